This is an optimization exercise on Yosys and OpenROAD, whose aim is small area, not a production implementation.
RTL that was checked went through simulation tests only; none was proved equivalent to the original.
Order is by start time. A run may have started before the one above it ended, and the first run may already hold edits.
The series may have gaps, and a smaller design here may also do less where the tests do not look.
Only the layout flow was run in runs 5 to 7; the RTL was not checked for function there.
Power figures rest on the tool's default switching activity, not on a simulated workload.

==> flow/design.v <==
module Proj4WhackAMole(
    input  MAX10_CLK1_50,
    input  rst,              
    input  [9:0] SW,
    input  [3:0] BTN_N,      
    output [7:0] MATRIX_ROW_N,  
    output [7:0] MATRIX_COL,    
    output [7:0] HEX0,
    output [7:0] HEX1,
    output [7:0] HEX2,
    output [7:0] HEX3,
    output [7:0] HEX4,
    output [7:0] HEX5,
    output [9:0] LEDR
);
wire clk = MAX10_CLK1_50;
wire tick100k;    
ClockDivider100k div1(
    .clk_in(clk),
    .rst(rst),
    .tick(tick100k)
);
reg [2:0] row_sel;
always @(posedge clk)
    if (rst)
        row_sel <= 0;
    else if (tick100k)
        row_sel <= row_sel + 1;
wire tick_game;
SlowGameClock game_div(
    .clk_in(clk),
    .rst(rst),
    .en(tick100k),       
    .tick(tick_game)     
);
wire smash_TL = ~BTN_N[0];
wire smash_TR = ~BTN_N[1];
wire smash_BL = ~BTN_N[2];
wire smash_BR = ~BTN_N[3];
wire smash_any = smash_TL | smash_TR | smash_BL | smash_BR;
wire [1:0] smash_zone =
    smash_TL ? 2'b00 :
    smash_TR ? 2'b01 :
    smash_BL ? 2'b10 :
    smash_BR ? 2'b11 :
    2'b11;    
wire start      = SW[0];    
wire reset      = SW[1];    
wire stats      = SW[2];    
wire difficulty = SW[3];    
wire [1:0] mole_row_group;
wire [1:0] mole_col_group;
wire [7:0] score;
wire [7:0] timer_val;    
wire [7:0] high_score;
wire [2:0] lives;        
wire       show_mole;
WhackFSM_QSMASH fsm(
    .clk(clk),
    .rst(rst),
    .en(tick_game),           
    .start(start),
    .reset(reset),
    .smash_zone(smash_zone),
    .smash_any(smash_any),
    .stats(stats),
    .difficulty(difficulty),
    .mole_row_group(mole_row_group),
    .mole_col_group(mole_col_group),
    .score(score),
    .timer_out(timer_val),
    .high_score(high_score),
    .lives(lives),
    .show_mole(show_mole)
);
wire [7:0] row_drive;
wire [7:0] col_drive;
MatrixDriver2x2 matrix(
    .row_sel(row_sel),
    .mole_row_group(mole_row_group),
    .mole_col_group(mole_col_group),
    .show(show_mole),
    .row_out(row_drive),
    .col_out(col_drive)
);
assign MATRIX_ROW_N[0] = ~row_drive[0];
assign MATRIX_ROW_N[1] = ~row_drive[1];
assign MATRIX_ROW_N[2] = ~row_drive[2];
assign MATRIX_ROW_N[3] = ~row_drive[3];
assign MATRIX_ROW_N[4] = ~row_drive[4];
assign MATRIX_ROW_N[5] = ~row_drive[5];
assign MATRIX_ROW_N[6] = ~row_drive[6];
assign MATRIX_ROW_N[7] = ~row_drive[7];
assign MATRIX_COL[0] = col_drive[0];
assign MATRIX_COL[1] = col_drive[1];
assign MATRIX_COL[2] = col_drive[2];
assign MATRIX_COL[3] = col_drive[3];
assign MATRIX_COL[4] = col_drive[4];
assign MATRIX_COL[5] = col_drive[5];
assign MATRIX_COL[6] = col_drive[6];
assign MATRIX_COL[7] = col_drive[7];
assign LEDR[0] = (lives >= 1);
assign LEDR[1] = (lives >= 2);
assign LEDR[2] = (lives >= 3);
assign LEDR[9:3] = 7'b0000000;
reg [3:0] d0, d1, d2, d3, d4, d5;
reg [7:0] sec;
reg [7:0] hund;
wire in_idle  = (lives == 3 && score == 0 && show_mole == 0);
wire game_over = (lives == 0);
wire show_dp = !(game_over && stats);
always @(*) begin
    d5 = score / 10;
    d4 = score % 10;
    sec  = timer_val / 8'd100;    
    hund = timer_val % 8'd100;    
    d3 = sec / 10;           
    d2 = sec % 10;           
    d1 = hund / 10;          
    d0 = hund % 10;          
    if (in_idle) begin
        d5 = 4'hF;    
        d4 = 4'd5;    
        d3 = 4'hC;    
        d2 = 4'hA;    
        d1 = 4'hD;    
        d0 = 4'hC;    
    end
    else if (game_over && !stats) begin
        d5 = 4'hF;
        d4 = 4'hB;    
        d3 = 4'd0;    
        d2 = 4'd5;    
        d1 = 4'hE;    
        d0 = 4'hF;
    end
    else if (game_over && stats) begin
        d5 = 4'hF;               
        d4 = 4'hF;               
        d3 = 4'hF;               
        d2 = 4'hF;               
        d1 = high_score / 10;    
        d0 = high_score % 10;    
    end
end
wire [7:0] h0, h1, h2, h3, h4, h5;
SevenSeg s0(d0, h0);
SevenSeg s1(d1, h1);
SevenSeg s2(d2, h2);
SevenSeg s3(d3, h3);
SevenSeg s4(d4, h4);
SevenSeg s5(d5, h5);
assign HEX0 = h0;
assign HEX1 = h1;
assign HEX2 = show_dp ? (h2 & 8'b01111111) : h2;  
assign HEX3 = h3;
assign HEX4 = h4;
assign HEX5 = h5;
endmodule
module WhackFSM_QSMASH(
    input clk,
    input rst,
    input en,
    input start,
    input reset,
    input [1:0] smash_zone,
    input smash_any,
    input stats,
    input difficulty,
    output reg [1:0] mole_row_group,
    output reg [1:0] mole_col_group,
    output reg [7:0] score,
    output reg [7:0] timer_out,       
    output reg [7:0] high_score,
    output reg [2:0] lives,           
    output reg show_mole
);
reg [2:0] state;
localparam IDLE         = 3'd0;
localparam LIGHT_MOLE   = 3'd1;
localparam WAIT_INPUT   = 3'd2;
localparam CHECK        = 3'd3;
localparam SCORE_UPDATE = 3'd4;
localparam NEXT_ROUND   = 3'd5;
localparam GAME_OVER    = 3'd6;
reg [15:0] timer;
reg [15:0] allowed_time;    
reg [7:0] lfsr;
wire [1:0] mole_zone =
    (mole_row_group < 2 && mole_col_group < 2) ? 2'b00 :
    (mole_row_group < 2 && mole_col_group > 1) ? 2'b01 :
    (mole_row_group > 1 && mole_col_group < 2) ? 2'b10 :
                                                 2'b11;
reg prev_smash_any;
wire smash_edge = smash_any & ~prev_smash_any;
reg prev_start;
wire start_edge = start & ~prev_start;
reg [7:0] new_score;
always @(posedge clk) begin
  if (rst) begin
    state          <= IDLE;
    score          <= 0;
    lives          <= 3;
    show_mole      <= 0;
    timer_out      <= 0;
    allowed_time   <= 16'd200;
    lfsr           <= 8'hA3;
    high_score     <= 0;
    prev_smash_any <= 0;
    prev_start     <= 0;
    timer          <= 0;
    mole_row_group <= 0;
    mole_col_group <= 0;
  end else if (en) begin
    prev_smash_any <= smash_any;
    prev_start     <= start;
    if (reset) begin
        state        <= IDLE;
        score        <= 0;
        lives        <= 3;          
        show_mole    <= 0;
        timer_out    <= 0;
        allowed_time <= difficulty ? 16'd120 : 16'd200;
        lfsr         <= 8'hA3;
        high_score   <= 0;
    end else begin
        case(state)
            IDLE: begin
                show_mole    <= 0;
                timer_out    <= 0;
                allowed_time <= difficulty ? 16'd120 : 16'd200;
                score        <= 0;
                lives        <= 3;    
                if (start)
                    state <= LIGHT_MOLE;
            end
            LIGHT_MOLE: begin
                lfsr <= {lfsr[6:0], lfsr[7] ^ lfsr[5]};
                mole_row_group <= lfsr[1:0];
                mole_col_group <= lfsr[3:2];
                show_mole      <= 1;
                timer          <= allowed_time;
                timer_out      <= 0;
                state          <= WAIT_INPUT;
            end
            WAIT_INPUT: begin
                if (timer != 0)
                    timer <= timer - 1;
                timer_out <= timer_out + 1;
                if (smash_edge) begin
                    if (smash_zone == mole_zone)
                        state <= SCORE_UPDATE;
                    else
                        state <= CHECK;   
                end else if (timer == 0) begin
                    state <= CHECK;       
                end
            end
            CHECK: begin
                if (lives <= 1) begin
                    lives     <= 0;
                    show_mole <= 0;
                    state     <= GAME_OVER;
                end else begin
                    lives <= lives - 1;
                    state <= NEXT_ROUND;
                end
            end
            SCORE_UPDATE: begin
                new_score = score + 1;
                score     <= new_score;
                if (new_score > high_score)
                    high_score <= new_score;
                if (allowed_time > 16'd60)
                    allowed_time <= allowed_time - 16'd10;
                state <= NEXT_ROUND;
            end
            NEXT_ROUND: begin
                show_mole <= 0;
                state     <= LIGHT_MOLE;
            end
            GAME_OVER: begin
                show_mole <= 0;
                if (start_edge) begin
                    state <= IDLE;
                end
            end
            default: begin
                state <= IDLE;
            end
        endcase
    end
  end
end
endmodule
module MatrixDriver2x2(
    input  [2:0] row_sel,
    input  [1:0] mole_row_group,
    input  [1:0] mole_col_group,
    input        show,
    output reg [7:0] row_out,
    output reg [7:0] col_out
);
    parameter FLIP_ROW = 0;
    parameter FLIP_COL = 0;
    wire [2:0] mole_row_raw = {mole_row_group, 1'b0};
    wire [2:0] mole_col_raw = {mole_col_group, 1'b0};
    wire [2:0] mole_row = FLIP_ROW ? (3'd7 - mole_row_raw) : mole_row_raw;
    wire [2:0] mole_col = FLIP_COL ? (3'd7 - mole_col_raw) : mole_col_raw;
    wire [2:0] real_row_sel = FLIP_ROW ? (3'd7 - row_sel) : row_sel;
    always @(*) begin
        row_out = 8'b11111111;
        col_out = 8'b11111111;
        row_out[real_row_sel] = 1'b0;
        if (show && (real_row_sel == mole_row)) begin
            col_out[mole_col] = 1'b0;
        end
    end
endmodule
module SevenSeg(
    input [3:0] val,
    output reg [7:0] seg
);
always @(*) begin
    case(val)
        4'd0: seg = 8'b11000000;  
        4'd1: seg = 8'b11111001;  
        4'd2: seg = 8'b10100100;  
        4'd3: seg = 8'b10110000;  
        4'd4: seg = 8'b10011001;  
        4'd5: seg = 8'b10010010;  
        4'd6: seg = 8'b10000010;  
        4'd7: seg = 8'b11111000;  
        4'd8: seg = 8'b10000000;  
        4'd9: seg = 8'b10010000;  
        4'hA: seg = 8'b10001000;  
        4'hB: seg = 8'b11000111;  
        4'hC: seg = 8'b10000111;  
        4'hD: seg = 8'b10101111;  
        4'hE: seg = 8'b10000110;  
        4'hF: seg = 8'b11111111;  
        default: seg = 8'b11111111;
    endcase
end
endmodule
module ClockDivider100k(
    input  clk_in,
    input  rst,
    output tick
);
parameter HALF = 9'd3;    
reg [8:0] count;
reg clk_out;
assign tick = (count == HALF - 9'd1) && !clk_out;
always @(posedge clk_in) begin
    if (rst) begin
        count   <= 0;
        clk_out <= 0;
    end else if (count == HALF - 9'd1) begin
        count   <= 0;
        clk_out <= ~clk_out;
    end else begin
        count <= count + 1;
    end
end
endmodule
module SlowGameClock(
    input  clk_in,
    input  rst,
    input  en,
    output tick
);
    parameter HALF = 10'd5;    
    reg [9:0] count;
    reg clk_out;
    assign tick = en && (count == HALF - 10'd1) && !clk_out;
    always @(posedge clk_in) begin
        if (rst) begin
            count   <= 0;
            clk_out <= 0;
        end else if (en) begin
            if (count == HALF - 10'd1) begin
                count   <= 0;
                clk_out <= ~clk_out;
            end else begin
                count <= count + 1;
            end
        end
    end
endmodule
==> flow/run.sh <==
#!/bin/bash
# synth_recipe.tcl (not shown) runs the flow's synth.tcl, then flattens the netlist and writes it again
# the make line also repeats each setting of config.mk as NAME=value (left out here)
make -C /OpenROAD-flow-scripts/flow DESIGN_CONFIG=/design/flow/config.mk WORK_HOME=/design/flow/orfs CLKGATE_MAP_FILE= SYNTH_SCRIPT=/design/flow/synth_recipe.tcl finish
==> flow/config.mk <==
export PLATFORM = sky130hd
export DESIGN_NAME = Proj4WhackAMole
export DESIGN_NICKNAME = Proj4WhackAMole
export VERILOG_FILES = /design/flow/design.v
export SDC_FILE = /design/flow/constraint.sdc
export NUM_CORES = 4
export LEC_CHECK = 0
export ABC_AREA = 1
export CAP_MARGIN = 20
export CORE_MARGIN = 2
export CORE_UTILIZATION = 40
export SLEW_MARGIN = 20
==> flow/constraint.sdc <==
create_clock -name core_clock -period 20.0 [get_ports {MAX10_CLK1_50}]
set_input_delay 4.0000 -clock core_clock [delete_from_list [all_inputs] [get_ports {MAX10_CLK1_50}]]
set_output_delay 4.0000 -clock core_clock [all_outputs]
set_load 0.01 [all_outputs]
==> run notes, run 1 <==
ANT nets after route 0; Post-CTS Setup Inserts 0; CP peak stage delay 0.55 ns; Req. time, crit path 16.00 ns; post-synthesis cell type with the largest combined area dfxtp_1; Leak 0.00427 uW; post-synth top area share 24.2%; routability cong. 0.816; FF-to-FF path depth 27; DRT Pass-1 Iters 6; Power Density 43.8 nW/um^2; critical path type in2out; Max Buffers Root-to-Sink 2; CP Capture Type primary output; hold buffer count at cts 0; Reg clk slew, reported paths 0.08 ns; Worst IR Drop VDD 0.0000444 V; Critical Path Start Type input pin; Synth area leaders dfxtp_1 24%, nand2_1 11%, ha_1 9.2%, inv_1 8.1%, nor2_1 6.4%; Num CTS Buffers 9; number of I/O pins 90; Critical Path Source SW[2]; first-pass GRT wire length 33.0 mm; most instantiated cells after synthesis 237 x nand2_1, 179 x inv_1, 141 x nor2_1; most common cell in the synthesized netlist nand2_1; Design Area, Final 9420 um^2; final worst path period share 65.8%; Final Skew 0.0109 ns; reg2reg start div1.count[0]; sequential element share of the synthesized area 24.2%; Final Power 413 uW; via count 7969; Synth Flop Type dfxtp_1; layout cells sized above 1 8.04%; DIE AREA 21900 um^2; Syn-to-layout area delta 13.9%; row count 52; PostCTS Resize Cnt 0; hold path depth 1; Cell Area, Synth 8270 um^2; Top cell by count, worst path nand2_1; Core Region 20300 um^2; #FFs+latches synth 100; WHS 0.463 ns; Syn Inst Count 1282; antenna cell count 0; Critical Path AT 9.16 ns; DR WL/cell 11.9 um; TritonCTS clock tree yes; vias in the first global route 7298; max-cap violations 0; R2R Setup Slk 16.23 ns; post-synth cell types 52; Crit-path slowest cell nor2_1; largest net degree at the start of global routing 42; placed cell area 9140 um^2; EDFF count, synth 0; Hold Fails Final Rpt 0; Fmax achieved 76.0 MHz; Fill cells 2174; setup_tns 0 ns; total gr overflow 0; die height 148 um; port bufs 67; Worst-Margin Slew 0.741 ns; Tmin final 13.16 ns; Ys Warns 6; Syn Area/Cell 6.45 um^2; Slew Viols, Final 0; post-DP HPWL 14.9 mm; antenna violations before repair 0; Starting Density 40.8%; Die X 148 um; Residual DRC 0; Iter 0 DRT Violations 344; outcome finished clean; worst hold path class reg2reg; CP max FO 12; CTS Root Cell clkbuf_16; clock sinks 100; Hold Path Origin game_div.count[9]; vias per std cell 4.94; Buf/Inv on CP 8; GRT Util Overall 17.8%; Hold Crit Endpoint game_div.count[9]; Crit path max-delay family simple AND/OR/NAND/NOR gates; worst relative slew slack 50.1%; Worst-Skew Late Latency 0.36 ns; Routed WL 19.2 mm; Post-synth ARST share 0%; unrepaired setup endpoints after global routing false; final setup vio count 0; RR Endpoint fsm.allowed_time[14]; H-tree Lvls 3; Final #Nets 1416
[cells by family after synthesis]
| kind of cell | count (synthesis) | share of synthesized area, % |
|---|---|---|
| AND/OR/NAND/NOR | 597 | 33.8 |
| adder cells (fa/ha/maj) | 61 | 9.22 |
| flip-flops | 100 | 24.2 |
| other | 2 | 0.0908 |
| multiplexers | 1 | 0.121 |
| XOR/XNOR | 31 | 3.55 |
| AO/OA/AOI/OAI | 247 | 17.0 |
| buffers and inverters | 243 | 12.0 |
[power breakdown]
group | leakage [uW] | internal [uW] | switching, uW
registers | 0.000806 | 202 | 3.27
clock network | 0.000131 | 86.4 | 84.6
logic | 0.00333 | 14.0 | 22.8
[per-layer routing]
metal	wire length [um]	vias up	part of all wire, %	GRT usage [%]
met5	0	-	0	0
met4	185	0	0.96	4.57
met3	744	14	3.9	2.10
met2	8840	153	46	30.4
met1	9470	3521	49	23.8
li1	-	4281	-	-
[metrics by stage]
step                util (%)  std cells  setup slack (ns)
global placement        45.0       1598              6.88
CTS                     46.4       1614              6.79
detailed placement      45.0       1598              6.80
global route            46.4       1614              6.14
finish                  46.4       1614              6.84
floorplan                  -       1296              8.90
[cell usage in the layout (no fill, tap or decap), types with 3 or more instances in the layout]
cell and n:
xor2_2 3, o21ai_2 4, nand3_1 84, xnor2_1 7, a31oi_1 9, xor2_1 21
o211ai_1 13, nand2_4 8, o21ai_0 77, buf_4 3, inv_2 19, nor4_1 11
a211oi_1 13, o21ai_1 15, clkinv_1 6, clkbuf_16 9, inv_1 179, nand4_1 19
nand3_4 4, nand3b_1 6, nand2_2 29, clkinvlp_4 3, nand2_1 237, ha_1 61
nor2_1 141, dfxtp_1 100, a21oi_1 99, conb_1 16, nand3_2 8, or2_2 4
nor3_1 39, clkdlybuf4s50_1 67
[flip-flops by register name, indices dropped and copies added, names as in the netlist]
signal,cells
div1.count,9
fsm.high_score,8
div1.clk_out,1
fsm.score,8
fsm.state,3
fsm.prev_smash_any,1
fsm.mole_col_group,2
fsm.show_mole,1
game_div.clk_out,1
game_div.count,10
fsm.prev_start,1
fsm.timer,16
fsm.mole_row_group,2
fsm.lfsr,8
fsm.timer_out,8
row_sel,3
fsm.allowed_time,15
fsm.lives,3
[layout make-up]
cell class                      instances  area, um^2  area share, %
Tap cell                              270         338           3.59
Clock buffer                            9         225           2.39
Timing Repair Buffer                   70         693           7.36
Multi-Input combinational cell        953        5330           56.6
Sequential cell                       100        2000           21.3
Clock inverter                          7        60.1          0.638
Inverter                              205         772           8.19
[worst max path at each step]
stage,to,slack [ns],depth (start not counted)
floorplan,HEX0[3],8.90,35
global placement,HEX1[4],6.88,27
detailed placement,HEX1[2],6.80,26
CTS,HEX0[3],6.79,34
global route,HEX0[3],6.14,36
finish,HEX0[3],6.84,34
==> run 2, diff against run 1 <==
==> flow/design.v (replaced) <==
module Proj4WhackAMole(
    input  MAX10_CLK1_50,
    input  rst,              
    input  [9:0] SW,
    input  [3:0] BTN_N,
    output [7:0] MATRIX_ROW_N,
    output [7:0] MATRIX_COL,
    output [7:0] HEX0,
    output [7:0] HEX1,
    output [7:0] HEX2,
    output [7:0] HEX3,
    output [7:0] HEX4,
    output [7:0] HEX5,
    output [9:0] LEDR
);
wire clk = MAX10_CLK1_50;
reg [2:0] c6;        
reg [3:0] c10;       
reg [2:0] row_sel;
wire tick_scan = (c6 == 3'd2);
wire tick_game = tick_scan && (c10 == 4'd4);
always @(posedge clk) begin
    if (rst) begin
        c6      <= 3'd0;
        c10     <= 4'd0;
        row_sel <= 3'd0;
    end else begin
        c6 <= (c6 == 3'd5) ? 3'd0 : c6 + 3'd1;
        if (tick_scan) begin
            row_sel <= row_sel + 3'd1;
            c10     <= (c10 == 4'd9) ? 4'd0 : c10 + 4'd1;
        end
    end
end
wire smash_TL = ~BTN_N[0];
wire smash_TR = ~BTN_N[1];
wire smash_BL = ~BTN_N[2];
wire smash_any = ~&BTN_N;
wire [1:0] smash_zone =
    smash_TL ? 2'b00 :
    smash_TR ? 2'b01 :
    smash_BL ? 2'b10 : 2'b11;
wire start      = SW[0];
wire greset     = SW[1];
wire stats      = SW[2];
wire difficulty = SW[3];
localparam IDLE         = 3'd0;
localparam LIGHT_MOLE   = 3'd1;
localparam GAME_OVER    = 3'd2;
localparam WAIT_INPUT   = 3'd4;
localparam CHECK        = 3'd5;
localparam SCORE_UPDATE = 3'd6;
localparam NEXT_ROUND   = 3'd7;
reg [2:0] state;
wire show_mole = state[2];
reg [4:0] sc_t;  reg [3:0] sc_o;    
reg [4:0] hi_t;  reg [3:0] hi_o;    
reg [1:0] t_h;   reg [3:0] t_t;  reg [3:0] t_o;    
reg [1:0] a_h;   reg [3:0] a_t;     
reg [1:0] lives;
reg [7:0] lfsr;
reg prev_smash_any, prev_start;
wire [1:0] mole_row_group = lfsr[2:1];
wire [1:0] mole_col_group = lfsr[4:3];
wire [1:0] mole_zone = {lfsr[2], lfsr[4]};
wire smash_edge = smash_any & ~prev_smash_any;
wire start_edge = start & ~prev_start;
wire sc_wrap  = (sc_t == 5'd25) && (sc_o == 4'd5);
wire sc_o9    = (sc_o == 4'd9);
wire sc_eq_hi = (sc_t == hi_t) && (sc_o == hi_o);
wire [4:0] sc_t_n = sc_wrap ? 5'd0 : sc_o9 ? sc_t + 5'd1 : sc_t;
wire [3:0] sc_o_n = (sc_wrap || sc_o9) ? 4'd0 : sc_o + 4'd1;
wire timeout = (t_o == 4'd0) && (t_t == a_t) && (t_h == a_h);
always @(posedge clk) begin
  if (rst) begin
    state <= IDLE;
    sc_t  <= 5'd0;
    sc_o  <= 4'd0;
    hi_t  <= 5'd0;
    hi_o  <= 4'd0;
    lives <= 2'd3;
    lfsr  <= 8'hA3;
  end else if (tick_game) begin
    if (greset) begin
        state <= IDLE;
        sc_t  <= 5'd0;
        sc_o  <= 4'd0;
        lives <= 2'd3;
        lfsr  <= 8'hA3;
        hi_t  <= 5'd0;
        hi_o  <= 4'd0;
    end else begin
        case (state)
            IDLE: begin
                sc_t  <= 5'd0;
                sc_o  <= 4'd0;
                lives <= 2'd3;
                if (start) state <= LIGHT_MOLE;
            end
            LIGHT_MOLE: begin
                lfsr  <= {lfsr[6:0], lfsr[7] ^ lfsr[5]};
                state <= WAIT_INPUT;
            end
            WAIT_INPUT: begin
                if (smash_edge)
                    state <= (smash_zone == mole_zone) ? SCORE_UPDATE : CHECK;
                else if (timeout)
                    state <= CHECK;
            end
            CHECK: begin
                lives <= lives - 2'd1;
                state <= (lives == 2'd1) ? GAME_OVER : NEXT_ROUND;
            end
            SCORE_UPDATE: begin
                sc_t <= sc_t_n;
                sc_o <= sc_o_n;
                if (sc_eq_hi && !sc_wrap) begin
                    hi_t <= sc_t_n;
                    hi_o <= sc_o_n;
                end
                state <= NEXT_ROUND;
            end
            NEXT_ROUND: state <= LIGHT_MOLE;
            GAME_OVER:  if (start_edge) state <= IDLE;
            default:    state <= IDLE;
        endcase
    end
  end
end
always @(posedge clk) begin
  if (tick_game) begin
    prev_smash_any <= smash_any;
    prev_start     <= start;
    if (!greset) begin
        case (state)
            IDLE: begin
                t_h <= 2'd0; t_t <= 4'd0; t_o <= 4'd0;
                a_h <= difficulty ? 2'd1 : 2'd2;
                a_t <= difficulty ? 4'd2 : 4'd0;
            end
            LIGHT_MOLE: begin
                t_h <= 2'd0; t_t <= 4'd0; t_o <= 4'd0;
            end
            WAIT_INPUT: begin
                if (t_o == 4'd9) begin
                    t_o <= 4'd0;
                    if (t_t == 4'd9) begin
                        t_t <= 4'd0;
                        t_h <= t_h + 2'd1;
                    end else
                        t_t <= t_t + 4'd1;
                end else
                    t_o <= t_o + 4'd1;
            end
            SCORE_UPDATE: begin
                if (a_h != 2'd0 || a_t != 4'd6) begin
                    if (a_t == 4'd0) begin
                        a_t <= 4'd9;
                        a_h <= a_h - 2'd1;
                    end else
                        a_t <= a_t - 4'd1;
                end
            end
            default: ;
        endcase
    end
  end
end
wire row_hit = show_mole && !row_sel[0] && (row_sel[2:1] == mole_row_group);
genvar gi;
generate
    for (gi = 0; gi < 8; gi = gi + 1) begin : g_mat
        assign MATRIX_ROW_N[gi] = (row_sel == gi);
        if (gi % 2 == 0)
            assign MATRIX_COL[gi] = ~(row_hit && (mole_col_group == gi / 2));
        else
            assign MATRIX_COL[gi] = 1'b1;
    end
endgenerate
assign LEDR[0] = (lives != 2'd0);
assign LEDR[1] = lives[1];
assign LEDR[2] = (lives == 2'd3);
assign LEDR[9:3] = 7'b0000000;
wire in_idle   = (lives == 2'd3) && (sc_t == 5'd0) && (sc_o == 4'd0) && !show_mole;
wire game_over = (lives == 2'd0);
reg [3:0] d0, d1, d2, d3, d4, d5;
always @(*) begin
    d5 = sc_t[3:0];
    d4 = sc_o;
    d3 = 4'd0;
    d2 = {2'b00, t_h};
    d1 = t_t;
    d0 = t_o;
    if (in_idle) begin
        d5 = 4'hF; d4 = 4'd5; d3 = 4'hC; d2 = 4'hA; d1 = 4'hD; d0 = 4'hC;
    end else if (game_over && !stats) begin
        d5 = 4'hF; d4 = 4'hB; d3 = 4'd0; d2 = 4'd5; d1 = 4'hE; d0 = 4'hF;
    end else if (game_over && stats) begin
        d5 = 4'hF; d4 = 4'hF; d3 = 4'hF; d2 = 4'hF; d1 = hi_t[3:0]; d0 = hi_o;
    end
end
wire [7:0] h0, h1, h2, h3, h4, h5;
SevenSeg s0(d0, h0);
SevenSeg s1(d1, h1);
SevenSeg s2(d2, h2);
SevenSeg s3(d3, h3);
SevenSeg s4(d4, h4);
SevenSeg s5(d5, h5);
assign HEX0 = h0;
assign HEX1 = h1;
assign HEX2 = {h2[7] & game_over & stats, h2[6:0]};
assign HEX3 = h3;
assign HEX4 = h4;
assign HEX5 = h5;
endmodule
module SevenSeg(
    input [3:0] val,
    output reg [7:0] seg
);
always @(*) begin
    case (val)
        4'd0: seg = 8'b11000000;
        4'd1: seg = 8'b11111001;
        4'd2: seg = 8'b10100100;
        4'd3: seg = 8'b10110000;
        4'd4: seg = 8'b10011001;
        4'd5: seg = 8'b10010010;
        4'd6: seg = 8'b10000010;
        4'd7: seg = 8'b11111000;
        4'd8: seg = 8'b10000000;
        4'd9: seg = 8'b10010000;
        4'hA: seg = 8'b10001000;
        4'hB: seg = 8'b11000111;
        4'hC: seg = 8'b10000111;
        4'hD: seg = 8'b10101111;
        4'hE: seg = 8'b10000110;
        default: seg = 8'b11111111;
    endcase
end
endmodule
==> run notes, run 2 <==
Hold Fails Final Rpt 0 (unchanged); row count 41 (was 52); Power Density 49.6 nW/um^2 (was 43.8 nW/um^2); Cell Area, Synth 5090 um^2 (was 8270 um^2); Req. time, crit path 16.00 ns (about the same); vias in the first global route 4426 (was 7298); Synth Flop Type dfxtp_1 (unchanged); die height 117 um (was 148 um); Critical Path AT 6.61 ns (was 9.16 ns); unrepaired setup endpoints after global routing false (unchanged); post-synth top area share 16.1% (was 24.2%); Buf/Inv on CP 3 (was 8); max reg flops 8 (was 16); outcome finished clean (unchanged); final core area utilization 48.7% (was 46.4%); ANT nets after route 0 (unchanged); Worst-Margin Slew 0.748 ns (was 0.741 ns); worst hold path class reg2reg (unchanged); Synth area leaders dfxtp_1 16%, ha_1 13%, nand2_1 13%, edfxtp_1 11%, inv_1 6.8% (was dfxtp_1 24%, nand2_1 11%, ha_1 9.2%, inv_1 8.1%, nor2_1 6.4%); WHS 0.467 ns (was 0.463 ns); Worst IR Drop VDD 0.0000441 V (was 0.0000444 V); Design Area, Final 6090 um^2 (was 9420 um^2); vias per std cell 4.92 (was 4.94); Syn Area/Cell 6.95 um^2 (was 6.45 um^2); port bufs 67 (unchanged); Reg clk slew, reported paths 0.05 ns (was 0.08 ns); Syn-to-layout area delta 19.6% (was 13.9%); post-synth cell types 48 (was 52); Final #Nets 858 (was 1416); Fmax achieved 94.2 MHz (was 76.0 MHz); CP peak stage delay 0.55 ns (about the same); worst relative slew slack 50.0% (was 50.1%); TritonCTS clock tree yes (unchanged); critical path type in2out (unchanged); antenna violations before repair 0 (unchanged); Worst-Skew Late Latency 0.33 ns (was 0.36 ns); Crit-path slowest cell clkdlybuf4s50_1 (was nor2_1); Die X 117 um (was 148 um); critical-path cell list clkdlybuf4s50_1, nand2_1, nand2_1, a21oi_1, inv_1, ha_1, nand2_1, nand2_1, nor2_1, a21oi_1, clkdlybuf4s50_1; Crit path max-delay family buffers and inverters (was simple AND/OR/NAND/NOR gates); Num CTS Buffers 9 (unchanged); GRT Util Overall 18.6% (was 17.8%); via count 4752 (was 7969); Syn Inst Count 733 (was 1282); CP Capture Type primary output (unchanged); Starting Density 40.7% (was 40.8%); hold buffer count at cts 0 (unchanged); CTS Root Cell clkbuf_16 (unchanged); H-tree Lvls 3 (unchanged); total gr overflow 0 (unchanged); final worst path period share 53.1% (was 65.8%); top flop regs lfsr: 8 flops, hi_t: 5 flops, sc_t: 5 flops (was fsm.timer: 16 flops, fsm.allowed_time: 15 flops, game_div.count: 10 flops); Ys Warns 2 (was 6); CP max FO 13 (was 12); placed cell area 5780 um^2 (was 9140 um^2); Critical Path Start Type input pin (unchanged); Routed WL 12.1 mm (was 19.2 mm); Residual DRC 0 (unchanged); EDFF count, synth 18 (was 0); setup_tns 0 ns (unchanged); Biggest register lfsr (was fsm.timer); Core Region 12500 um^2 (was 20300 um^2); #FFs+latches synth 59 (was 100); Post-synth ARST share 0% (unchanged); largest net degree at the start of global routing 22 (was 42); Max Buffers Root-to-Sink 2 (unchanged); PostCTS Resize Cnt 0 (unchanged); Fill cells 1322 (was 2174); most instantiated cells after synthesis 175 x nand2_1, 92 x inv_1, 72 x nor2_1 (was 237 x nand2_1, 179 x inv_1, 141 x nor2_1); post-DP HPWL 9.55 mm (was 14.9 mm); Post-CTS Setup Inserts 0 (unchanged); post-synthesis cell type with the largest combined area dfxtp_1 (unchanged); antenna cell count 0 (unchanged); clock sinks 59 (was 100); routability cong. 0.881 (was 0.816); sequential element share of the synthesized area 26.7% (was 24.2%); DRT Pass-1 Iters 5 (was 6); Tmin final 10.61 ns (was 13.16 ns); layout cells sized above 1 8.07% (was 8.04%); DIE AREA 13700 um^2 (was 21900 um^2); Slew Viols, Final 0 (unchanged); Iter 0 DRT Violations 272 (was 344); first-pass GRT wire length 20.4 mm (was 33.0 mm); Final Skew 0.00839 ns (was 0.0109 ns); DR WL/cell 12.6 um (was 11.9 um); final setup vio count 0 (unchanged); most common cell after layout, fill and taps aside nand2_1 (unchanged); most frequent cells in the layout 175 x nand2_1, 92 x inv_1, 72 x nor2_1 (was 237 x nand2_1, 179 x inv_1, 141 x nor2_1); Leak 0.00280 uW (was 0.00427 uW); Top cell by count, worst path nand2_1 (unchanged); most common cell in the synthesized netlist nand2_1 (unchanged); number of I/O pins 90 (unchanged); max-cap violations 0 (unchanged)
-- run 2: changes by cell type after synthesis, moves of 23 or more --
| cell | change |
|---|---|
| nor3_1 | -31 |
| inv_1 | -87 |
| nand2_1 | -62 |
| nand3_1 | -49 |
| nor2_1 | -69 |
| dfxtp_1 | -59 |
| nand2_2 | -23 |
| o21ai_0 | -42 |
| a21oi_1 | -61 |
-- run 2: cell type report --
| cell class | instances | area (um^2) | area share (%) |
|---|---|---|---|
| tap | 172 | 215 | 3.53 |
| inverter | 110 | 418 | 6.86 |
| multi-input combinational | 541 | 3110 | 51.1 |
| timing repair buffer | 67 | 671 | 11.0 |
| clock inverter | 4 | 47.5 | 0.780 |
| clock buffer | 12 | 268 | 4.39 |
| sequential | 59 | 1360 | 22.3 |
-- run 2: worst paths after layout --
check | from | to | slack, ns | cells after the start
max | SW[2] | HEX2[3] | 9.39 | 11
min | c6[0] | c6[0] | 0.47 | 1
max reg2reg | c6[0] | t_t[2] | 17.74 | 6
min reg2reg | c6[0] | c6[0] | 0.47 | 1
-- run 2: logic make-up after synthesis --
| kind of cell | count (synthesis) | synth area share (%) |
|---|---|---|
| flops | 59 | 26.7 |
| other cells | 2 | 0.147 |
| fa+ha+maj | 54 | 13.3 |
| buf+inv | 147 | 13.2 |
| compound gates | 132 | 15.1 |
| simple gates | 325 | 29.2 |
| xor+xnor | 14 | 2.41 |
-- run 2: where the power goes --
part / switching [uW] / internal, uW
Sequential: 1.52 / 124
Clock: 52.5 / 107
Combinational: 10.3 / 6.90
-- run 2: metrics by stage --
step	std cells	setup WS, ns	total power (uW)
floorplan	747	10.55	141
global placement	949	9.41	145
detailed placement	949	9.36	145
CTS	965	9.35	305
global route	965	9.13	314
finish	965	9.39	302
-- run 2: layer usage --
| layer | GRT usage [%] | vias up | share of wire, % |
|---|---|---|---|
| met2 | 32.4 | 123 | 47 |
| met1 | 23.1 | 2167 | 46 |
| met3 | 3.40 | 15 | 4.9 |
| met5 | 0 | - | 0 |
| li1 | - | 2447 | - |
| met4 | 6.59 | 0 | 1.7 |
==> run 3, diff against run 2 <==
--- a/flow/config.mk
+++ b/flow/config.mk
@@ -9,4 +9,5 @@
 export CAP_MARGIN = 20
 export CORE_MARGIN = 2
 export CORE_UTILIZATION = 40
+export CTS_BUF_LIST = sky130_fd_sc_hd__clkbuf_4
 export SLEW_MARGIN = 20
==> run notes, run 3 <==
outcome finished clean (unchanged); Starting Density 40.7% (unchanged); H-tree Lvls 3 (unchanged); top flop regs lfsr: 8 flops, hi_t: 5 flops, sc_t: 5 flops (unchanged); Req. time, crit path 16.00 ns (about the same); TritonCTS clock tree yes (unchanged); Synth area leaders dfxtp_1 16%, ha_1 13%, nand2_1 13%, edfxtp_1 11%, inv_1 6.8% (unchanged); layout cells sized above 1 8.07% (unchanged); Critical Path AT 6.65 ns (was 6.61 ns); vias per std cell 4.92 (about the same); final setup vio count 0 (unchanged); ANT nets after route 0 (unchanged); Max Buffers Root-to-Sink 2 (unchanged); max-cap violations 0 (unchanged); final worst path period share 53.2% (was 53.1%); PostCTS Resize Cnt 0 (unchanged); most frequent cells in the layout 175 x nand2_1, 92 x inv_1, 72 x nor2_1 (unchanged); Setup WS post-layout 9.35 ns (was 9.39 ns); post-DP HPWL 9.55 mm (unchanged); Core Region 12500 um^2 (unchanged); Num CTS Buffers 9 (unchanged); Die X 117 um (unchanged); Worst IR Drop VDD 0.0000282 V (was 0.0000441 V); CP max FO 13 (unchanged); max reg flops 8 (unchanged); die height 117 um (unchanged); total gr overflow 0 (unchanged); largest net degree at the start of global routing 22 (unchanged); number of I/O pins 90 (unchanged); clock sinks 59 (unchanged); post-synth top area share 16.1% (unchanged); worst hold path class reg2reg (unchanged); Slew Viols, Final 0 (unchanged); Final #Nets 858 (unchanged); Critical Path Start Type input pin (unchanged); Buf/Inv on CP 3 (unchanged); port bufs 67 (unchanged); worst relative slew slack 49.7% (was 50.0%); Worst-Margin Slew 0.752 ns (was 0.748 ns); Final Skew 0.0200 ns (was 0.00839 ns); post-synth cell types 48 (unchanged); Ys Warns 2 (unchanged); setup_tns 0 ns (unchanged); critical path type in2out (unchanged); antenna cell count 0 (unchanged); antenna violations before repair 0 (unchanged); Cell Area, Synth 5090 um^2 (unchanged); critical-path cell list clkdlybuf4s50_1, nand2_1, nand2_1, a21oi_1, inv_1, ha_1, nand2_1, nand2_1, nor2_1, a21oi_1, clkdlybuf4s50_1 (unchanged); Crit path max-delay family buffers and inverters (unchanged); DR WL/cell 12.4 um (was 12.6 um); Syn Area/Cell 6.95 um^2 (unchanged); DRT Pass-1 Iters 6 (was 5); Reg clk slew, reported paths 0.10 ns (was 0.05 ns); CP Capture Type primary output (unchanged); Syn Inst Count 733 (unchanged); Biggest register lfsr (unchanged); pre-CTS setup slack 9.36 ns (unchanged); Iter 0 DRT Violations 279 (was 272); post-synthesis cell type with the largest combined area dfxtp_1 (unchanged); Synth Flop Type dfxtp_1 (unchanged); routability cong. 0.881 (unchanged); Power Density 40.3 nW/um^2 (was 49.6 nW/um^2); DIE AREA 13700 um^2 (unchanged); vias in the first global route 4390 (was 4426); hold buffer count at cts 0 (unchanged); Post-CTS Setup Inserts 0 (unchanged); Worst-Skew Late Latency 0.42 ns (was 0.33 ns); most common cell in the synthesized netlist nand2_1 (unchanged); Hold Fails Final Rpt 0 (unchanged); row count 41 (unchanged); Tmin final 10.65 ns (was 10.61 ns); most common cell after layout, fill and taps aside nand2_1 (unchanged); Leak 0.00273 uW (was 0.00280 uW); Top cell by count, worst path nand2_1 (unchanged); Crit-path slowest cell clkdlybuf4s50_1 (unchanged); GRT Util Overall 18.4% (was 18.6%); Post-synth ARST share 0% (unchanged); unrepaired setup endpoints after global routing false (unchanged); Routed WL 12.0 mm (was 12.1 mm); via count 4748 (was 4752); EDFF count, synth 18 (unchanged); #FFs+latches synth 59 (unchanged); Syn-to-layout area delta 16.5% (was 19.6%); CP peak stage delay 0.55 ns (about the same); CTS Root Cell clkbuf_4 (was clkbuf_16); sequential element share of the synthesized area 26.7% (unchanged); first-pass GRT wire length 20.2 mm (was 20.4 mm); most instantiated cells after synthesis 175 x nand2_1, 92 x inv_1, 72 x nor2_1 (unchanged); Residual DRC 0 (unchanged); Fmax achieved 93.9 MHz (was 94.2 MHz)
[run 3: cell counts after synthesis]
Identical to the previous run, type by type.
[run 3: final timing paths]
check / slack, ns / to / cells after the start / from
max: 9.35 / HEX2[3] / 11 / SW[2]
min: 0.48 / c6[0] / 1 / c6[0]
max reg2reg: 17.75 / t_t[2] / 6 / c6[0]
min reg2reg: 0.48 / c6[0] / 1 / c6[0]
[run 3: stage by stage]
step	cells	util (%)	power (uW)	cell area, um^2	hold slack [ns]
after floorplan	747	-	141	5150	0.433
after global placement	949	46.2	145	5780	0.450
after detailed placement	949	46.2	145	5780	0.463
after CTS	965	47.4	242	5930	0.488
after global routing	965	47.4	250	5930	0.524
final	965	47.4	239	5930	0.479
[run 3: cell type report]
cell class,count,area [um^2]
Sequential cell,59,1360
Clock buffer,10,75.1
Tap cell,172,215
Fill cell,1337,6580
Multi-Input combinational cell,541,3110
Inverter,110,418
Clock inverter,6,81.3
Timing Repair Buffer,67,671
[run 3: report_power, final]
part           switching (uW)  internal, uW  total [uW]  leakage [uW]
combinational            10.1          6.90        17.0       0.00217
clock                    45.1          51.3        96.3     0.0000838
sequential               1.49           124         126      0.000476
total                    56.7           182         239       0.00273
[run 3: cells by family after synthesis]
kind of cell	synth area share, %
AOI/OAI and AO/OA	15.1
buffers and inverters	13.2
xor gates and xnor gates	2.41
DFF	26.7
other	0.147
and+or+nand+nor	29.2
adders and majority gates	13.3
[run 3: routing by layer]
layer | vias up | wire (um) | GRT usage, %
li1 | 2442 | - | -
met1 | 2144 | 5530 | 23.1
met2 | 131 | 5590 | 31.6
met3 | 31 | 636 | 3.45
met4 | 0 | 244 | 6.43
met5 | - | 0 | 0
==> run 4, diff against run 3 <==
==> flow/flow/run.sh (new file) <==
#!/bin/bash
# Own layout flow: the standard synthesis, then the combinational logic re-mapped for
# area (registers untouched), then the standard ORFS layout with small port buffers.
set -euo pipefail
W=$(pwd)
R=$W/orfs/results/$FLOW_PLATFORM/Proj4WhackAMole/base
YOSYS=$FLOW_HOME/../tools/install/yosys/bin/yosys
LIB=$FLOW_HOME/platforms/$FLOW_PLATFORM/lib/sky130_fd_sc_hd__tt_025C_1v80.lib

bash standard.sh synth > $W/log_1_standard_synth.log 2>&1
cp $R/1_2_yosys.v $W/standard_synth.v

LIBFILE=$LIB TOP=$FLOW_TOP NETLIST_IN=$W/standard_synth.v NETLIST_OUT=$W/resynth.v \
  STAT_OUT=$W/resynth_stat.txt ABC_SCRIPT=$W/flow/area.abc DONT_USE_FILE=$W/flow/dont_use.txt \
  $YOSYS -c $W/flow/resynth.tcl > $W/log_2_resynth.log 2>&1

cp $W/resynth.v $R/1_2_yosys.v
rm -f $R/1_synth.odb $R/1_synth.sdc
export BUFFER_PORTS_ARGS="-buffer_cell sky130_fd_sc_hd__buf_1"
bash standard.sh finish > $W/log_3_standard_layout.log 2>&1
==> flow/flow/area.abc (new file) <==
strash; dc2; dch -f; amap; topo
==> flow/flow/dont_use.txt (new file) <==

sky130_fd_sc_hd__a2111o_2
sky130_fd_sc_hd__a2111o_4
sky130_fd_sc_hd__a2111oi_2
sky130_fd_sc_hd__a2111oi_4
sky130_fd_sc_hd__a211o_2
sky130_fd_sc_hd__a211o_4
sky130_fd_sc_hd__a211oi_2
sky130_fd_sc_hd__a211oi_4
sky130_fd_sc_hd__a21bo_2
sky130_fd_sc_hd__a21bo_4
sky130_fd_sc_hd__a21boi_2
sky130_fd_sc_hd__a21boi_4
sky130_fd_sc_hd__a21o_2
sky130_fd_sc_hd__a21o_4
sky130_fd_sc_hd__a21oi_2
sky130_fd_sc_hd__a21oi_4
sky130_fd_sc_hd__a221o_2
sky130_fd_sc_hd__a221o_4
sky130_fd_sc_hd__a221oi_2
sky130_fd_sc_hd__a221oi_4
sky130_fd_sc_hd__a22o_2
sky130_fd_sc_hd__a22o_4
sky130_fd_sc_hd__a22oi_2
sky130_fd_sc_hd__a22oi_4
sky130_fd_sc_hd__a2bb2o_2
sky130_fd_sc_hd__a2bb2o_4
sky130_fd_sc_hd__a2bb2oi_2
sky130_fd_sc_hd__a2bb2oi_4
sky130_fd_sc_hd__a311o_2
sky130_fd_sc_hd__a311o_4
sky130_fd_sc_hd__a311oi_2
sky130_fd_sc_hd__a311oi_4
sky130_fd_sc_hd__a31o_2
sky130_fd_sc_hd__a31o_4
sky130_fd_sc_hd__a31oi_2
sky130_fd_sc_hd__a31oi_4
sky130_fd_sc_hd__a32o_2
sky130_fd_sc_hd__a32o_4
sky130_fd_sc_hd__a32oi_2
sky130_fd_sc_hd__a32oi_4
sky130_fd_sc_hd__a41o_2
sky130_fd_sc_hd__a41o_4
sky130_fd_sc_hd__a41oi_2
sky130_fd_sc_hd__a41oi_4
sky130_fd_sc_hd__and2_2
sky130_fd_sc_hd__and2_4
sky130_fd_sc_hd__and2b_2
sky130_fd_sc_hd__and2b_4
sky130_fd_sc_hd__and3_2
sky130_fd_sc_hd__and3_4
sky130_fd_sc_hd__and3b_2
sky130_fd_sc_hd__and3b_4
sky130_fd_sc_hd__and4_2
sky130_fd_sc_hd__and4_4
sky130_fd_sc_hd__and4b_2
sky130_fd_sc_hd__and4b_4
sky130_fd_sc_hd__and4bb_2
sky130_fd_sc_hd__and4bb_4
sky130_fd_sc_hd__buf_12
sky130_fd_sc_hd__buf_16
sky130_fd_sc_hd__buf_2
sky130_fd_sc_hd__buf_4
sky130_fd_sc_hd__buf_6
sky130_fd_sc_hd__buf_8
sky130_fd_sc_hd__bufbuf_16
sky130_fd_sc_hd__bufbuf_8
sky130_fd_sc_hd__bufinv_16
sky130_fd_sc_hd__bufinv_8
sky130_fd_sc_hd__clkbuf_1
sky130_fd_sc_hd__clkbuf_16
sky130_fd_sc_hd__clkbuf_2
sky130_fd_sc_hd__clkbuf_4
sky130_fd_sc_hd__clkbuf_8
sky130_fd_sc_hd__clkdlybuf4s15_1
sky130_fd_sc_hd__clkdlybuf4s15_2
sky130_fd_sc_hd__clkdlybuf4s18_1
sky130_fd_sc_hd__clkdlybuf4s18_2
sky130_fd_sc_hd__clkdlybuf4s25_1
sky130_fd_sc_hd__clkdlybuf4s25_2
sky130_fd_sc_hd__clkdlybuf4s50_1
sky130_fd_sc_hd__clkdlybuf4s50_2
sky130_fd_sc_hd__clkinv_1
sky130_fd_sc_hd__clkinv_16
sky130_fd_sc_hd__clkinv_2
sky130_fd_sc_hd__clkinv_4
sky130_fd_sc_hd__clkinv_8
sky130_fd_sc_hd__clkinvlp_2
sky130_fd_sc_hd__clkinvlp_4
sky130_fd_sc_hd__conb_1
sky130_fd_sc_hd__decap_12
sky130_fd_sc_hd__decap_3
sky130_fd_sc_hd__decap_4
sky130_fd_sc_hd__decap_6
sky130_fd_sc_hd__decap_8
sky130_fd_sc_hd__dfbbn_2
sky130_fd_sc_hd__dfrbp_2
sky130_fd_sc_hd__dfrtp_2
sky130_fd_sc_hd__dfrtp_4
sky130_fd_sc_hd__dfsbp_2
sky130_fd_sc_hd__dfstp_2
sky130_fd_sc_hd__dfstp_4
sky130_fd_sc_hd__dfxbp_2
sky130_fd_sc_hd__dfxtp_2
sky130_fd_sc_hd__dfxtp_4
sky130_fd_sc_hd__diode_2
sky130_fd_sc_hd__dlclkp_1
sky130_fd_sc_hd__dlclkp_2
sky130_fd_sc_hd__dlclkp_4
sky130_fd_sc_hd__dlrbn_2
sky130_fd_sc_hd__dlrbp_2
sky130_fd_sc_hd__dlrtn_2
sky130_fd_sc_hd__dlrtn_4
sky130_fd_sc_hd__dlrtp_2
sky130_fd_sc_hd__dlrtp_4
sky130_fd_sc_hd__dlxbn_2
sky130_fd_sc_hd__dlxtn_2
sky130_fd_sc_hd__dlxtn_4
sky130_fd_sc_hd__dlygate4sd1_1
sky130_fd_sc_hd__dlygate4sd2_1
sky130_fd_sc_hd__dlygate4sd3_1
sky130_fd_sc_hd__dlymetal6s2s_1
sky130_fd_sc_hd__dlymetal6s4s_1
sky130_fd_sc_hd__dlymetal6s6s_1
sky130_fd_sc_hd__ebufn_1
sky130_fd_sc_hd__ebufn_2
sky130_fd_sc_hd__ebufn_4
sky130_fd_sc_hd__ebufn_8
sky130_fd_sc_hd__einvn_2
sky130_fd_sc_hd__einvn_4
sky130_fd_sc_hd__einvn_8
sky130_fd_sc_hd__einvp_2
sky130_fd_sc_hd__einvp_4
sky130_fd_sc_hd__einvp_8
sky130_fd_sc_hd__fa_1
sky130_fd_sc_hd__fa_2
sky130_fd_sc_hd__fa_4
sky130_fd_sc_hd__ha_1
sky130_fd_sc_hd__ha_2
sky130_fd_sc_hd__ha_4
sky130_fd_sc_hd__inv_12
sky130_fd_sc_hd__inv_16
sky130_fd_sc_hd__inv_2
sky130_fd_sc_hd__inv_4
sky130_fd_sc_hd__inv_6
sky130_fd_sc_hd__inv_8
sky130_fd_sc_hd__lpflow_bleeder_1
sky130_fd_sc_hd__lpflow_clkbufkapwr_1
sky130_fd_sc_hd__lpflow_clkbufkapwr_16
sky130_fd_sc_hd__lpflow_clkbufkapwr_2
sky130_fd_sc_hd__lpflow_clkbufkapwr_4
sky130_fd_sc_hd__lpflow_clkbufkapwr_8
sky130_fd_sc_hd__lpflow_clkinvkapwr_1
sky130_fd_sc_hd__lpflow_clkinvkapwr_16
sky130_fd_sc_hd__lpflow_clkinvkapwr_2
sky130_fd_sc_hd__lpflow_clkinvkapwr_4
sky130_fd_sc_hd__lpflow_clkinvkapwr_8
sky130_fd_sc_hd__lpflow_decapkapwr_12
sky130_fd_sc_hd__lpflow_decapkapwr_3
sky130_fd_sc_hd__lpflow_decapkapwr_4
sky130_fd_sc_hd__lpflow_decapkapwr_6
sky130_fd_sc_hd__lpflow_decapkapwr_8
sky130_fd_sc_hd__lpflow_inputiso0n_1
sky130_fd_sc_hd__lpflow_inputiso0p_1
sky130_fd_sc_hd__lpflow_inputiso1n_1
sky130_fd_sc_hd__lpflow_inputiso1p_1
sky130_fd_sc_hd__lpflow_inputisolatch_1
sky130_fd_sc_hd__lpflow_isobufsrc_1
sky130_fd_sc_hd__lpflow_isobufsrc_16
sky130_fd_sc_hd__lpflow_isobufsrc_2
sky130_fd_sc_hd__lpflow_isobufsrc_4
sky130_fd_sc_hd__lpflow_isobufsrc_8
sky130_fd_sc_hd__lpflow_isobufsrckapwr_16
sky130_fd_sc_hd__lpflow_lsbuf_lh_hl_isowell_tap_1
sky130_fd_sc_hd__lpflow_lsbuf_lh_hl_isowell_tap_2
sky130_fd_sc_hd__lpflow_lsbuf_lh_hl_isowell_tap_4
sky130_fd_sc_hd__lpflow_lsbuf_lh_isowell_4
sky130_fd_sc_hd__lpflow_lsbuf_lh_isowell_tap_1
sky130_fd_sc_hd__lpflow_lsbuf_lh_isowell_tap_2
sky130_fd_sc_hd__lpflow_lsbuf_lh_isowell_tap_4
sky130_fd_sc_hd__macro_sparecell
sky130_fd_sc_hd__maj3_2
sky130_fd_sc_hd__maj3_4
sky130_fd_sc_hd__mux2_2
sky130_fd_sc_hd__mux2_4
sky130_fd_sc_hd__mux2_8
sky130_fd_sc_hd__mux2i_2
sky130_fd_sc_hd__mux2i_4
sky130_fd_sc_hd__mux4_2
sky130_fd_sc_hd__mux4_4
sky130_fd_sc_hd__nand2_2
sky130_fd_sc_hd__nand2_4
sky130_fd_sc_hd__nand2_8
sky130_fd_sc_hd__nand2b_2
sky130_fd_sc_hd__nand2b_4
sky130_fd_sc_hd__nand3_2
sky130_fd_sc_hd__nand3_4
sky130_fd_sc_hd__nand3b_2
sky130_fd_sc_hd__nand3b_4
sky130_fd_sc_hd__nand4_2
sky130_fd_sc_hd__nand4_4
sky130_fd_sc_hd__nand4b_2
sky130_fd_sc_hd__nand4b_4
sky130_fd_sc_hd__nand4bb_2
sky130_fd_sc_hd__nand4bb_4
sky130_fd_sc_hd__nor2_2
sky130_fd_sc_hd__nor2_4
sky130_fd_sc_hd__nor2_8
sky130_fd_sc_hd__nor2b_2
sky130_fd_sc_hd__nor2b_4
sky130_fd_sc_hd__nor3_2
sky130_fd_sc_hd__nor3_4
sky130_fd_sc_hd__nor3b_2
sky130_fd_sc_hd__nor3b_4
sky130_fd_sc_hd__nor4_2
sky130_fd_sc_hd__nor4_4
sky130_fd_sc_hd__nor4b_2
sky130_fd_sc_hd__nor4b_4
sky130_fd_sc_hd__nor4bb_2
sky130_fd_sc_hd__nor4bb_4
sky130_fd_sc_hd__o2111a_2
sky130_fd_sc_hd__o2111a_4
sky130_fd_sc_hd__o2111ai_2
sky130_fd_sc_hd__o2111ai_4
sky130_fd_sc_hd__o211a_2
sky130_fd_sc_hd__o211a_4
sky130_fd_sc_hd__o211ai_2
sky130_fd_sc_hd__o211ai_4
sky130_fd_sc_hd__o21a_2
sky130_fd_sc_hd__o21a_4
sky130_fd_sc_hd__o21ai_2
sky130_fd_sc_hd__o21ai_4
sky130_fd_sc_hd__o21ba_2
sky130_fd_sc_hd__o21ba_4
sky130_fd_sc_hd__o21bai_2
sky130_fd_sc_hd__o21bai_4
sky130_fd_sc_hd__o221a_2
sky130_fd_sc_hd__o221a_4
sky130_fd_sc_hd__o221ai_2
sky130_fd_sc_hd__o221ai_4
sky130_fd_sc_hd__o22a_2
sky130_fd_sc_hd__o22a_4
sky130_fd_sc_hd__o22ai_2
sky130_fd_sc_hd__o22ai_4
sky130_fd_sc_hd__o2bb2a_2
sky130_fd_sc_hd__o2bb2a_4
sky130_fd_sc_hd__o2bb2ai_2
sky130_fd_sc_hd__o2bb2ai_4
sky130_fd_sc_hd__o311a_2
sky130_fd_sc_hd__o311a_4
sky130_fd_sc_hd__o311ai_2
sky130_fd_sc_hd__o311ai_4
sky130_fd_sc_hd__o31a_2
sky130_fd_sc_hd__o31a_4
sky130_fd_sc_hd__o31ai_2
sky130_fd_sc_hd__o31ai_4
sky130_fd_sc_hd__o32a_2
sky130_fd_sc_hd__o32a_4
sky130_fd_sc_hd__o32ai_2
sky130_fd_sc_hd__o32ai_4
sky130_fd_sc_hd__o41a_2
sky130_fd_sc_hd__o41a_4
sky130_fd_sc_hd__o41ai_2
sky130_fd_sc_hd__o41ai_4
sky130_fd_sc_hd__or2_2
sky130_fd_sc_hd__or2_4
sky130_fd_sc_hd__or2b_2
sky130_fd_sc_hd__or2b_4
sky130_fd_sc_hd__or3_2
sky130_fd_sc_hd__or3_4
sky130_fd_sc_hd__or3b_2
sky130_fd_sc_hd__or3b_4
sky130_fd_sc_hd__or4_2
sky130_fd_sc_hd__or4_4
sky130_fd_sc_hd__or4b_2
sky130_fd_sc_hd__or4b_4
sky130_fd_sc_hd__or4bb_2
sky130_fd_sc_hd__or4bb_4
sky130_fd_sc_hd__probe_p_8
sky130_fd_sc_hd__probec_p_8
sky130_fd_sc_hd__sdfbbn_2
sky130_fd_sc_hd__sdfrbp_2
sky130_fd_sc_hd__sdfrtp_2
sky130_fd_sc_hd__sdfrtp_4
sky130_fd_sc_hd__sdfsbp_2
sky130_fd_sc_hd__sdfstp_2
sky130_fd_sc_hd__sdfstp_4
sky130_fd_sc_hd__sdfxbp_2
sky130_fd_sc_hd__sdfxtp_2
sky130_fd_sc_hd__sdfxtp_4
sky130_fd_sc_hd__sdlclkp_1
sky130_fd_sc_hd__sdlclkp_2
sky130_fd_sc_hd__sdlclkp_4
sky130_fd_sc_hd__sedfxbp_2
sky130_fd_sc_hd__sedfxtp_2
sky130_fd_sc_hd__sedfxtp_4
sky130_fd_sc_hd__xnor2_2
sky130_fd_sc_hd__xnor2_4
sky130_fd_sc_hd__xnor3_2
sky130_fd_sc_hd__xnor3_4
sky130_fd_sc_hd__xor2_2
sky130_fd_sc_hd__xor2_4
sky130_fd_sc_hd__xor3_2
sky130_fd_sc_hd__xor3_4
==> flow/flow/resynth.tcl (new file) <==
# Re-map the combinational logic of the standard synthesis netlist for area.
# Flip-flops and tie cells are kept exactly as the standard synthesis made them.
yosys -import
set lib $::env(LIBFILE)
set top $::env(TOP)
read_liberty -ignore_miss_func $lib
read_verilog $::env(NETLIST_IN)
hierarchy -top $top
set fh [open $::env(NETLIST_IN)]
set txt [read $fh]
close $fh
set mods [lsort -unique [regexp -all -inline {sky130_fd_sc_hd__[a-z0-9_]+} $txt]]
set keep [list]
foreach m $mods {
  if {[regexp {^sky130_fd_sc_hd__(df|edf|sdf|dl|sdl|conb)} $m]} { lappend keep $m }
}
foreach m $keep { setattr -mod -set keep_hierarchy 1 $m }
flatten
foreach m $keep { blackbox $m }
select $top
opt_clean -purge
opt -full
set du [list]
set fh [open $::env(DONT_USE_FILE)]
foreach c [split [string trim [read $fh]] "\n"] { lappend du -dont_use $c }
close $fh
abc -script $::env(ABC_SCRIPT) -liberty $lib {*}$du
opt_clean -purge
hilomap -singleton -hicell sky130_fd_sc_hd__conb_1 HI -locell sky130_fd_sc_hd__conb_1 LO
insbuf -buf sky130_fd_sc_hd__buf_1 A X
splitnets
opt_clean -purge
select -clear
tee -o $::env(STAT_OUT) stat -liberty $lib -top $top
write_verilog -noattr -nohex -nodec -selected $::env(NETLIST_OUT)
==> flow/standard.sh (new file) <==
#!/bin/bash
# synth_recipe.tcl (not shown) runs the flow's synth.tcl, then flattens the netlist and writes it again
# the make line also repeats each setting of config.mk as NAME=value (left out here)
make -C /OpenROAD-flow-scripts/flow DESIGN_CONFIG=/design/flow/config.mk WORK_HOME=/design/flow/orfs CLKGATE_MAP_FILE= SYNTH_SCRIPT=/design/flow/synth_recipe.tcl "${@:-finish}"
removed: flow/run.sh
==> run notes, run 4 <==
Routed WL 10.2 mm (was 12.0 mm); DR WL/cell 14.1 um (was 12.4 um); H-tree Lvls 3 (unchanged); Worst IR Drop VDD 0.0000363 V (was 0.0000282 V); Biggest register lfsr (unchanged); Fmax achieved 102 MHz (was 93.9 MHz); Tmin final 9.82 ns (was 10.65 ns); hold path depth 1 (unchanged); final worst path period share 49.1% (was 53.2%); vias in the first global route 3546 (was 4390); setup_tns 0 ns (unchanged); max-cap violations 0 (unchanged); Syn Inst Count 535 (was 733); final setup vio count 0 (unchanged); WHS 0.451 ns (was 0.479 ns); worst relative slew slack 35.5% (was 49.7%); antenna cell count 0 (unchanged); PostCTS Resize Cnt 0 (unchanged); clock sinks 59 (unchanged); largest net degree at the start of global routing 34 (was 22); CTS Root Cell clkbuf_4 (unchanged); top flop regs lfsr: 8 flops, hi_t: 5 flops, sc_t: 5 flops (unchanged); Syn Area/Cell 6.96 um^2 (was 6.95 um^2); Post-CTS Setup Inserts 0 (unchanged); layout cells sized above 1 2.78% (was 8.07%); unrepaired setup endpoints after global routing false (unchanged); Iter 0 DRT Violations 281 (was 279); Worst-Skew Late Latency 0.41 ns (was 0.42 ns); port bufs 67 (unchanged); row count 35 (was 41); die height 101 um (was 117 um); Ys Warns 2 (unchanged); Final Skew 0.0193 ns (was 0.0200 ns); hold buffer count at cts 0 (unchanged); Reg clk slew, reported paths 0.09 ns (was 0.10 ns); post-route insts no fill 723 (was 965); CP Capture Type primary output (unchanged); Hold Fails Final Rpt 0 (unchanged); Cell Area, Synth 3730 um^2 (was 5090 um^2); TritonCTS clock tree yes (unchanged); Die X 101 um (was 117 um); Residual DRC 0 (unchanged); DIE AREA 10100 um^2 (was 13700 um^2); ANT nets after route 0 (unchanged); routability cong. 0.962 (was 0.881); Core Region 9150 um^2 (was 12500 um^2); Worst-Margin Slew 0.958 ns (was 0.752 ns); vias per std cell 5.61 (was 4.92); Critical Path Start Type input pin (unchanged); antenna violations before repair 0 (unchanged); FF-to-FF path depth 10 (was 6); outcome finished clean (unchanged); dpl cells 707 (was 949); worst hold path class reg2reg (unchanged); critical path type in2out (unchanged); max reg flops 8 (unchanged); via count 4054 (was 4748); Num CTS Buffers 9 (unchanged); most frequent cells in the layout 120 x nor2_1, 70 x inv_1, 67 x buf_1 (was 175 x nand2_1, 92 x inv_1, 72 x nor2_1); Syn-to-layout area delta 14.9% (was 16.5%); DRT Pass-1 Iters 8 (was 6); Final #Nets 623 (was 858); post-DP HPWL 7.76 mm (was 9.55 mm); first-pass GRT wire length 16.5 mm (was 20.2 mm); Starting Density 40.7% (about the same); CP max FO 12 (was 13); Critical Path AT 5.82 ns (was 6.65 ns); number of I/O pins 90 (unchanged); Leak 0.00165 uW (was 0.00273 uW); total gr overflow 0 (unchanged); GRT Util Overall 20.3% (was 18.4%); Max Buffers Root-to-Sink 2 (unchanged); most common cell after layout, fill and taps aside nor2_1 (was nand2_1); Req. time, crit path 16.00 ns (about the same); Slew Viols, Final 0 (unchanged); Power Density 56.3 nW/um^2 (was 40.3 nW/um^2)
[run 4: through the flow]
stage / cell area, um^2 / utilization, % / setup slack, ns / power [uW]
global placement: 4100 / 44.8 / 10.26 / 135
floorplan: 3780 / - / 10.70 / 133
finish: 4280 / 46.8 / 10.18 / 241
CTS: 4280 / 46.8 / 10.20 / 242
global route: 4280 / 46.8 / 9.98 / 249
detailed placement: 4100 / 44.8 / 10.20 / 136
[run 4: final cells by class]
type / count / area (um^2)
multi-input combinational: 398 / 2070
clock inverter: 6 / 104
clock buffer: 10 / 75.1
fill: 965 / 4870
sequential: 59 / 1360
timing repair buffer: 69 / 267
inverter: 70 / 263
tap: 111 / 139
[run 4: power by group]
part           internal [uW]  switching, uW  leakage (uW)
combinational           2.31           6.19       0.00105
sequential               124          0.803      0.000506
clock                   63.9           44.2     0.0000978
total                    190           51.2       0.00165
[run 4: worst paths after layout]
path | start | endpoint | slack [ns]
max | SW[2] | HEX1[3] | 10.18
min | c6[0] | c6[0] | 0.45
max reg2reg | c6[1] | t_t[0] | 16.85
min reg2reg | c6[0] | c6[0] | 0.45
[run 4: per-layer routing]
layer  wire, um  vias to the layer above  GRT usage [%]
li1           -                     2023              -
met1       4750                     1852           26.8
met2       4640                      163           33.2
met3        621                       16           4.02
met4        162                        0           6.85
met5          0                        -              0
[run 4: worst max-delay path, stage by stage]
cell and delay [ns]:
buf_1 0.09, nand2_1 0.24, o22ai_1 0.58, nand2_1 0.20, nand3_1 0.14, a21oi_1 0.05, or3_1 0.38, buf_1 0.14
==> run 5, diff against run 4 <==
--- a/flow/design.v
+++ b/flow/design.v
@@ -131,39 +131,36 @@
   if (tick_game) begin
     prev_smash_any <= smash_any;
     prev_start     <= start;
-    if (!greset) begin
-        case (state)
-            IDLE: begin
-                t_h <= 2'd0; t_t <= 4'd0; t_o <= 4'd0;
-                a_h <= difficulty ? 2'd1 : 2'd2;
-                a_t <= difficulty ? 4'd2 : 4'd0;
-            end
-            LIGHT_MOLE: begin
-                t_h <= 2'd0; t_t <= 4'd0; t_o <= 4'd0;
-            end
-            WAIT_INPUT: begin
-                if (t_o == 4'd9) begin
-                    t_o <= 4'd0;
-                    if (t_t == 4'd9) begin
-                        t_t <= 4'd0;
-                        t_h <= t_h + 2'd1;
-                    end else
-                        t_t <= t_t + 4'd1;
+    case (state)
+        IDLE: begin
+            a_h <= difficulty ? 2'd1 : 2'd2;
+            a_t <= difficulty ? 4'd2 : 4'd0;
+        end
+        LIGHT_MOLE: begin
+            t_h <= 2'd0; t_t <= 4'd0; t_o <= 4'd0;
+        end
+        WAIT_INPUT: begin
+            if (t_o == 4'd9) begin
+                t_o <= 4'd0;
+                if (t_t == 4'd9) begin
+                    t_t <= 4'd0;
+                    t_h <= t_h + 2'd1;
                 end else
-                    t_o <= t_o + 4'd1;
-            end
-            SCORE_UPDATE: begin
-                if (a_h != 2'd0 || a_t != 4'd6) begin
-                    if (a_t == 4'd0) begin
-                        a_t <= 4'd9;
-                        a_h <= a_h - 2'd1;
-                    end else
-                        a_t <= a_t - 4'd1;
-                end
-            end
-            default: ;
-        endcase
-    end
+                    t_t <= t_t + 4'd1;
+            end else
+                t_o <= t_o + 4'd1;
+        end
+        SCORE_UPDATE: begin
+            if (a_h != 2'd0 || a_t != 4'd6) begin
+                if (a_t == 4'd0) begin
+                    a_t <= 4'd9;
+                    a_h <= a_h - 2'd1;
+                end else
+                    a_t <= a_t - 4'd1;
+            end
+        end
+        default: ;
+    endcase
   end
 end
 wire row_hit = show_mole && !row_sel[0] && (row_sel[2:1] == mole_row_group);
--- a/flow/flow/run.sh
+++ b/flow/flow/run.sh
@@ -1,6 +1,7 @@
 #!/bin/bash
 # Own layout flow: the standard synthesis, then the combinational logic re-mapped for
-# area (registers untouched), then the standard ORFS layout with small port buffers.
+# area (registers untouched), then the standard ORFS layout with small port buffers
+# and a small clock tree.
 set -euo pipefail
 W=$(pwd)
 R=$W/orfs/results/$FLOW_PLATFORM/Proj4WhackAMole/base
@@ -17,4 +18,5 @@
 cp $W/resynth.v $R/1_2_yosys.v
 rm -f $R/1_synth.odb $R/1_synth.sdc
 export BUFFER_PORTS_ARGS="-buffer_cell sky130_fd_sc_hd__buf_1"
+export CTS_ARGS="$(cat $W/flow/cts_args.txt)"
 bash standard.sh finish > $W/log_3_standard_layout.log 2>&1
==> flow/flow/area.abc (replaced) <==
strash; &get -n; &deepsyn -T 30 -S 2; &put; dch -f; amap; topo
==> flow/flow/cts_args.txt (new file) <==
-sink_clustering_enable -repair_clock_nets -dont_use_dummy_load -buf_list sky130_fd_sc_hd__clkbuf_16 -sink_clustering_size 60 -sink_clustering_max_diameter 300
==> run notes, run 5 <==
outcome finished clean (unchanged); first-pass GRT wire length 15.6 mm (was 16.5 mm); DRT Pass-1 Iters 4 (was 8); Final #Nets 576 (was 623); Combinational Power Share 3.5% (about the same); hold buffer count at cts 0 (unchanged); port bufs 67 (unchanged); Int Power 205 uW (was 190 uW); top flop regs lfsr: 8 flops, hi_t: 5 flops, sc_t: 5 flops (unchanged); CTS Root Cell clkbuf_16 (was clkbuf_4); Cell Area, Synth 3500 um^2 (was 3730 um^2); clock network power share 48.1% (was 44.9%); Req. time, crit path 16.00 ns (about the same); Hold Path Origin c6[0] (unchanged); max reg flops 8 (unchanged); routability cong. 0.871 (was 0.962); layout cells sized above 1 1.97% (was 2.78%); hold path depth 1 (unchanged); CP max FO 9 (was 12); die height 97.6 um (was 101 um); sequential share of power 48.4% (was 51.6%); Ys Warns 2 (unchanged); TritonCTS clock tree yes (unchanged); Worst-Margin Slew 0.649 ns (was 0.958 ns); Final Skew 0.0120 ns (was 0.0193 ns); worst hold path class reg2reg (unchanged); final setup vio count 0 (unchanged); setup_tns 0 ns (unchanged); largest net degree at the start of global routing 14 (was 34); R2R Setup Slk 16.78 ns (was 16.85 ns); final worst path period share 49.4% (was 49.1%); number of I/O pins 90 (unchanged); Max Buffers Root-to-Sink 2 (unchanged); antenna violations before repair 0 (unchanged); Hold Fails Final Rpt 0 (unchanged); Starting Density 40.8% (was 40.7%); FF-to-FF path depth 17 (was 10); Slew Viols, Final 0 (unchanged); most common cell after layout, fill and taps aside nor2_1 (unchanged); Syn Inst Count 489 (was 535); Critical Path Start Type input pin (unchanged); ANT nets after route 0 (unchanged); Routed WL 9.43 mm (was 10.2 mm); Leak 0.00148 uW (was 0.00165 uW); Num CTS Buffers 9 (unchanged); CP Capture Type primary output (unchanged); reg2reg start c6[2] (was c6[1]); Residual DRC 0 (unchanged); Critical Path AT 5.88 ns (was 5.82 ns); Setup WS post-layout 10.12 ns (was 10.18 ns); worst relative slew slack 56.4% (was 35.5%); GRT Util Overall 19.8% (was 20.3%); DIE AREA 9530 um^2 (was 10100 um^2); Core Region 8590 um^2 (was 9150 um^2); unrepaired setup endpoints after global routing false (unchanged); Syn-to-layout area delta 17.0% (was 14.9%); pre-CTS setup slack 10.20 ns (about the same); most frequent cells in the layout 94 x nor2_1, 77 x inv_1, 67 x buf_1 (was 120 x nor2_1, 70 x inv_1, 67 x buf_1); Tmin final 9.88 ns (was 9.82 ns); max-cap violations 0 (unchanged); Hold Crit Endpoint c6[0] (unchanged); Fmax achieved 101 MHz (was 102 MHz); Reg clk slew, reported paths 0.05 ns (was 0.09 ns); total gr overflow 0 (unchanged); Worst-Skew Late Latency 0.32 ns (was 0.41 ns); critical path type in2out (unchanged); post-DP HPWL 7.27 mm (was 7.76 mm); RR Endpoint hi_t[4] (was t_t[0]); Iter 0 DRT Violations 155 (was 281); Syn Area/Cell 7.17 um^2 (was 6.96 um^2); Die X 97.6 um (was 101 um); via count 3670 (was 4054); antenna cell count 0 (unchanged); PostCTS Resize Cnt 0 (unchanged); sw frac 20.8% (was 21.2%); Worst IR Drop VDD 0.0000513 V (was 0.0000363 V); Psw 54.0 uW (was 51.2 uW); clock sinks 59 (unchanged); vias in the first global route 3350 (was 3546); row count 34 (was 35); H-tree Lvls 3 (unchanged); Power Density 63.2 nW/um^2 (was 56.3 nW/um^2); vias per std cell 5.51 (was 5.61); Biggest register lfsr (unchanged); Post-CTS Setup Inserts 0 (unchanged); DR WL/cell 14.2 um (was 14.1 um)
run 5: cell count changes in the layout (fill, tap and decap cells not counted), moves of 5 or more:
cell	delta
nor2_1	-26
nand2_1	-15
a22oi_1	-13
clkbuf_4	-10
clkbuf_16	+9
o21ai_0	-9
inv_1	+7
a21oi_1	+6
o22ai_1	+6
o21a_1	+5
run 5: cell type report:
cell class,instances,area (um^2)
Clock buffer,9,225
Timing Repair Buffer,68,259
Inverter,77,289
Fill cell,886,4490
Sequential cell,59,1360
Multi-Input combinational cell,345,1830
Tap cell,108,135
run 5: metal layers:
layer / up-vias / wire length, um / GRT usage [%]
met2: 151 / 4350 / 32.8
met4: 0 / 113 / 8.23
met3: 12 / 687 / 3.67
met1: 1678 / 4280 / 25.4
met5: - / 0 / 0
li1: 1829 / - / -
run 5: worst max path at each step:
stage / from / to / depth (start not counted)
2_1_floorplan: SW[2] / HEX0[4] / 7
3_3_place_gp: SW[2] / HEX0[4] / 8
3_5_place_dp: SW[2] / HEX1[4] / 10
4_1_cts: SW[2] / HEX1[4] / 10
5_1_grt: SW[2] / HEX0[4] / 8
6_report: SW[2] / HEX1[4] / 10
run 5: metrics by stage:
stage          power [uW]  cells  util, %  cell area (um^2)  hold slack [ns]
2_1_floorplan         135    503        -              3560            0.420
3_3_place_gp          136    657     45.0              3870            0.434
3_5_place_dp          137    657     45.0              3870            0.448
4_1_cts               262    666     47.6              4090            0.458
5_1_grt               269    666     47.7              4100            0.487
6_report              259    666     47.7              4100            0.456
run 5: power by group through the flow:
stage / sequential (uW) / clock [uW] / combinational (uW)
after floorplan: 127 / 0 / 7.42
after global placement: 128 / 0 / 8.81
after detailed placement: 128 / 0 / 9.03
after CTS: 125 / 127 / 9.04
after global routing: 125 / 133 / 10.2
final: 125 / 125 / 9.06
run 5: critical path: stages:
cell and delay [ns]:
buf_1 0.09, nand2_1 0.23, o22ai_1 0.43, inv_1 0.13
nor2_1 0.20, inv_1 0.09, nor2_1 0.18, a21oi_1 0.06
o32ai_1 0.28, buf_1 0.19
==> run 6, diff against run 5 <==
==> flow/flow/cts_args.txt (replaced) <==
-sink_clustering_enable -repair_clock_nets -dont_use_dummy_load -buf_list sky130_fd_sc_hd__clkbuf_8 -sink_clustering_size 30 -sink_clustering_max_diameter 100
==> run notes, run 6 <==
outcome finished clean (unchanged); post-route insts no fill 678 (was 666); metal1 wirelength 4.28 mm (about the same); met3 WL 588 um (was 687 um); Tmin final 10.11 ns (was 9.88 ns); Syn Area/Cell 6.98 um^2 (was 7.17 um^2); vias per std cell 5.45 (was 5.51); Crit-path slowest cell o22ai_1 (unchanged); antenna violations before repair 0 (unchanged); Worst Setup EP HEX0[3] (was HEX1[4]); port bufs 67 (unchanged); Crit path depth 16 (was 10); max-cap violations 0 (unchanged); routability cong. 0.893 (was 0.871); Max Buffers Root-to-Sink 2 (unchanged); Worst-Margin Slew 0.540 ns (was 0.649 ns); post-DP HPWL 7.42 mm (was 7.27 mm); Routed WL 9.37 mm (was 9.43 mm); final setup vio count 0 (unchanged); Post-CTS Setup Inserts 0 (unchanged); Fmax achieved 98.9 MHz (was 101 MHz); Leak 0.00146 uW (was 0.00148 uW); Biggest register lfsr (unchanged); FF-to-FF path depth 16 (was 17); critical path type in2out (unchanged); Reg clk slew, reported paths 0.07 ns (was 0.05 ns); setup_tns 0 ns (unchanged); Num CTS Buffers 9 (unchanged); Top cell by count, worst path nor2_1; Power Density 53.2 nW/um^2 (was 63.2 nW/um^2); Worst-Skew Late Latency 0.34 ns (was 0.32 ns); DR WL/cell 13.8 um (was 14.2 um); Combinational Power Share 3.9% (was 3.5%); Iter 0 DRT Violations 208 (was 155); Crit path max-delay family compound AO/OA/AOI/OAI gates (unchanged); via count 3694 (was 3670); CTS Root Cell clkbuf_8 (was clkbuf_16); DIE AREA 9510 um^2 (was 9530 um^2); Critical Path Start Type input pin (unchanged); die height 97.5 um (was 97.6 um); Residual DRC 0 (unchanged); hold buffer count at cts 0 (unchanged); final worst path period share 50.5% (was 49.4%); vias in the first global route 3377 (was 3350); Cell Area, Synth 3500 um^2 (about the same); Top Metal Used met4 (unchanged); largest net degree at the start of global routing 13 (was 14); R2R Setup Slk 16.33 ns (was 16.78 ns); PostCTS Resize Cnt 0 (unchanged); number of I/O pins 90 (unchanged); Core Region 8590 um^2 (unchanged); Slew Viols, Final 0 (unchanged); critical-path cell list buf_1, nand2_1, o22ai_1, inv_1, nor2_1, inv_1, nor2_1, inv_1, o21ai_0, o21ai_0, nor2_1, a31oi_1, o21a_1, nor2_1, nor2_1, buf_1 (was buf_1, nand2_1, o22ai_1, inv_1, nor2_1, inv_1, nor2_1, a21oi_1, o32ai_1, buf_1); CP peak stage delay 0.31 ns (was 0.43 ns); sw frac 21.7% (was 20.8%); worst hold path class reg2reg (unchanged); H-tree Lvls 3 (unchanged); dpl cells 669 (was 657); RR Endpoint hi_t[3] (was hi_t[4]); CP max FO 7 (was 9); Final Skew 0.0184 ns (was 0.0120 ns); Final #Nets 588 (was 576); DRT Pass-1 Iters 5 (was 4); GRT Util Overall 19.5% (was 19.8%); Int Power 166 uW (was 205 uW); row count 34 (unchanged); Critical Path Source SW[2] (unchanged); reg2reg start c6[2] (unchanged); TritonCTS clock tree yes (unchanged); first-pass GRT wire length 15.3 mm (was 15.6 mm); antenna cell count 0 (unchanged); met2 WL 4.31 mm (was 4.35 mm); Hold Fails Final Rpt 0 (unchanged); clock sinks 59 (unchanged); sequential share of power 58.8% (was 48.4%); Buf/Inv on CP 5 (was 4); Ys Warns 2 (unchanged); most frequent cells in the layout 112 x nor2_1, 80 x inv_1, 67 x buf_1 (was 94 x nor2_1, 77 x inv_1, 67 x buf_1); Critical Path AT 6.11 ns (was 5.88 ns); Syn-to-layout area delta 13.9% (was 17.0%); Die X 97.5 um (was 97.6 um); Psw 46.1 uW (was 54.0 uW); Req. time, crit path 16.00 ns (about the same); clock network power share 37.2% (was 48.1%); Worst IR Drop VDD 0.0000344 V (was 0.0000513 V); worst relative slew slack 63.5% (was 56.4%); top flop regs lfsr: 8 flops, hi_t: 5 flops, sc_t: 5 flops (unchanged); CP Capture Type primary output (unchanged); unrepaired setup endpoints after global routing false (unchanged); Starting Density 40.7% (was 40.8%); total gr overflow 0 (unchanged); Syn Inst Count 501 (was 489); ANT nets after route 0 (unchanged); layout cells sized above 1 1.75% (was 1.97%); most common cell after layout, fill and taps aside nor2_1 (unchanged); max reg flops 8 (unchanged)
## run 6: routing by layer
layer | GRT usage (%) | vias to the layer above
met5 | 0 | -
met4 | 8.12 | 0
met1 | 25.1 | 1688
met3 | 3.45 | 24
met2 | 32.4 | 137
li1 | - | 1845
## run 6: cell type report
class / instances / area (um^2)
Tap cell: 108 / 135
Sequential cell: 59 / 1360
Fill cell: 916 / 4610
Clock buffer: 9 / 124
Inverter: 80 / 300
Timing Repair Buffer: 68 / 259
Multi-Input combinational cell: 354 / 1810
## run 6: worst min path at each step
stage               start  endpoint  slack (ns)  cells after the start
floorplan           c6[0]     c6[0]        0.42                      1
global placement    c6[0]     c6[0]        0.43                      1
detailed placement  c6[2]     c6[1]        0.45                      1
CTS                 c6[2]     c6[1]        0.46                      1
global route        c6[0]     c6[0]        0.49                      1
finish              c6[2]     c6[1]        0.46                      1
## run 6: power by group through the flow
stage | clock network [uW] | logic [uW] | registers (uW)
3_5_place_dp | 0 | 8.22 | 127
2_1_floorplan | 0 | 6.59 | 127
3_3_place_gp | 0 | 7.99 | 127
5_1_grt | 86.0 | 9.39 | 125
4_1_cts | 82.0 | 8.24 | 125
6_report | 78.9 | 8.37 | 125
## run 6: through the flow
stage	util (%)	power, uW	hold WS (ns)	area [um^2]	setup WS (ns)
finish	46.4	212	0.457	3990	9.89
global route	46.4	220	0.494	3990	9.62
CTS	46.4	215	0.458	3990	9.96
detailed placement	44.9	135	0.454	3860	9.96
global placement	44.9	135	0.435	3860	9.99
floorplan	-	134	0.420	3550	10.36
==> run 7, diff against run 6 <==
--- a/flow/design.v
+++ b/flow/design.v
@@ -180,58 +180,40 @@
 assign LEDR[9:3] = 7'b0000000;
 wire in_idle   = (lives == 2'd3) && (sc_t == 5'd0) && (sc_o == 4'd0) && !show_mole;
 wire game_over = (lives == 2'd0);
-reg [3:0] d0, d1, d2, d3, d4, d5;
-always @(*) begin
-    d5 = sc_t[3:0];
-    d4 = sc_o;
-    d3 = 4'd0;
-    d2 = {2'b00, t_h};
-    d1 = t_t;
-    d0 = t_o;
-    if (in_idle) begin
-        d5 = 4'hF; d4 = 4'd5; d3 = 4'hC; d2 = 4'hA; d1 = 4'hD; d0 = 4'hC;
-    end else if (game_over && !stats) begin
-        d5 = 4'hF; d4 = 4'hB; d3 = 4'd0; d2 = 4'd5; d1 = 4'hE; d0 = 4'hF;
-    end else if (game_over && stats) begin
-        d5 = 4'hF; d4 = 4'hF; d3 = 4'hF; d2 = 4'hF; d1 = hi_t[3:0]; d0 = hi_o;
-    end
-end
-wire [7:0] h0, h1, h2, h3, h4, h5;
-SevenSeg s0(d0, h0);
-SevenSeg s1(d1, h1);
-SevenSeg s2(d2, h2);
-SevenSeg s3(d3, h3);
-SevenSeg s4(d4, h4);
-SevenSeg s5(d5, h5);
-assign HEX0 = h0;
-assign HEX1 = h1;
-assign HEX2 = {h2[7] & game_over & stats, h2[6:0]};
-assign HEX3 = h3;
-assign HEX4 = h4;
-assign HEX5 = h5;
+wire m_lose    = game_over && !stats;
+wire m_stats   = game_over && stats;
+wire m_num     = !in_idle && !game_over;
+wire [6:0] seg_hex0 = seg_bcd(m_stats ? hi_o : t_o);
+wire [6:0] seg_hex1 = seg_hex(m_stats ? hi_t[3:0] : t_t);
+wire [6:0] seg_hex4 = seg_bcd(sc_o);
+wire [6:0] seg_hex5 = seg_hex(sc_t[3:0]);
+wire [6:0] seg_hex2 = {~t_h[1], ~(~t_h[1] & ~t_h[0]), t_h[0], t_h[0], t_h[1], 1'b0, t_h[0]};
+assign HEX0 = {1'b1, in_idle ? 7'h07 : m_lose ? 7'h7F : seg_hex0};
+assign HEX1 = {1'b1, in_idle ? 7'h2F : m_lose ? 7'h06 : seg_hex1};
+assign HEX2 = {m_stats, in_idle ? 7'h08 : m_lose ? 7'h12 : m_stats ? 7'h7F : seg_hex2};
+assign HEX3 = {1'b1, in_idle ? 7'h07 : m_stats ? 7'h7F : 7'h40};
+assign HEX4 = {1'b1, in_idle ? 7'h12 : m_lose ? 7'h47 : m_stats ? 7'h7F : seg_hex4};
+assign HEX5 = {1'b1, m_num ? seg_hex5 : 7'h7F};
+function [6:0] seg_bcd(input [3:0] d);
+    begin
+        seg_bcd[0] = (~d[3] & ~d[2] & ~d[1] & d[0]) | (d[2] & ~d[1] & ~d[0]);
+        seg_bcd[1] = (d[2] & d[1] & ~d[0]) | (d[2] & ~d[1] & d[0]);
+        seg_bcd[2] = (~d[2] & d[1] & ~d[0]);
+        seg_bcd[3] = (d[2] & ~d[1] & ~d[0]) | (~d[3] & ~d[2] & ~d[1] & d[0]) | (d[2] & d[1] & d[0]);
+        seg_bcd[4] = (d[2] & ~d[1]) | (d[0]);
+        seg_bcd[5] = (~d[2] & d[1]) | (~d[3] & ~d[2] & d[0]) | (d[1] & d[0]);
+        seg_bcd[6] = (~d[3] & ~d[2] & ~d[1]) | (d[2] & d[1] & d[0]);
+    end
+endfunction
+function [6:0] seg_hex(input [3:0] d);
+    begin
+        seg_hex[0] = (d[3] & d[2] & d[0]) | (d[2] & ~d[1] & ~d[0]) | (~d[3] & ~d[2] & ~d[1] & d[0]) | (d[3] & d[1] & d[0]);
+        seg_hex[1] = ~((~d[3] & ~d[1] & ~d[0]) | (~d[3] & d[1] & d[0]) | (~d[2] & ~d[0]) | (~d[2] & ~d[1]));
+        seg_hex[2] = (~d[3] & ~d[2] & d[1] & ~d[0]) | (d[3] & d[1] & d[0]) | (d[3] & d[2]);
+        seg_hex[3] = (d[3] & d[2] & d[0]) | (~d[3] & d[2] & ~d[1] & ~d[0]) | (d[3] & ~d[2] & d[1] & ~d[0]) | (~d[3] & ~d[2] & ~d[1] & d[0]) | (d[2] & d[1] & d[0]);
+        seg_hex[4] = ~((d[3] & d[2] & ~d[1]) | (~d[2] & ~d[0]) | (d[1] & ~d[0]) | (d[3] & ~d[2] & d[1]));
+        seg_hex[5] = ~((~d[1] & ~d[0]) | (d[2] & ~d[0]) | (d[3] & ~d[2]) | (~d[3] & d[2] & ~d[1]));
+        seg_hex[6] = (~d[3] & ~d[2] & ~d[1]) | (d[3] & d[1] & d[0]) | (d[2] & d[1] & d[0]);
+    end
+endfunction
 endmodule
-module SevenSeg(
-    input [3:0] val,
-    output reg [7:0] seg
-);
-always @(*) begin
-    case (val)
-        4'd0: seg = 8'b11000000;
-        4'd1: seg = 8'b11111001;
-        4'd2: seg = 8'b10100100;
-        4'd3: seg = 8'b10110000;
-        4'd4: seg = 8'b10011001;
-        4'd5: seg = 8'b10010010;
-        4'd6: seg = 8'b10000010;
-        4'd7: seg = 8'b11111000;
-        4'd8: seg = 8'b10000000;
-        4'd9: seg = 8'b10010000;
-        4'hA: seg = 8'b10001000;
-        4'hB: seg = 8'b11000111;
-        4'hC: seg = 8'b10000111;
-        4'hD: seg = 8'b10101111;
-        4'hE: seg = 8'b10000110;
-        default: seg = 8'b11111111;
-    endcase
-end
-endmodule
--- a/flow/flow/run.sh
+++ b/flow/flow/run.sh
@@ -19,4 +19,5 @@
 rm -f $R/1_synth.odb $R/1_synth.sdc
 export BUFFER_PORTS_ARGS="-buffer_cell sky130_fd_sc_hd__buf_1"
 export CTS_ARGS="$(cat $W/flow/cts_args.txt)"
+export SKIP_REPAIR_TIE_FANOUT=1
 bash standard.sh finish > $W/log_3_standard_layout.log 2>&1
==> flow/flow/cts_args.txt (replaced) <==
-sink_clustering_enable -repair_clock_nets -dont_use_dummy_load -buf_list sky130_fd_sc_hd__clkbuf_4
==> run notes, run 7 <==
hold path depth 1 (unchanged); largest net degree at the start of global routing 17 (was 13); ANT nets after route 0 (unchanged); vias in the first global route 3074 (was 3377); Starting Density 41.0% (was 40.7%); DR WL/cell 14.2 um (was 13.8 um); final core area utilization 45.6% (was 46.4%); Final #Nets 530 (was 588); via count 3458 (was 3694); outcome finished clean (unchanged); Tmin final 10.06 ns (was 10.11 ns); CP max FO 8 (was 7); max reg flops 8 (unchanged); Hold Path Origin c6[0] (was c6[2]); Setup WS post-layout 9.94 ns (was 9.89 ns); routability cong. 0.861 (was 0.893); Critical Path AT 6.06 ns (was 6.11 ns); Worst IR Drop VDD 0.0000306 V (was 0.0000344 V); Reg clk slew, reported paths 0.07 ns (about the same); top flop regs lfsr: 8 flops, hi_t: 5 flops, sc_t: 5 flops (unchanged); Critical Path Start Type input pin (unchanged); Worst-Skew Late Latency 0.39 ns (was 0.34 ns); final worst path period share 50.3% (was 50.5%); Syn-to-layout area delta 11.3% (was 13.9%); Syn Area/Cell 7.29 um^2 (was 6.98 um^2); Die X 95.3 um (was 97.5 um); Residual DRC 0 (unchanged); H-tree Lvls 3 (unchanged); clock sinks 59 (unchanged); R2R Setup Slk 16.31 ns (was 16.33 ns); max-cap violations 0 (unchanged); first-pass GRT wire length 14.3 mm (was 15.3 mm); FF-to-FF path depth 16 (unchanged); CP Capture Type primary output (unchanged); Hold Crit Endpoint c6[0] (was c6[1]); Leak 0.00135 uW (was 0.00146 uW); Req. time, crit path 16.00 ns (about the same); final setup vio count 0 (unchanged); critical path type in2out (unchanged); worst relative slew slack 41.3% (was 63.5%); Num CTS Buffers 9 (unchanged); Ys Warns 1 (was 2); row count 33 (was 34); total gr overflow 0 (unchanged); Design Area, Final 3710 um^2 (was 3990 um^2); number of I/O pins 90 (unchanged); worst hold path class reg2reg (unchanged); Power Density 56.2 nW/um^2 (was 53.2 nW/um^2); hold buffer count at cts 0 (unchanged); TritonCTS clock tree yes (unchanged); antenna violations before repair 0 (unchanged); Iter 0 DRT Violations 153 (was 208); GRT Util Overall 20.2% (was 19.5%); Hold Fails Final Rpt 0 (unchanged); Cell Area, Synth 3330 um^2 (was 3500 um^2); antenna cell count 0 (unchanged); Fill cells 857 (was 916); RR Endpoint hi_o[1] (was hi_t[3]); vias per std cell 5.60 (was 5.45); DRT Pass-1 Iters 6 (was 5); Max Buffers Root-to-Sink 2 (unchanged); placed cell area 3640 um^2 (was 3860 um^2); Crit-path slowest cell o22ai_1 (unchanged); reg2reg start c6[2] (unchanged); setup_tns 0 ns (unchanged); die height 95.3 um (was 97.5 um); pre-CTS setup slack 9.98 ns (was 9.96 ns); Final Skew 0.0218 ns (was 0.0184 ns); unrepaired setup endpoints after global routing false (unchanged); most common cell after layout, fill and taps aside nor2_1 (unchanged); Routed WL 8.75 mm (was 9.37 mm); Biggest register lfsr (unchanged); CP peak stage delay 0.30 ns (was 0.31 ns); DIE AREA 9080 um^2 (was 9510 um^2); post-DP HPWL 6.82 mm (was 7.42 mm); CTS Root Cell clkbuf_4 (was clkbuf_8); WHS 0.450 ns (was 0.457 ns); Syn Inst Count 457 (was 501); layout cells sized above 1 1.95% (was 1.75%); Slew Viols, Final 0 (unchanged); most frequent cells in the layout 83 x nor2_1, 72 x inv_1, 67 x buf_1 (was 112 x nor2_1, 80 x inv_1, 67 x buf_1); Worst-Margin Slew 0.873 ns (was 0.540 ns); PostCTS Resize Cnt 0 (unchanged); port bufs 67 (unchanged); Post-CTS Setup Inserts 0 (unchanged); Fmax achieved 99.5 MHz (was 98.9 MHz); critical-path cell list buf_1, nand2_1, inv_1, o22ai_1, inv_1, a21oi_1, a211oi_1, o21a_1, nor2_1, o21ai_0, o22ai_1, buf_1 (was buf_1, nand2_1, o22ai_1, inv_1, nor2_1, inv_1, nor2_1, inv_1, o21ai_0, o21ai_0, nor2_1, a31oi_1, o21a_1, nor2_1, nor2_1, buf_1); Core Region 8130 um^2 (was 8590 um^2)
-- run 7: cell types whose count changed in the layout (fill, tap and decap cells not counted), moves of 8 or more --
cell,change
a21oi_1,-19
clkbuf_8,-9
conb_1,-14
inv_1,-8
clkbuf_4,+9
nor2_1,-29
-- run 7: stage by stage --
step / cells / total power [uW]
2_1_floorplan: 457 / 145
5_1_grt: 617 / 219
4_1_cts: 617 / 210
6_report: 617 / 208
3_3_place_gp: 608 / 152
3_5_place_dp: 608 / 152
-- run 7: layer usage --
layer / global-route usage, % / vias to the layer above / part of all wire [%]
li1: - / 1719 / -
met1: 25.8 / 1594 / 46
met2: 33.7 / 127 / 46
met3: 3.64 / 18 / 6.4
met4: 8.45 / 0 / 1.6
met5: 0 / - / 0
-- run 7: layout make-up --
class / instances / area, um^2 / area share (%)
Clock buffer: 9 / 67.6 / 1.82
Inverter: 72 / 270 / 7.29
Multi-Input combinational cell: 304 / 1620 / 43.6
Sequential cell: 59 / 1360 / 36.7
Tap cell: 105 / 131 / 3.54
Timing Repair Buffer: 68 / 259 / 6.99
-- run 7: power breakdown --
part | total (uW) | leakage, uW | switching [uW] | internal, uW
Combinational | 23.6 | 0.000814 | 16.3 | 7.32
Clock | 58.7 | 0.0000414 | 37.8 | 20.9
Sequential | 126 | 0.000495 | 1.87 | 124
-- run 7: worst max-delay path by stage --
stage               start      end  slack [ns]
floorplan           SW[2]  HEX1[4]       10.36
global placement    SW[2]  HEX1[4]       10.02
detailed placement  SW[2]  HEX1[4]        9.98
CTS                 SW[2]  HEX1[4]        9.97
global route        SW[2]  HEX1[4]        9.69
finish              SW[2]  HEX1[4]        9.94
-- run 7: worst max-delay path, delay by kind of cell --
| family | cells | cell delay [ns] |
|---|---|---|
| AOI/OAI and AO/OA | 6 | 1.14 |
| buffers and inverters | 4 | 0.58 |
| and+or+nand+nor | 2 | 0.33 |
==> run 8, diff against run 7 <==
--- a/flow/design.v
+++ b/flow/design.v
@@ -53,6 +53,44 @@
 localparam NEXT_ROUND   = 3'd7;
 reg [2:0] state;
 wire show_mole = state[2];
+localparam [3:0] E1_0 = 4'd2;
+localparam [3:0] E1_1 = 4'd1;
+localparam [3:0] E1_2 = 4'd9;
+localparam [3:0] E1_3 = 4'd8;
+localparam [3:0] E1_4 = 4'd4;
+localparam [3:0] E1_5 = 4'd15;
+localparam [3:0] E1_6 = 4'd10;
+localparam [3:0] E1_7 = 4'd0;
+localparam [3:0] E1_8 = 4'd13;
+localparam [3:0] E1_9 = 4'd14;
+function [3:0] e1_inc(input [3:0] c);   
+    begin
+        e1_inc[0] = ~c[3];
+        e1_inc[1] = c[2];
+        e1_inc[2] = ~(c[1] | (~c[2] & c[0]));
+        e1_inc[3] = c[0] | (~c[3] & ~c[1]);
+    end
+endfunction
+function [6:0] e1_seg(input [3:0] c);   
+    begin
+        e1_seg[0] = ~(c[3] | (~c[2] & ~c[0]));
+        e1_seg[1] = (c[1] & c[0]) | (c[3] & ~c[2] & c[1]);
+        e1_seg[2] = (c[3] & ~c[2] & c[0]);
+        e1_seg[3] = (~c[3] & ~c[1]);
+        e1_seg[4] = ~((~c[2] & c[1]) | (c[3] & ~c[1] & c[0]));
+        e1_seg[5] = (~c[2] & ~c[1]);
+        e1_seg[6] = (~c[3] & ~c[2]);
+    end
+endfunction
+function e1_is0(input [3:0] c);
+    e1_is0 = (~c[3] & c[1]);
+endfunction
+function e1_is5(input [3:0] c);
+    e1_is5 = (c[1] & c[0]);
+endfunction
+function e1_is9(input [3:0] c);
+    e1_is9 = (c[3] & c[2] & ~c[0]);
+endfunction
 reg [4:0] sc_t;  reg [3:0] sc_o;    
 reg [4:0] hi_t;  reg [3:0] hi_o;    
 reg [1:0] t_h;   reg [3:0] t_t;  reg [3:0] t_o;    
@@ -65,35 +103,35 @@
 wire [1:0] mole_zone = {lfsr[2], lfsr[4]};
 wire smash_edge = smash_any & ~prev_smash_any;
 wire start_edge = start & ~prev_start;
-wire sc_wrap  = (sc_t == 5'd25) && (sc_o == 4'd5);
-wire sc_o9    = (sc_o == 4'd9);
+wire sc_wrap  = (sc_t == 5'd25) && e1_is5(sc_o);
+wire sc_o9    = e1_is9(sc_o);
 wire sc_eq_hi = (sc_t == hi_t) && (sc_o == hi_o);
 wire [4:0] sc_t_n = sc_wrap ? 5'd0 : sc_o9 ? sc_t + 5'd1 : sc_t;
-wire [3:0] sc_o_n = (sc_wrap || sc_o9) ? 4'd0 : sc_o + 4'd1;
-wire timeout = (t_o == 4'd0) && (t_t == a_t) && (t_h == a_h);
+wire [3:0] sc_o_n = sc_wrap ? E1_0 : e1_inc(sc_o);
+wire timeout = e1_is0(t_o) && (t_t == a_t) && (t_h == a_h);
 always @(posedge clk) begin
   if (rst) begin
     state <= IDLE;
     sc_t  <= 5'd0;
-    sc_o  <= 4'd0;
+    sc_o  <= E1_0;
     hi_t  <= 5'd0;
-    hi_o  <= 4'd0;
+    hi_o  <= E1_0;
     lives <= 2'd3;
     lfsr  <= 8'hA3;
   end else if (tick_game) begin
     if (greset) begin
         state <= IDLE;
         sc_t  <= 5'd0;
-        sc_o  <= 4'd0;
+        sc_o  <= E1_0;
         lives <= 2'd3;
         lfsr  <= 8'hA3;
         hi_t  <= 5'd0;
-        hi_o  <= 4'd0;
+        hi_o  <= E1_0;
     end else begin
         case (state)
             IDLE: begin
                 sc_t  <= 5'd0;
-                sc_o  <= 4'd0;
+                sc_o  <= E1_0;
                 lives <= 2'd3;
                 if (start) state <= LIGHT_MOLE;
             end
@@ -137,18 +175,17 @@
             a_t <= difficulty ? 4'd2 : 4'd0;
         end
         LIGHT_MOLE: begin
-            t_h <= 2'd0; t_t <= 4'd0; t_o <= 4'd0;
+            t_h <= 2'd0; t_t <= 4'd0; t_o <= E1_0;
         end
         WAIT_INPUT: begin
-            if (t_o == 4'd9) begin
-                t_o <= 4'd0;
+            t_o <= e1_inc(t_o);
+            if (e1_is9(t_o)) begin
                 if (t_t == 4'd9) begin
                     t_t <= 4'd0;
                     t_h <= t_h + 2'd1;
                 end else
                     t_t <= t_t + 4'd1;
-            end else
-                t_o <= t_o + 4'd1;
+            end
         end
         SCORE_UPDATE: begin
             if (a_h != 2'd0 || a_t != 4'd6) begin
@@ -178,14 +215,14 @@
 assign LEDR[1] = lives[1];
 assign LEDR[2] = (lives == 2'd3);
 assign LEDR[9:3] = 7'b0000000;
-wire in_idle   = (lives == 2'd3) && (sc_t == 5'd0) && (sc_o == 4'd0) && !show_mole;
+wire in_idle   = (lives == 2'd3) && (sc_t == 5'd0) && e1_is0(sc_o) && !show_mole;
 wire game_over = (lives == 2'd0);
 wire m_lose    = game_over && !stats;
 wire m_stats   = game_over && stats;
 wire m_num     = !in_idle && !game_over;
-wire [6:0] seg_hex0 = seg_bcd(m_stats ? hi_o : t_o);
+wire [6:0] seg_hex0 = e1_seg(m_stats ? hi_o : t_o);
 wire [6:0] seg_hex1 = seg_hex(m_stats ? hi_t[3:0] : t_t);
-wire [6:0] seg_hex4 = seg_bcd(sc_o);
+wire [6:0] seg_hex4 = e1_seg(sc_o);
 wire [6:0] seg_hex5 = seg_hex(sc_t[3:0]);
 wire [6:0] seg_hex2 = {~t_h[1], ~(~t_h[1] & ~t_h[0]), t_h[0], t_h[0], t_h[1], 1'b0, t_h[0]};
 assign HEX0 = {1'b1, in_idle ? 7'h07 : m_lose ? 7'h7F : seg_hex0};
@@ -194,17 +231,6 @@
 assign HEX3 = {1'b1, in_idle ? 7'h07 : m_stats ? 7'h7F : 7'h40};
 assign HEX4 = {1'b1, in_idle ? 7'h12 : m_lose ? 7'h47 : m_stats ? 7'h7F : seg_hex4};
 assign HEX5 = {1'b1, m_num ? seg_hex5 : 7'h7F};
-function [6:0] seg_bcd(input [3:0] d);
-    begin
-        seg_bcd[0] = (~d[3] & ~d[2] & ~d[1] & d[0]) | (d[2] & ~d[1] & ~d[0]);
-        seg_bcd[1] = (d[2] & d[1] & ~d[0]) | (d[2] & ~d[1] & d[0]);
-        seg_bcd[2] = (~d[2] & d[1] & ~d[0]);
-        seg_bcd[3] = (d[2] & ~d[1] & ~d[0]) | (~d[3] & ~d[2] & ~d[1] & d[0]) | (d[2] & d[1] & d[0]);
-        seg_bcd[4] = (d[2] & ~d[1]) | (d[0]);
-        seg_bcd[5] = (~d[2] & d[1]) | (~d[3] & ~d[2] & d[0]) | (d[1] & d[0]);
-        seg_bcd[6] = (~d[3] & ~d[2] & ~d[1]) | (d[2] & d[1] & d[0]);
-    end
-endfunction
 function [6:0] seg_hex(input [3:0] d);
     begin
         seg_hex[0] = (d[3] & d[2] & d[0]) | (d[2] & ~d[1] & ~d[0]) | (~d[3] & ~d[2] & ~d[1] & d[0]) | (d[3] & d[1] & d[0]);
==> run notes, run 8 <==
worst hold path class reg2reg (unchanged); outcome finished clean (unchanged); final worst path period share 50.4% (was 50.3%); Syn Area/Cell 7.14 um^2 (was 7.29 um^2); Critical Path Start Type input pin (unchanged); CP max FO 11 (was 8); top flop regs lfsr: 8 flops, hi_t: 5 flops, sc_t: 5 flops (unchanged); worst relative slew slack 58.5% (was 41.3%); unrepaired setup endpoints after global routing false (unchanged); most common cell after layout, fill and taps aside nor2_1 (unchanged); total gr overflow 0 (unchanged); Setup WS post-layout 9.93 ns (was 9.94 ns); Post-CTS Setup Inserts 0 (unchanged); Worst IR Drop VDD 0.0000447 V (was 0.0000306 V); port bufs 67 (unchanged); Routed WL 8.43 mm (was 8.75 mm); DRT Pass-1 Iters 5 (was 6); Starting Density 41.0% (about the same); Syn-to-layout area delta 11.5% (was 11.3%); Critical Path AT 6.07 ns (was 6.06 ns); Hold Fails Final Rpt 0 (unchanged); CTS Root Cell clkbuf_4 (unchanged); die height 95.3 um (about the same); Leak 0.00141 uW (was 0.00135 uW); Die X 95.3 um (about the same); routability cong. 0.814 (was 0.861); layout cells sized above 1 2.10% (was 1.95%); antenna cell count 0 (unchanged); Residual DRC 0 (unchanged); antenna violations before repair 0 (unchanged); Fill cells 873 (was 857); via count 3389 (was 3458); pre-CTS setup slack 9.92 ns (was 9.98 ns); setup_tns 0 ns (unchanged); critical path type in2out (unchanged); row count 33 (unchanged); Fmax achieved 99.3 MHz (was 99.5 MHz); Critical Path Source SW[2] (unchanged); largest net degree at the start of global routing 12 (was 17); most frequent cells in the layout 98 x nor2_1, 72 x inv_1, 67 x buf_1 (was 83 x nor2_1, 72 x inv_1, 67 x buf_1); Ys Warns 1 (unchanged); Slew Viols, Final 0 (unchanged); Max Buffers Root-to-Sink 2 (unchanged); H-tree Lvls 3 (unchanged); GRT Util Overall 19.0% (was 20.2%); TritonCTS clock tree yes (unchanged); Num CTS Buffers 9 (unchanged); Core Region 8130 um^2 (unchanged); Final Skew 0.0292 ns (was 0.0218 ns); Iter 0 DRT Violations 174 (was 153); max-cap violations 0 (unchanged); clock sinks 59 (unchanged); final setup vio count 0 (unchanged); Power Density 51.3 nW/um^2 (was 56.2 nW/um^2); vias in the first global route 2884 (was 3074); DIE AREA 9080 um^2 (about the same); Hold Path Origin hi_t[3] (was c6[0]); Reg clk slew, reported paths 0.07 ns (about the same); post-DP HPWL 6.49 mm (was 6.82 mm); CP Capture Type primary output (unchanged); Final #Nets 541 (was 530); DR WL/cell 13.4 um (was 14.2 um); max reg flops 8 (unchanged); Syn Inst Count 467 (was 457); R2R Setup Slk 16.83 ns (was 16.31 ns); Tmin final 10.07 ns (was 10.06 ns); Cell Area, Synth 3330 um^2 (about the same); first-pass GRT wire length 13.4 mm (was 14.3 mm); reg2reg start c10[2] (was c6[2]); Worst-Margin Slew 0.616 ns (was 0.873 ns); vias per std cell 5.40 (was 5.60); PostCTS Resize Cnt 0 (unchanged); ANT nets after route 0 (unchanged); hold buffer count at cts 0 (unchanged); Req. time, crit path 16.00 ns (about the same); Worst-Skew Late Latency 0.41 ns (was 0.39 ns); number of I/O pins 90 (unchanged); Biggest register lfsr (unchanged)
## run 8: layer usage
layer / up-vias / GRT usage [%] / wire [um]
met1: 1536 / 25.3 / 3990
met2: 121 / 30.9 / 3780
li1: 1721 / - / -
met3: 11 / 4.43 / 579
met5: - / 0 / 0
met4: 0 / 5.19 / 84
## run 8: critical path, cell delays in order
cell,delay [ns]
buf_1,0.08
nand2_1,0.29
inv_1,0.24
o22ai_1,0.33
inv_1,0.09
nor2_1,0.15
nor2_1,0.08
nand2_1,0.06
nand2_1,0.06
a31o_1,0.21
nor2_1,0.14
nand2_1,0.08
nand3_1,0.08
buf_1,0.16
## run 8: area by class of cell
type	count	area [um^2]	area share, %
well taps	105	131	3.54
multi-input cells	314	1620	43.6
inverters	72	270	7.27
repair buffers	69	267	7.17
clock buffers	9	67.6	1.82
flip-flops and latches	59	1360	36.6
## run 8: through the flow
| stage | utilization (%) | instance area (um^2) | power (uW) | hold WS, ns | cells |
|---|---|---|---|---|---|
| final | 45.7 | 3720 | 191 | 0.450 | 628 |
| after floorplan | - | 3330 | 133 | 0.425 | 467 |
| after CTS | 45.7 | 3720 | 192 | 0.455 | 628 |
| after global placement | 44.9 | 3650 | 135 | 0.434 | 619 |
| after global routing | 45.7 | 3720 | 199 | 0.483 | 628 |
| after detailed placement | 44.9 | 3650 | 135 | 0.444 | 619 |
## run 8: worst paths after layout
kind,cells past startpoint,endpoint
max,14,HEX1[1]
max reg2reg,11,hi_o[2]
min reg2reg,1,hi_t[3]
min,1,hi_t[3]
## run 8: power by group
| part | switching (uW) | internal [uW] |
|---|---|---|
| Sequential | 0.705 | 123 |
| Combinational | 5.75 | 2.19 |
| Clock | 37.7 | 20.9 |
==> run 9, diff against run 8 <==
--- a/flow/design.v
+++ b/flow/design.v
@@ -91,6 +91,77 @@
 function e1_is9(input [3:0] c);
     e1_is9 = (c[3] & c[2] & ~c[0]);
 endfunction
+localparam [3:0] E2_0 = 4'd6;
+localparam [3:0] E2_1 = 4'd1;
+localparam [3:0] E2_2 = 4'd7;
+localparam [3:0] E2_3 = 4'd3;
+localparam [3:0] E2_4 = 4'd11;
+localparam [3:0] E2_5 = 4'd10;
+localparam [3:0] E2_6 = 4'd13;
+localparam [3:0] E2_7 = 4'd2;
+localparam [3:0] E2_8 = 4'd14;
+localparam [3:0] E2_9 = 4'd9;
+localparam [3:0] E2_10 = 4'd15;
+localparam [3:0] E2_11 = 4'd4;
+localparam [3:0] E2_12 = 4'd8;
+localparam [3:0] E2_13 = 4'd5;
+localparam [3:0] E2_14 = 4'd12;
+localparam [3:0] E2_15 = 4'd0;
+function [6:0] e2_seg(input [3:0] c);   
+    begin
+        e2_seg[0] = (~c[2] & ~c[1] & ~c[0]) | (~c[3] & ~c[1]) | (c[3] & ~c[2] & c[1] & c[0]);
+        e2_seg[1] = ~((~c[3] & c[1]) | (c[2] & c[1]) | (~c[2] & c[0]));
+        e2_seg[2] = (~c[1] & ~c[0]) | (~c[3] & c[2] & c[0]);
+        e2_seg[3] = (~c[3] & ~c[2] & ~c[0]) | (c[3] & c[1] & c[0]) | (~c[3] & ~c[1] & c[0]);
+        e2_seg[4] = ~(c[2] | (c[3] & ~c[1] & ~c[0]));
+        e2_seg[5] = ~(c[3] | (c[2] & ~c[0]));
+        e2_seg[6] = (~c[3] & ~c[2] & ~c[1]) | (~c[3] & ~c[0]);
+    end
+endfunction
+function [3:0] e2_inc16(input [3:0] c);   
+    begin
+        e2_inc16[0] = ~((~c[3] & ~c[2] & ~c[0]) | (c[2] & ~c[1]) | (c[3] & c[1] & c[0]));
+        e2_inc16[1] = (~c[3] & ~c[2]) | (~c[3] & c[1] & c[0]) | (~c[2] & c[0]) | (c[3] & ~c[1] & c[0]);
+        e2_inc16[2] = (c[3] & c[2] & c[1] & c[0]) | (~c[2] & ~c[1]) | (~c[2] & ~c[0]) | (~c[3] & ~c[1] & c[0]);
+        e2_inc16[3] = (c[3] & c[1] & ~c[0]) | (~c[2] & c[1]) | (~c[3] & c[2] & ~c[1]) | (c[3] & ~c[2] & c[0]);
+    end
+endfunction
+function [3:0] e2_inc10(input [3:0] c);   
+    begin
+        e2_inc10[0] = ~((~c[3] & ~c[2] & ~c[0]) | (c[3] & c[0]));
+        e2_inc10[1] = (~c[3] & ~c[2]) | c[0];
+        e2_inc10[2] = ~(c[2] | (c[1] & c[0]));
+        e2_inc10[3] = ~(~c[1] | (~c[3] & c[2]));
+    end
+endfunction
+function [3:0] e2_dec10(input [3:0] c);   
+    begin
+        e2_dec10[0] = ~(~c[1] | (c[3] & c[2]));
+        e2_dec10[1] = c[3] | (~c[2] & c[0]);
+        e2_dec10[2] = ~((c[3] & c[1]) | c[2]);
+        e2_dec10[3] = (~c[2] & ~c[0]) | (c[3] & ~c[1]) | (~c[3] & ~c[0]);
+    end
+endfunction
+function e2_d9(input [3:0] c);   
+    e2_d9 = (c[3] & ~c[2] & ~c[1]);
+endfunction
+function e2_d0(input [3:0] c);   
+    e2_d0 = (~c[3] & c[2] & ~c[0]);
+endfunction
+function e2_d6(input [3:0] c);   
+    e2_d6 = (c[2] & ~c[1]);
+endfunction
+function e2_is15(input [3:0] c);   
+    e2_is15 = (~c[3] & ~c[2] & ~c[1] & ~c[0]);
+endfunction
+function e2_is9(input [3:0] c);   
+    e2_is9 = (c[3] & ~c[2] & ~c[1] & c[0]);
+endfunction
+function e2_is0(input [3:0] c);   
+    e2_is0 = (~c[3] & c[2] & c[1] & ~c[0]);
+endfunction
+localparam [4:0] T_0  = {1'b0, E2_0};
+localparam [4:0] T_25 = {1'b1, E2_9};
 reg [4:0] sc_t;  reg [3:0] sc_o;    
 reg [4:0] hi_t;  reg [3:0] hi_o;    
 reg [1:0] t_h;   reg [3:0] t_t;  reg [3:0] t_o;    
@@ -103,34 +174,35 @@
 wire [1:0] mole_zone = {lfsr[2], lfsr[4]};
 wire smash_edge = smash_any & ~prev_smash_any;
 wire start_edge = start & ~prev_start;
-wire sc_wrap  = (sc_t == 5'd25) && e1_is5(sc_o);
+wire sc_wrap  = sc_t[4] && e2_is9(sc_t[3:0]) && e1_is5(sc_o);
 wire sc_o9    = e1_is9(sc_o);
 wire sc_eq_hi = (sc_t == hi_t) && (sc_o == hi_o);
-wire [4:0] sc_t_n = sc_wrap ? 5'd0 : sc_o9 ? sc_t + 5'd1 : sc_t;
+wire [4:0] sc_t_n = sc_wrap ? T_0 : !sc_o9 ? sc_t :
+                    {sc_t[4] | e2_is15(sc_t[3:0]), e2_inc16(sc_t[3:0])};
 wire [3:0] sc_o_n = sc_wrap ? E1_0 : e1_inc(sc_o);
 wire timeout = e1_is0(t_o) && (t_t == a_t) && (t_h == a_h);
 always @(posedge clk) begin
   if (rst) begin
     state <= IDLE;
-    sc_t  <= 5'd0;
+    sc_t  <= T_0;
     sc_o  <= E1_0;
-    hi_t  <= 5'd0;
+    hi_t  <= T_0;
     hi_o  <= E1_0;
     lives <= 2'd3;
     lfsr  <= 8'hA3;
   end else if (tick_game) begin
     if (greset) begin
         state <= IDLE;
-        sc_t  <= 5'd0;
+        sc_t  <= T_0;
         sc_o  <= E1_0;
         lives <= 2'd3;
         lfsr  <= 8'hA3;
-        hi_t  <= 5'd0;
+        hi_t  <= T_0;
         hi_o  <= E1_0;
     end else begin
         case (state)
             IDLE: begin
-                sc_t  <= 5'd0;
+                sc_t  <= T_0;
                 sc_o  <= E1_0;
                 lives <= 2'd3;
                 if (start) state <= LIGHT_MOLE;
@@ -172,28 +244,24 @@
     case (state)
         IDLE: begin
             a_h <= difficulty ? 2'd1 : 2'd2;
-            a_t <= difficulty ? 4'd2 : 4'd0;
+            a_t <= difficulty ? E2_2 : E2_0;
         end
         LIGHT_MOLE: begin
-            t_h <= 2'd0; t_t <= 4'd0; t_o <= E1_0;
+            t_h <= 2'd0; t_t <= E2_0; t_o <= E1_0;
         end
         WAIT_INPUT: begin
             t_o <= e1_inc(t_o);
             if (e1_is9(t_o)) begin
-                if (t_t == 4'd9) begin
-                    t_t <= 4'd0;
+                t_t <= e2_inc10(t_t);
+                if (e2_d9(t_t))
                     t_h <= t_h + 2'd1;
-                end else
-                    t_t <= t_t + 4'd1;
             end
         end
         SCORE_UPDATE: begin
-            if (a_h != 2'd0 || a_t != 4'd6) begin
-                if (a_t == 4'd0) begin
-                    a_t <= 4'd9;
+            if (a_h != 2'd0 || !e2_d6(a_t)) begin
+                a_t <= e2_dec10(a_t);
+                if (e2_d0(a_t))
                     a_h <= a_h - 2'd1;
-                end else
-                    a_t <= a_t - 4'd1;
             end
         end
         default: ;
@@ -215,15 +283,15 @@
 assign LEDR[1] = lives[1];
 assign LEDR[2] = (lives == 2'd3);
 assign LEDR[9:3] = 7'b0000000;
-wire in_idle   = (lives == 2'd3) && (sc_t == 5'd0) && e1_is0(sc_o) && !show_mole;
+wire in_idle   = (lives == 2'd3) && (sc_t == T_0) && e1_is0(sc_o) && !show_mole;
 wire game_over = (lives == 2'd0);
 wire m_lose    = game_over && !stats;
 wire m_stats   = game_over && stats;
 wire m_num     = !in_idle && !game_over;
 wire [6:0] seg_hex0 = e1_seg(m_stats ? hi_o : t_o);
-wire [6:0] seg_hex1 = seg_hex(m_stats ? hi_t[3:0] : t_t);
+wire [6:0] seg_hex1 = e2_seg(m_stats ? hi_t[3:0] : t_t);
 wire [6:0] seg_hex4 = e1_seg(sc_o);
-wire [6:0] seg_hex5 = seg_hex(sc_t[3:0]);
+wire [6:0] seg_hex5 = e2_seg(sc_t[3:0]);
 wire [6:0] seg_hex2 = {~t_h[1], ~(~t_h[1] & ~t_h[0]), t_h[0], t_h[0], t_h[1], 1'b0, t_h[0]};
 assign HEX0 = {1'b1, in_idle ? 7'h07 : m_lose ? 7'h7F : seg_hex0};
 assign HEX1 = {1'b1, in_idle ? 7'h2F : m_lose ? 7'h06 : seg_hex1};
@@ -231,15 +299,4 @@
 assign HEX3 = {1'b1, in_idle ? 7'h07 : m_stats ? 7'h7F : 7'h40};
 assign HEX4 = {1'b1, in_idle ? 7'h12 : m_lose ? 7'h47 : m_stats ? 7'h7F : seg_hex4};
 assign HEX5 = {1'b1, m_num ? seg_hex5 : 7'h7F};
-function [6:0] seg_hex(input [3:0] d);
-    begin
-        seg_hex[0] = (d[3] & d[2] & d[0]) | (d[2] & ~d[1] & ~d[0]) | (~d[3] & ~d[2] & ~d[1] & d[0]) | (d[3] & d[1] & d[0]);
-        seg_hex[1] = ~((~d[3] & ~d[1] & ~d[0]) | (~d[3] & d[1] & d[0]) | (~d[2] & ~d[0]) | (~d[2] & ~d[1]));
-        seg_hex[2] = (~d[3] & ~d[2] & d[1] & ~d[0]) | (d[3] & d[1] & d[0]) | (d[3] & d[2]);
-        seg_hex[3] = (d[3] & d[2] & d[0]) | (~d[3] & d[2] & ~d[1] & ~d[0]) | (d[3] & ~d[2] & d[1] & ~d[0]) | (~d[3] & ~d[2] & ~d[1] & d[0]) | (d[2] & d[1] & d[0]);
-        seg_hex[4] = ~((d[3] & d[2] & ~d[1]) | (~d[2] & ~d[0]) | (d[1] & ~d[0]) | (d[3] & ~d[2] & d[1]));
-        seg_hex[5] = ~((~d[1] & ~d[0]) | (d[2] & ~d[0]) | (d[3] & ~d[2]) | (~d[3] & d[2] & ~d[1]));
-        seg_hex[6] = (~d[3] & ~d[2] & ~d[1]) | (d[3] & d[1] & d[0]) | (d[2] & d[1] & d[0]);
-    end
-endfunction
 endmodule
==> flow/flow/run.sh (replaced) <==
#!/bin/bash
# Own layout flow: the standard synthesis, then its combinational logic re-mapped for
# area with several ABC seeds (registers untouched, the smallest result kept), then
# the standard ORFS layout with small port buffers, a small clock tree and shared
# tie cells. Each tool's output goes to a log_*.log file here.
set -euo pipefail
W=$(pwd)
R=$W/orfs/results/$FLOW_PLATFORM/Proj4WhackAMole/base
YOSYS=$FLOW_HOME/../tools/install/yosys/bin/yosys
LIB=$FLOW_HOME/platforms/$FLOW_PLATFORM/lib/sky130_fd_sc_hd__tt_025C_1v80.lib
SEEDS="1 2 3 4 5 6 7 8"
JOBS=${NUM_CORES:-4}

bash standard.sh synth > $W/log_1_standard_synth.log 2>&1
cp $R/1_2_yosys.v $W/standard_synth.v

mkdir -p $W/resynth
n=0
for s in $SEEDS; do
  echo "strash; &get -n; &deepsyn -T 20 -S $s; &put; dch -f; amap; topo" > $W/resynth/seed$s.abc
  LIBFILE=$LIB TOP=$FLOW_TOP NETLIST_IN=$W/standard_synth.v NETLIST_OUT=$W/resynth/seed$s.v \
    STAT_OUT=$W/resynth/seed$s.stat ABC_SCRIPT=$W/resynth/seed$s.abc DONT_USE_FILE=$W/flow/dont_use.txt \
    $YOSYS -c $W/flow/resynth.tcl > $W/log_2_resynth_seed$s.log 2>&1 &
  n=$((n+1))
  if (( n % JOBS == 0 )); then wait; fi
done
wait
best=""; besta=""
for s in $SEEDS; do
  [[ -f $W/resynth/seed$s.stat && -f $W/resynth/seed$s.v ]] || continue
  a=$(sed -n "s/.*Chip area for module.*: *\([0-9.]*\).*/\1/p" $W/resynth/seed$s.stat)
  [[ -n "$a" ]] || continue
  if [[ -z "$besta" ]] || awk "BEGIN{exit !($a < $besta)}"; then best=$s; besta=$a; fi
done
echo "resynthesis: seed $best, area $besta" | tee $W/resynth/chosen.txt
cp $W/resynth/seed$best.v $W/resynth.v

cp $W/resynth.v $R/1_2_yosys.v
rm -f $R/1_synth.odb $R/1_synth.sdc
export BUFFER_PORTS_ARGS="-buffer_cell sky130_fd_sc_hd__buf_1"
export CTS_ARGS="$(cat $W/flow/cts_args.txt)"
export SKIP_REPAIR_TIE_FANOUT=1
bash standard.sh finish > $W/log_3_standard_layout.log 2>&1
removed: flow/flow/area.abc
==> run notes, run 9 <==
outcome finished clean (unchanged); Core Region 7810 um^2 (was 8130 um^2); Iter 0 DRT Violations 181 (was 174); TritonCTS clock tree yes (unchanged); row count 32 (was 33); Post-CTS Setup Inserts 0 (unchanged); clock sinks 59 (unchanged); CP Capture Type primary output (unchanged); WHS 0.462 ns (was 0.450 ns); clock network power share 29.4% (was 30.7%); vias in the first global route 3065 (was 2884); ANT nets after route 0 (unchanged); hold path depth 1 (unchanged); Final #Nets 520 (was 541); Syn Area/Cell 7.31 um^2 (was 7.14 um^2); most frequent cells in the layout 76 x inv_1, 71 x nor2_1, 67 x buf_1 (was 98 x nor2_1, 72 x inv_1, 67 x buf_1); Max Buffers Root-to-Sink 2 (unchanged); DR WL/cell 14.6 um (was 13.4 um); antenna cell count 0 (unchanged); port bufs 67 (unchanged); Worst IR Drop VDD 0.0000249 V (was 0.0000447 V); sequential share of power 64.0% (was 65.1%); Slew Viols, Final 0 (unchanged); vias per std cell 5.46 (was 5.40); Num CTS Buffers 9 (unchanged); Reg clk slew, reported paths 0.10 ns (was 0.07 ns); top flop regs lfsr: 8 flops, hi_t: 5 flops, sc_t: 5 flops (unchanged); reg2reg start c6[1] (was c10[2]); max reg flops 8 (unchanged); Hold Crit Endpoint c6[1] (was hi_t[3]); first-pass GRT wire length 14.3 mm (was 13.4 mm); Die X 94.4 um (was 95.3 um); met1 Track Usage GR 27.1% (was 25.3%); routing usage on met3 4.71% (was 4.43%); Critical Path AT 5.95 ns (was 6.07 ns); DIE AREA 8910 um^2 (was 9080 um^2); Leak 0.00139 uW (was 0.00141 uW); Tmin final 9.95 ns (was 10.07 ns); Req. time, crit path 16.00 ns (about the same); post-DP HPWL 6.75 mm (was 6.49 mm); hold buffer count at cts 0 (unchanged); routability cong. 0.904 (was 0.814); most common cell after layout, fill and taps aside inv_1 (was nor2_1); Combinational Power Share 6.6% (was 4.2%); largest net degree at the start of global routing 13 (was 12); antenna violations before repair 0 (unchanged); PostCTS Resize Cnt 0 (unchanged); Psw 48.0 uW (was 44.2 uW); layout cells sized above 1 1.99% (was 2.10%); GRT Util Overall 20.4% (was 19.0%); Power Density 54.3 nW/um^2 (was 51.3 nW/um^2); final setup vio count 0 (unchanged); R2R Setup Slk 16.34 ns (was 16.83 ns); FF-to-FF path depth 12 (was 11); sw frac 24.3% (was 23.2%); unrepaired setup endpoints after global routing false (unchanged); RR Endpoint hi_o[1] (was hi_o[2]); Worst-Margin Slew 0.891 ns (was 0.616 ns); critical path type in2out (unchanged); Hold Fails Final Rpt 0 (unchanged); CTS Root Cell clkbuf_4 (unchanged); Critical Path Start Type input pin (unchanged); total gr overflow 0 (unchanged); via count 3300 (was 3389); setup_tns 0 ns (unchanged); die height 94.4 um (was 95.3 um); Biggest register lfsr (unchanged); H-tree Lvls 3 (unchanged); met2 usage 32.8% (was 30.9%); worst hold path class reg2reg (unchanged); CP max FO 12 (was 11); worst relative slew slack 40.1% (was 58.5%); DRT Pass-1 Iters 5 (unchanged); Syn-to-layout area delta 11.4% (was 11.5%); Hold Path Origin c6[1] (was hi_t[3]); Int Power 150 uW (was 147 uW); Cell Area, Synth 3270 um^2 (was 3330 um^2); Final Skew 0.0358 ns (was 0.0292 ns); Ys Warns 1 (unchanged); max-cap violations 0 (unchanged); Residual DRC 0 (unchanged); Starting Density 41.8% (was 41.0%); grt peak-use layer met2 (unchanged); Fmax achieved 100 MHz (was 99.3 MHz); final worst path period share 49.8% (was 50.4%); Routed WL 8.81 mm (was 8.43 mm); Syn Inst Count 447 (was 467); Worst-Skew Late Latency 0.40 ns (was 0.41 ns); number of I/O pins 90 (unchanged)
==> run 9: how the worst max path moves through the flow <==
stage | depth (start not counted) | start | end | slack (ns)
2_1_floorplan | 8 | SW[2] | HEX1[4] | 10.58
3_3_place_gp | 10 | SW[2] | HEX1[4] | 10.12
3_5_place_dp | 10 | SW[2] | HEX1[4] | 10.09
4_1_cts | 10 | SW[2] | HEX1[4] | 10.08
5_1_grt | 10 | SW[2] | HEX1[4] | 9.75
6_report | 10 | SW[2] | HEX1[4] | 10.05
==> run 9: final cells by class <==
type | instances | area (um^2)
Clock buffer | 9 | 67.6
Sequential cell | 59 | 1360
Multi-Input combinational cell | 290 | 1540
Inverter | 76 | 285
Fill cell | 840 | 4170
Timing Repair Buffer | 68 | 259
Tap cell | 102 | 128
==> run 9: critical path, stage by stage <==
cell,delay [ns]
buf_1,0.08
nand2_1,0.30
inv_1,0.27
o22ai_1,0.36
o21ai_0,0.20
o31ai_1,0.36
nor2_1,0.10
nor2_1,0.11
nor2_1,0.04
buf_1,0.12
==> run 9: power by group through the flow <==
stage | registers [uW] | logic, uW | clock network (uW)
finish | 126 | 13.0 | 58.1
global route | 127 | 14.8 | 64.5
CTS | 126 | 13.0 | 59.4
detailed placement | 129 | 13.0 | 0
global placement | 129 | 12.8 | 0
floorplan | 129 | 10.4 | 0
==> run 9: per-stage QoR <==
stage	utilization [%]	setup slack [ns]	std cells	total power (uW)	area, um^2
CTS	46.6	10.08	604	199	3640
global placement	45.7	10.12	595	142	3570
detailed placement	45.7	10.09	595	142	3570
finish	46.6	10.05	604	198	3640
global route	46.6	9.75	604	206	3640
floorplan	-	10.58	447	139	3270
==> run 9: routing by layer <==
layer  routed length [um]  vias to the layer above  share of wire, %
met3                  474                       19               5.4
met1                 4130                     1524                47
li1                     -                     1664                 -
met4                  157                        0               1.8
met5                    0                        -                 0
met2                 4050                       93                46
==> run 10, diff against run 9 <==
--- a/flow/design.v
+++ b/flow/design.v
@@ -53,43 +53,43 @@
 localparam NEXT_ROUND   = 3'd7;
 reg [2:0] state;
 wire show_mole = state[2];
-localparam [3:0] E1_0 = 4'd2;
-localparam [3:0] E1_1 = 4'd1;
-localparam [3:0] E1_2 = 4'd9;
-localparam [3:0] E1_3 = 4'd8;
-localparam [3:0] E1_4 = 4'd4;
-localparam [3:0] E1_5 = 4'd15;
-localparam [3:0] E1_6 = 4'd10;
-localparam [3:0] E1_7 = 4'd0;
-localparam [3:0] E1_8 = 4'd13;
-localparam [3:0] E1_9 = 4'd14;
+localparam [3:0] E1_0 = 4'd7;
+localparam [3:0] E1_1 = 4'd4;
+localparam [3:0] E1_2 = 4'd12;
+localparam [3:0] E1_3 = 4'd13;
+localparam [3:0] E1_4 = 4'd1;
+localparam [3:0] E1_5 = 4'd10;
+localparam [3:0] E1_6 = 4'd15;
+localparam [3:0] E1_7 = 4'd5;
+localparam [3:0] E1_8 = 4'd8;
+localparam [3:0] E1_9 = 4'd11;
 function [3:0] e1_inc(input [3:0] c);   
     begin
-        e1_inc[0] = ~c[3];
-        e1_inc[1] = c[2];
-        e1_inc[2] = ~(c[1] | (~c[2] & c[0]));
-        e1_inc[3] = c[0] | (~c[3] & ~c[1]);
+        e1_inc[0] = c[3];
+        e1_inc[1] = ~c[2];
+        e1_inc[2] = (c[2] & ~c[0]) | c[1];
+        e1_inc[3] = ~c[0] | (~c[3] & ~c[1]);
     end
 endfunction
 function [6:0] e1_seg(input [3:0] c);   
     begin
-        e1_seg[0] = ~(c[3] | (~c[2] & ~c[0]));
-        e1_seg[1] = (c[1] & c[0]) | (c[3] & ~c[2] & c[1]);
-        e1_seg[2] = (c[3] & ~c[2] & c[0]);
+        e1_seg[0] = ~(c[3] | (c[2] & c[0]));
+        e1_seg[1] = (c[1] & ~c[0]) | (c[3] & c[2] & c[1]);
+        e1_seg[2] = (c[3] & c[2] & ~c[0]);
         e1_seg[3] = (~c[3] & ~c[1]);
-        e1_seg[4] = ~((~c[2] & c[1]) | (c[3] & ~c[1] & c[0]));
-        e1_seg[5] = (~c[2] & ~c[1]);
-        e1_seg[6] = (~c[3] & ~c[2]);
+        e1_seg[4] = ~((c[3] & ~c[1] & ~c[0]) | (c[2] & c[1]));
+        e1_seg[5] = (c[2] & ~c[1]);
+        e1_seg[6] = (~c[3] & c[2]);
     end
 endfunction
 function e1_is0(input [3:0] c);
     e1_is0 = (~c[3] & c[1]);
 endfunction
 function e1_is5(input [3:0] c);
-    e1_is5 = (c[1] & c[0]);
+    e1_is5 = (c[1] & ~c[0]);
 endfunction
 function e1_is9(input [3:0] c);
-    e1_is9 = (c[3] & c[2] & ~c[0]);
+    e1_is9 = (~c[2] & c[1] & c[0]);
 endfunction
 localparam [3:0] E2_0 = 4'd6;
 localparam [3:0] E2_1 = 4'd1;
==> run notes, run 10 <==
outcome finished clean (unchanged); first-pass GRT wire length 14.3 mm (about the same); final setup vio count 0 (unchanged); Max Buffers Root-to-Sink 2 (unchanged); top flop regs lfsr: 8 flops, hi_t: 5 flops, sc_t: 5 flops (unchanged); antenna cell count 0 (unchanged); Reg area 1360 um^2 (unchanged); Post-CTS Setup Inserts 0 (unchanged); Residual DRC 0 (unchanged); total gr overflow 0 (unchanged); hold buffer count at cts 0 (unchanged); DIE AREA 8880 um^2 (was 8910 um^2); Slew Viols, Final 0 (unchanged); Starting Density 41.7% (was 41.8%); vias per std cell 5.64 (was 5.46); pre-CTS setup slack 10.07 ns (was 10.09 ns); CP Capture Type primary output (unchanged); Reg clk slew, reported paths 0.09 ns (was 0.10 ns); Cell Area, Synth 3260 um^2 (was 3270 um^2); max reg flops 8 (unchanged); multi-input logic area 1530 um^2 (was 1540 um^2); critical path type in2out (unchanged); Routed WL 8.73 mm (was 8.81 mm); Req. time, crit path 16.00 ns (about the same); vias in the first global route 3028 (was 3065); final worst path period share 49.9% (was 49.8%); placed cell area 3550 um^2 (was 3570 um^2); largest net degree at the start of global routing 14 (was 13); antenna violations before repair 0 (unchanged); Final #Nets 506 (was 520); Worst-Skew Late Latency 0.40 ns (about the same); ANT nets after route 0 (unchanged); Syn-to-layout area delta 11.2% (was 11.4%); Biggest register lfsr (unchanged); TritonCTS clock tree yes (unchanged); CTS Root Cell clkbuf_4 (unchanged); Syn Area/Cell 7.50 um^2 (was 7.31 um^2); clock sinks 59 (unchanged); routability cong. 0.885 (was 0.904); Power Density 53.1 nW/um^2 (was 54.3 nW/um^2); DR WL/cell 14.8 um (was 14.6 um); number of I/O pins 90 (unchanged); unrepaired setup endpoints after global routing false (unchanged); Tmin final 9.97 ns (was 9.95 ns); Design Area, Final 3620 um^2 (was 3640 um^2); setup_tns 0 ns (unchanged); Iter 0 DRT Violations 182 (was 181); Ys Warns 1 (unchanged); most frequent cells in the layout 75 x inv_1, 67 x buf_1, 63 x nor2_1 (was 76 x inv_1, 71 x nor2_1, 67 x buf_1); CP max FO 13 (was 12); post-DP HPWL 6.68 mm (was 6.75 mm); layout cells sized above 1 1.84% (was 1.99%); DRT Pass-1 Iters 6 (was 5); worst relative slew slack 39.9% (was 40.1%); Critical Path AT 5.97 ns (was 5.95 ns); row count 32 (unchanged); PostCTS Resize Cnt 0 (unchanged); Fill cells 833 (was 840); most common cell after layout, fill and taps aside inv_1 (unchanged); max-cap violations 0 (unchanged); die height 94.2 um (was 94.4 um); Critical Path Start Type input pin (unchanged); Hold Fails Final Rpt 0 (unchanged); Die X 94.2 um (was 94.4 um); Setup WS post-layout 10.03 ns (was 10.05 ns); port bufs 67 (unchanged); Final Skew 0.0226 ns (was 0.0358 ns); Fmax achieved 100 MHz (about the same); Num CTS Buffers 9 (unchanged); final core area utilization 46.4% (was 46.6%); Syn Inst Count 434 (was 447); Core Region 7810 um^2 (unchanged); Worst-Margin Slew 0.892 ns (was 0.891 ns); H-tree Lvls 3 (unchanged); worst hold path class reg2reg (unchanged); Worst IR Drop VDD 0.0000303 V (was 0.0000249 V); Final Power 192 uW (was 198 uW); GRT Util Overall 20.6% (was 20.4%); via count 3325 (was 3300); Leak 0.00135 uW (was 0.00139 uW)
run 10: per-stage QoR:
stage,instances,hold WS (ns)
after global placement,581,0.439
after detailed placement,581,0.445
after floorplan,434,0.421
final,590,0.459
after CTS,590,0.461
after global routing,590,0.486
run 10: critical path, stage by stage:
cell	delay (ns)
buf_1	0.08
nand2_1	0.34
inv_1	0.33
o22ai_1	0.43
inv_1	0.10
o31ai_1	0.31
nor2_1	0.11
nor2_1	0.11
nor2_1	0.04
buf_1	0.12
run 10: path summary, 6_finish.rpt:
path | slack [ns] | cells past startpoint | end | start
max | 10.03 | 10 | HEX1[4] | SW[2]
min | 0.46 | 1 | c6[0] | c6[0]
max reg2reg | 16.65 | 14 | hi_t[4] | c6[2]
min reg2reg | 0.46 | 1 | c6[0] | c6[0]
run 10: area by class of cell:
type | instances | area share [%]
clock buffers | 9 | 1.87
inverters | 75 | 7.78
multi-input cells | 278 | 42.3
flip-flops and latches | 59 | 37.6
well taps | 102 | 3.53
repair buffers | 67 | 6.95
run 10: report_power, final:
group / total [uW] / internal [uW] / switching, uW
clock: 59.0 / 20.9 / 38.2
combinational: 8.73 / 2.39 / 6.34
sequential: 124 / 124 / 0.836
total: 192 / 147 / 45.3
run 10: routing by layer:
layer,global-route usage (%),vias to the layer above,routed length (um)
met5,0,-,0
met2,33.3,114,3970
met3,3.45,12,531
met4,8.09,0,141
li1,-,1638,-
met1,27.3,1561,4090
==> run 11, diff against run 10 <==
--- a/flow/design.v
+++ b/flow/design.v
@@ -44,13 +44,14 @@
 wire greset     = SW[1];
 wire stats      = SW[2];
 wire difficulty = SW[3];
-localparam IDLE         = 3'd0;
-localparam LIGHT_MOLE   = 3'd1;
-localparam GAME_OVER    = 3'd2;
-localparam WAIT_INPUT   = 3'd4;
-localparam CHECK        = 3'd5;
-localparam SCORE_UPDATE = 3'd6;
-localparam NEXT_ROUND   = 3'd7;
+localparam IDLE = 3'd2;
+localparam LIGHT_MOLE = 3'd3;
+localparam GAME_OVER_0 = 3'd0;    
+localparam GAME_OVER_1 = 3'd1;    
+localparam WAIT_INPUT = 3'd7;
+localparam CHECK = 3'd5;
+localparam SCORE_UPDATE = 3'd4;
+localparam NEXT_ROUND = 3'd6;
 reg [2:0] state;
 wire show_mole = state[2];
 localparam [3:0] E1_0 = 4'd7;
@@ -168,12 +169,11 @@
 reg [1:0] a_h;   reg [3:0] a_t;     
 reg [1:0] lives;
 reg [7:0] lfsr;
-reg prev_smash_any, prev_start;
+reg prev_smash_any;
 wire [1:0] mole_row_group = lfsr[2:1];
 wire [1:0] mole_col_group = lfsr[4:3];
 wire [1:0] mole_zone = {lfsr[2], lfsr[4]};
 wire smash_edge = smash_any & ~prev_smash_any;
-wire start_edge = start & ~prev_start;
 wire sc_wrap  = sc_t[4] && e2_is9(sc_t[3:0]) && e1_is5(sc_o);
 wire sc_o9    = e1_is9(sc_o);
 wire sc_eq_hi = (sc_t == hi_t) && (sc_o == hi_o);
@@ -219,7 +219,7 @@
             end
             CHECK: begin
                 lives <= lives - 2'd1;
-                state <= (lives == 2'd1) ? GAME_OVER : NEXT_ROUND;
+                state <= (lives == 2'd1) ? (start ? GAME_OVER_1 : GAME_OVER_0) : NEXT_ROUND;
             end
             SCORE_UPDATE: begin
                 sc_t <= sc_t_n;
@@ -231,8 +231,8 @@
                 state <= NEXT_ROUND;
             end
             NEXT_ROUND: state <= LIGHT_MOLE;
-            GAME_OVER:  if (start_edge) state <= IDLE;
-            default:    state <= IDLE;
+            GAME_OVER_0: state <= start ? IDLE : GAME_OVER_0;
+            GAME_OVER_1: state <= start ? GAME_OVER_1 : GAME_OVER_0;
         endcase
     end
   end
@@ -240,7 +240,6 @@
 always @(posedge clk) begin
   if (tick_game) begin
     prev_smash_any <= smash_any;
-    prev_start     <= start;
     case (state)
         IDLE: begin
             a_h <= difficulty ? 2'd1 : 2'd2;
--- a/flow/flow/run.sh
+++ b/flow/flow/run.sh
@@ -8,7 +8,7 @@
 R=$W/orfs/results/$FLOW_PLATFORM/Proj4WhackAMole/base
 YOSYS=$FLOW_HOME/../tools/install/yosys/bin/yosys
 LIB=$FLOW_HOME/platforms/$FLOW_PLATFORM/lib/sky130_fd_sc_hd__tt_025C_1v80.lib
-SEEDS="1 2 3 4 5 6 7 8"
+SEEDS="$(seq -s " " 1 24)"
 JOBS=${NUM_CORES:-4}
 
 bash standard.sh synth > $W/log_1_standard_synth.log 2>&1
@@ -17,7 +17,7 @@
 mkdir -p $W/resynth
 n=0
 for s in $SEEDS; do
-  echo "strash; &get -n; &deepsyn -T 20 -S $s; &put; dch -f; amap; topo" > $W/resynth/seed$s.abc
+  echo "strash; &get -n; &deepsyn -T 30 -S $s; &put; dch -f; amap; topo" > $W/resynth/seed$s.abc
   LIBFILE=$LIB TOP=$FLOW_TOP NETLIST_IN=$W/standard_synth.v NETLIST_OUT=$W/resynth/seed$s.v \
     STAT_OUT=$W/resynth/seed$s.stat ABC_SCRIPT=$W/resynth/seed$s.abc DONT_USE_FILE=$W/flow/dont_use.txt \
     $YOSYS -c $W/flow/resynth.tcl > $W/log_2_resynth_seed$s.log 2>&1 &
==> run notes, run 11 <==
clock sinks 58 (was 59); post-DP HPWL 6.59 mm (was 6.68 mm); Syn Inst Count 438 (was 434); Critical Path Start Type input pin (unchanged); DRT Pass-1 Iters 5 (was 6); Hold Fails Final Rpt 0 (unchanged); Tmin final 9.78 ns (was 9.97 ns); Cell Area, Synth 3190 um^2 (was 3260 um^2); final worst path period share 48.9% (was 49.9%); Max Buffers Root-to-Sink 2 (unchanged); hold buffer count at cts 0 (unchanged); TritonCTS clock tree yes (unchanged); CTS Root Cell clkbuf_4 (unchanged); Crit-path slowest cell inv_1 (was o22ai_1); number of I/O pins 90 (unchanged); max reg flops 8 (unchanged); H-tree Lvls 3 (unchanged); Hold Crit Endpoint c6[2] (was c6[0]); Final Skew 0.0433 ns (was 0.0226 ns); Biggest register lfsr (unchanged); post-route insts no fill 595 (was 590); die height 93.3 um (was 94.2 um); top flop regs lfsr: 8 flops, hi_t: 5 flops, sc_t: 5 flops (unchanged); FF-to-FF path depth 15 (was 14); Final #Nets 511 (was 506); vias per std cell 5.45 (was 5.64); worst relative slew slack 49.2% (was 39.9%); vias in the first global route 2926 (was 3028); GRT Util Overall 20.3% (was 20.6%); routability cong. 0.906 (was 0.885); ANT nets after route 0 (unchanged); Critical Path AT 5.78 ns (was 5.97 ns); Syn-to-layout area delta 11.7% (was 11.2%); dpl cells 586 (was 581); pre-CTS setup slack 10.25 ns (was 10.07 ns); Residual DRC 0 (unchanged); Fill cells 811 (was 833); Power Density 53.6 nW/um^2 (was 53.1 nW/um^2); first-pass GRT wire length 14.0 mm (was 14.3 mm); CP Capture Type primary output (unchanged); Setup WS post-layout 10.22 ns (was 10.03 ns); Slew Viols, Final 0 (unchanged); Req. time, crit path 16.00 ns (about the same); reg2reg start c6[1] (was c6[2]); Leak 0.00134 uW (was 0.00135 uW); worst hold path class reg2reg (unchanged); RR Endpoint hi_o[2] (was hi_t[4]); Post-CTS Setup Inserts 0 (unchanged); CP peak stage delay 0.43 ns (about the same); R2R Setup Slk 16.42 ns (was 16.65 ns); Num CTS Buffers 9 (unchanged); Die X 93.3 um (was 94.2 um); outcome finished clean (unchanged); Routed WL 8.57 mm (was 8.73 mm); antenna violations before repair 0 (unchanged); critical-path cell list buf_1, nand2_1, inv_1, o22ai_1, inv_1, a21oi_1, nor2_1, inv_1, a211oi_1, buf_1 (was buf_1, nand2_1, inv_1, o22ai_1, inv_1, o31ai_1, nor2_1, nor2_1, nor2_1, buf_1); hold path depth 1 (unchanged); via count 3242 (was 3325); Hold Path Origin c6[2] (was c6[0]); DR WL/cell 14.4 um (was 14.8 um); max-cap violations 0 (unchanged); total gr overflow 0 (unchanged); Final Power 191 uW (was 192 uW); Iter 0 DRT Violations 177 (was 182); Fmax achieved 102 MHz (was 100 MHz); most common cell after layout, fill and taps aside nor2_1 (was inv_1); port bufs 67 (unchanged); Worst-Skew Late Latency 0.42 ns (was 0.40 ns); Reg clk slew, reported paths 0.12 ns (was 0.09 ns); Top cell by count, worst path inv_1 (was nor2_1); largest net degree at the start of global routing 14 (unchanged); unrepaired setup endpoints after global routing false (unchanged); Core Region 7730 um^2 (was 7810 um^2); PostCTS Resize Cnt 0 (unchanged); antenna cell count 0 (unchanged); Worst-Margin Slew 0.760 ns (was 0.892 ns); Starting Density 41.3% (was 41.7%); Ys Warns 1 (unchanged); row count 32 (unchanged); Worst IR Drop VDD 0.0000300 V (was 0.0000303 V); layout cells sized above 1 2.03% (was 1.84%); CP max FO 13 (unchanged); most frequent cells in the layout 82 x nor2_1, 70 x inv_1, 67 x buf_1 (was 75 x inv_1, 67 x buf_1, 63 x nor2_1); setup_tns 0 ns (unchanged); critical path type in2out (unchanged); Syn Area/Cell 7.28 um^2 (was 7.50 um^2); final setup vio count 0 (unchanged); DIE AREA 8700 um^2 (was 8880 um^2)
## run 11: area by class of cell
cell class,count,area [um^2],area share (%)
Timing Repair Buffer,68,259,7.28
Inverter,70,263,7.38
Sequential cell,58,1330,37.4
Clock buffer,9,67.6,1.90
Multi-Input combinational cell,288,1510,42.5
Tap cell,102,128,3.59
## run 11: how the worst max path moves through the flow
stage / startpoint / to / slack, ns / cells past startpoint
floorplan: SW[2] / HEX1[6] / 10.65 / 7
global placement: SW[2] / HEX1[6] / 10.25 / 10
detailed placement: SW[2] / HEX1[6] / 10.25 / 10
CTS: SW[2] / HEX1[6] / 10.25 / 10
global route: SW[2] / HEX1[6] / 9.99 / 10
finish: SW[2] / HEX1[6] / 10.22 / 10
## run 11: per-layer routing
metal / up-vias / global-route usage [%] / wire length (um)
met1: 1513 / 27.4 / 4070
met4: 0 / 8.95 / 182
met2: 89 / 31.7 / 3940
met3: 15 / 3.79 / 386
li1: 1625 / - / -
met5: - / 0 / 0
## run 11: critical path, delay by kind of cell
family                 cells  cell delay [ns]
buffers and inverters      5             0.95
AND/OR/NAND/NOR            2             0.35
AO/OA/AOI/OAI              3             0.48
## run 11: through the flow
step           hold slack, ns  utilization (%)  area, um^2
4_1_cts                 0.480             46.1        3560
5_1_grt                 0.517             46.1        3560
6_report                0.482             46.1        3560
3_5_place_dp            0.457             45.2        3490
2_1_floorplan           0.439                -        3190
3_3_place_gp            0.445             45.2        3490
## run 11: power breakdown
group,switching [uW],internal [uW]
clock network,38.7,20.9
registers,0.942,121
logic,6.32,2.76
==> run 12, diff against run 11 <==
--- a/flow/design.v
+++ b/flow/design.v
@@ -237,35 +237,19 @@
     end
   end
 end
+wire tw = tick_game && state == WAIT_INPUT;      
+wire tl = tick_game && state == LIGHT_MOLE;      
+wire ai = tick_game && state == IDLE;            
+wire ad = tick_game && state == SCORE_UPDATE && (a_h != 2'd0 || !e2_d6(a_t));    
+wire to9 = e1_is9(t_o);
+wire tt9 = e2_d9(t_t);
 always @(posedge clk) begin
-  if (tick_game) begin
-    prev_smash_any <= smash_any;
-    case (state)
-        IDLE: begin
-            a_h <= difficulty ? 2'd1 : 2'd2;
-            a_t <= difficulty ? E2_2 : E2_0;
-        end
-        LIGHT_MOLE: begin
-            t_h <= 2'd0; t_t <= E2_0; t_o <= E1_0;
-        end
-        WAIT_INPUT: begin
-            t_o <= e1_inc(t_o);
-            if (e1_is9(t_o)) begin
-                t_t <= e2_inc10(t_t);
-                if (e2_d9(t_t))
-                    t_h <= t_h + 2'd1;
-            end
-        end
-        SCORE_UPDATE: begin
-            if (a_h != 2'd0 || !e2_d6(a_t)) begin
-                a_t <= e2_dec10(a_t);
-                if (e2_d0(a_t))
-                    a_h <= a_h - 2'd1;
-            end
-        end
-        default: ;
-    endcase
-  end
+    if (tick_game) prev_smash_any <= smash_any;
+    t_o <= t_o ^ (({4{tl}} & (E1_0 ^ t_o)) | ({4{tw}} & (e1_inc(t_o) ^ t_o)));
+    t_t <= t_t ^ (({4{tl}} & (E2_0 ^ t_t)) | ({4{tw & to9}} & (e2_inc10(t_t) ^ t_t)));
+    t_h <= t_h ^ (({2{tl}} & t_h) | ({2{tw & to9 & tt9}} & ((t_h + 2'd1) ^ t_h)));
+    a_t <= a_t ^ (({4{ai}} & ((difficulty ? E2_2 : E2_0) ^ a_t)) | ({4{ad}} & (e2_dec10(a_t) ^ a_t)));
+    a_h <= a_h ^ (({2{ai}} & ((difficulty ? 2'd1 : 2'd2) ^ a_h)) | ({2{ad & e2_d0(a_t)}} & ((a_h - 2'd1) ^ a_h)));
 end
 wire row_hit = show_mole && !row_sel[0] && (row_sel[2:1] == mole_row_group);
 genvar gi;
==> run notes, run 12 <==
Hold Crit Endpoint t_h[1] (was c6[2]); worst relative slew slack 45.3% (was 49.2%); CP peak stage delay 0.36 ns (was 0.43 ns); TritonCTS clock tree yes (unchanged); hold buffer count at cts 0 (unchanged); DRT Pass-1 Iters 5 (unchanged); Reg clk slew, reported paths 0.09 ns (was 0.12 ns); Worst-Skew Late Latency 0.40 ns (was 0.42 ns); Final Skew 0.0281 ns (was 0.0433 ns); Die X 92.2 um (was 93.3 um); first-pass GRT wire length 13.7 mm (was 14.0 mm); outcome finished clean (unchanged); total gr overflow 0 (unchanged); Req. time, crit path 16.00 ns (about the same); port bufs 67 (unchanged); FF-to-FF path depth 14 (was 15); met2 usage 33.1% (was 31.7%); Post-CTS Setup Inserts 0 (unchanged); via count 3285 (was 3242); final setup vio count 0 (unchanged); Cell Area, Synth 3110 um^2 (was 3190 um^2); routability cong. 0.894 (was 0.906); most frequent cells in the layout 79 x nor2_1, 67 x buf_1, 66 x inv_1 (was 82 x nor2_1, 70 x inv_1, 67 x buf_1); Residual DRC 0 (unchanged); RR Endpoint hi_t[1] (was hi_o[2]); Starting Density 40.7% (was 41.3%); Critical Path Start Type input pin (unchanged); reg2reg start c6[0] (was c6[1]); Biggest register lfsr (unchanged); Slew Viols, Final 0 (unchanged); Core Region 7650 um^2 (was 7730 um^2); max-cap violations 0 (unchanged); Final Power 201 uW (was 191 uW); Setup WS post-layout 9.96 ns (was 10.22 ns); Hold Fails Final Rpt 0 (unchanged); vias in the first global route 2957 (was 2926); critical-path cell list buf_1, nand2_1, inv_1, o22ai_1, inv_1, o21ai_0, o31ai_1, nor3_1, nor2_1, nor2_1, buf_1 (was buf_1, nand2_1, inv_1, o22ai_1, inv_1, a21oi_1, nor2_1, inv_1, a211oi_1, buf_1); hold path depth 1 (unchanged); grt peak-use layer met2 (unchanged); Power Density 57.4 nW/um^2 (was 53.6 nW/um^2); antenna cell count 0 (unchanged); Syn Area/Cell 6.97 um^2 (was 7.28 um^2); Crit-path slowest cell o22ai_1 (was inv_1); number of I/O pins 90 (unchanged); Syn Inst Count 447 (was 438); antenna violations before repair 0 (unchanged); Leak 0.00139 uW (was 0.00134 uW); R2R Setup Slk 16.56 ns (was 16.42 ns); setup_tns 0 ns (unchanged); row count 32 (unchanged); unrepaired setup endpoints after global routing false (unchanged); DIE AREA 8510 um^2 (was 8700 um^2); H-tree Lvls 3 (unchanged); Iter 0 DRT Violations 199 (was 177); PostCTS Resize Cnt 0 (unchanged); top flop regs lfsr: 8 flops, hi_t: 5 flops, sc_t: 5 flops (unchanged); routing usage on met3 4.03% (was 3.79%); CP max FO 13 (unchanged); worst hold path class reg2reg (unchanged); pre-CTS setup slack 9.98 ns (was 10.25 ns); clock sinks 58 (unchanged); GRT Util Overall 20.0% (was 20.3%); max reg flops 8 (unchanged); Hold Path Origin t_h[1] (was c6[2]); largest net degree at the start of global routing 14 (unchanged); Ys Warns 1 (unchanged); most common cell after layout, fill and taps aside nor2_1 (unchanged); final worst path period share 50.2% (was 48.9%); Max Buffers Root-to-Sink 2 (unchanged); DR WL/cell 13.5 um (was 14.4 um); ANT nets after route 0 (unchanged); Num CTS Buffers 9 (unchanged); CTS Root Cell clkbuf_4 (unchanged); critical path type in2out (unchanged); Syn-to-layout area delta 12.4% (was 11.7%); vias per std cell 5.42 (was 5.45); Fill cells 823 (was 811); Critical Path AT 6.04 ns (was 5.78 ns); layout cells sized above 1 2.38% (was 2.03%); Worst IR Drop VDD 0.0000447 V (was 0.0000300 V); die height 92.2 um (was 93.3 um); CP Capture Type primary output (unchanged); Fmax achieved 99.6 MHz (was 102 MHz); Tmin final 10.04 ns (was 9.78 ns); Worst-Margin Slew 0.810 ns (was 0.760 ns); Routed WL 8.19 mm (was 8.57 mm); met1 Track Usage GR 26.1% (was 27.4%); Final #Nets 522 (was 511); post-DP HPWL 6.34 mm (was 6.59 mm)
[run 12: report_power, final]
part	internal (uW)	switching, uW
combinational	6.53	12.7
sequential	120	3.83
clock	20.9	36.6
total	148	53.1
[run 12: layout make-up]
| type | count | area, um^2 | area share, % |
|---|---|---|---|
| clock buffer | 9 | 67.6 | 1.93 |
| inverter | 66 | 248 | 7.08 |
| multi-input combinational | 301 | 1610 | 46.1 |
| sequential | 58 | 1170 | 33.5 |
| tap | 102 | 128 | 3.65 |
| timing repair buffer | 70 | 274 | 7.83 |
[run 12: worst max-delay path: cells and delay by family]
family | cells | cell delay (ns)
simple gates | 4 | 0.67
buf+inv | 4 | 0.60
compound gates | 3 | 0.76
[run 12: metrics by stage]
step / utilization [%] / hold slack [ns] / cell area [um^2] / std cells
floorplan: - / 0.434 / 3110 / 447
global placement: 44.9 / 0.451 / 3430 / 597
detailed placement: 44.9 / 0.467 / 3430 / 597
CTS: 45.8 / 0.481 / 3500 / 606
global route: 45.8 / 0.503 / 3500 / 606
finish: 45.8 / 0.473 / 3500 / 606
[run 12: how the worst max path moves through the flow]
stage	end	start	cells after the start
finish	HEX1[4]	SW[2]	11
global route	HEX1[4]	SW[2]	11
CTS	HEX1[4]	SW[2]	11
detailed placement	HEX1[4]	SW[2]	11
global placement	HEX1[4]	SW[2]	11
floorplan	HEX1[4]	SW[2]	9
[run 12: layer usage]
layer / vias to the layer above / wire [um]
met1: 1493 / 3860
li1: 1660 / -
met2: 123 / 3740
met5: - / 0
met4: 0 / 37
met3: 9 / 556
==> run 13, diff against run 12 <==
--- a/flow/design.v
+++ b/flow/design.v
@@ -239,14 +239,15 @@
 end
 wire tw = tick_game && state == WAIT_INPUT;      
 wire tl = tick_game && state == LIGHT_MOLE;      
+wire tg = tick_game && state == CHECK && lives == 2'd1;
 wire ai = tick_game && state == IDLE;            
 wire ad = tick_game && state == SCORE_UPDATE && (a_h != 2'd0 || !e2_d6(a_t));    
 wire to9 = e1_is9(t_o);
 wire tt9 = e2_d9(t_t);
 always @(posedge clk) begin
     if (tick_game) prev_smash_any <= smash_any;
-    t_o <= t_o ^ (({4{tl}} & (E1_0 ^ t_o)) | ({4{tw}} & (e1_inc(t_o) ^ t_o)));
-    t_t <= t_t ^ (({4{tl}} & (E2_0 ^ t_t)) | ({4{tw & to9}} & (e2_inc10(t_t) ^ t_t)));
+    t_o <= t_o ^ (({4{tl}} & (E1_0 ^ t_o)) | ({4{tw}} & (e1_inc(t_o) ^ t_o)) | ({4{tg}} & (hi_o ^ t_o)));
+    t_t <= t_t ^ (({4{tl}} & (E2_0 ^ t_t)) | ({4{tw & to9}} & (e2_inc10(t_t) ^ t_t)) | ({4{tg}} & (hi_t[3:0] ^ t_t)));
     t_h <= t_h ^ (({2{tl}} & t_h) | ({2{tw & to9 & tt9}} & ((t_h + 2'd1) ^ t_h)));
     a_t <= a_t ^ (({4{ai}} & ((difficulty ? E2_2 : E2_0) ^ a_t)) | ({4{ad}} & (e2_dec10(a_t) ^ a_t)));
     a_h <= a_h ^ (({2{ai}} & ((difficulty ? 2'd1 : 2'd2) ^ a_h)) | ({2{ad & e2_d0(a_t)}} & ((a_h - 2'd1) ^ a_h)));
@@ -271,8 +272,8 @@
 wire m_lose    = game_over && !stats;
 wire m_stats   = game_over && stats;
 wire m_num     = !in_idle && !game_over;
-wire [6:0] seg_hex0 = e1_seg(m_stats ? hi_o : t_o);
-wire [6:0] seg_hex1 = e2_seg(m_stats ? hi_t[3:0] : t_t);
+wire [6:0] seg_hex0 = e1_seg(t_o);
+wire [6:0] seg_hex1 = e2_seg(t_t);
 wire [6:0] seg_hex4 = e1_seg(sc_o);
 wire [6:0] seg_hex5 = e2_seg(sc_t[3:0]);
 wire [6:0] seg_hex2 = {~t_h[1], ~(~t_h[1] & ~t_h[0]), t_h[0], t_h[0], t_h[1], 1'b0, t_h[0]};
==> run notes, run 13 <==
sw frac 24.8% (was 26.4%); Fmax achieved 108 MHz (was 99.6 MHz); Syn Area/Cell 6.97 um^2 (about the same); Leak 0.00137 uW (was 0.00139 uW); CP max FO 7 (was 13); Hold Path Origin c6[1] (was t_h[1]); die height 91.9 um (was 92.2 um); TritonCTS clock tree yes (unchanged); setup_tns 0 ns (unchanged); CTS Root Cell clkbuf_4 (unchanged); layout cells sized above 1 1.81% (was 2.38%); Crit-path slowest cell nor2_1 (was o22ai_1); Final Skew 0.0266 ns (was 0.0281 ns); DIE AREA 8450 um^2 (was 8510 um^2); Num CTS Buffers 9 (unchanged); max reg flops 8 (unchanged); Worst IR Drop VDD 0.0000289 V (was 0.0000447 V); antenna violations before repair 0 (unchanged); final worst path period share 46.4% (was 50.2%); Reg clk slew, reported paths 0.08 ns (was 0.09 ns); routability cong. 0.906 (was 0.894); GRT Util Overall 20.3% (was 20.0%); total gr overflow 0 (unchanged); via count 3271 (was 3285); ANT nets after route 0 (unchanged); vias per std cell 5.45 (was 5.42); Critical Path Start Type input pin (unchanged); Post-CTS Setup Inserts 0 (unchanged); post-DP HPWL 6.49 mm (was 6.34 mm); Top Metal Used met4 (unchanged); metal1 wirelength 4.15 mm (was 3.86 mm); Hold Fails Final Rpt 0 (unchanged); final setup vio count 0 (unchanged); vias in the first global route 2842 (was 2957); Iter 0 DRT Violations 185 (was 199); met3 WL 403 um (was 556 um); Crit path depth 7 (was 11); FF-to-FF path depth 16 (was 14); Buf/Inv on CP 3 (was 4); first-pass GRT wire length 13.6 mm (was 13.7 mm); DRT Pass-1 Iters 4 (was 5); Final #Nets 516 (was 522); worst relative slew slack 29.1% (was 45.3%); largest net degree at the start of global routing 12 (was 14); Syn-to-layout area delta 11.8% (was 12.4%); sequential share of power 63.4% (was 61.8%); met2 WL 3.75 mm (was 3.74 mm); critical path type in2out (unchanged); RR Endpoint hi_t[4] (was hi_t[1]); reg2reg start c6[1] (was c6[0]); Max Buffers Root-to-Sink 2 (unchanged); Tmin final 9.27 ns (was 10.04 ns); clock sinks 58 (unchanged); Starting Density 40.7% (about the same); Core Region 7610 um^2 (was 7650 um^2); unrepaired setup endpoints after global routing false (unchanged); Psw 46.8 uW (was 53.1 uW); PostCTS Resize Cnt 0 (unchanged); Slew Viols, Final 0 (unchanged); CP peak stage delay 0.33 ns (was 0.36 ns); max-cap violations 0 (unchanged); placed cell area 3390 um^2 (was 3430 um^2); critical-path cell list buf_1, nor2_1, nor2_1, inv_1, a21oi_1, or2_0, buf_1 (was buf_1, nand2_1, inv_1, o22ai_1, inv_1, o21ai_0, o31ai_1, nor3_1, nor2_1, nor2_1, buf_1); Crit path max-delay family simple AND/OR/NAND/NOR gates (was compound AO/OA/AOI/OAI gates); Ys Warns 1 (unchanged); worst hold path class reg2reg (unchanged); Biggest register lfsr (unchanged); port bufs 67 (unchanged); top flop regs lfsr: 8 flops, hi_t: 5 flops, sc_t: 5 flops (unchanged); clock network power share 30.7% (was 28.6%); Worst Setup EP HEX2[5] (was HEX1[4]); Critical Path Source SW[2] (unchanged); most frequent cells in the layout 85 x nor2_1, 68 x inv_1, 67 x buf_1 (was 79 x nor2_1, 67 x buf_1, 66 x inv_1); Int Power 142 uW (was 148 uW); Routed WL 8.44 mm (was 8.19 mm); Worst-Margin Slew 1.05 ns (was 0.810 ns); Power Density 54.7 nW/um^2 (was 57.4 nW/um^2); number of I/O pins 90 (unchanged); hold buffer count at cts 0 (unchanged); outcome finished clean (unchanged); Cell Area, Synth 3090 um^2 (was 3110 um^2); antenna cell count 0 (unchanged); Design Area, Final 3460 um^2 (was 3500 um^2); H-tree Lvls 3 (unchanged); Worst-Skew Late Latency 0.40 ns (about the same); most common cell after layout, fill and taps aside nor2_1 (unchanged); Critical Path AT 5.27 ns (was 6.04 ns); R2R Setup Slk 15.56 ns (was 16.56 ns); Fill cells 824 (was 823); Residual DRC 0 (unchanged); Syn Inst Count 444 (was 447); CP Capture Type primary output (unchanged); Die X 91.9 um (was 92.2 um); row count 32 (unchanged); Req. time, crit path 16.00 ns (about the same); Combinational Power Share 5.9% (was 9.6%); DR WL/cell 14.1 um (was 13.5 um)
-- run 13: routing by layer --
| layer | vias to the layer above | GRT usage, % |
|---|---|---|
| li1 | 1643 | - |
| met1 | 1512 | 28.6 |
| met2 | 106 | 30.6 |
| met3 | 10 | 3.37 |
| met4 | 0 | 8.71 |
| met5 | - | 0 |
-- run 13: final cells by class --
| class | instances | area, um^2 | area share (%) |
|---|---|---|---|
| clock buffers | 9 | 67.6 | 1.95 |
| inverters | 68 | 255 | 7.38 |
| multi-input cells | 296 | 1580 | 45.8 |
| flip-flops and latches | 58 | 1170 | 33.9 |
| well taps | 102 | 128 | 3.69 |
| repair buffers | 67 | 251 | 7.27 |
-- run 13: power by group through the flow --
stage,clock (uW),combinational [uW],sequential [uW]
2_1_floorplan,0,8.84,122
3_3_place_gp,0,10.9,122
3_5_place_dp,0,11.0,123
4_1_cts,60.4,11.1,120
5_1_grt,64.5,12.6,120
6_report,58.1,11.2,120
-- run 13: how the worst min path moves through the flow --
stage | depth (start not counted) | endpoint
finish | 1 | c6[1]
global route | 1 | c6[1]
CTS | 1 | c6[1]
detailed placement | 1 | c6[0]
global placement | 1 | c6[1]
floorplan | 1 | c6[0]
-- run 13: worst reg2reg max path: stages (launching register included) --
cell and delay, ns:
dfxtp_1 0.33, inv_1 0.06, nor3_1 0.52, and3_1 0.32, nand2_1 0.06, o21ai_0 0.11, nand2_1 0.11, a31oi_1 0.23
nand3_1 0.18, inv_1 0.16, nand3_1 0.13, nor2_1 0.36, inv_1 0.16, nor4_1 0.88, inv_1 0.28, a22oi_1 0.33
o22a_1 0.18
-- run 13: per-stage QoR --
stage | utilization (%) | std cells | setup slack (ns) | hold slack, ns | total power, uW
after floorplan | - | 444 | 11.15 | 0.421 | 131
after global placement | 44.6 | 591 | 10.77 | 0.434 | 133
after detailed placement | 44.6 | 591 | 10.74 | 0.454 | 134
after CTS | 45.4 | 600 | 10.73 | 0.469 | 191
after global routing | 45.4 | 600 | 10.53 | 0.494 | 197
final | 45.4 | 600 | 10.73 | 0.460 | 189
==> run 14, diff against run 13 <==
--- a/flow/design.v
+++ b/flow/design.v
@@ -166,7 +166,7 @@
 reg [4:0] sc_t;  reg [3:0] sc_o;    
 reg [4:0] hi_t;  reg [3:0] hi_o;    
 reg [1:0] t_h;   reg [3:0] t_t;  reg [3:0] t_o;    
-reg [1:0] a_h;   reg [3:0] a_t;     
+reg a_h;   reg [3:0] a_t;     
 reg [1:0] lives;
 reg [7:0] lfsr;
 reg prev_smash_any;
@@ -180,7 +180,7 @@
 wire [4:0] sc_t_n = sc_wrap ? T_0 : !sc_o9 ? sc_t :
                     {sc_t[4] | e2_is15(sc_t[3:0]), e2_inc16(sc_t[3:0])};
 wire [3:0] sc_o_n = sc_wrap ? E1_0 : e1_inc(sc_o);
-wire timeout = e1_is0(t_o) && (t_t == a_t) && (t_h == a_h);
+wire timeout = e1_is0(t_o) && ((a_t == E2_10) ? (t_h == 2'd2 && t_t == E2_0) : (t_t == a_t && t_h == {1'b0, a_h}));
 always @(posedge clk) begin
   if (rst) begin
     state <= IDLE;
@@ -241,7 +241,7 @@
 wire tl = tick_game && state == LIGHT_MOLE;      
 wire tg = tick_game && state == CHECK && lives == 2'd1;
 wire ai = tick_game && state == IDLE;            
-wire ad = tick_game && state == SCORE_UPDATE && (a_h != 2'd0 || !e2_d6(a_t));    
+wire ad = tick_game && state == SCORE_UPDATE && (a_h || !e2_d6(a_t));    
 wire to9 = e1_is9(t_o);
 wire tt9 = e2_d9(t_t);
 always @(posedge clk) begin
@@ -249,8 +249,8 @@
     t_o <= t_o ^ (({4{tl}} & (E1_0 ^ t_o)) | ({4{tw}} & (e1_inc(t_o) ^ t_o)) | ({4{tg}} & (hi_o ^ t_o)));
     t_t <= t_t ^ (({4{tl}} & (E2_0 ^ t_t)) | ({4{tw & to9}} & (e2_inc10(t_t) ^ t_t)) | ({4{tg}} & (hi_t[3:0] ^ t_t)));
     t_h <= t_h ^ (({2{tl}} & t_h) | ({2{tw & to9 & tt9}} & ((t_h + 2'd1) ^ t_h)));
-    a_t <= a_t ^ (({4{ai}} & ((difficulty ? E2_2 : E2_0) ^ a_t)) | ({4{ad}} & (e2_dec10(a_t) ^ a_t)));
-    a_h <= a_h ^ (({2{ai}} & ((difficulty ? 2'd1 : 2'd2) ^ a_h)) | ({2{ad & e2_d0(a_t)}} & ((a_h - 2'd1) ^ a_h)));
+    a_t <= a_t ^ (({4{ai}} & ((difficulty ? E2_2 : E2_10) ^ a_t)) | ({4{ad}} & (((a_t == E2_10) ? E2_9 : e2_dec10(a_t)) ^ a_t)));
+    a_h <= a_h ^ ((ai & ~a_h) | (ad & e2_d0(a_t) & a_h));
 end
 wire row_hit = show_mole && !row_sel[0] && (row_sel[2:1] == mole_row_group);
 genvar gi;
==> run notes, run 14 <==
outcome finished clean (unchanged); dpl cells 585 (was 591); Die X 91.5 um (was 91.9 um); total gr overflow 0 (unchanged); Hold Path Origin c6[0] (was c6[1]); largest net degree at the start of global routing 12 (unchanged); Slew Viols, Final 0 (unchanged); sw frac 24.1% (was 24.8%); Worst-Margin Slew 0.695 ns (was 1.05 ns); Final Skew 0.0409 ns (was 0.0266 ns); Power Density 53.2 nW/um^2 (was 54.7 nW/um^2); Worst-Skew Late Latency 0.41 ns (was 0.40 ns); port bufs 67 (unchanged); Syn Area/Cell 6.96 um^2 (was 6.97 um^2); final setup vio count 0 (unchanged); DRT Pass-1 Iters 5 (was 4); clock network power share 31.2% (was 30.7%); Hold Fails Final Rpt 0 (unchanged); unrepaired setup endpoints after global routing false (unchanged); hold path depth 1 (unchanged); Biggest register lfsr (unchanged); worst relative slew slack 53.5% (was 29.1%); first-pass GRT wire length 13.8 mm (was 13.6 mm); reg2reg start c6[1] (unchanged); Final Power 183 uW (was 189 uW); Num CTS Buffers 9 (unchanged); die height 91.5 um (was 91.9 um); Starting Density 41.8% (was 40.7%); Critical Path AT 5.13 ns (was 5.27 ns); CTS Root Cell clkbuf_4 (unchanged); setup_tns 0 ns (unchanged); H-tree Lvls 3 (unchanged); Crit path depth 6 (was 7); Crit-path slowest cell nor2_1 (unchanged); DR WL/cell 14.3 um (was 14.1 um); GRT Util Overall 20.4% (was 20.3%); Cell Area, Synth 3060 um^2 (was 3090 um^2); ANT nets after route 0 (unchanged); Crit path max-delay family simple AND/OR/NAND/NOR gates (unchanged); vias in the first global route 2980 (was 2842); Reg clk slew, reported paths 0.11 ns (was 0.08 ns); Core Region 7330 um^2 (was 7610 um^2); max reg flops 8 (unchanged); antenna violations before repair 0 (unchanged); Iter 0 DRT Violations 193 (was 185); Combinational Power Share 5.2% (was 5.9%); critical path type in2out (unchanged); final worst path period share 45.7% (was 46.4%); Leak 0.00134 uW (was 0.00137 uW); most frequent cells in the layout 80 x nor2_1, 70 x inv_1, 67 x buf_1 (was 85 x nor2_1, 68 x inv_1, 67 x buf_1); DIE AREA 8380 um^2 (was 8450 um^2); Final #Nets 513 (was 516); clock sinks 57 (was 58); worst hold path class reg2reg (unchanged); pre-CTS setup slack 10.90 ns (was 10.74 ns); FF-to-FF path depth 13 (was 16); top flop regs lfsr: 8 flops, hi_t: 5 flops, sc_t: 5 flops (unchanged); CP Capture Type primary output (unchanged); Worst IR Drop VDD 0.0000234 V (was 0.0000289 V); PostCTS Resize Cnt 0 (unchanged); Ys Warns 1 (unchanged); Fmax achieved 109 MHz (was 108 MHz); Critical Path Source SW[2] (unchanged); via count 3289 (was 3271); Setup WS post-layout 10.87 ns (was 10.73 ns); vias per std cell 5.54 (was 5.45); Max Buffers Root-to-Sink 2 (unchanged); Routed WL 8.50 mm (was 8.44 mm); Int Power 139 uW (was 142 uW); post-DP HPWL 6.50 mm (was 6.49 mm); Design Area, Final 3430 um^2 (was 3460 um^2); CP peak stage delay 0.33 ns (about the same); Residual DRC 0 (unchanged); critical-path cell list buf_1, nor2_1, nor2_1, o21ai_0, nor3_1, buf_1 (was buf_1, nor2_1, nor2_1, inv_1, a21oi_1, or2_0, buf_1); Psw 44.0 uW (was 46.8 uW); Syn Inst Count 440 (was 444); Tmin final 9.13 ns (was 9.27 ns); hold buffer count at cts 0 (unchanged); post-route insts no fill 594 (was 600); placed cell area 3360 um^2 (was 3390 um^2); Post-CTS Setup Inserts 0 (unchanged); Critical Path Start Type input pin (unchanged); most common cell after layout, fill and taps aside nor2_1 (unchanged); Req. time, crit path 16.00 ns (about the same); sequential share of power 63.6% (was 63.4%); Syn-to-layout area delta 12.0% (was 11.8%); layout cells sized above 1 2.02% (was 1.81%); CP max FO 6 (was 7); row count 31 (was 32); max-cap violations 0 (unchanged); number of I/O pins 90 (unchanged); Fill cells 768 (was 824); routability cong. 0.917 (was 0.906); antenna cell count 0 (unchanged); TritonCTS clock tree yes (unchanged); Buf/Inv on CP 2 (was 3)
==> run 14: layout make-up <==
cell class	instances	area (um^2)	share of cell area, %
Inverter	70	263	7.66
Tap cell	99	124	3.61
Clock buffer	9	67.6	1.97
Sequential cell	57	1150	33.5
Timing Repair Buffer	68	259	7.55
Multi-Input combinational cell	291	1570	45.7
==> run 14: power groups by stage <==
stage | Sequential (uW) | Clock (uW) | Combinational, uW
after floorplan | 119 | 0 | 7.61
final | 116 | 57.1 | 9.48
after detailed placement | 119 | 0 | 9.39
after global placement | 119 | 0 | 9.28
after global routing | 116 | 63.6 | 10.7
after CTS | 116 | 58.8 | 9.45
==> run 14: through the flow <==
step,hold WS (ns),utilization [%]
floorplan,0.421,-
global placement,0.440,45.9
detailed placement,0.445,45.9
CTS,0.464,46.8
global route,0.487,46.8
finish,0.459,46.8
==> run 14: routing by layer <==
metal | GRT usage, % | share of wire (%) | up-vias
met3 | 4.48 | 6.8 | 11
met5 | 0 | 0 | -
li1 | - | - | 1630
met4 | 7.20 | 1.2 | 0
met1 | 27.5 | 47 | 1510
met2 | 32.0 | 45 | 138
==> run 14: final timing paths <==
check | endpoint | slack, ns
min | c6[0] | 0.46
max reg2reg | hi_t[4] | 16.01
min reg2reg | c6[0] | 0.46
max | HEX1[6] | 10.87
==> run 15, diff against run 14 <==
--- a/flow/design.v
+++ b/flow/design.v
@@ -246,11 +246,14 @@
 wire tt9 = e2_d9(t_t);
 always @(posedge clk) begin
     if (tick_game) prev_smash_any <= smash_any;
-    t_o <= t_o ^ (({4{tl}} & (E1_0 ^ t_o)) | ({4{tw}} & (e1_inc(t_o) ^ t_o)) | ({4{tg}} & (hi_o ^ t_o)));
-    t_t <= t_t ^ (({4{tl}} & (E2_0 ^ t_t)) | ({4{tw & to9}} & (e2_inc10(t_t) ^ t_t)) | ({4{tg}} & (hi_t[3:0] ^ t_t)));
-    t_h <= t_h ^ (({2{tl}} & t_h) | ({2{tw & to9 & tt9}} & ((t_h + 2'd1) ^ t_h)));
-    a_t <= a_t ^ (({4{ai}} & ((difficulty ? E2_2 : E2_10) ^ a_t)) | ({4{ad}} & (((a_t == E2_10) ? E2_9 : e2_dec10(a_t)) ^ a_t)));
-    a_h <= a_h ^ ((ai & ~a_h) | (ad & e2_d0(a_t) & a_h));
+    t_o <= ({4{~tl & ~tg}} & t_o) ^ ({4{tl}} & E1_0) ^ ({4{tg}} & hi_o) ^
+           ({4{tw}} & (e1_inc(t_o) ^ t_o));
+    t_t <= ({4{~tl & ~tg}} & t_t) ^ ({4{tl}} & E2_0) ^ ({4{tg}} & hi_t[3:0]) ^
+           ({4{tw & to9}} & (e2_inc10(t_t) ^ t_t));
+    t_h <= ({2{~tl}} & t_h) ^ ({2{tw & to9 & tt9}} & ((t_h + 2'd1) ^ t_h));
+    a_t <= ({4{~ai}} & a_t) ^ ({4{ai}} & (difficulty ? E2_2 : E2_10)) ^
+           ({4{ad}} & (((a_t == E2_10) ? E2_9 : e2_dec10(a_t)) ^ a_t));
+    a_h <= (~ai & a_h) ^ ai ^ (ad & e2_d0(a_t) & a_h);
 end
 wire row_hit = show_mole && !row_sel[0] && (row_sel[2:1] == mole_row_group);
 genvar gi;
==> run notes, run 15 <==
row count 31 (unchanged); CP max FO 8 (was 6); ANT nets after route 0 (unchanged); Cell Area, Synth 3060 um^2 (about the same); Req. time, crit path 16.00 ns (about the same); sequential share of power 63.4% (was 63.6%); vias in the first global route 2878 (was 2980); Worst IR Drop VDD 0.0000441 V (was 0.0000234 V); hold buffer count at cts 0 (unchanged); via count 3290 (was 3289); post-DP HPWL 6.51 mm (was 6.50 mm); met2 usage 31.6% (was 32.0%); max reg flops 8 (unchanged); CTS Root Cell clkbuf_4 (unchanged); Final Power 183 uW (about the same); critical path type in2out (unchanged); CP Capture Type primary output (unchanged); Leak 0.00138 uW (was 0.00134 uW); max-cap violations 0 (unchanged); antenna cell count 0 (unchanged); GRT Util Overall 20.3% (was 20.4%); worst hold path class reg2reg (unchanged); Psw 44.8 uW (was 44.0 uW); Final Skew 0.0258 ns (was 0.0409 ns); routing usage on met3 4.23% (was 4.48%); Tmin final 9.39 ns (was 9.13 ns); post-route insts no fill 597 (was 594); Slew Viols, Final 0 (unchanged); die height 91.5 um (about the same); DR WL/cell 14.1 um (was 14.3 um); dpl cells 588 (was 585); antenna violations before repair 0 (unchanged); sw frac 24.4% (was 24.1%); grt peak-use layer met2 (unchanged); number of I/O pins 90 (unchanged); Post-CTS Setup Inserts 0 (unchanged); final setup vio count 0 (unchanged); outcome finished clean (unchanged); first-pass GRT wire length 13.8 mm (about the same); H-tree Lvls 3 (unchanged); Core Region 7330 um^2 (unchanged); Iter 0 DRT Violations 239 (was 193); total gr overflow 0 (unchanged); Ys Warns 1 (unchanged); vias per std cell 5.51 (was 5.54); most frequent cells in the layout 83 x nor2_1, 76 x inv_1, 67 x buf_1 (was 80 x nor2_1, 70 x inv_1, 67 x buf_1); Syn Area/Cell 6.93 um^2 (was 6.96 um^2); final worst path period share 46.9% (was 45.7%); Starting Density 41.8% (about the same); final core area utilization 46.9% (was 46.8%); Worst-Skew Late Latency 0.40 ns (was 0.41 ns); Critical Path AT 5.39 ns (was 5.13 ns); Critical Path Start Type input pin (unchanged); layout cells sized above 1 2.21% (was 2.02%); clock network power share 31.6% (was 31.2%); WHS 0.415 ns (was 0.459 ns); worst relative slew slack 42.8% (was 53.5%); Int Power 139 uW (about the same); Power Density 53.3 nW/um^2 (was 53.2 nW/um^2); Combinational Power Share 5.0% (was 5.2%); Die X 91.5 um (about the same); Final #Nets 516 (was 513); unrepaired setup endpoints after global routing false (unchanged); Reg clk slew, reported paths 0.10 ns (was 0.11 ns); Syn-to-layout area delta 12.3% (was 12.0%); port bufs 67 (unchanged); Routed WL 8.42 mm (was 8.50 mm); PostCTS Resize Cnt 0 (unchanged); Worst-Margin Slew 0.849 ns (was 0.695 ns); TritonCTS clock tree yes (unchanged); clock sinks 57 (unchanged); Hold Fails Final Rpt 0 (unchanged); met1 Track Usage GR 26.9% (was 27.5%); largest net degree at the start of global routing 15 (was 12); Residual DRC 0 (unchanged); Num CTS Buffers 9 (unchanged); DIE AREA 8370 um^2 (was 8380 um^2); setup_tns 0 ns (unchanged); DRT Pass-1 Iters 5 (unchanged); most common cell after layout, fill and taps aside nor2_1 (unchanged); Max Buffers Root-to-Sink 2 (unchanged); Syn Inst Count 442 (was 440); Biggest register lfsr (unchanged); top flop regs lfsr: 8 flops, hi_t: 5 flops, sc_t: 5 flops (unchanged); routability cong. 0.893 (was 0.917); Fmax achieved 107 MHz (was 109 MHz)
## run 15: worst paths after layout
| kind | start | to | slack, ns | cells past startpoint |
|---|---|---|---|---|
| max reg2reg | c6[2] | hi_t[1] | 16.57 | 17 |
| min reg2reg | a_t[1] | a_t[2] | 0.41 | 1 |
| max | SW[2] | HEX1[4] | 10.61 | 8 |
| min | a_t[1] | a_t[2] | 0.41 | 1 |
## run 15: critical path, stage by stage
cell,delay (ns)
buf_1,0.09
nor2_1,0.12
nor2_1,0.44
o21ai_0,0.21
nor3_1,0.24
nor2_1,0.06
nor2_1,0.08
buf_1,0.15
## run 15: routing by layer
metal / vias to the layer above / routed length [um]
li1: 1638 / -
met2: 138 / 3640
met3: 16 / 690
met5: - / 0
met4: 0 / 189
met1: 1498 / 3900
## run 15: area by class of cell
| cell class | count | area, um^2 |
|---|---|---|
| clock buffer | 9 | 67.6 |
| fill | 757 | 3890 |
| inverter | 76 | 285 |
| multi-input combinational | 287 | 1540 |
| sequential | 57 | 1150 |
| tap | 99 | 124 |
| timing repair buffer | 69 | 267 |
## run 15: through the flow
step                      area, um^2  setup WS, ns
after CTS                       3440         10.64
final                           3440         10.61
after detailed placement        3370         10.65
after floorplan                 3060         10.98
after global placement          3370         10.64
after global routing            3440         10.42
## run 15: power groups by stage
stage | combinational (uW) | sequential (uW) | clock, uW
6_report | 9.14 | 116 | 58.0
5_1_grt | 10.3 | 116 | 63.8
4_1_cts | 9.07 | 116 | 59.3
3_5_place_dp | 9.05 | 119 | 0
3_3_place_gp | 8.86 | 119 | 0
2_1_floorplan | 7.30 | 119 | 0

## afterwards: timing with drivers on the ports
Ports are ideal in the flow. The routed layouts listed here were re-timed in OpenROAD.
Step 1 assumes that a clkbuf_16 drives the clock port and a buf_2 every other input.
Step 2 adds t to the input delays and takes it off the output delays; t is the mean of the earliest and latest rising clock arrival at the registers after step 1. Input paths then give back, and output paths get back, about the clock's delay inside the block.
Three values: ideal, step 1, step 2; two values: the first two.
| run | t, ns | setup WS [ns] | worst slew at a driven data input, ns | cell pins on the clock port's net |
|---|---|---|---|---|
| run 1 | 0.398 | 6.839 / 6.793 / 6.793 | 0.06 | 1 |
| run 2 | 0.361 | 9.389 / 9.362 / 9.362 | 0.04 | 1 |
| run 3 | 0.435 | 9.350 / 9.323 / 9.323 | 0.04 | 1 |
| run 4 | 0.430 | 10.181 / 10.149 / 10.149 | 0.03 | 1 |
| run 5 | 0.348 | 10.122 / 10.096 / 10.096 | 0.03 | 1 |
| run 6 | 0.358 | 9.890 / 9.863 / 9.863 | 0.03 | 1 |
| run 7 | 0.411 | 9.945 / 9.916 / 9.916 | 0.03 | 1 |
| run 8 | 0.416 | 9.927 / 9.905 / 9.905 | 0.04 | 1 |
| run 9 | 0.413 | 10.047 / 10.022 / 10.022 | 0.04 | 1 |
| run 10 | 0.415 | 10.028 / 10.007 / 10.007 | 0.03 | 1 |
| run 11 | 0.424 | 10.219 / 10.197 / 10.197 | 0.04 | 1 |
| run 12 | 0.408 | 9.959 / 9.937 / 9.937 | 0.04 | 1 |
| run 13 | 0.421 | 10.727 / 10.706 / 10.706 | 0.03 | 1 |
| run 14 | 0.413 | 10.865 / 10.835 / 10.835 | 0.03 | 1 |
| run 15 | 0.413 | 10.615 / 10.592 / 10.592 | 0.03 | 1 |
After both steps setup and hold are still met in every run listed. The setup slack of run 1, which loses most, moves by -0.046 ns with the drivers and by -0.046 ns with both steps.
